What follows belongs to an exercise in optimizing a design on an open flow for small area, a short achievable clock period and few clock cycles; a production flow would make more cautious choices. RTL that was checked went through simulation tests only; none was proved equivalent to the original. Runs are listed by start time; runs that overlapped did not see each other's results, and the first one shown may already differ from the original design. Some runs may be left out. An edit can pass the tests and still lose a function that they never use. The RTL of runs 2 to 4, 6 to 9, 12 and 17 was laid out without a check of its function. Power figures rest on the tool's default switching activity, not on a simulated workload.

### config.mk
export PLATFORM = sky130hd
export DESIGN_NAME = CHIP
export DESIGN_NICKNAME = CHIP
export VERILOG_FILES = /design/flow/design.v
export SDC_FILE = /design/flow/constraint.sdc
export NUM_CORES = 8
export LEC_CHECK = 0
export CAP_MARGIN = 20
export CORE_MARGIN = 2
export CORE_UTILIZATION = 40
export SETUP_SLACK_MARGIN = 0.3
export SLEW_MARGIN = 20
### constraint.sdc
create_clock -name core_clock -period 11.0 [get_ports {clk}]
set_input_delay 2.2000 -clock core_clock [delete_from_list [all_inputs] [get_ports {clk}]]
set_output_delay 2.2000 -clock core_clock [all_outputs]
set_load 0.01 [all_outputs]
### design.v
module CHIP(clk,
            rst_n,
            mem_wen_D,
            mem_addr_D,
            mem_wdata_D,
            mem_rdata_D,
            mem_addr_I,
            mem_rdata_I);
    input         clk, rst_n ;
    output        mem_wen_D  ;
    output [31:0] mem_addr_D ;
    output [31:0] mem_wdata_D;
    input  [31:0] mem_rdata_D;
    output [31:0] mem_addr_I ;
    input  [31:0] mem_rdata_I;
    reg    [31:0] PC          ;              
    reg    [31:0] PC_nxt      ;              
    wire          regWrite    ;              
    wire   [ 4:0] rs1, rs2, rd;              
    wire   [31:0] rs1_data    ;              
    wire   [31:0] rs2_data    ;              
    wire   [31:0] rd_data     ;              
    reg_file reg0(                           
        .clk(clk),                           
        .rst_n(rst_n),                       
        .wen(regWrite),                      
        .a1(rs1),                            
        .a2(rs2),                            
        .aw(rd),                             
        .d(rd_data),                         
        .q1(rs1_data),                       
        .q2(rs2_data));                      
    wire [6:0] opcode;
    wire [2:0] func3;
    wire [6:0] func7;
    wire [5:0] shamt;
    wire [11:0] imm12, imm_branch, imm_sw;
    wire [19:0] imm20, imm_jal;
    assign mem_addr_I = PC;
    assign opcode = mem_rdata_I[6:0];
    assign func3 = mem_rdata_I[14:12];
    assign func7 = mem_rdata_I[31:25];
    assign rd = mem_rdata_I[11:7];
    assign rs1 = mem_rdata_I[19:15];
    assign rs2 = mem_rdata_I[24:20];
    assign shamt = mem_rdata_I[25:20];
    assign imm12 = mem_rdata_I[31:20];
    assign imm_branch = {mem_rdata_I[31], mem_rdata_I[7], mem_rdata_I[30:25], mem_rdata_I[11:8]};
    assign imm_sw = {mem_rdata_I[31:25], mem_rdata_I[11:7]};
    assign imm20 = mem_rdata_I[31:12];
    assign imm_jal = {mem_rdata_I[31], mem_rdata_I[19:12], mem_rdata_I[20], mem_rdata_I[30:21]};
    reg alu_running, alu_running_nxt;
    wire mulDiv_valid;
    wire mulDiv_ready;
    wire [1:0] mulDiv_mode;
    assign mulDiv_mode = 2'd0;  
    wire [63:0] mulDiv_out;
    mulDiv alu(
        .clk(clk),
        .rst_n(rst_n),
        .valid(mulDiv_valid),
        .ready(mulDiv_ready),
        .mode(mulDiv_mode),   
        .in_A(rs1_data),
        .in_B(rs2_data),
        .out(mulDiv_out)
    );
    parameter auipc = 7'b0010111;
    parameter jal = 7'b1101111;
    parameter jalr = 7'b1100111;
    parameter branch = 7'b1100011;  
    parameter lw = 7'b0000011;
    parameter sw = 7'b0100011;
    parameter i_type = 7'b0010011;  
    parameter arith = 7'b0110011;   
    parameter beq = 3'b000;
    parameter bge = 3'b101;
    parameter addi = 3'b000;
    parameter slti = 3'b010;
    parameter slli = 3'b001;
    parameter srli = 3'b101;
    parameter xor3 = 3'b100;
    parameter add = 7'b0000000;  
    parameter sub = 7'b0100000;
    parameter mul = 7'b0000001;
    assign regWrite = !(opcode == branch)
                      && !(opcode == sw)
                      && !(opcode == mul && alu_running == 1'b0) 
                      && !(opcode == mul && alu_running == 1'b1 && mulDiv_ready == 1'b0);
    assign mem_wen_D = (opcode == sw);
    assign mem_addr_D = (opcode == lw) ? (rs1_data + {{20{imm12[11]}}, imm12}) :
                        (opcode == sw) ? (rs1_data + {{20{imm_sw[11]}}, imm_sw}) : 32'd0;
    assign mem_wdata_D = (opcode == sw) ? rs2_data : 32'd0;
    assign mulDiv_valid = (opcode == arith) && (func7 == mul) && (alu_running == 0);
    assign rd_data  = (opcode == auipc) ? (PC + {imm20, {12'd0}}) :
                      (opcode == jal || opcode == jalr) ? (PC + 4) :
                      (opcode == lw) ? mem_rdata_D :
                      (opcode == i_type) ? ( (func3 == addi) ? (rs1_data + {{20{imm12[11]}}, imm12}) : ((func3 == slti) ? {31'd0, ($signed(rs1_data) < $signed({{20{imm12[11]}}, imm12}))} :
                      ((func3 == slli) ? (rs1_data << shamt) : (rs1_data >> shamt))) ) :
                      (opcode == arith) ? ( (func3 == xor3) ? (rs1_data ^ rs2_data) : ((func7 == add) ? (rs1_data + rs2_data) :
                      ((func7 == sub) ? (rs1_data - rs2_data) : (mulDiv_ready == 1) ? mulDiv_out[31:0] : 32'd0)) ) : 32'd0;
    always @(*) begin
        case(opcode)
            jal : PC_nxt = PC + {{11{imm_jal[19]}}, imm_jal, 1'd0};
            jalr : PC_nxt = (rs1_data + {{20{imm12[11]}}, imm12}) & 32'hfffffffe;
            branch : begin
                case(func3)
                    beq : PC_nxt = (rs1_data == rs2_data) ? (PC + {{19{imm_branch[11]}}, imm_branch, 1'd0}) : (PC + 4);
                    bge : PC_nxt = ($signed(rs1_data) >= $signed(rs2_data)) ? (PC + {{19{imm_branch[11]}}, imm_branch, 1'd0}) : (PC + 4);
                    default : PC_nxt = PC + 4;
                endcase
            end
            arith : begin
                case(func7)
                    mul : PC_nxt = (mulDiv_ready == 1) ? (PC + 4) : PC;
                    default : PC_nxt = PC + 4;
                endcase
            end
            default : PC_nxt = PC + 4;
        endcase
    end
    always @(*) begin
        case(opcode)
            arith : begin
                case(func7)
                    mul : begin
                        case(alu_running)
                            1'b0 : alu_running_nxt = 1'b1;
                            1'b1 : begin
                                case(mulDiv_ready)
                                    1'b0 : alu_running_nxt = 1'b1;
                                    1'b1 : alu_running_nxt = 1'b0;
                                endcase
                            end 
                        endcase
                    end
                    default: alu_running_nxt = 1'b0;
                endcase
            end
            default : alu_running_nxt = 1'b0;
        endcase
    end
    always @(posedge clk or negedge rst_n) begin
        if (!rst_n) begin
            PC <= 32'h00010000;  
            alu_running <= 1'b0;
        end
        else begin
            PC <= PC_nxt;
            alu_running <= alu_running_nxt;
        end
    end
endmodule
module reg_file(clk, rst_n, wen, a1, a2, aw, d, q1, q2);
    parameter BITS = 32;
    parameter word_depth = 32;
    parameter addr_width = 5;  
    input clk, rst_n, wen;  
    input [BITS-1:0] d;
    input [addr_width-1:0] a1, a2, aw;
    output [BITS-1:0] q1, q2;
    reg [BITS-1:0] mem [0:word_depth-1];
    reg [BITS-1:0] mem_nxt [0:word_depth-1];
    integer i;
    assign q1 = mem[a1];
    assign q2 = mem[a2];
    always @(*) begin
        for (i=0; i<word_depth; i=i+1)
            mem_nxt[i] = (wen && (aw == i)) ? d : mem[i];
    end
    always @(posedge clk or negedge rst_n) begin
        if (!rst_n) begin
            mem[0] <= 0;
            for (i=1; i<word_depth; i=i+1) begin
                case(i)
                    32'd2: mem[i] <= 32'hbffffff0;
                    32'd3: mem[i] <= 32'h10008000;
                    default: mem[i] <= 32'h0;
                endcase
            end
        end
        else begin
            mem[0] <= 0;
            for (i=1; i<word_depth; i=i+1)
                mem[i] <= mem_nxt[i];
        end
    end
endmodule
module mulDiv(clk, rst_n, valid, ready, mode, in_A, in_B, out);
    input         clk, rst_n;
    input         valid;
    input  [1:0]  mode;  
    output        ready;
    input  [31:0] in_A, in_B;
    output [63:0] out;
    parameter IDLE = 3'd0;
    parameter MUL  = 3'd1;
    parameter DIV  = 3'd2;
    parameter AND = 3'd3;
    parameter AVG = 3'd4;
    parameter OUT  = 3'd5;
    reg  [ 2:0] state, state_nxt;
    reg  [ 4:0] counter, counter_nxt;
    reg  [63:0] shreg, shreg_nxt;
    reg  [31:0] alu_in, alu_in_nxt;
    reg  [32:0] alu_out;
    assign ready = (state == OUT) ? 1 : 0;
    assign out = (state == OUT) ? shreg : 0;
    always @(*) begin
        case(state)
            IDLE: begin
                if (valid == 0) begin
                    state_nxt = IDLE;
                end
                else begin
                    case(mode)
                        2'd0 : state_nxt = MUL;
                        2'd1 : state_nxt = DIV;
                        2'd2 : state_nxt = AND;
                        2'd3 : state_nxt = AVG;
                    endcase
                end
            end
            MUL : begin
                state_nxt = (counter != 31) ? MUL : OUT;
            end
            DIV : begin
                state_nxt = (counter != 31) ? DIV : OUT;
            end
            AND : state_nxt = OUT;
            AVG : state_nxt = OUT;
            OUT : state_nxt = IDLE;
            default : state_nxt = IDLE;
        endcase
    end
    always @(*) begin
        case(state)
            MUL : counter_nxt = counter + 1;
            DIV : counter_nxt = counter + 1;
            default : counter_nxt = 5'd0;
        endcase
    end
    always @(*) begin
        case(state)
            IDLE: begin
                if (valid) alu_in_nxt = in_B;
                else       alu_in_nxt = 0;
            end
            OUT : alu_in_nxt = 0;
            default: alu_in_nxt = alu_in;
        endcase
    end
    always @(*) begin
        case(state)
            MUL : alu_out = shreg[0] ? alu_in : 0;
            DIV : alu_out = (shreg[62:31] >= alu_in) ? {1'b0, shreg[62:31] - alu_in} : {1'b0, shreg[62:31]};
            AND : alu_out = {1'b0, shreg[31:0] & alu_in};
            AVG : alu_out = (shreg[32:0] + alu_in) >> 1;
            default : alu_out = 0;
        endcase
    end
    always @(*) begin
        case(state)
            IDLE: shreg_nxt = valid ? {32'd0, in_A} : 0;
            MUL : shreg_nxt = {1'b0, shreg[63:1]} + {alu_out[31:0], 31'd0};
            DIV : shreg_nxt = (shreg[62:31] >= alu_in) ? {alu_out[31:0], shreg[30:0], 1'b1} : {alu_out[31:0], shreg[30:0], 1'b0};
            AND : shreg_nxt = {32'd0, alu_out[31:0]};
            AVG : shreg_nxt = {32'd0, alu_out[31:0]};
            OUT : shreg_nxt = 0;
            default: shreg_nxt = shreg;
        endcase
    end
    always @(posedge clk or negedge rst_n) begin
        if (!rst_n) begin
            state <= IDLE;
            counter <= 5'd0;
            alu_in <= 32'd0;
            shreg <= 64'd0;
        end
        else begin
            state <= state_nxt;
            counter <= counter_nxt;
            alu_in <= alu_in_nxt;
            shreg <= shreg_nxt;
        end
    end
endmodule
### run.sh
#!/bin/bash
# synth_recipe.tcl (not shown) runs the flow's synth.tcl, then flattens the netlist and writes it again
# the make line also repeats each setting of config.mk as NAME=value (left out here)
make -C /OpenROAD-flow-scripts/flow DESIGN_CONFIG=/design/flow/config.mk WORK_HOME=/design/flow/orfs CLKGATE_MAP_FILE= SYNTH_SCRIPT=/design/flow/synth_recipe.tcl finish
==> impl_metrics.json, run 1 <==
{
  "status": "no timing/DRC/antenna violations",
  "drive_gt1_frac": 0.115,
  "arrival_ns": 8.57,
  "hp-class": "flop to flop",
  "setup_slack_ns": 0.230,
  "clk_latency_ns": 0.85,
  "ff2ff_path_depth": 27,
  "synthToLayoutAreaGrowth_pct": 15.2,
  "io_buffer_count": 161,
  "yosysTopAreaCell": "dfrtp_1",
  "clk_pin_slew_ns": 0.05,
  "wl_per_cell_um": 39.0,
  "placementRows": 164,
  "numCtsBuffers": 136,
  "cp-end-kind": "primary output",
  "dieWidth_um": 453,
  "maxCapViolations": 0,
  "clkPwrFrac": 0.363,
  "ys_ff_latch": 1128,
  "pre_cts_slack_ns": -0.108,
  "yosys.area.top_type_share": 0.340,
  "syn_area_um2": 80700,
  "critPathMaxFanout": 21,
  "regToRegSetupSlack_ns": 2.53,
  "wl_um": 493000,
  "rsz0062_at_grt": "yes",
  "core_area_um2": 200000,
  "cts.sinks": 1128,
  "hold_violations": 0,
  "reg2reg_to": "alu.shreg[61]",
  "setup.worst_path.start": "mem_rdata_I[18]",
  "grt_usage": 0.464,
  "final_max_slew_viol_count": 0,
  "cts-root-buf": "clkbuf_16",
  "nNetsFinal": 10200,
  "synth_async_sr_flop_share": 1.00,
  "antenna_left": 0,
  "fmax_mhz": 92.8,
  "cts_tree": "built",
  "synth-seq-area-share": 0.350,
  "dr.pass1.iters": 12,
  "drcViolationCount": 0,
  "setup_violations": 0,
  "syn_avg_cell_area_um2": 8.18,
  "p_sw_frac": 0.368,
  "slew_headroom": 0.0602,
  "syn_inst": 9871,
  "clock_skew_ns": 0.0521,
  "power.density_nw_per_um2": 143,
  "worst_ir_drop_vdd_uv": 205,
  "antenna_found_initial": 41,
  "routed-via-count": 91800,
  "worstSetupEndpoint": "mem_addr_D[31]",
  "ys_top_cells_by_area": "dfrtp_1 (34%), o21ai_0 (5.7%), nand2_1 (5.6%)",
  "cp_data_required_time_ns": 8.80,
  "holdWs_ns": 0.458,
  "htree_levels": 4,
  "internal_power_mw": 8.43,
  "critPathKind": "input pin to primary output",
  "gr-total-overflow": 0,
  "r2r_start": "alu.shreg[31]",
  "drt-vias-per-instance": 7.25,
  "cts_setup_buffers": 0,
  "grt_pass1_wl_um": 678000,
  "period_share": 0.979,
  "dieArea_um2": 205000,
  "worstMarginPinSlew_ns": 1.41,
  "dp_hpwl_um": 339000,
  "gp_congestion": 1.08,
  "cts_hold_buffers": 0,
  "synth_edf_count": 0,
  "yosysWarningCount": 5,
  "cts_buffer_depth": 3,
  "start_util": 0.403,
  "startpoint_type": "input pin",
  "final.fill_count": 19600,
  "p_comb_frac": 0.267,
  "ys.flop_type": "dfrtp_1",
  "grt_pass1_vias": 85000,
  "die_h_um": 453,
  "p_leak_nw": 40.9,
  "p_switching_mw": 4.90,
  "p_seq_frac": 0.370,
  "finalCriticalPeriod_ns": 10.77,
  "first_iter_violations": 17400,
  "grt_max_degree": 171,
  "io_pins": 163,
  "synth_cell_type_count": 110
}
[power by group through the flow]
stage          Sequential (mW)  Combinational (mW)  Clock (mW)
2_1_floorplan             4.75                1.94           0
3_3_place_gp              4.96                3.36           0
3_5_place_dp              4.96                3.37           0
4_1_cts                   4.89                3.39        4.84
5_1_grt                   4.92                3.71        5.02
6_report                  4.93                3.55        4.84
[critical path, cell delays in order]
cell             delay, ns
clkdlybuf4s50_1       0.46
buf_4                 0.34
or3b_4                0.48
nor2_2                0.64
buf_12                0.31
a2111oi_0             0.13
and4_1                0.28
and2_1                0.28
inv_1                 0.14
ha_1                  0.25
or4_1                 0.64
or3_1                 0.45
or3_1                 0.36
nor2_1                0.14
a2111oi_1             0.11
buf_4                 0.16
o22a_1                0.20
a21oi_2               0.24
buf_4                 0.16
clkdlybuf4s50_1       0.55
[state kept, by name, summed over array words and instances, names as in the netlist]
signal / flops
PC: 31
reg0.mem: 992
alu.state: 3
alu_running: 1
alu.shreg: 64
alu.alu_in: 32
alu.counter: 5
[how the worst min path moves through the flow]
stage / startpoint / endpoint / slack (ns) / cells past startpoint
floorplan: alu.counter[0] / alu.counter[0] / 0.43 / 1
global placement: alu.counter[0] / alu.counter[0] / 0.45 / 1
detailed placement: alu.counter[0] / alu.counter[0] / 0.45 / 1
CTS: alu.counter[0] / alu.counter[0] / 0.46 / 1
global route: alu.counter[0] / alu.counter[0] / 0.48 / 1
finish: alu.counter[0] / alu.counter[0] / 0.46 / 1
[cells in the final DEF (no fill, tap or decap), types with 43 or more instances in the layout]
master / synthesis / routed
o211ai_1: 72 / 72
nand3_1: 245 / 236
o31ai_1: 77 / 73
a21oi_1: 485 / 479
mux4_2: 43 / 43
and3_1: 536 / 536
a32o_1: 50 / 50
a21o_1: 114 / 113
o21a_1: 45 / 45
and2_1: 49 / 44
xnor2_1: 156 / 156
o21ai_1: 178 / 179
o22ai_1: 57 / 54
a2111oi_0: 145 / 142
a22oi_1: 352 / 352
mux2i_1: 111 / 111
a221oi_1: 198 / 197
buf_4: 16 / 518
xor2_1: 57 / 57
nor2_1: 753 / 694
buf_12: 0 / 57
nand4_1: 116 / 116
clkdlybuf4s50_1: 0 / 152
inv_1: 200 / 198
ha_1: 289 / 289
o21ai_0: 921 / 915
nand2_1: 1202 / 1178
a211oi_1: 59 / 59
a22o_1: 161 / 161
a31oi_1: 175 / 175
nor2b_1: 69 / 67
clkbuf_16: 0 / 138
nor3_1: 174 / 155
dfrtp_1: 1098 / 1098
o21bai_1: 48 / 48
or3_1: 57 / 55
[logic make-up after synthesis]
group,share of synthesized area
buffers and inverters,0.0532
other,0.0000464
xor gates and xnor gates,0.0231
and+or+nand+nor,0.206
muxes,0.0273
DFF,0.350
AOI/OAI and AO/OA,0.293
adders and majority gates,0.0473
[stage by stage]
stage                     power [mW]  std cells   util  setup TNS [ns]  area, um^2
after floorplan                 6.69       9871      -               0       80700
after global placement          8.32      12400  0.440          -0.154       88100
after detailed placement        8.33      12400  0.440          -0.108       88100
after CTS                       13.1      12600  0.463               0       92800
after global routing            13.6      12600  0.464               0       93000
final                           13.3      12700  0.464               0       93000
[final cells by class]
cell class,instances,area [um^2],area share
sequential,1128,28300,0.304
multi-input combinational,7653,49200,0.529
tap,2656,3320,0.0357
clock inverter,64,876,0.00942
antenna,12,30.0,0.000323
timing repair buffer,740,6670,0.0718
inverter,221,830,0.00892
clock buffer,186,3840,0.0413
[synthesized netlist by cell type (29+ instances only)]
cell type,instances
a2111oi_0,145
a211o_1,30
a211oi_1,59
a21o_1,114
a21oi_1,485
a221o_1,29
a221oi_1,198
a222oi_1,42
a22o_1,161
a22oi_1,352
a31oi_1,175
a32o_1,50
and2_1,49
and3_1,536
and4_1,41
buf_1,43
buf_2,63
clkbuf_1,732
dfrtp_1,1098
dfstp_2,30
ha_1,289
inv_1,200
mux2i_1,111
mux4_2,43
nand2_1,1202
nand2b_1,37
nand3_1,245
nand4_1,116
nor2_1,753
nor2b_1,69
nor3_1,174
nor4_1,43
o211ai_1,72
o21a_1,45
o21ai_0,921
o21ai_1,178
o21bai_1,48
o221ai_1,33
o22ai_1,57
o31ai_1,77
or3_1,57
xnor2_1,156
xor2_1,57
[repair_timing]
item	4_1_cts	5_1_grt
hold endpoints to repair	0	0
endpoints found under the setup margin	13	16
gates resized for setup	5	15
pin swaps	0	1
[layer usage]
layer | vias to the layer above | GRT usage | part of all wire
met4 | 45 | 0.329 | 0.092
met1 | 44300 | 0.567 | 0.36
met3 | 2506 | 0.210 | 0.15
met5 | - | 0.00886 | 0.0011
li1 | 37000 | - | -
met2 | 8020 | 0.644 | 0.39
Testbench counts, summed over its fixed seeds: cycles 344,195.
==> inputs of run 2 (changes only) <==
==> design.v (replaced) <==
module CHIP(clk,
            rst_n,
            mem_wen_D,
            mem_addr_D,
            mem_wdata_D,
            mem_rdata_D,
            mem_addr_I,
            mem_rdata_I);
    input         clk, rst_n ;
    output        mem_wen_D  ;
    output [31:0] mem_addr_D ;
    output [31:0] mem_wdata_D;
    input  [31:0] mem_rdata_D;
    output [31:0] mem_addr_I ;
    input  [31:0] mem_rdata_I;
    reg  [31:2] pc_f;                
    reg         init;                
    reg         d_valid;
    reg  [31:0] ir;
    reg  [31:2] pc_d;
    reg         e_valid;
    reg  [31:0] e_op1, e_op2, e_aux;
    reg  [4:0]  e_rd;
    reg         e_wr;                
    reg         e_load, e_store, e_branch, e_bge, e_jalr, e_link, e_mul;
    reg         e_sub, e_xor, e_slt, e_sll, e_srl;
    reg         e_pred;              
    reg         e_fwd1, e_fwd2, e_fwd3;
    reg         m_wr, m_load, m_store;
    reg  [4:0]  m_rd;
    reg  [31:0] m_res, m_wdata;
    reg         mu_busy;
    reg  [4:0]  mu_rd;
    reg  [31:0] mu_a, mu_b, mu_p;
    wire        mu_done = mu_busy && (mu_b == 32'd0 || mu_a == 32'd0);
    wire        mu_wb   = mu_done && !m_wr;
    wire        wp_we   = m_wr || mu_wb;
    wire [4:0]  wp_addr = m_wr ? m_rd : mu_rd;
    wire [31:0] wp_data = m_wr ? (m_load ? mem_rdata_D : m_res) : mu_p;
    wire [31:0] rf [0:31];
    assign rf[0] = 32'd0;
    genvar g;
    generate
        for (g = 1; g < 32; g = g + 1) begin : R
            reg [31:0] q;
            assign rf[g] = q;
            if (g == 2 || g == 3) begin : S
                always @(posedge clk or negedge rst_n) begin
                    if (!rst_n)
                        q <= (g == 2) ? 32'hbffffff0 : 32'h10008000;
                    else if (wp_we && wp_addr == g)
                        q <= wp_data;
                end
            end else begin : N
                always @(posedge clk) begin
                    if (init || (wp_we && wp_addr == g))
                        q <= init ? 32'd0 : wp_data;
                end
            end
        end
    endgenerate
    wire [6:0] op  = ir[6:0];
    wire [4:0] rd  = ir[11:7];
    wire [2:0] f3  = ir[14:12];
    wire [4:0] rs1 = ir[19:15];
    wire [4:0] rs2 = ir[24:20];
    wire d_auipc  = (op[6:4] == 3'b001) &&  op[2];
    wire d_opimm  = (op[6:4] == 3'b001) && !op[2];
    wire d_load   = (op[6:4] == 3'b000);
    wire d_store  = (op[6:4] == 3'b010);
    wire d_opreg  = (op[6:4] == 3'b011);
    wire d_branch = (op[6:4] == 3'b110) && (op[3:2] == 2'b00);
    wire d_jalr   = (op[6:4] == 3'b110) && (op[3:2] == 2'b01);
    wire d_jal    = (op[6:4] == 3'b110) && op[3];
    wire d_mul    = d_opreg && ir[25] && (f3 != 3'b100);
    wire d_use1 = !d_auipc && !d_jal;
    wire d_use2 = d_opreg || d_branch || d_store;
    wire d_wr   = !d_branch && !d_store && (rd != 5'd0);
    wire [31:0] imm_i = {{20{ir[31]}}, ir[31:20]};
    wire [31:0] imm_s = {{20{ir[31]}}, ir[31:25], ir[11:7]};
    wire [31:0] imm_b = {{19{ir[31]}}, ir[31], ir[7], ir[30:25], ir[11:8], 1'b0};
    wire [31:0] imm_u = {ir[31:12], 12'd0};
    wire [31:0] imm_j = {{11{ir[31]}}, ir[31], ir[19:12], ir[20], ir[30:21], 1'b0};
    wire [31:0] rd1 = rf[rs1];
    wire [31:0] rd2 = rf[rs2];
    wire [31:0] v1  = (wp_we && wp_addr == rs1 && rs1 != 5'd0) ? wp_data : rd1;
    wire [31:0] v2  = (wp_we && wp_addr == rs2 && rs2 != 5'd0) ? wp_data : rd2;
    wire e_hit1 = e_valid && e_wr && (e_rd == rs1);
    wire e_hit2 = e_valid && e_wr && (e_rd == rs2);
    wire e_hitd = e_valid && e_wr && (e_rd == rd);
    wire m_hit1 = mu_busy && !mu_wb && (mu_rd == rs1);
    wire m_hit2 = mu_busy && !mu_wb && (mu_rd == rs2);
    wire m_hitd = mu_busy && !mu_wb && (mu_rd == rd);
    wire e_slow = e_load || e_mul;        
    wire d_stall = d_valid && (
        (e_slow && ((d_use1 && e_hit1) || (d_use2 && e_hit2))) ||
        (e_mul && e_valid && e_wr && d_wr && e_hitd) ||
        (d_use1 && m_hit1) || (d_use2 && m_hit2) || (d_wr && m_hitd) ||
        (d_mul && d_wr && ((e_valid && e_mul && e_wr) || (mu_busy && !mu_wb))));
    wire [31:0] d_tgt_imm = d_jal ? imm_j : imm_b;
    wire [31:2] d_tgt = pc_d + d_tgt_imm[31:2];
    wire [31:2] d_pc4 = pc_d + 30'd1;
    wire d_jalr_pred = d_jalr && (ir[31:21] == 11'd0) && !e_hit1;
    wire d_pred = d_jal || (d_branch && ir[31]) || d_jalr_pred;
    wire d_go = d_valid && !d_stall;
    wire d_redirect = d_go && d_pred;
    wire [31:2] d_target = d_jalr_pred ? v1[31:2] : d_tgt;
    wire [31:0] a  = e_fwd1 ? m_res : e_op1;
    wire [31:0] b  = e_fwd2 ? m_res : e_op2;
    wire [31:0] sd = e_fwd3 ? m_res : e_aux;
    wire [31:0] b_inv = e_sub ? ~b : b;
    wire [32:0] sum_x = {1'b0, a} + {1'b0, b_inv} + {32'd0, e_sub};
    wire [31:0] sum   = sum_x[31:0];
    wire        lt    = (a[31] != b[31]) ? a[31] : sum[31];    
    wire        eq    = (a == b);
    wire [31:0] sll   = a << b[4:0];
    wire [31:0] srl   = a >> b[4:0];
    wire [31:0] e_res = e_link ? sd :
                        e_xor  ? (a ^ b) :
                        e_slt  ? {31'd0, lt} :
                        e_sll  ? sll :
                        e_srl  ? srl : sum;
    wire br_taken = e_bge ? !lt : eq;
    wire e_mis_br   = e_branch && (br_taken != e_pred);
    wire e_mis_jalr = e_jalr && !(e_pred && !a[0]);
    wire e_redirect = e_valid && (e_mis_br || e_mis_jalr);
    wire [31:2] e_target = e_jalr ? sum[31:2] : sd[31:2];
    assign mem_addr_I = {pc_f, 2'b00};
    always @(posedge clk or negedge rst_n) begin
        if (!rst_n) begin
            pc_f    <= 30'h00004000;
            d_valid <= 1'b0;
            init    <= 1'b1;
        end else begin
            init <= 1'b0;
            if (e_redirect) begin
                pc_f    <= e_target;
                d_valid <= 1'b0;
            end else if (d_redirect) begin
                pc_f    <= d_target;
                d_valid <= 1'b0;
            end else if (!d_stall) begin
                pc_f    <= pc_f + 30'd1;
                d_valid <= 1'b1;
            end
        end
    end
    always @(posedge clk) begin
        if (!d_stall) begin
            ir   <= mem_rdata_I;
            pc_d <= pc_f;
        end
    end
    always @(posedge clk or negedge rst_n) begin
        if (!rst_n) e_valid <= 1'b0;
        else        e_valid <= d_go && !e_redirect;
    end
    always @(posedge clk) begin
        e_op1 <= d_auipc ? {pc_d, 2'b00} : v1;
        e_op2 <= (d_opreg || d_branch) ? v2 :
                 d_store ? imm_s :
                 d_auipc ? imm_u : imm_i;
        e_aux <= d_store ? v2 :
                 (d_branch && !ir[31]) ? {d_tgt, 2'b00} : {d_pc4, 2'b00};
        e_rd     <= rd;
        e_wr     <= d_wr;
        e_load   <= d_load;
        e_store  <= d_store;
        e_branch <= d_branch;
        e_bge    <= f3[0];
        e_jalr   <= d_jalr;
        e_link   <= d_jal || d_jalr;
        e_mul    <= d_mul;
        e_sub    <= (d_opreg && ir[30]) || d_branch || (d_opimm && f3 == 3'b010);
        e_xor    <= d_opreg && f3 == 3'b100;
        e_slt    <= d_opimm && f3 == 3'b010;
        e_sll    <= d_opimm && f3 == 3'b001;
        e_srl    <= d_opimm && f3 == 3'b101;
        e_pred   <= (d_branch && ir[31]) || d_jalr_pred;
        e_fwd1   <= e_hit1 && d_use1 && !d_auipc;
        e_fwd2   <= e_hit2 && (d_opreg || d_branch);
        e_fwd3   <= e_hit2 && d_store;
    end
    wire e_go = e_valid && !e_mul;
    always @(posedge clk or negedge rst_n) begin
        if (!rst_n) begin
            m_wr    <= 1'b0;
            m_load  <= 1'b0;
            m_store <= 1'b0;
        end else begin
            m_wr    <= e_go && e_wr;
            m_load  <= e_go && e_load;
            m_store <= e_go && e_store;
        end
    end
    always @(posedge clk) begin
        m_rd    <= e_rd;
        m_res   <= e_res;
        m_wdata <= sd;
    end
    assign mem_wen_D   = m_store;
    assign mem_addr_D  = m_res;
    assign mem_wdata_D = m_wdata;
    wire mu_issue = e_valid && e_mul && e_wr;
    wire [31:0] pp0 = mu_b[0] ? mu_a : 32'd0;
    wire [31:0] pp1 = mu_b[1] ? {mu_a[30:0], 1'b0} : 32'd0;
    wire [31:0] pp2 = mu_b[2] ? {mu_a[29:0], 2'b0} : 32'd0;
    wire [31:0] pp3 = mu_b[3] ? {mu_a[28:0], 3'b0} : 32'd0;
    always @(posedge clk or negedge rst_n) begin
        if (!rst_n) mu_busy <= 1'b0;
        else if (mu_issue) mu_busy <= 1'b1;
        else if (mu_wb) mu_busy <= 1'b0;
    end
    always @(posedge clk) begin
        if (mu_issue) begin
            mu_a  <= a;
            mu_b  <= b;
            mu_p  <= 32'd0;
            mu_rd <= e_rd;
        end else if (!mu_done) begin
            mu_a <= {mu_a[27:0], 4'd0};
            mu_b <= {4'd0, mu_b[31:4]};
            mu_p <= mu_p + pp0 + pp1 + pp2 + pp3;
        end
    end
endmodule
==> run 2 against run 1 <==
Effect of this change:
- core utilization down 0.32 points
- design area fell by 12%
- first-iteration DRC count shrank 28%
- fmax is 71% higher
- global-route usage decreased by 9.2 points
- sequential power is about 90% higher
- wire length is 29% lower
- via count is 30% lower
==> impl_metrics.json, run 2 <==
{
  "core_area_um2": 178000,
  "antenna_found_initial": 20,
  "final_cell_mix": "edfxtp_1 (1057), nand2_1 (722), a22oi_1 (643), o21ai_0 (369), nor2_1 (324)",
  "arrival_ns": 7.01,
  "cts_hold_buffers": 0,
  "synth-seq-area-share": 0.540,
  "critPathKind": "flop to flop",
  "synthToLayoutAreaGrowth_pct": 14.7,
  "routed-via-count": 64300,
  "clk_latency_ns": 0.85,
  "dp_hpwl_um": 213000,
  "final_max_slew_viol_count": 0,
  "clock_skew_ns": 0.0559,
  "fin_area_um2": 82200,
  "synth_common_cells": "edfxtp_1 (1057), nand2_1 (726), a22oi_1 (643)",
  "ys_ff_latch": 1377,
  "grt_pass1_wl_um": 474000,
  "first_iter_violations": 12600,
  "start_util": 0.402,
  "drt-vias-per-instance": 7.02,
  "syn_area_um2": 71700,
  "grt_usage": 0.373,
  "yosysMostFrequentCell": "edfxtp_1",
  "syn_inst": 6561,
  "status": "no timing/DRC/antenna violations",
  "drive_gt1_frac": 0.109,
  "die_h_um": 427,
  "fin_util": 0.461,
  "finalCriticalPeriod_ns": 6.31,
  "post_cts_resized": 0,
  "wl_um": 350000,
  "holdWs_ns": 0.455,
  "gr-total-overflow": 0,
  "critPathMaxFanout": 36,
  "yosysWarningCount": 1,
  "cp-end-kind": "flop",
  "setup_violations": 0,
  "dieArea_um2": 183000,
  "placementRows": 155,
  "gp_congestion": 1.02,
  "cts.sinks": 1377,
  "layout_commonest_cell": "edfxtp_1",
  "io_buffer_count": 158,
  "cts_tree": "built",
  "synth_cell_type_count": 91,
  "synth_edf_count": 1057,
  "hold_violations": 0,
  "drcViolationCount": 0,
  "dpl_cell_area_um2": 76900,
  "clk_pin_slew_ns": 0.07,
  "cts_buffer_depth": 3,
  "htree_levels": 4,
  "dr.pass1.iters": 14,
  "power.total_mw": 24.6,
  "numCtsBuffers": 152,
  "synth_async_sr_flop_share": 0.0733,
  "worst_ir_drop_vdd_uv": 187,
  "antenna_left": 0,
  "worstMarginPinSlew_ns": 1.36,
  "largest_register_ffs": 992,
  "io_pins": 163,
  "hp-class": "flop to flop",
  "maxCapViolations": 0,
  "rsz0062_at_grt": "no",
  "p_leak_nw": 30.5,
  "yosysTopAreaCell": "edfxtp_1",
  "yosys.area.top_type_share": 0.443,
  "grt_max_degree": 94,
  "largest-register": "R.q",
  "wl_per_cell_um": 38.2,
  "cts-root-buf": "clkbuf_16",
  "fmax_mhz": 158,
  "ys_top_cells_by_area": "edfxtp_1 (44%), a22oi_1 (6.7%), dfxtp_1 (6.1%)",
  "nNetsFinal": 6907,
  "grt_pass1_vias": 60100,
  "power.density_nw_per_um2": 300,
  "tns_ns": 0,
  "cts_setup_buffers": 0,
  "period_share": 0.574,
  "startpoint_type": "flop",
  "slew_headroom": 0.0820,
  "dieWidth_um": 427,
  "syn_avg_cell_area_um2": 10.9,
  "cp_data_required_time_ns": 11.70,
  "ys.flop_type": "edfxtp_1"
}
## run 2: cell count changes in the layout (fill, tap and decap cells not counted), moves of 175 or more
cell | previous run | this run
edfxtp_1 | 0 | 1057
o21ai_0 | 915 | 369
buf_4 | 518 | 236
dfrtp_1 | 1098 | 69
nand2_1 | 1178 | 722
dfxtp_1 | 0 | 214
a22oi_1 | 352 | 643
a21oi_1 | 479 | 259
ha_1 | 289 | 93
o21ai_1 | 179 | 4
and3_1 | 536 | 41
nor2_1 | 694 | 324
## run 2: power by group
part / total, mW / switching, mW / internal [mW]
sequential: 9.38 / 1.61 / 7.76
combinational: 9.94 / 6.70 / 3.24
clock: 5.31 / 2.30 / 3.02
total: 24.6 / 10.6 / 14.0
## run 2: area by class of cell
class | instances | area [um^2]
Timing Repair Buffer | 394 | 3350
Fill cell | 16200 | 96000
Sequential cell | 1377 | 38700
Tap cell | 2355 | 2950
Multi-Input combinational cell | 4479 | 31000
Clock buffer | 202 | 4210
Antenna cell | 21 | 52.6
Clock inverter | 80 | 962
Inverter | 254 | 953
## run 2: critical path, cell delays in order (launching register included)
cell and delay (ns):
dfxtp_2 0.31, buf_4 0.53, mux2i_1 1.00, inv_1 0.39
ha_1 0.55, nand2_1 0.16, nor3_1 0.16, o21ai_1 0.16
a21oi_1 0.41, a211oi_1 0.09, nand3b_1 0.39, a21oi_1 0.34
mux2i_1 0.27, o21a_2 0.95, mux2_2 0.42
## run 2: routing by layer
layer,global-route usage,vias up,wire [um]
met4,0.272,28,33900
met1,0.444,30900,117000
li1,-,25300,-
met5,0.0286,-,787
met3,0.166,1863,56600
met2,0.528,6131,142000
## run 2: cell families (layout without fill, tap and decap cells)
group | after synthesis | in the layout | synth area share
AO/OA/AOI/OAI | 2047 | 2047 | 0.200
XOR/XNOR | 230 | 230 | 0.0285
adder cells (fa/ha/maj) | 183 | 183 | 0.0414
buffers and inverters | 707 | 930 | 0.0386
flip-flops | 1377 | 1377 | 0.540
multiplexers | 285 | 285 | 0.0414
other | 1 | 24 | 0.0000523
AND/OR/NAND/NOR | 1731 | 1731 | 0.110
## run 2: worst paths after layout
path                       startpoint        end  slack [ns]  cells after the start
hold / removal                e_rd[3]    m_rd[3]        0.45                      0
min in group asynchronous       rst_n   pc_f[25]        1.34                      1
hold reg to reg               e_rd[3]    m_rd[3]        0.45                      0
setup / recovery               e_fwd1    pc_f[2]        4.69                     14
max in group asynchronous       rst_n  R[3].q[5]        8.08                      2
setup reg to reg               e_fwd1    pc_f[2]        4.69                     14
## run 2: through the flow
stage / setup WS (ns) / std cells
after global routing: 4.62 / 9145
after CTS: 4.92 / 9141
after global placement: 4.98 / 8859
after floorplan: 6.11 / 6563
final: 4.69 / 9162
after detailed placement: 4.95 / 8859
==> inputs of run 3 (changes only) <==
==> design.v (replaced) <==
module CHIP(clk,
            rst_n,
            mem_wen_D,
            mem_addr_D,
            mem_wdata_D,
            mem_rdata_D,
            mem_addr_I,
            mem_rdata_I);
    input         clk, rst_n ;
    output        mem_wen_D  ;
    output [31:0] mem_addr_D ;
    output [31:0] mem_wdata_D;
    input  [31:0] mem_rdata_D;
    output [31:0] mem_addr_I ;
    input  [31:0] mem_rdata_I;
    reg  [31:2] pc_f;                
    reg         init;                
    reg         d_valid;
    reg  [31:0] ir;
    reg  [31:2] pc_d;
    reg         e_valid;
    reg  [31:0] e_op1;               
    reg  [31:0] e_op2;               
    reg  [31:0] e_aux;               
    reg  [4:0]  e_rd;
    reg  [4:0]  e_sh;
    reg         e_wr;                
    reg         e_load, e_store, e_branch, e_bge, e_jalr, e_link, e_mul;
    reg         e_sub, e_xor, e_slt, e_sll, e_srl;
    reg         e_pred;              
    reg         m_wr, m_load, m_store;
    reg  [4:0]  m_rd;
    reg  [31:0] m_res, m_wdata;
    reg         mu_busy, mu_fin;
    reg  [4:0]  mu_rd;
    reg  [31:0] mu_a, mu_b, mu_s, mu_c;
    wire        mu_last = (mu_b == 32'd0) || (mu_a == 32'd0);
    wire        mu_wb   = mu_busy && mu_fin && !m_wr;
    wire        wp_we   = m_wr || mu_wb;
    wire [4:0]  wp_addr = m_wr ? m_rd : mu_rd;
    wire [31:0] wp_data = m_wr ? (m_load ? mem_rdata_D : m_res) : mu_s;
    wire [31:0] wd_clr = wp_data & {32{~init}};
    wire [31:0] wd_set = wp_data | {32{init}};
    wire [31:0] rf [0:31];
    assign rf[0] = 32'd0;
    genvar g;
    generate
        for (g = 1; g < 32; g = g + 1) begin : R
            localparam [31:0] RV = (g == 2) ? 32'hbffffff0 :
                                   (g == 3) ? 32'h10008000 : 32'd0;
            reg [31:0] q;
            assign rf[g] = q;
            always @(posedge clk) begin
                if (init || (wp_we && wp_addr == g))
                    q <= (wd_set & RV) | (wd_clr & ~RV);
            end
        end
    endgenerate
    wire [6:0] op  = ir[6:0];
    wire [4:0] rd  = ir[11:7];
    wire [2:0] f3  = ir[14:12];
    wire [4:0] rs1 = ir[19:15];
    wire [4:0] rs2 = ir[24:20];
    wire d_auipc  = (op[6:4] == 3'b001) &&  op[2];
    wire d_opimm  = (op[6:4] == 3'b001) && !op[2];
    wire d_load   = (op[6:4] == 3'b000);
    wire d_store  = (op[6:4] == 3'b010);
    wire d_opreg  = (op[6:4] == 3'b011);
    wire d_branch = (op[6:4] == 3'b110) && (op[3:2] == 2'b00);
    wire d_jalr   = (op[6:4] == 3'b110) && (op[3:2] == 2'b01);
    wire d_jal    = (op[6:4] == 3'b110) && op[3];
    wire d_mul    = d_opreg && ir[25] && (f3 != 3'b100);
    wire d_sub    = (d_opreg && ir[30]) || d_branch || (d_opimm && f3 == 3'b010);
    wire d_use1 = !d_auipc && !d_jal;
    wire d_use2 = d_opreg || d_branch || d_store;
    wire d_wr   = !d_branch && !d_store && (rd != 5'd0);
    wire [31:0] imm_i = {{20{ir[31]}}, ir[31:20]};
    wire [31:0] imm_s = {{20{ir[31]}}, ir[31:25], ir[11:7]};
    wire [31:0] imm_b = {{19{ir[31]}}, ir[31], ir[7], ir[30:25], ir[11:8], 1'b0};
    wire [31:0] imm_u = {ir[31:12], 12'd0};
    wire [31:0] imm_j = {{11{ir[31]}}, ir[31], ir[19:12], ir[20], ir[30:21], 1'b0};
    wire [31:0] v1 = (wp_we && wp_addr == rs1) ? wp_data : rf[rs1];
    wire [31:0] v2 = (wp_we && wp_addr == rs2) ? wp_data : rf[rs2];
    wire e_hit1 = e_valid && e_wr && (e_rd == rs1);
    wire e_hit2 = e_valid && e_wr && (e_rd == rs2);
    wire e_hitd = e_valid && e_wr && (e_rd == rd);
    wire m_wait = mu_busy && !mu_wb;
    wire m_hit1 = m_wait && (mu_rd == rs1);
    wire m_hit2 = m_wait && (mu_rd == rs2);
    wire m_hitd = m_wait && (mu_rd == rd);
    wire e_slow = e_load || e_mul;        
    wire d_stall = d_valid && (
        (e_slow && ((d_use1 && e_hit1) || (d_use2 && e_hit2))) ||
        (e_mul && d_wr && e_hitd) ||
        (d_use1 && m_hit1) || (d_use2 && m_hit2) || (d_wr && m_hitd) ||
        (d_mul && d_wr && ((e_valid && e_mul && e_wr) || m_wait)));
    wire [31:0] d_tgt_imm = d_jal ? imm_j : imm_b;
    wire [31:2] d_tgt = pc_d + d_tgt_imm[31:2];
    wire [31:2] d_pc4 = pc_d + 30'd1;
    wire d_jalr_pred = d_jalr && (ir[31:21] == 11'd0) && !e_hit1;
    wire d_pred = d_jal || (d_branch && ir[31]) || d_jalr_pred;
    wire d_go = d_valid && !d_stall;
    wire d_redirect = d_go && d_pred;
    wire [31:2] d_target = d_jalr_pred ? v1[31:2] : d_tgt;
    wire [31:0] a = e_op1;
    wire [31:0] b = e_op2;
    wire [32:0] sum_c = {a, 1'b1} + {b, e_sub};
    wire [31:0] sum = sum_c[32:1];
    wire        b31 = b[31] ^ e_sub;
    wire        lt  = (a[31] != b31) ? a[31] : sum[31];    
    wire        eq  = &(a ^ b);                            
    wire [31:0] sll = a << e_sh;
    wire [31:0] srl = a >> e_sh;
    wire [31:0] e_res = e_link ? e_aux :
                        e_xor  ? (a ^ b) :
                        e_slt  ? {31'd0, lt} :
                        e_sll  ? sll :
                        e_srl  ? srl : sum;
    wire br_taken   = e_bge ? !lt : eq;
    wire e_mis_br   = e_branch && (br_taken != e_pred);
    wire e_mis_jalr = e_jalr && !(e_pred && !a[0]);
    wire e_redirect = e_valid && (e_mis_br || e_mis_jalr);
    wire [31:2] e_target = e_jalr ? sum[31:2] : e_aux[31:2];
    assign mem_addr_I = {pc_f, 2'b00};
    always @(posedge clk or negedge rst_n) begin
        if (!rst_n) begin
            pc_f    <= 30'h00004000;
            d_valid <= 1'b0;
            init    <= 1'b1;
        end else begin
            init <= 1'b0;
            if (e_redirect) begin
                pc_f    <= e_target;
                d_valid <= 1'b0;
            end else if (d_redirect) begin
                pc_f    <= d_target;
                d_valid <= 1'b0;
            end else if (!d_stall) begin
                pc_f    <= pc_f + 30'd1;
                d_valid <= 1'b1;
            end
        end
    end
    always @(posedge clk) begin
        if (!d_stall) begin
            ir   <= mem_rdata_I;
            pc_d <= pc_f;
        end
    end
    wire [31:0] f1 = e_hit1 ? e_res : v1;
    wire [31:0] f2 = e_hit2 ? e_res : v2;
    always @(posedge clk or negedge rst_n) begin
        if (!rst_n) e_valid <= 1'b0;
        else        e_valid <= d_go && !e_redirect;
    end
    always @(posedge clk) begin
        e_op1 <= d_auipc ? {pc_d, 2'b00} : f1;
        e_op2 <= ((d_opreg || d_branch) ? f2 :
                  d_store ? imm_s :
                  d_auipc ? imm_u : imm_i) ^ {32{d_sub}};
        e_aux <= d_store ? f2 :
                 (d_branch && !ir[31]) ? {d_tgt, 2'b00} : {d_pc4, 2'b00};
        e_sh     <= ir[24:20];
        e_rd     <= rd;
        e_wr     <= d_wr;
        e_load   <= d_load;
        e_store  <= d_store;
        e_branch <= d_branch;
        e_bge    <= f3[0];
        e_jalr   <= d_jalr;
        e_link   <= d_jal || d_jalr;
        e_mul    <= d_mul;
        e_sub    <= d_sub;
        e_xor    <= d_opreg && f3 == 3'b100;
        e_slt    <= d_opimm && f3 == 3'b010;
        e_sll    <= d_opimm && f3 == 3'b001;
        e_srl    <= d_opimm && f3 == 3'b101;
        e_pred   <= (d_branch && ir[31]) || d_jalr_pred;
    end
    wire e_go = e_valid && !e_mul;
    always @(posedge clk or negedge rst_n) begin
        if (!rst_n) begin
            m_wr    <= 1'b0;
            m_load  <= 1'b0;
            m_store <= 1'b0;
        end else begin
            m_wr    <= e_go && e_wr;
            m_load  <= e_go && e_load;
            m_store <= e_go && e_store;
        end
    end
    always @(posedge clk) begin
        m_rd    <= e_rd;
        m_res   <= e_res;
        m_wdata <= e_aux;
    end
    assign mem_wen_D   = m_store;
    assign mem_addr_D  = m_res;
    assign mem_wdata_D = m_wdata;
    wire mu_issue = e_valid && e_mul && e_wr;
    wire [31:0] pp0 = mu_b[0] ? mu_a : 32'd0;
    wire [31:0] pp1 = mu_b[1] ? {mu_a[30:0], 1'b0} : 32'd0;
    wire [31:0] pp2 = mu_b[2] ? {mu_a[29:0], 2'b0} : 32'd0;
    wire [31:0] pp3 = mu_b[3] ? {mu_a[28:0], 3'b0} : 32'd0;
    wire [31:0] s1 = mu_s ^ mu_c ^ pp0;
    wire [31:0] c1 = {((mu_s & mu_c) | (mu_s & pp0) | (mu_c & pp0)), 1'b0};
    wire [31:0] s2 = pp1 ^ pp2 ^ pp3;
    wire [31:0] c2 = {((pp1 & pp2) | (pp1 & pp3) | (pp2 & pp3)), 1'b0};
    wire [31:0] s3 = s1 ^ c1 ^ s2;
    wire [31:0] c3 = {((s1 & c1) | (s1 & s2) | (c1 & s2)), 1'b0};
    wire [31:0] s4 = s3 ^ c3 ^ c2;
    wire [31:0] c4 = {((s3 & c3) | (s3 & c2) | (c3 & c2)), 1'b0};
    always @(posedge clk or negedge rst_n) begin
        if (!rst_n)        mu_busy <= 1'b0;
        else if (mu_issue) mu_busy <= 1'b1;
        else if (mu_wb)    mu_busy <= 1'b0;
    end
    always @(posedge clk) begin
        if (mu_issue) begin
            mu_a   <= a;
            mu_b   <= b;
            mu_s   <= 32'd0;
            mu_c   <= 32'd0;
            mu_fin <= 1'b0;
            mu_rd  <= e_rd;
        end else if (!mu_last) begin
            mu_a <= {mu_a[27:0], 4'd0};
            mu_b <= {4'd0, mu_b[31:4]};
            mu_s <= s4;
            mu_c <= c4;
        end else if (!mu_fin) begin
            mu_s   <= mu_s + mu_c;
            mu_fin <= 1'b1;
        end
    end
endmodule
--- a/config.mk
+++ b/config.mk
@@ -7,6 +7,6 @@
 export LEC_CHECK = 0
 export CAP_MARGIN = 20
 export CORE_MARGIN = 2
-export CORE_UTILIZATION = 40
-export SETUP_SLACK_MARGIN = 0.3
+export CORE_UTILIZATION = 55
+export SETUP_SLACK_MARGIN = 5
 export SLEW_MARGIN = 20
==> run 3 against run 2 <==
Effect of this change:
- register-to-register slack improved by 0.77 ns
- die area decreased by 25%
- via count increased by 2.6%
- clock power increased by 4.7%
- combinational power decreased by 18%
- count of clock-buffer cells in the layout decreased by 20
- sequential share of layout area increased by 0.50 points
- critical endpoint is now e_op2[2]
- highest routed layer unchanged
==> impl_metrics.json, run 3 <==
{
  "die_h_um": 369,
  "rsz0062_at_grt": "no",
  "final.fill_count": 10500,
  "layout_commonest_cell": "edfxtp_1",
  "synth-seq-area-share": 0.539,
  "cts_setup_buffers": 0,
  "pre_cts_slack_ns": 5.58,
  "gr-total-overflow": 0,
  "first_iter_violations": 13000,
  "final_cell_mix": "edfxtp_1 (1121), a22oi_1 (900), nand2_1 (766), nor2_1 (365), a21oi_1 (328)",
  "ys_top_cells_by_area": "edfxtp_1 (46%), a22oi_1 (9.2%), dfxtp_1 (6.8%)",
  "syn_area_um2": 73400,
  "cp_data_required_time_ns": 11.68,
  "ys.flop_type": "edfxtp_1",
  "syn_avg_cell_area_um2": 11.0,
  "tns_ns": 0,
  "grt_pass1_vias": 61600,
  "hp-class": "flop to flop",
  "cts.sinks": 1409,
  "setup_slack_ns": 5.45,
  "p_switching_mw": 9.49,
  "grt_max_degree": 88,
  "cts_hold_buffers": 0,
  "holdWs_ns": 0.374,
  "period_share": 0.504,
  "multiInputGateArea_um2": 32000,
  "maxCapViolations": 0,
  "drt-vias-per-instance": 7.63,
  "dp_hpwl_um": 220000,
  "status": "no timing/DRC/antenna violations",
  "placementRows": 134,
  "drcViolationCount": 0,
  "startpoint_type": "flop",
  "clkPwrFrac": 0.241,
  "power.density_nw_per_um2": 277,
  "cp_common_cell": "a21oi_1",
  "io_buffer_count": 158,
  "dieWidth_um": 369,
  "clk_pin_slew_ns": 0.06,
  "numCtsBuffers": 150,
  "syn_inst": 6662,
  "p_seq_frac": 0.405,
  "synth_cell_type_count": 93,
  "finalCriticalPeriod_ns": 5.55,
  "p_leak_nw": 31.4,
  "setup_violations": 0,
  "seq_area_um2": 39600,
  "cts_tree": "built",
  "wl_per_cell_um": 41.1,
  "crit_path_max_incr_delay_ns": 1.13,
  "core_area_um2": 133000,
  "slew_headroom": 0.115,
  "largest-register": "R.q",
  "cts-root-buf": "clkbuf_16",
  "p_comb_frac": 0.355,
  "yosysTopAreaCell": "edfxtp_1",
  "nNetsFinal": 7015,
  "clock_skew_ns": 0.0589,
  "cp-end-kind": "flop",
  "wl_um": 355000,
  "grt_usage": 0.510,
  "drive_gt1_frac": 0.101,
  "start_util": 0.552,
  "cts_buffer_depth": 3,
  "post_cts_resized": 0,
  "ys_ff_latch": 1409,
  "cp_top_family": "simple AND/OR/NAND/NOR gates",
  "largest_register_ffs": 992,
  "synthToLayoutAreaGrowth_pct": 13.4,
  "routed-via-count": 66000,
  "fmax_mhz": 180,
  "clk_latency_ns": 0.84,
  "gp_congestion": 1.06,
  "antenna_found_initial": 33,
  "slowest_stage": "nor2_4",
  "synth_edf_count": 1121,
  "p_sw_frac": 0.411,
  "yosysWarningCount": 1,
  "io_pins": 163,
  "synth_common_cells": "edfxtp_1 (1121), a22oi_1 (900), nand2_1 (768)",
  "dieArea_um2": 136000,
  "worst_ir_drop_vdd_uv": 188,
  "critPathMaxFanout": 18,
  "crit_buf_inv": 1,
  "yosysMostFrequentCell": "edfxtp_1",
  "hold_violations": 0,
  "internal_power_mw": 13.6,
  "synth_async_sr_flop_share": 0.0263,
  "antenna_left": 0,
  "grt_pass1_wl_um": 481000,
  "final_max_slew_viol_count": 0,
  "yosys.area.top_type_share": 0.458,
  "fin_util": 0.626,
  "power.total_mw": 23.1,
  "path_cells": "nand2b_1 -> nor2_4 -> buf_4 -> a22oi_1 -> nand2_1 -> nor3_1 -> a21oi_1 -> a21oi_1 -> nand2_1 -> o21ai_0 -> a21oi_1 -> xnor2_1",
  "critPathKind": "flop to flop",
  "htree_levels": 4,
  "worstMarginPinSlew_ns": 1.31,
  "dr.pass1.iters": 13,
  "arrival_ns": 6.22
}
[run 3: area by class of cell]
cell class / instances / share of cell area
multi-input combinational: 4579 / 0.384
tap: 1768 / 0.0266
inverter: 221 / 0.00999
clock inverter: 96 / 0.0163
antenna: 16 / 0.000481
sequential: 1409 / 0.476
timing repair buffer: 376 / 0.0388
clock buffer: 182 / 0.0479
[run 3: metal layers]
layer / wire [um] / global-route usage / part of all wire / up-vias
met5: 719 / 0.0246 / 0.0020 / -
met1: 115000 / 0.606 / 0.32 / 31500
li1: - / - / - / 25600
met3: 58700 / 0.225 / 0.17 / 2114
met2: 144000 / 0.721 / 0.41 / 6690
met4: 36700 / 0.395 / 0.10 / 40
[run 3: kinds of logic after synthesis]
family                   share of synthesized area
other                                    0.0000511
AND/OR/NAND/NOR                              0.123
AO/OA/AOI/OAI                                0.193
flip-flops                                   0.539
buffers and inverters                       0.0358
adder cells (fa/ha/maj)                     0.0481
XOR/XNOR                                    0.0196
multiplexers                                0.0406
[run 3: worst paths after layout]
check                           startpoint         end  slack [ns]  cells after the start
worst max-delay path                ir[23]    e_op2[2]        5.45                     12
worst min-delay path              e_aux[7]  m_wdata[7]        0.37                      0
worst max register to register      ir[23]    e_op2[2]        5.45                     12
worst min register to register    e_aux[7]  m_wdata[7]        0.37                      0
max in group asynchronous            rst_n        m_wr        9.01                      2
min in group asynchronous            rst_n    pc_f[20]        1.48                      2
[run 3: worst reg2reg max path: cells and delay by family, from the launching register on]
family | cells | cell delay [ns]
AND/OR/NAND/NOR | 5 | 2.11
flip-flops | 1 | 0.81
XOR/XNOR | 1 | 0.25
buffers and inverters | 1 | 0.63
AO/OA/AOI/OAI | 5 | 1.63
[run 3: power groups by stage]
stage / sequential (mW) / clock (mW) / combinational, mW
final: 9.34 / 5.56 / 8.19
after global routing: 9.39 / 5.72 / 8.52
after CTS: 9.23 / 5.52 / 7.80
after detailed placement: 9.31 / 0 / 7.75
after global placement: 9.30 / 0 / 7.68
after floorplan: 8.49 / 0 / 4.47
[run 3: through the flow]
stage	cells	cell area [um^2]
floorplan	6664	73500
finish	8647	83300
global route	8634	83200
global placement	8351	77800
CTS	8630	83200
detailed placement	8352	77900
==> inputs of run 4 (changes only) <==
==> flow/run.sh (new file) <==
#!/bin/bash
set -o pipefail
bash standard.sh CORE_UTILIZATION=55 SETUP_SLACK_MARGIN=7.5 finish > orfs_flow.log 2>&1
==> standard.sh (new file) <==
#!/bin/bash
# synth_recipe.tcl (not shown) runs the flow's synth.tcl, then flattens the netlist and writes it again
# the make line also repeats each setting of config.mk as NAME=value (left out here)
make -C /OpenROAD-flow-scripts/flow DESIGN_CONFIG=/design/flow/config.mk WORK_HOME=/design/flow/orfs CLKGATE_MAP_FILE= SYNTH_SCRIPT=/design/flow/synth_recipe.tcl "${@:-finish}"
--- a/config.mk
+++ b/config.mk
@@ -7,6 +7,6 @@
 export LEC_CHECK = 0
 export CAP_MARGIN = 20
 export CORE_MARGIN = 2
-export CORE_UTILIZATION = 55
-export SETUP_SLACK_MARGIN = 5
+export CORE_UTILIZATION = 40
+export SETUP_SLACK_MARGIN = 0.3
 export SLEW_MARGIN = 20
removed: run.sh
==> run 4 against run 3 <==
Effect of this change:
- sequential power about the same
- combinational power increased by 21%
- worst hold slack improved by 0.0025 ns
- register-to-register slack improved by 1.5 ns
- count of clock-buffer cells in the layout increased by 2
- setup slack improved by 1.5 ns
- first-iteration DRC count increased by 6.4%
- core utilization increased by 4.1 points
- critical path depth increased by 1
- final cell count increased by 2.9%
- die area unchanged
- design area increased by 6.5%
- critical path type unchanged
==> impl_metrics.json, run 4 <==
{
  "largest_register_ffs": 992,
  "first_iter_violations": 13800,
  "power.total_mw": 24.5,
  "worstSetupEndpoint": "pc_f[27]",
  "critPathMaxFanout": 16,
  "startpoint_type": "flop",
  "rsz0062_at_grt": "yes",
  "cp-end-kind": "flop",
  "synth-seq-area-share": 0.539,
  "numCtsBuffers": 150,
  "gp_congestion": 1.07,
  "status": "no timing/DRC/antenna violations",
  "yosys.area.top_type_share": 0.458,
  "io_buffer_count": 158,
  "nNetsFinal": 7271,
  "placementRows": 134,
  "tns_ns": 0,
  "r2r_start": "ir[16]",
  "start_util": 0.552,
  "critPathKind": "flop to flop",
  "wl_per_cell_um": 41.1,
  "cts-root-buf": "clkbuf_16",
  "core_area_um2": 133000,
  "antenna_left": 0,
  "grt_pass1_vias": 63200,
  "gr-total-overflow": 0,
  "dr.pass1.iters": 12,
  "drcViolationCount": 0,
  "synth_common_cells": "edfxtp_1 (1121), a22oi_1 (900), nand2_1 (768)",
  "antenna_found_initial": 28,
  "cp_data_required_time_ns": 11.71,
  "largest-register": "R.q",
  "ys_top_cells_by_area": "edfxtp_1 (46%), a22oi_1 (9.2%), dfxtp_1 (6.8%)",
  "cts_hold_buffers": 0,
  "cts_buffer_depth": 3,
  "htree_levels": 4,
  "clock_skew_ns": 0.0384,
  "cts.sinks": 1409,
  "synthToLayoutAreaGrowth_pct": 20.8,
  "p_sw_frac": 0.419,
  "synth_async_sr_flop_share": 0.0263,
  "internal_power_mw": 14.2,
  "syn_inst": 6662,
  "ys_ff_latch": 1409,
  "p_leak_nw": 33.6,
  "ys.flop_type": "edfxtp_1",
  "synth_edf_count": 1121,
  "setup_violations": 0,
  "io_pins": 163,
  "drive_gt1_frac": 0.213,
  "setup.worst_path.start": "ir[16]",
  "die_h_um": 369,
  "worstMarginPinSlew_ns": 1.21,
  "p_switching_mw": 10.2,
  "grt_usage": 0.523,
  "clk_latency_ns": 0.84,
  "final_max_slew_viol_count": 0,
  "clkPwrFrac": 0.214,
  "wl_um": 366000,
  "period_share": 0.366,
  "arrival_ns": 4.74,
  "layout_commonest_cell": "edfxtp_1",
  "dieWidth_um": 369,
  "yosysTopAreaCell": "edfxtp_1",
  "dp_hpwl_um": 220000,
  "pre_cts_slack_ns": 5.50,
  "yosysMostFrequentCell": "edfxtp_1",
  "clk_pin_slew_ns": 0.06,
  "drt-vias-per-instance": 7.66,
  "final_cell_mix": "edfxtp_1 (1121), a22oi_1 (894), nand2_1 (732), buf_4 (349), nor2_1 (329)",
  "fin_area_um2": 88700,
  "p_comb_frac": 0.405,
  "p_seq_frac": 0.381,
  "slew_headroom": 0.189,
  "holdWs_ns": 0.377,
  "syn_area_um2": 73400,
  "regToRegSetupSlack_ns": 6.97,
  "grt_max_degree": 91,
  "hp-class": "flop to flop",
  "hold_violations": 0,
  "reg2reg_to": "pc_f[27]",
  "fmax_mhz": 248,
  "finalCriticalPeriod_ns": 4.03,
  "ff2ff_path_depth": 13,
  "grt_pass1_wl_um": 494000,
  "dpl_cell_area_um2": 77800,
  "setup_slack_ns": 6.97,
  "routed-via-count": 68100,
  "cts_tree": "built",
  "synth_cell_type_count": 93,
  "power.density_nw_per_um2": 276,
  "maxCapViolations": 0,
  "worst_ir_drop_vdd_uv": 175,
  "dieArea_um2": 136000,
  "syn_avg_cell_area_um2": 11.0,
  "yosysWarningCount": 1
}
run 4: how the worst min path moves through the flow:
stage,from,end,depth (start not counted)
final,e_aux[15],m_wdata[15],0
after floorplan,e_aux[1],m_wdata[1],0
after global routing,e_aux[15],m_wdata[15],0
after detailed placement,e_aux[7],m_wdata[7],0
after global placement,e_aux[15],m_wdata[15],0
after CTS,e_aux[15],m_wdata[15],0
run 4: cell type report:
cell class                 instances  area [um^2]
fill                           10000        44300
sequential                      1409        39800
multi-input combinational       4580        34800
timing repair buffer             631         5980
clock buffer                     184         4060
tap                             1768         2210
clock inverter                    93          980
inverter                         221          860
antenna                           15         37.5
run 4: worst max-delay path, stage by stage (launching register included):
cell      delay, ns
edfxtp_1       0.34
buf_4          0.32
nand3b_1       0.44
nor2_4         0.04
buf_4          0.31
a222oi_1       0.38
nand3_1        0.14
nor3_1         0.17
nand2_1        0.30
a22oi_1        0.63
nor2_1         0.11
a21oi_1        0.26
o221ai_1       0.17
mux2_4         0.28
run 4: power by group through the flow:
stage	registers, mW	clock network, mW	logic (mW)
floorplan	8.48	0	4.49
global placement	9.25	0	7.79
detailed placement	9.26	0	7.86
CTS	9.17	5.20	8.83
global route	9.36	5.41	10.2
finish	9.32	5.24	9.92
run 4: stage by stage:
stage,cells,utilization
final,8901,0.667
after global routing,8889,0.667
after CTS,8815,0.651
after detailed placement,8337,0.585
after global placement,8337,0.585
after floorplan,6664,-
run 4: logic make-up after synthesis:
group,after synthesis,share of synthesized area
compound gates,2030,0.193
xor+xnor,164,0.0196
fa+ha+maj,212,0.0481
buf+inv,676,0.0358
flops,1409,0.539
mux,217,0.0406
other cells,1,0.0000511
simple gates,1953,0.123
run 4: per-layer routing:
layer,vias up,part of all wire,GRT usage
met2,6981,0.40,0.733
met4,24,0.11,0.412
met5,-,0.0011,0.0214
met1,32600,0.32,0.623
li1,26200,-,-
met3,2325,0.17,0.234
run 4: repair_timing:
| item | in CTS | in global routing |
|---|---|---|
| gates cloned | 6 | 3 |
| resized for setup | 971 | 319 |
| pin swaps | 129 | 112 |
| buffers inserted | 195 | 64 |
| setup endpoints to repair | 994 | 741 |
==> inputs of run 5 (changes only) <==
--- a/design.v
+++ b/design.v
@@ -23,18 +23,18 @@
     reg  [31:0] e_op2;               
     reg  [31:0] e_aux;               
     reg  [4:0]  e_rd;
-    reg  [4:0]  e_sh;
     reg         e_wr;                
     reg         e_load, e_store, e_branch, e_bge, e_jalr, e_link, e_mul;
-    reg         e_sub, e_xor, e_slt, e_sll, e_srl;
+    reg         e_sub, e_add, e_xor, e_slt;
+    reg  [3:0]  e_sl1, e_sl2, e_sr1, e_sr2;    
+    reg  [1:0]  e_sl3, e_sr3;
     reg         e_pred;              
     reg         m_wr, m_load, m_store;
     reg  [4:0]  m_rd;
     reg  [31:0] m_res, m_wdata;
-    reg         mu_busy, mu_fin;
+    reg         mu_busy, mu_fin, mu_last;
     reg  [4:0]  mu_rd;
     reg  [31:0] mu_a, mu_b, mu_s, mu_c;
-    wire        mu_last = (mu_b == 32'd0) || (mu_a == 32'd0);
     wire        mu_wb   = mu_busy && mu_fin && !m_wr;
     wire        wp_we   = m_wr || mu_wb;
     wire [4:0]  wp_addr = m_wr ? m_rd : mu_rd;
@@ -61,6 +61,7 @@
     wire [2:0] f3  = ir[14:12];
     wire [4:0] rs1 = ir[19:15];
     wire [4:0] rs2 = ir[24:20];
+    wire [4:0] sh  = ir[24:20];
     wire d_auipc  = (op[6:4] == 3'b001) &&  op[2];
     wire d_opimm  = (op[6:4] == 3'b001) && !op[2];
     wire d_load   = (op[6:4] == 3'b000);
@@ -70,7 +71,12 @@
     wire d_jalr   = (op[6:4] == 3'b110) && (op[3:2] == 2'b01);
     wire d_jal    = (op[6:4] == 3'b110) && op[3];
     wire d_mul    = d_opreg && ir[25] && (f3 != 3'b100);
-    wire d_sub    = (d_opreg && ir[30]) || d_branch || (d_opimm && f3 == 3'b010);
+    wire d_xor    = d_opreg && (f3 == 3'b100);
+    wire d_slt    = d_opimm && (f3 == 3'b010);
+    wire d_sll    = d_opimm && (f3 == 3'b001);
+    wire d_srl    = d_opimm && (f3 == 3'b101);
+    wire d_sub    = (d_opreg && ir[30]) || d_branch || d_slt;
+    wire d_add    = !d_xor && !d_slt && !d_sll && !d_srl && !d_jal && !d_jalr;
     wire d_use1 = !d_auipc && !d_jal;
     wire d_use2 = d_opreg || d_branch || d_store;
     wire d_wr   = !d_branch && !d_store && (rd != 5'd0);
@@ -97,25 +103,44 @@
     wire [31:0] d_tgt_imm = d_jal ? imm_j : imm_b;
     wire [31:2] d_tgt = pc_d + d_tgt_imm[31:2];
     wire [31:2] d_pc4 = pc_d + 30'd1;
-    wire d_jalr_pred = d_jalr && (ir[31:21] == 11'd0) && !e_hit1;
+    wire x1_busy = (e_valid && e_wr && e_rd == 5'd1) ||
+                   (wp_we && wp_addr == 5'd1) || (mu_busy && mu_rd == 5'd1);
+    wire d_jalr_pred = d_jalr && (rs1 == 5'd1) && (ir[31:21] == 11'd0) && !x1_busy;
     wire d_pred = d_jal || (d_branch && ir[31]) || d_jalr_pred;
     wire d_go = d_valid && !d_stall;
     wire d_redirect = d_go && d_pred;
-    wire [31:2] d_target = d_jalr_pred ? v1[31:2] : d_tgt;
+    wire [31:2] d_target = d_jalr_pred ? rf[1][31:2] : d_tgt;
     wire [31:0] a = e_op1;
     wire [31:0] b = e_op2;
     wire [32:0] sum_c = {a, 1'b1} + {b, e_sub};
     wire [31:0] sum = sum_c[32:1];
-    wire        b31 = b[31] ^ e_sub;
-    wire        lt  = (a[31] != b31) ? a[31] : sum[31];    
-    wire        eq  = &(a ^ b);                            
-    wire [31:0] sll = a << e_sh;
-    wire [31:0] srl = a >> e_sh;
-    wire [31:0] e_res = e_link ? e_aux :
-                        e_xor  ? (a ^ b) :
-                        e_slt  ? {31'd0, lt} :
-                        e_sll  ? sll :
-                        e_srl  ? srl : sum;
+    wire [31:0] bt = ~b;
+    reg  [31:0] t_lt, t_eq;
+    integer k, w;
+    always @(*) begin
+        t_lt = ~a & bt;
+        t_lt[31] = a[31] & ~bt[31];
+        t_eq = ~(a ^ bt);
+        for (w = 1; w < 32; w = w * 2)
+            for (k = 2 * w - 1; k < 32; k = k + 2 * w) begin
+                t_lt[k] = t_lt[k] | (t_eq[k] & t_lt[k - w]);
+                t_eq[k] = t_eq[k] & t_eq[k - w];
+            end
+    end
+    wire lt = t_lt[31];
+    wire eq = t_eq[31];
+    wire [31:0] l1 = ({32{e_sl1[0]}} & a) | ({32{e_sl1[1]}} & {a[30:0], 1'b0}) |
+                     ({32{e_sl1[2]}} & {a[29:0], 2'b0}) | ({32{e_sl1[3]}} & {a[28:0], 3'b0});
+    wire [31:0] l2 = ({32{e_sl2[0]}} & l1) | ({32{e_sl2[1]}} & {l1[27:0], 4'b0}) |
+                     ({32{e_sl2[2]}} & {l1[23:0], 8'b0}) | ({32{e_sl2[3]}} & {l1[19:0], 12'b0});
+    wire [31:0] l3 = ({32{e_sl3[0]}} & l2) | ({32{e_sl3[1]}} & {l2[15:0], 16'b0});
+    wire [31:0] r1 = ({32{e_sr1[0]}} & a) | ({32{e_sr1[1]}} & {1'b0, a[31:1]}) |
+                     ({32{e_sr1[2]}} & {2'b0, a[31:2]}) | ({32{e_sr1[3]}} & {3'b0, a[31:3]});
+    wire [31:0] r2 = ({32{e_sr2[0]}} & r1) | ({32{e_sr2[1]}} & {4'b0, r1[31:4]}) |
+                     ({32{e_sr2[2]}} & {8'b0, r1[31:8]}) | ({32{e_sr2[3]}} & {12'b0, r1[31:12]});
+    wire [31:0] r3 = ({32{e_sr3[0]}} & r2) | ({32{e_sr3[1]}} & {16'b0, r2[31:16]});
+    wire [31:0] e_res = ({32{e_add}} & sum) | ({32{e_xor}} & (a ^ b)) |
+                        {31'd0, e_slt & lt} | ({32{e_link}} & e_aux) | l3 | r3;
     wire br_taken   = e_bge ? !lt : eq;
     wire e_mis_br   = e_branch && (br_taken != e_pred);
     wire e_mis_jalr = e_jalr && !(e_pred && !a[0]);
@@ -124,22 +149,25 @@
     assign mem_addr_I = {pc_f, 2'b00};
     always @(posedge clk or negedge rst_n) begin
         if (!rst_n) begin
-            pc_f    <= 30'h00004000;
             d_valid <= 1'b0;
             init    <= 1'b1;
         end else begin
             init <= 1'b0;
-            if (e_redirect) begin
-                pc_f    <= e_target;
+            if (init || e_redirect || d_redirect)
                 d_valid <= 1'b0;
-            end else if (d_redirect) begin
-                pc_f    <= d_target;
-                d_valid <= 1'b0;
-            end else if (!d_stall) begin
-                pc_f    <= pc_f + 30'd1;
+            else if (!d_stall)
                 d_valid <= 1'b1;
-            end
-        end
+        end
+    end
+    always @(posedge clk) begin
+        if (init)
+            pc_f <= 30'h00004000;
+        else if (e_redirect)
+            pc_f <= e_target;
+        else if (d_redirect)
+            pc_f <= d_target;
+        else if (!d_stall)
+            pc_f <= pc_f + 30'd1;
     end
     always @(posedge clk) begin
         if (!d_stall) begin
@@ -160,7 +188,6 @@
                   d_auipc ? imm_u : imm_i) ^ {32{d_sub}};
         e_aux <= d_store ? f2 :
                  (d_branch && !ir[31]) ? {d_tgt, 2'b00} : {d_pc4, 2'b00};
-        e_sh     <= ir[24:20];
         e_rd     <= rd;
         e_wr     <= d_wr;
         e_load   <= d_load;
@@ -171,10 +198,15 @@
         e_link   <= d_jal || d_jalr;
         e_mul    <= d_mul;
         e_sub    <= d_sub;
-        e_xor    <= d_opreg && f3 == 3'b100;
-        e_slt    <= d_opimm && f3 == 3'b010;
-        e_sll    <= d_opimm && f3 == 3'b001;
-        e_srl    <= d_opimm && f3 == 3'b101;
+        e_add    <= d_add;
+        e_xor    <= d_xor;
+        e_slt    <= d_slt;
+        e_sl1    <= {4{d_sll}} & (4'b0001 << sh[1:0]);
+        e_sl2    <= 4'b0001 << sh[3:2];
+        e_sl3    <= sh[4] ? 2'b10 : 2'b01;
+        e_sr1    <= {4{d_srl}} & (4'b0001 << sh[1:0]);
+        e_sr2    <= 4'b0001 << sh[3:2];
+        e_sr3    <= sh[4] ? 2'b10 : 2'b01;
         e_pred   <= (d_branch && ir[31]) || d_jalr_pred;
     end
     wire e_go = e_valid && !e_mul;
@@ -217,20 +249,22 @@
     end
     always @(posedge clk) begin
         if (mu_issue) begin
-            mu_a   <= a;
-            mu_b   <= b;
-            mu_s   <= 32'd0;
-            mu_c   <= 32'd0;
-            mu_fin <= 1'b0;
-            mu_rd  <= e_rd;
+            mu_a    <= a;
+            mu_b    <= b;
+            mu_s    <= 32'd0;
+            mu_c    <= 32'd0;
+            mu_fin  <= 1'b0;
+            mu_last <= (a == 32'd0) || (b == 32'd0);
+            mu_rd   <= e_rd;
         end else if (!mu_last) begin
-            mu_a <= {mu_a[27:0], 4'd0};
-            mu_b <= {4'd0, mu_b[31:4]};
-            mu_s <= s4;
-            mu_c <= c4;
+            mu_a    <= {mu_a[27:0], 4'd0};
+            mu_b    <= {4'd0, mu_b[31:4]};
+            mu_s    <= s4;
+            mu_c    <= c4;
+            mu_last <= (mu_a[27:0] == 28'd0) || (mu_b[31:4] == 28'd0);
         end else if (!mu_fin) begin
-            mu_s   <= mu_s + mu_c;
-            mu_fin <= 1'b1;
+            mu_s    <= mu_s + mu_c;
+            mu_fin  <= 1'b1;
         end
     end
 endmodule
==> run 5 against run 4 <==
Effect of this change:
- wire length up 3.3%
- sequential share of layout area about the same
- synthesized area is 0.28% higher
- global-route usage up 1.0 points
- first-iteration DRC count increased by 13%
- synthesized cell count is 2.1% higher
- clock power is 1% higher
- critical path type unchanged
- highest routed layer unchanged
==> impl_metrics.json, run 5 <==
{
  "ys_top_cells_by_area": "edfxtp_1 (46%), a22oi_1 (11%), dfxtp_1 (7.9%)",
  "synth_cell_type_count": 110,
  "yosys.area.top_type_share": 0.457,
  "drive_gt1_frac": 0.205,
  "dp_hpwl_um": 226000,
  "synth-seq-area-share": 0.538,
  "routed-via-count": 70100,
  "setup_slack_ns": 7.25,
  "cp_common_cell": "buf_6",
  "slew_headroom": 0.199,
  "drcViolationCount": 0,
  "clk_latency_ns": 0.84,
  "holdWs_ns": 0.389,
  "dieWidth_um": 370,
  "startpoint_type": "flop",
  "grt_pass1_wl_um": 507000,
  "syn_area_um2": 73600,
  "critPathMaxFanout": 4,
  "synth_edf_count": 1121,
  "power.total_mw": 19.9,
  "largest-register": "R.q",
  "gr-total-overflow": 0,
  "reg2reg_to": "pc_f[30]",
  "yosysTopAreaCell": "edfxtp_1",
  "ff2ff_path_depth": 19,
  "cp_top_family": "compound AO/OA/AOI/OAI gates",
  "cp-end-kind": "flop",
  "whs_path_depth": 0,
  "dr.pass1.iters": 13,
  "worstMarginPinSlew_ns": 1.20,
  "numCtsBuffers": 150,
  "nNetsFinal": 7436,
  "first_iter_violations": 15700,
  "yosysMostFrequentCell": "edfxtp_1",
  "min_to": "m_wdata[30]",
  "layout_commonest_cell": "edfxtp_1",
  "final.fill_count": 10100,
  "final_max_slew_viol_count": 0,
  "path_cells": "buf_6 -> nand2_4 -> nor2_4 -> and2_4 -> buf_6 -> nand2_2 -> nand2_2 -> inv_2 -> fa_2 -> nor2b_2 -> o31a_1 -> o221ai_4 -> buf_6 -> a21oi_4 -> a21oi_4 -> o41ai_2 -> xor2_1 -> o32ai_1 -> o32ai_1",
  "slowest_stage": "edfxtp_1",
  "cts-root-buf": "clkbuf_16",
  "grt_max_degree": 118,
  "r2r_start": "ir[6]",
  "htree_levels": 4,
  "cts.sinks": 1418,
  "rsz0062_at_grt": "yes",
  "crit_path_max_incr_delay_ns": 0.38,
  "hp-class": "flop to flop",
  "synthToLayoutAreaGrowth_pct": 20.9,
  "critPathKind": "flop to flop",
  "maxCapViolations": 0,
  "fmax_mhz": 267,
  "power.density_nw_per_um2": 223,
  "pre_cts_slack_ns": 5.70,
  "antenna_left": 0,
  "wl_um": 378000,
  "min-delay-start": "e_aux[30]",
  "cts_hold_buffers": 0,
  "wl_per_cell_um": 41.9,
  "die_h_um": 370,
  "grt_pass1_vias": 64500,
  "antenna_found_initial": 25,
  "cts_tree": "built",
  "syn_avg_cell_area_um2": 10.8,
  "tns_ns": 0,
  "grt_usage": 0.534,
  "period_share": 0.341,
  "gp_congestion": 1.09,
  "ys_ff_latch": 1418,
  "cp_data_required_time_ns": 11.72,
  "dieArea_um2": 137000,
  "arrival_ns": 4.47,
  "syn_inst": 6803,
  "core_area_um2": 133000,
  "drt-vias-per-instance": 7.75,
  "io_pins": 163,
  "final_cell_mix": "edfxtp_1 (1121), a22oi_1 (1065), nand2_1 (769), buf_4 (383), nor2_1 (248)",
  "cts_buffer_depth": 3,
  "synth_common_cells": "edfxtp_1 (1121), a22oi_1 (1066), nand2_1 (804)",
  "clock_skew_ns": 0.0381,
  "crit_buf_inv": 4,
  "worst_ir_drop_vdd_uv": 179,
  "yosysWarningCount": 1,
  "setup_violations": 0,
  "largest_register_ffs": 992,
  "p_leak_nw": 34.0,
  "status": "no timing/DRC/antenna violations",
  "clk_pin_slew_ns": 0.07,
  "ys.flop_type": "edfxtp_1",
  "finalCriticalPeriod_ns": 3.75,
  "regToRegSetupSlack_ns": 7.25,
  "start_util": 0.553,
  "hold_violations": 0,
  "synth_async_sr_flop_share": 0.00494,
  "placementRows": 134,
  "io_buffer_count": 158
}
-- run 5: metal layers --
metal,track usage,wire [um]
met5,0.00734,447
met4,0.444,43400
met3,0.254,65900
met2,0.743,150000
met1,0.620,118000
-- run 5: metrics by stage --
stage                     cells  utilization  instance area (um^2)
after floorplan            6805            -                 73800
after global placement     8439        0.585                 77800
after detailed placement   8439        0.585                 77800
after CTS                  8926        0.652                 86800
after global routing       9018        0.669                 89000
final                      9034        0.669                 89100
-- run 5: logic make-up after synthesis --
kind of cell    Yosys count  share of synthesized area
simple gates           1928                      0.123
compound gates         2173                      0.209
fa+ha+maj               244                     0.0534
flops                  1418                      0.538
xor+xnor                172                     0.0206
mux                     111                     0.0153
buf+inv                 756                     0.0398
other cells               1                  0.0000509
-- run 5: how the worst max path moves through the flow --
stage	startpoint	end	slack [ns]	cells past startpoint
global placement	mem_rdata_D[25]	e_op2[25]	5.75	9
detailed placement	mem_rdata_D[25]	e_op2[25]	5.70	9
floorplan	mem_rdata_D[24]	R[10].q[24]	7.50	4
global route	ir[6]	pc_f[26]	7.18	20
finish	ir[6]	pc_f[30]	7.25	19
CTS	ir[6]	pc_f[27]	7.36	19
-- run 5: power by group --
part | switching [mW] | internal [mW]
sequential | 0.922 | 7.13
clock | 2.34 | 2.95
combinational | 4.24 | 2.31
-- run 5: worst reg2reg max path, cell delays in order, from the launching register on --
cell,delay (ns)
edfxtp_1,0.38
buf_6,0.13
nand2_4,0.05
nor2_4,0.12
and2_4,0.18
buf_6,0.12
nand2_2,0.05
nand2_2,0.10
inv_2,0.04
fa_2,0.37
nor2b_2,0.13
o31a_1,0.22
o221ai_4,0.18
buf_6,0.16
a21oi_4,0.20
a21oi_4,0.11
o41ai_2,0.30
xor2_1,0.29
o32ai_1,0.17
o32ai_1,0.32
-- run 5: layout make-up --
type | count | area (um^2) | area share
Sequential cell | 1418 | 39900 | 0.448
Multi-Input combinational cell | 4631 | 34400 | 0.387
Timing Repair Buffer | 675 | 6380 | 0.0716
Clock buffer | 178 | 4010 | 0.0450
Tap cell | 1768 | 2210 | 0.0248
Clock inverter | 98 | 1060 | 0.0119
Inverter | 250 | 1030 | 0.0115
Antenna cell | 16 | 40.0 | 0.000450
-- run 5: what timing repair did --
item / 4_1_cts / 5_1_grt
endpoints found under the setup margin: 1402 / 660
pin swaps: 81 / 114
setup buffers: 208 / 88
gates cloned: 3 / 4
resized for setup: 1010 / 328
Testbench counts for the RTL of run 5, summed over its fixed seeds: cycles 217,804.
==> inputs of run 6 (changes only) <==
--- a/design.v
+++ b/design.v
@@ -18,13 +18,14 @@
     reg         d_valid;
     reg  [31:0] ir;
     reg  [31:2] pc_d;
+    reg         d_fp;                
     reg         e_valid;
     reg  [31:0] e_op1;               
     reg  [31:0] e_op2;               
     reg  [31:0] e_aux;               
     reg  [4:0]  e_rd;
     reg         e_wr;                
-    reg         e_load, e_store, e_branch, e_bge, e_jalr, e_link, e_mul;
+    reg         e_load, e_store, e_branch, e_bge, e_jal, e_jalr, e_link, e_mul;
     reg         e_sub, e_add, e_xor, e_slt;
     reg  [3:0]  e_sl1, e_sl2, e_sr1, e_sr2;    
     reg  [1:0]  e_sl3, e_sr3;
@@ -38,9 +39,9 @@
     wire        mu_wb   = mu_busy && mu_fin && !m_wr;
     wire        wp_we   = m_wr || mu_wb;
     wire [4:0]  wp_addr = m_wr ? m_rd : mu_rd;
-    wire [31:0] wp_data = m_wr ? (m_load ? mem_rdata_D : m_res) : mu_s;
-    wire [31:0] wd_clr = wp_data & {32{~init}};
-    wire [31:0] wd_set = wp_data | {32{init}};
+    wire [31:0] wp_data = ({32{m_wr &  m_load}} & mem_rdata_D) |
+                          ({32{m_wr & ~m_load}} & m_res) |
+                          ({32{mu_wb}} & mu_s);
     wire [31:0] rf [0:31];
     assign rf[0] = 32'd0;
     genvar g;
@@ -52,7 +53,7 @@
             assign rf[g] = q;
             always @(posedge clk) begin
                 if (init || (wp_we && wp_addr == g))
-                    q <= (wd_set & RV) | (wd_clr & ~RV);
+                    q <= (RV == 32'd0) ? wp_data : (wp_data | (RV & {32{init}}));
             end
         end
     endgenerate
@@ -76,7 +77,7 @@
     wire d_sll    = d_opimm && (f3 == 3'b001);
     wire d_srl    = d_opimm && (f3 == 3'b101);
     wire d_sub    = (d_opreg && ir[30]) || d_branch || d_slt;
-    wire d_add    = !d_xor && !d_slt && !d_sll && !d_srl && !d_jal && !d_jalr;
+    wire d_add    = !d_xor && !d_slt && !d_sll && !d_srl && !d_jalr;
     wire d_use1 = !d_auipc && !d_jal;
     wire d_use2 = d_opreg || d_branch || d_store;
     wire d_wr   = !d_branch && !d_store && (rd != 5'd0);
@@ -100,16 +101,10 @@
         (e_mul && d_wr && e_hitd) ||
         (d_use1 && m_hit1) || (d_use2 && m_hit2) || (d_wr && m_hitd) ||
         (d_mul && d_wr && ((e_valid && e_mul && e_wr) || m_wait)));
-    wire [31:0] d_tgt_imm = d_jal ? imm_j : imm_b;
+    wire [31:0] d_tgt_imm = ir[3] ? imm_j : imm_b;
     wire [31:2] d_tgt = pc_d + d_tgt_imm[31:2];
     wire [31:2] d_pc4 = pc_d + 30'd1;
-    wire x1_busy = (e_valid && e_wr && e_rd == 5'd1) ||
-                   (wp_we && wp_addr == 5'd1) || (mu_busy && mu_rd == 5'd1);
-    wire d_jalr_pred = d_jalr && (rs1 == 5'd1) && (ir[31:21] == 11'd0) && !x1_busy;
-    wire d_pred = d_jal || (d_branch && ir[31]) || d_jalr_pred;
     wire d_go = d_valid && !d_stall;
-    wire d_redirect = d_go && d_pred;
-    wire [31:2] d_target = d_jalr_pred ? rf[1][31:2] : d_tgt;
     wire [31:0] a = e_op1;
     wire [31:0] b = e_op2;
     wire [32:0] sum_c = {a, 1'b1} + {b, e_sub};
@@ -144,9 +139,32 @@
     wire br_taken   = e_bge ? !lt : eq;
     wire e_mis_br   = e_branch && (br_taken != e_pred);
     wire e_mis_jalr = e_jalr && !(e_pred && !a[0]);
-    wire e_redirect = e_valid && (e_mis_br || e_mis_jalr);
+    wire e_mis_jal  = e_jal && !e_pred;
+    wire e_redirect = e_valid && (e_mis_br || e_mis_jalr || e_mis_jal);
     wire [31:2] e_target = e_jalr ? sum[31:2] : e_aux[31:2];
     assign mem_addr_I = {pc_f, 2'b00};
+    wire [31:0] fi = mem_rdata_I;
+    wire f_jal  = (fi[6:2] == 5'b11011);
+    wire f_bwd  = (fi[6:2] == 5'b11000) && fi[31];
+    wire x1_busy = (d_valid && d_wr && rd == 5'd1) ||
+                   (e_valid && e_wr && e_rd == 5'd1) ||
+                   (m_wr && m_rd == 5'd1) || (mu_busy && mu_rd == 5'd1);
+    wire f_ret  = (fi[6:2] == 5'b11001) && (fi[19:15] == 5'd1) &&
+                  (fi[31:21] == 11'd0) && !x1_busy;
+    wire [11:2] f_lo_j = pc_f[11:2] + {fi[20], fi[30:22]};
+    wire [11:2] f_lo_b = pc_f[11:2] + {fi[7], fi[30:25], fi[11:9]};
+    wire f_take = f_jal || f_bwd || f_ret;
+    wire [31:2] pc_f1  = pc_f + 30'd1;
+    wire [31:2] pc_seq = ({30{f_jal}} & {pc_f[31:12], f_lo_j}) |
+                         ({30{f_bwd}} & {pc_f[31:12], f_lo_b}) |
+                         ({30{f_ret}} & rf[1][31:2]) |
+                         ({30{~f_take}} & pc_f1);
+    wire        use_seq = !init && !e_redirect && !d_redirect && !d_stall;
+    wire [10:0] d_lo  = {1'b0, pc_d[11:2]} + {1'b0, d_tgt_imm[11:2]};
+    wire        d_sg  = ir[31];
+    wire        d_far = (d_jal && (ir[19:12] != {8{d_sg}})) || (d_lo[10] != d_sg);
+    wire        d_mis = d_fp && (d_jal || d_branch) && d_far;
+    wire        d_redirect = d_go && d_mis;
     always @(posedge clk or negedge rst_n) begin
         if (!rst_n) begin
             d_valid <= 1'b0;
@@ -159,43 +177,45 @@
                 d_valid <= 1'b1;
         end
     end
-    always @(posedge clk) begin
-        if (init)
-            pc_f <= 30'h00004000;
-        else if (e_redirect)
-            pc_f <= e_target;
-        else if (d_redirect)
-            pc_f <= d_target;
-        else if (!d_stall)
-            pc_f <= pc_f + 30'd1;
-    end
+    wire [31:2] pc_other = init ? 30'h00004000 :
+                           e_redirect ? e_target :
+                           d_redirect ? d_pc4 : pc_f;
+    always @(posedge clk)
+        pc_f <= ({30{use_seq}} & pc_seq) | ({30{~use_seq}} & pc_other);
     always @(posedge clk) begin
         if (!d_stall) begin
             ir   <= mem_rdata_I;
             pc_d <= pc_f;
-        end
-    end
-    wire [31:0] f1 = e_hit1 ? e_res : v1;
-    wire [31:0] f2 = e_hit2 ? e_res : v2;
+            d_fp <= f_take;
+        end
+    end
+    wire        byp1 = e_hit1 && d_use1;
+    wire        byp2 = e_hit2 && (d_opreg || d_branch);
+    wire        byp3 = e_hit2 && d_store;
+    wire [31:0] op1_n = d_auipc ? {pc_d, 2'b00} : d_jal ? {d_pc4, 2'b00} : v1;
+    wire [31:0] op2_n = ((d_opreg || d_branch) ? v2 :
+                         d_store ? imm_s :
+                         d_auipc ? imm_u :
+                         d_jal ? 32'd0 : imm_i) ^ {32{d_sub}};
+    wire [31:0] aux_n = d_store ? v2 :
+                        (d_jal || (d_branch && !ir[31])) ? {d_tgt, 2'b00} : {d_pc4, 2'b00};
     always @(posedge clk or negedge rst_n) begin
         if (!rst_n) e_valid <= 1'b0;
         else        e_valid <= d_go && !e_redirect;
     end
     always @(posedge clk) begin
-        e_op1 <= d_auipc ? {pc_d, 2'b00} : f1;
-        e_op2 <= ((d_opreg || d_branch) ? f2 :
-                  d_store ? imm_s :
-                  d_auipc ? imm_u : imm_i) ^ {32{d_sub}};
-        e_aux <= d_store ? f2 :
-                 (d_branch && !ir[31]) ? {d_tgt, 2'b00} : {d_pc4, 2'b00};
+        e_op1 <= byp1 ? e_res : op1_n;
+        e_op2 <= byp2 ? (e_res ^ {32{d_sub}}) : op2_n;
+        e_aux <= byp3 ? e_res : aux_n;
         e_rd     <= rd;
         e_wr     <= d_wr;
         e_load   <= d_load;
         e_store  <= d_store;
         e_branch <= d_branch;
         e_bge    <= f3[0];
+        e_jal    <= d_jal;
         e_jalr   <= d_jalr;
-        e_link   <= d_jal || d_jalr;
+        e_link   <= d_jalr;
         e_mul    <= d_mul;
         e_sub    <= d_sub;
         e_add    <= d_add;
@@ -207,7 +227,7 @@
         e_sr1    <= {4{d_srl}} & (4'b0001 << sh[1:0]);
         e_sr2    <= 4'b0001 << sh[3:2];
         e_sr3    <= sh[4] ? 2'b10 : 2'b01;
-        e_pred   <= (d_branch && ir[31]) || d_jalr_pred;
+        e_pred   <= d_fp && !d_mis;
     end
     wire e_go = e_valid && !e_mul;
     always @(posedge clk or negedge rst_n) begin
==> flow/run.sh (replaced) <==
#!/bin/bash
# The standard ORFS layout (standard.sh), with its timing repair aimed
# well below the clock period (a repair target only: the design is still
# constrained and signed off at the design's period) and plain buffers on the
# ports. ORFS writes each step's log under orfs/logs; make's output goes to
# orfs_flow.log.
set -o pipefail
bash standard.sh CORE_UTILIZATION=55 SETUP_SLACK_MARGIN=7.5 \
    "BUFFER_PORTS_ARGS=-buffer_cell sky130_fd_sc_hd__buf_4" \
    finish > orfs_flow.log 2>&1
==> run 6 against run 5 <==
Effect of this change:
- critical path type unchanged
- synthesized area fell by 0.26%
- largest power group unchanged
- final cell count fell by 2.0%
- setup slack worse by 0.32 ns
- fmax shrank 7.8%
- design area increased by 1.0%
- core utilization increased by 0.78 points
- global-route usage is 0.46 points higher
- register-to-register slack got worse by 0.32 ns
- wire length rose by 2.6%
==> impl_metrics.json, run 6 <==
{
  "worst_ir_drop_vdd_uv": 154,
  "synthToLayoutAreaGrowth_pct": 22.5,
  "fmax_mhz": 246,
  "final_cell_mix": "edfxtp_1 (1122), a22oi_1 (635), buf_4 (473), nand2_1 (441), nor2_1 (256)",
  "io_buffer_count": 158,
  "slowest_stage": "edfxtp_1",
  "ys.flop_type": "edfxtp_1",
  "die_h_um": 369,
  "cp_data_required_time_ns": 11.69,
  "yosysMostFrequentCell": "edfxtp_1",
  "grt_max_degree": 72,
  "hp-class": "flop to flop",
  "largest-register": "R.q",
  "antenna_left": 0,
  "synth_edf_count": 1122,
  "synth_cell_type_count": 84,
  "syn_avg_cell_area_um2": 11.2,
  "ys_top_cells_by_area": "edfxtp_1 (46%), dfxtp_1 (7.9%), a22oi_1 (6.5%)",
  "placementRows": 134,
  "critPathKind": "flop to flop",
  "grt_pass1_wl_um": 508000,
  "gr-total-overflow": 0,
  "pre_cts_slack_ns": 5.53,
  "rsz0062_at_grt": "yes",
  "period_share": 0.370,
  "slew_headroom": 0.173,
  "routed-via-count": 70700,
  "io_pins": 163,
  "drcViolationCount": 0,
  "yosysWarningCount": 1,
  "htree_levels": 4,
  "start_util": 0.552,
  "cts-root-buf": "clkbuf_16",
  "ys_ff_latch": 1419,
  "clk_pin_slew_ns": 0.06,
  "dieWidth_um": 369,
  "grt_pass1_vias": 63800,
  "cp_common_cell": "buf_12",
  "first_iter_violations": 15400,
  "synth_common_cells": "edfxtp_1 (1122), a22oi_1 (639), nand2_1 (459)",
  "dieArea_um2": 136000,
  "status": "no timing/DRC/antenna violations",
  "clk_latency_ns": 0.86,
  "startpoint_type": "flop",
  "setup_violations": 0,
  "cp-end-kind": "flop",
  "cts_tree": "built",
  "antenna_found_initial": 27,
  "cts.sinks": 1419,
  "tns_ns": 0,
  "power.density_nw_per_um2": 225,
  "numCtsBuffers": 151,
  "maxCapViolations": 0,
  "yosys.area.top_type_share": 0.459,
  "layout_commonest_cell": "edfxtp_1",
  "largest_register_ffs": 992,
  "synth_async_sr_flop_share": 0.00493,
  "syn_area_um2": 73500,
  "wl_per_cell_um": 43.8,
  "clock_skew_ns": 0.0496,
  "critPathMaxFanout": 13,
  "wl_um": 388000,
  "core_area_um2": 133000,
  "grt_usage": 0.538,
  "final.fill_count": 9949,
  "syn_inst": 6557,
  "dp_hpwl_um": 223000,
  "final_max_slew_viol_count": 0,
  "dr.pass1.iters": 14,
  "crit_path_max_incr_delay_ns": 0.42,
  "p_leak_nw": 33.6,
  "drt-vias-per-instance": 7.99,
  "setup_slack_ns": 6.93,
  "gp_congestion": 1.07,
  "cts_buffer_depth": 3,
  "synth-seq-area-share": 0.540,
  "finalCriticalPeriod_ns": 4.07,
  "arrival_ns": 4.76,
  "drive_gt1_frac": 0.228,
  "cp_top_family": "compound AO/OA/AOI/OAI gates",
  "worstMarginPinSlew_ns": 1.23,
  "nNetsFinal": 7258,
  "yosysTopAreaCell": "edfxtp_1",
  "hold_violations": 0,
  "crit_buf_inv": 5,
  "path_cells": "buf_12 -> mux2_2 -> ha_1 -> nor2b_2 -> o31a_1 -> o21ba_4 -> o31a_1 -> or2_4 -> o21ai_4 -> nor4_4 -> buf_12 -> nor3_4 -> nand2_4 -> buf_12 -> buf_4 -> nand2b_4 -> buf_8 -> o22ai_2"
}
==> run 6: layer usage <==
metal,track usage,up-vias,share of wire
li1,-,26500,-
met1,0.629,33800,0.31
met2,0.746,7740,0.39
met3,0.259,2657,0.18
met4,0.434,54,0.12
met5,0.0442,-,0.0049
==> run 6: final cells by class <==
type	instances	area (um^2)	area share
tap	1768	2210	0.0246
antenna	24	60.1	0.000668
clock inverter	87	923	0.0103
timing repair inverter	1	6.26	0.0000695
multi-input combinational	4389	34500	0.384
sequential	1419	39900	0.444
inverter	268	1060	0.0118
timing repair buffer	704	7170	0.0797
clock buffer	190	4070	0.0452
==> run 6: final timing paths <==
path | start | end | slack [ns] | depth (start not counted)
max | ir[24] | pc_f[9] | 6.93 | 18
min | e_aux[5] | m_wdata[5] | 0.38 | 0
max reg2reg | ir[24] | pc_f[9] | 6.93 | 18
min reg2reg | e_aux[5] | m_wdata[5] | 0.38 | 0
max in group asynchronous | rst_n | init | 9.56 | 1
min in group asynchronous | rst_n | mu_busy | 1.20 | 1
==> run 6: kinds of logic (layout without fill, tap and decap cells) <==
group | after synthesis | count (layout) | share of synthesized area
AO/OA/AOI/OAI | 2245 | 2256 | 0.221
AND/OR/NAND/NOR | 1559 | 1561 | 0.103
flip-flops | 1419 | 1419 | 0.540
buffers and inverters | 764 | 1250 | 0.0396
adder cells (fa/ha/maj) | 258 | 258 | 0.0561
XOR/XNOR | 190 | 190 | 0.0227
multiplexers | 121 | 121 | 0.0167
other | 1 | 27 | 0.0000511
==> run 6: repair_timing <==
action | CTS | global route
endpoints found under the setup margin | 1643 | 252
resized for setup | 601 | 365
hold buffers | 0 | 0
pin swaps | 110 | 137
setup buffers | 215 | 97
cloned | 20 | 18
==> run 6: stage by stage <==
| step | hold slack [ns] | area, um^2 | std cells | util | power [mW] |
|---|---|---|---|---|---|
| after floorplan | 0.331 | 74100 | 6559 | - | 11.1 |
| after global placement | 0.360 | 77600 | 8193 | 0.584 | 13.6 |
| after detailed placement | 0.365 | 77600 | 8193 | 0.584 | 13.7 |
| after CTS | 0.372 | 87100 | 8705 | 0.655 | 19.4 |
| after global routing | 0.384 | 89900 | 8832 | 0.676 | 20.8 |
| final | 0.376 | 90000 | 8850 | 0.677 | 20.3 |
==> run 6: power by group <==
group / internal [mW] / switching, mW
clock network: 2.89 / 2.33
registers: 7.12 / 0.912
logic: 2.50 / 4.51
total: 12.5 / 7.75
==> inputs of run 7 (changes only) <==
--- a/design.v
+++ b/design.v
@@ -19,6 +19,9 @@
     reg  [31:0] ir;
     reg  [31:2] pc_d;
     reg         d_fp;                
+    reg  [11:2] d_lo;                
+    reg         d_lc;                
+    reg         d_far;               
     reg         e_valid;
     reg  [31:0] e_op1;               
     reg  [31:0] e_op2;               
@@ -101,8 +104,9 @@
         (e_mul && d_wr && e_hitd) ||
         (d_use1 && m_hit1) || (d_use2 && m_hit2) || (d_wr && m_hitd) ||
         (d_mul && d_wr && ((e_valid && e_mul && e_wr) || m_wait)));
-    wire [31:0] d_tgt_imm = ir[3] ? imm_j : imm_b;
-    wire [31:2] d_tgt = pc_d + d_tgt_imm[31:2];
+    wire [31:12] d_tgt_hi = pc_d[31:12] + {{12{ir[31]}}, (ir[3] ? ir[19:12] : {8{ir[31]}})} +
+                            {19'd0, d_lc};
+    wire [31:2] d_tgt = {d_tgt_hi, d_lo};
     wire [31:2] d_pc4 = pc_d + 30'd1;
     wire d_go = d_valid && !d_stall;
     wire [31:0] a = e_op1;
@@ -151,18 +155,17 @@
                    (m_wr && m_rd == 5'd1) || (mu_busy && mu_rd == 5'd1);
     wire f_ret  = (fi[6:2] == 5'b11001) && (fi[19:15] == 5'd1) &&
                   (fi[31:21] == 11'd0) && !x1_busy;
-    wire [11:2] f_lo_j = pc_f[11:2] + {fi[20], fi[30:22]};
-    wire [11:2] f_lo_b = pc_f[11:2] + {fi[7], fi[30:25], fi[11:9]};
+    wire [12:2] f_lo_j = {1'b0, pc_f[11:2]} + {1'b0, fi[20], fi[30:22]};
+    wire [12:2] f_lo_b = {1'b0, pc_f[11:2]} + {1'b0, fi[7], fi[30:25], fi[11:9]};
+    wire        f_far  = fi[2] ? ((fi[19:12] != {8{fi[31]}}) || (f_lo_j[12] != fi[31]))
+                               : (f_lo_b[12] != fi[31]);
     wire f_take = f_jal || f_bwd || f_ret;
     wire [31:2] pc_f1  = pc_f + 30'd1;
-    wire [31:2] pc_seq = ({30{f_jal}} & {pc_f[31:12], f_lo_j}) |
-                         ({30{f_bwd}} & {pc_f[31:12], f_lo_b}) |
+    wire [31:2] pc_seq = ({30{f_jal}} & {pc_f[31:12], f_lo_j[11:2]}) |
+                         ({30{f_bwd}} & {pc_f[31:12], f_lo_b[11:2]}) |
                          ({30{f_ret}} & rf[1][31:2]) |
                          ({30{~f_take}} & pc_f1);
     wire        use_seq = !init && !e_redirect && !d_redirect && !d_stall;
-    wire [10:0] d_lo  = {1'b0, pc_d[11:2]} + {1'b0, d_tgt_imm[11:2]};
-    wire        d_sg  = ir[31];
-    wire        d_far = (d_jal && (ir[19:12] != {8{d_sg}})) || (d_lo[10] != d_sg);
     wire        d_mis = d_fp && (d_jal || d_branch) && d_far;
     wire        d_redirect = d_go && d_mis;
     always @(posedge clk or negedge rst_n) begin
@@ -186,7 +189,10 @@
         if (!d_stall) begin
             ir   <= mem_rdata_I;
             pc_d <= pc_f;
-            d_fp <= f_take;
+            d_fp  <= f_take;
+            d_lo  <= fi[2] ? f_lo_j[11:2] : f_lo_b[11:2];
+            d_lc  <= fi[2] ? f_lo_j[12] : f_lo_b[12];
+            d_far <= f_far;
         end
     end
     wire        byp1 = e_hit1 && d_use1;
@@ -197,8 +203,9 @@
                          d_store ? imm_s :
                          d_auipc ? imm_u :
                          d_jal ? 32'd0 : imm_i) ^ {32{d_sub}};
+    wire        d_ptaken = d_fp && !d_mis;
     wire [31:0] aux_n = d_store ? v2 :
-                        (d_jal || (d_branch && !ir[31])) ? {d_tgt, 2'b00} : {d_pc4, 2'b00};
+                        (d_jal || (d_branch && !d_ptaken)) ? {d_tgt, 2'b00} : {d_pc4, 2'b00};
     always @(posedge clk or negedge rst_n) begin
         if (!rst_n) e_valid <= 1'b0;
         else        e_valid <= d_go && !e_redirect;
@@ -227,7 +234,7 @@
         e_sr1    <= {4{d_srl}} & (4'b0001 << sh[1:0]);
         e_sr2    <= 4'b0001 << sh[3:2];
         e_sr3    <= sh[4] ? 2'b10 : 2'b01;
-        e_pred   <= d_fp && !d_mis;
+        e_pred   <= d_ptaken;
     end
     wire e_go = e_valid && !e_mul;
     always @(posedge clk or negedge rst_n) begin
==> run 7 against run 6 <==
Effect of this change:
- the layout now fails its checks (capacitance limit, slew limit)
- synthesized area grew 0.34%
- fmax fell by 0.48%
- worst hold slack improved by 0.015 ns
- register-to-register slack lost 0.02 ns
- largest power group unchanged
==> impl_metrics.json, run 7 <==
{
  "status": "failed layout checks",
  "failed_checks": "capacitance limit, slew limit",
  "synth-seq-area-share": 0.543,
  "gr-total-overflow": 0,
  "synth_async_sr_flop_share": 0.00489,
  "cp_top_family": "simple AND/OR/NAND/NOR gates",
  "hp-class": "flop to flop",
  "worstMarginPinSlew_ns": 1.60,
  "gp_congestion": 1.11,
  "htree_levels": 4,
  "path_cells": "buf_12 -> or3_4 -> nor2_4 -> buf_6 -> buf_6 -> a222oi_1 -> nand3_1 -> nor4_4 -> nor2_2 -> a21oi_2 -> o21ai_0 -> o21ai_1 -> xnor2_4",
  "drt-vias-per-instance": 8.01,
  "wl_um": 398000,
  "syn_avg_cell_area_um2": 11.2,
  "critPathKind": "flop to flop",
  "grt_usage": 0.561,
  "grt_pass1_vias": 65500,
  "slew_headroom": -0.0704,
  "critPathMaxFanout": 26,
  "slowest_stage": "xnor2_4",
  "largest_register_ffs": 992,
  "grt_max_degree": 83,
  "yosys.area_share.simple": 0.104,
  "io_pins": 163,
  "crit_path_max_incr_delay_ns": 0.63,
  "power.density_nw_per_um2": 237,
  "grt_use_met2": 0.761,
  "clock_skew_ns": 0.0451,
  "muxShareOfSynthArea": 0.0167,
  "cts-root-buf": "clkbuf_16",
  "placementRows": 134,
  "synth_common_cells": "edfxtp_1 (1134), a22oi_1 (725), nand2_1 (545)",
  "startpoint_type": "flop",
  "syn_area_um2": 73700,
  "die_h_um": 370,
  "layout_commonest_cell": "edfxtp_1",
  "drcViolationCount": 0,
  "clk_pin_slew_ns": 0.06,
  "worst_ir_drop_vdd_uv": 215,
  "ys_ff_latch": 1431,
  "drive_gt1_frac": 0.241,
  "rsz0062_at_grt": "yes",
  "grt-busiest-layer": "met2",
  "maxCapViolations": 1,
  "fin_util": 0.681,
  "dieWidth_um": 370,
  "routed-via-count": 71500,
  "cp_common_cell": "buf_6",
  "cp_data_required_time_ns": 11.66,
  "grt.met3_usage": 0.312,
  "final_max_slew_viol_count": 2,
  "ys.flop_type": "edfxtp_1",
  "fmax_mhz": 245,
  "pre_cts_slack_ns": 5.34,
  "grt_pass1_wl_um": 527000,
  "met1_usage": 0.638,
  "cts_hold_buffers": 0,
  "yosys.area.top_type_share": 0.462,
  "crit_buf_inv": 3,
  "synthAdderAreaFrac": 0.0547,
  "hold_violations": 0,
  "clk_latency_ns": 0.87,
  "core_area_um2": 133000,
  "cts_buffer_depth": 3,
  "cts_tree": "built",
  "dr.pass1.iters": 11,
  "cp-end-kind": "flop",
  "first_iter_violations": 16000,
  "nNetsFinal": 7344,
  "yosysTopAreaCell": "edfxtp_1",
  "arrival_ns": 4.75,
  "setup_violations": 0,
  "dieArea_um2": 137000,
  "cts.sinks": 1431,
  "dp_hpwl_um": 225000,
  "setup_slack_ns": 6.91,
  "antenna_found_initial": 31,
  "numCtsBuffers": 153,
  "p_leak_nw": 34.2,
  "synthToLayoutAreaGrowth_pct": 23.1,
  "synth_compound_area_frac": 0.219,
  "largest-register": "R.q",
  "io_buffer_count": 158,
  "antenna_left": 0,
  "yosys.area_share.xor_xnor": 0.0228,
  "synth_cell_type_count": 88,
  "yosysWarningCount": 1,
  "synth_edf_count": 1134,
  "final_cell_mix": "edfxtp_1 (1134), a22oi_1 (710), nand2_1 (528), buf_4 (516), a21oi_1 (250)",
  "wl_per_cell_um": 44.5,
  "syn_inst": 6602,
  "start_util": 0.553,
  "final.fill_count": 9848,
  "finalCriticalPeriod_ns": 4.09,
  "ys_top_cells_by_area": "edfxtp_1 (46%), dfxtp_1 (7.9%), a22oi_1 (7.4%)",
  "yosysMostFrequentCell": "edfxtp_1",
  "tns_ns": 0,
  "period_share": 0.372,
  "synth_top_family_by_area": "compound AO/OA/AOI/OAI gates"
}
[run 7: changes by cell type in the layout (fill, tap and decap cells not counted), moves of 17 or more]
cell / before / now
a221oi_1: 227 / 194
a22o_1: 239 / 201
a22oi_1: 635 / 710
a31o_2: 21 / 2
and3_1: 49 / 31
buf_4: 473 / 516
dfxtp_1: 193 / 170
inv_2: 6 / 26
nand2_1: 441 / 528
nor2_1: 256 / 239
nor2_4: 69 / 49
[run 7: worst reg2reg max path: stages (launching register included)]
cell      delay (ns)
edfxtp_1        0.42
buf_12          0.21
or3_4           0.45
nor2_4          0.12
buf_6           0.34
buf_6           0.38
a222oi_1        0.15
nand3_1         0.15
nor4_4          0.10
nor2_2          0.28
a21oi_2         0.09
o21ai_0         0.34
o21ai_1         0.23
xnor2_4         0.63
[run 7: timing repair]
item | 4_1_cts | 5_1_grt
gates resized for setup | 683 | 343
gates cloned | 22 | 11
setup buffers | 245 | 113
pin swaps | 116 | 117
setup endpoints to repair | 1081 | 569
[run 7: cell type report]
class	count	area, um^2	share of cell area
Antenna cell	18	45.0	0.000496
Clock buffer	187	4080	0.0450
Clock inverter	86	836	0.00921
Inverter	272	1080	0.0119
Multi-Input combinational cell	4414	34600	0.381
Sequential cell	1431	40300	0.445
Tap cell	1768	2210	0.0244
Timing Repair Buffer	756	7540	0.0832
[run 7: stage by stage]
stage	hold WS, ns	total power, mW	cells	instance area [um^2]
2_1_floorplan	0.327	11.8	6604	74500
3_3_place_gp	0.385	14.5	8242	78100
3_5_place_dp	0.387	14.6	8244	78100
4_1_cts	0.396	20.4	8784	87900
5_1_grt	0.389	22.0	8919	90700
6_report	0.391	21.5	8932	90700
[run 7: metal layers]
layer | vias to the layer above | part of all wire
met4 | 58 | 0.12
met1 | 33800 | 0.30
met3 | 2891 | 0.19
met5 | - | 0.0037
met2 | 8152 | 0.38
li1 | 26600 | -
[run 7: kinds of logic (layout without fill, tap and decap cells)]
logic type / Yosys count / after routing
xor gates and xnor gates: 192 / 192
muxes: 120 / 120
buffers and inverters: 774 / 1301
other: 1 / 21
AOI/OAI and AO/OA: 2243 / 2254
adders and majority gates: 250 / 250
and+or+nand+nor: 1591 / 1595
DFF: 1431 / 1431
[run 7: worst paths after layout]
path | from | slack [ns] | endpoint | cells past startpoint
min in group asynchronous | rst_n | 1.18 | d_valid | 1
max reg2reg | ir[23] | 6.91 | e_op2[9] | 13
max | ir[23] | 6.91 | e_op2[9] | 13
min reg2reg | e_aux[4] | 0.39 | m_wdata[4] | 0
min | e_aux[4] | 0.39 | m_wdata[4] | 0
max in group asynchronous | rst_n | 9.59 | init | 1
[run 7: report_power, final]
group | switching [mW] | internal (mW)
sequential | 1.05 | 7.54
clock | 2.34 | 2.85
combinational | 5.12 | 2.59
==> inputs of run 8 (changes only) <==
--- a/design.v
+++ b/design.v
@@ -148,24 +148,18 @@
     wire [31:2] e_target = e_jalr ? sum[31:2] : e_aux[31:2];
     assign mem_addr_I = {pc_f, 2'b00};
     wire [31:0] fi = mem_rdata_I;
-    wire f_jal  = (fi[6:2] == 5'b11011);
-    wire f_bwd  = (fi[6:2] == 5'b11000) && fi[31];
     wire x1_busy = (d_valid && d_wr && rd == 5'd1) ||
                    (e_valid && e_wr && e_rd == 5'd1) ||
                    (m_wr && m_rd == 5'd1) || (mu_busy && mu_rd == 5'd1);
-    wire f_ret  = (fi[6:2] == 5'b11001) && (fi[19:15] == 5'd1) &&
-                  (fi[31:21] == 11'd0) && !x1_busy;
-    wire [12:2] f_lo_j = {1'b0, pc_f[11:2]} + {1'b0, fi[20], fi[30:22]};
-    wire [12:2] f_lo_b = {1'b0, pc_f[11:2]} + {1'b0, fi[7], fi[30:25], fi[11:9]};
-    wire        f_far  = fi[2] ? ((fi[19:12] != {8{fi[31]}}) || (f_lo_j[12] != fi[31]))
-                               : (f_lo_b[12] != fi[31]);
-    wire f_take = f_jal || f_bwd || f_ret;
-    wire [31:2] pc_f1  = pc_f + 30'd1;
-    wire [31:2] pc_seq = ({30{f_jal}} & {pc_f[31:12], f_lo_j[11:2]}) |
-                         ({30{f_bwd}} & {pc_f[31:12], f_lo_b[11:2]}) |
-                         ({30{f_ret}} & rf[1][31:2]) |
-                         ({30{~f_take}} & pc_f1);
-    wire        use_seq = !init && !e_redirect && !d_redirect && !d_stall;
+    wire [31:2] pc_seq_n;
+    wire        f_take, f_lc, f_far;
+    wire [11:2] f_lo;
+    wire [31:2] pc_other;
+    wire        use_seq;
+    fetch_pred fp(.fi(fi), .pc_f(pc_f), .x1(rf[1][31:2]), .x1_busy(x1_busy),
+                  .use_seq(use_seq), .pc_other(pc_other), .pc_next(pc_seq_n),
+                  .take(f_take), .lo(f_lo), .lc(f_lc), .far(f_far));
+    assign      use_seq = !init && !e_redirect && !d_redirect && !d_stall;
     wire        d_mis = d_fp && (d_jal || d_branch) && d_far;
     wire        d_redirect = d_go && d_mis;
     always @(posedge clk or negedge rst_n) begin
@@ -180,18 +174,18 @@
                 d_valid <= 1'b1;
         end
     end
-    wire [31:2] pc_other = init ? 30'h00004000 :
+    assign      pc_other = init ? 30'h00004000 :
                            e_redirect ? e_target :
                            d_redirect ? d_pc4 : pc_f;
     always @(posedge clk)
-        pc_f <= ({30{use_seq}} & pc_seq) | ({30{~use_seq}} & pc_other);
+        pc_f <= pc_seq_n;
     always @(posedge clk) begin
         if (!d_stall) begin
             ir   <= mem_rdata_I;
             pc_d <= pc_f;
             d_fp  <= f_take;
-            d_lo  <= fi[2] ? f_lo_j[11:2] : f_lo_b[11:2];
-            d_lc  <= fi[2] ? f_lo_j[12] : f_lo_b[12];
+            d_lo  <= f_lo;
+            d_lc  <= f_lc;
             d_far <= f_far;
         end
     end
@@ -295,3 +289,28 @@
         end
     end
 endmodule
+module fetch_pred(fi, pc_f, x1, x1_busy, use_seq, pc_other, pc_next, take, lo, lc, far);
+    input  [31:0] fi;
+    input  [31:2] pc_f, x1, pc_other;
+    input         x1_busy, use_seq;
+    output [31:2] pc_next;
+    output        take, lc, far;
+    output [11:2] lo;
+    wire jal = (fi[6:2] == 5'b11011);
+    wire bwd = (fi[6:2] == 5'b11000) && fi[31];
+    wire ret = (fi[6:2] == 5'b11001) && (fi[19:15] == 5'd1) &&
+               (fi[31:21] == 11'd0) && !x1_busy;
+    wire [12:2] lo_j = {1'b0, pc_f[11:2]} + {1'b0, fi[20], fi[30:22]};
+    wire [12:2] lo_b = {1'b0, pc_f[11:2]} + {1'b0, fi[7], fi[30:25], fi[11:9]};
+    assign far  = fi[2] ? ((fi[19:12] != {8{fi[31]}}) || (lo_j[12] != fi[31]))
+                        : (lo_b[12] != fi[31]);
+    assign take = jal || bwd || ret;
+    assign lo   = fi[2] ? lo_j[11:2] : lo_b[11:2];
+    assign lc   = fi[2] ? lo_j[12] : lo_b[12];
+    wire [31:2] pc_f1 = pc_f + 30'd1;
+    wire [31:2] seq = ({30{jal}} & {pc_f[31:12], lo_j[11:2]}) |
+                      ({30{bwd}} & {pc_f[31:12], lo_b[11:2]}) |
+                      ({30{ret}} & x1) |
+                      ({30{~take}} & pc_f1);
+    assign pc_next = ({30{use_seq}} & seq) | ({30{~use_seq}} & pc_other);
+endmodule
==> flow/run.sh (replaced) <==
#!/bin/bash
# The standard ORFS layout (standard.sh) with: hierarchical synthesis
# (each module mapped on its own, then flattened, as the standard synthesis
# does), timing repair aimed well below the clock period (a repair target
# only: the design is still constrained and signed off at the design's
# period), larger slew/capacitance margins, and plain buffers on the ports.
# ORFS writes each step's log under orfs/logs; make's output goes to
# orfs_flow.log.
set -o pipefail
bash standard.sh CORE_UTILIZATION=55 SETUP_SLACK_MARGIN=7.5 \
    SYNTH_HIERARCHICAL=1 SLEW_MARGIN=35 CAP_MARGIN=35 \
    "BUFFER_PORTS_ARGS=-buffer_cell sky130_fd_sc_hd__buf_4" \
    finish > orfs_flow.log 2>&1
==> run 8 against run 7 <==
Effect of this change:
- the layout fails its checks (antenna rules)
- non-clock buffer count up 2
- combinational power up 6.0%
- global-route usage down 0.82 points
- fmax up 9.0%
- sequential power up 2.4%
- critical path type unchanged
- critical endpoint is now e_op2[24]
- highest routed layer unchanged
==> impl_metrics.json, run 8 <==
{
  "yosysMostFrequentCell": "edfxtp_1",
  "cts_hold_buffers": 0,
  "core_area_um2": 137000,
  "dieArea_um2": 142000,
  "worst_ir_drop_vdd_uv": 218,
  "cts_tree": "built",
  "ff2ff_path_depth": 14,
  "final_cell_mix": "edfxtp_1 (1134), a22oi_1 (930), nand2_1 (596), buf_4 (476), nor2_1 (273)",
  "cts_buffer_depth": 3,
  "p_switching_mw": 8.88,
  "final.fill_count": 10200,
  "hp-class": "flop to flop",
  "cp-end-kind": "flop",
  "cp_common_cell": "buf_4",
  "drive_gt1_frac": 0.229,
  "finalCriticalPeriod_ns": 3.75,
  "period_share": 0.341,
  "stdcell_count": 9272,
  "cp_data_required_time_ns": 11.70,
  "drcViolationCount": 0,
  "cts.sinks": 1431,
  "status": "failed layout checks",
  "nNetsFinal": 7624,
  "placementRows": 136,
  "start_util": 0.555,
  "htree_levels": 4,
  "holdWs_ns": 0.358,
  "wl_um": 408000,
  "multiInputGateArea_um2": 36000,
  "dp_hpwl_um": 249000,
  "maxCapViolations": 0,
  "slowest_stage": "edfxtp_1",
  "grt_usage": 0.552,
  "grt_max_degree": 121,
  "fmax_mhz": 267,
  "cts-root-buf": "clkbuf_16",
  "yosys.area.top_type_share": 0.447,
  "syn_avg_cell_area_um2": 11.0,
  "synth-seq-area-share": 0.525,
  "numCtsBuffers": 155,
  "largest-register": "R.q",
  "synth_common_cells": "edfxtp_1 (1134), a22oi_1 (948), nand2_1 (605)",
  "layout_commonest_cell": "edfxtp_1",
  "routed-wl-met3_um": 73400,
  "critPathKind": "flop to flop",
  "crit_path_max_incr_delay_ns": 0.44,
  "synth_async_sr_flop_share": 0.00489,
  "routed-via-count": 74600,
  "first_iter_violations": 17400,
  "ys.flop_type": "edfxtp_1",
  "p_comb_frac": 0.364,
  "p_sw_frac": 0.396,
  "seq_area_um2": 40400,
  "yosysTopAreaCell": "edfxtp_1",
  "wl_per_cell_um": 44.0,
  "startpoint_type": "flop",
  "dieWidth_um": 376,
  "clk_pin_slew_ns": 0.06,
  "synth_cell_type_count": 104,
  "gr-total-overflow": 0,
  "setup_violations": 0,
  "worstMarginPinSlew_ns": 1.10,
  "antenna_left": 2,
  "syn_area_um2": 76300,
  "ys_ff_latch": 1431,
  "largest_register_ffs": 992,
  "arrival_ns": 4.45,
  "top_layer": "met5",
  "syn_inst": 6936,
  "antenna_found_initial": 42,
  "dp.cells": 8569,
  "clk_latency_ns": 0.87,
  "critPathMaxFanout": 10,
  "io_buffer_count": 158,
  "whs_path_depth": 0,
  "wl_met1_um": 126000,
  "final_max_slew_viol_count": 0,
  "rsz0062_at_grt": "yes",
  "failed_checks": "antenna rules",
  "clkPwrFrac": 0.243,
  "clock_skew_ns": 0.0552,
  "hold_violations": 0,
  "power.density_nw_per_um2": 241,
  "ys_top_cells_by_area": "edfxtp_1 (45%), a22oi_1 (9.3%), dfxtp_1 (7.6%)",
  "grt_pass1_vias": 66900,
  "drt-vias-per-instance": 8.05,
  "yosysWarningCount": 7,
  "gp_congestion": 1.07,
  "tns_ns": 0,
  "grt_pass1_wl_um": 539000,
  "synth_edf_count": 1134,
  "p_seq_frac": 0.393,
  "die_h_um": 376,
  "p_leak_nw": 35.9,
  "wl_met2_um": 157000,
  "slew_headroom": 0.266,
  "io_pins": 163,
  "synthToLayoutAreaGrowth_pct": 21.6,
  "dr.pass1.iters": 12,
  "path_cells": "buf_12 -> buf_4 -> nor3b_4 -> buf_6 -> and2_4 -> buf_4 -> buf_4 -> a2111oi_0 -> and3_1 -> a31oi_4 -> a211oi_1 -> o31ai_1 -> a31oi_1 -> xnor2_1",
  "internal_power_mw": 13.5
}
run 8: changes by cell type after synthesis, moves of 35 or more:
cell / previous run / this run
a2111oi_0: 6 / 47
a21oi_1: 318 / 224
a221oi_1: 209 / 39
a22o_1: 201 / 40
a22oi_1: 725 / 948
and3_1: 32 / 225
buf_2: 28 / 100
clkbuf_1: 402 / 367
nand2_1: 545 / 605
nand3_1: 168 / 206
o21ai_0: 292 / 232
run 8: worst max-delay path, delay by kind of cell, from the launching register on:
| kind | cells | cell delay [ns] |
|---|---|---|
| buffers and inverters | 5 | 1.20 |
| XOR/XNOR | 1 | 0.16 |
| flip-flops | 1 | 0.44 |
| AND/OR/NAND/NOR | 3 | 0.75 |
| AO/OA/AOI/OAI | 5 | 1.02 |
run 8: stage by stage:
stage	setup slack [ns]	total power [mW]	utilization	cell area [um^2]
after floorplan	6.95	12.2	-	76800
after global placement	5.26	15.4	0.580	79700
after detailed placement	5.22	15.5	0.581	79900
after CTS	7.35	21.4	0.650	89300
after global routing	7.35	22.9	0.674	92700
final	7.25	22.4	0.675	92800
run 8: layer usage:
layer | up-vias | global-route usage
met5 | - | 0.0477
met4 | 53 | 0.464
met3 | 3068 | 0.283
met2 | 8511 | 0.746
met1 | 35300 | 0.643
li1 | 27700 | -
run 8: worst paths after layout:
kind | slack [ns] | endpoint | startpoint
max | 7.25 | e_op2[24] | ir[21]
min | 0.36 | m_wdata[2] | e_aux[2]
max reg2reg | 7.25 | e_op2[24] | ir[21]
min reg2reg | 0.36 | m_wdata[2] | e_aux[2]
max in group asynchronous | 9.63 | init | rst_n
min in group asynchronous | 1.15 | m_wr | rst_n
run 8: logic make-up after synthesis:
logic type,after synthesis,share of synthesized area
compound gates,2157,0.208
xor+xnor,195,0.0224
fa+ha+maj,250,0.0528
buf+inv,822,0.0464
flops,1431,0.525
mux,134,0.0178
other cells,1,0.0000492
simple gates,1946,0.128
run 8: modules after synthesis, one instance, submodules excluded:
module | times used | cell area [um^2]
fetch_pred | 1 | 2400
CHIP | 1 | 73900
run 8: repair_timing:
action,in CTS,in global routing
gates resized for setup,667,316
endpoints found under the setup margin,884,480
cloned,13,16
pin swaps,112,124
buffers inserted,170,167
run 8: area by class of cell:
type	count	share of cell area
repair buffers	758	0.0837
inverters	269	0.0112
multi-input cells	4693	0.388
flip-flops and latches	1431	0.435
diodes	47	0.00127
clock buffers	197	0.0453
clock inverters	83	0.0110
well taps	1794	0.0242
run 8: power by group through the flow:
stage / Combinational (mW) / Clock, mW / Sequential [mW]
2_1_floorplan: 4.00 / 0 / 8.23
4_1_cts: 7.34 / 5.38 / 8.72
3_3_place_gp: 6.58 / 0 / 8.81
5_1_grt: 8.44 / 5.59 / 8.86
3_5_place_dp: 6.71 / 0 / 8.83
6_report: 8.16 / 5.44 / 8.80
==> inputs of run 9 (changes only) <==
--- a/design.v
+++ b/design.v
@@ -19,6 +19,7 @@
     reg  [31:0] ir;
     reg  [31:2] pc_d;
     reg         d_fp;                
+    reg  [31:1] d_s1, d_s2;          
     reg  [11:2] d_lo;                
     reg         d_lc;                
     reg         d_far;               
@@ -89,8 +90,18 @@
     wire [31:0] imm_b = {{19{ir[31]}}, ir[31], ir[7], ir[30:25], ir[11:8], 1'b0};
     wire [31:0] imm_u = {ir[31:12], 12'd0};
     wire [31:0] imm_j = {{11{ir[31]}}, ir[31], ir[19:12], ir[20], ir[30:21], 1'b0};
-    wire [31:0] v1 = (wp_we && wp_addr == rs1) ? wp_data : rf[rs1];
-    wire [31:0] v2 = (wp_we && wp_addr == rs2) ? wp_data : rf[rs2];
+    reg  [31:0] rv1, rv2;
+    integer n;
+    always @(*) begin
+        rv1 = 32'd0;
+        rv2 = 32'd0;
+        for (n = 1; n < 32; n = n + 1) begin
+            rv1 = rv1 | ({32{d_s1[n]}} & rf[n]);
+            rv2 = rv2 | ({32{d_s2[n]}} & rf[n]);
+        end
+    end
+    wire [31:0] v1 = (wp_we && wp_addr == rs1) ? wp_data : rv1;
+    wire [31:0] v2 = (wp_we && wp_addr == rs2) ? wp_data : rv2;
     wire e_hit1 = e_valid && e_wr && (e_rd == rs1);
     wire e_hit2 = e_valid && e_wr && (e_rd == rs2);
     wire e_hitd = e_valid && e_wr && (e_rd == rd);
@@ -160,7 +171,8 @@
                   .use_seq(use_seq), .pc_other(pc_other), .pc_next(pc_seq_n),
                   .take(f_take), .lo(f_lo), .lc(f_lc), .far(f_far));
     assign      use_seq = !init && !e_redirect && !d_redirect && !d_stall;
-    wire        d_mis = d_fp && (d_jal || d_branch) && d_far;
+    wire        d_mis = d_fp && (((d_jal || d_branch) && d_far) ||
+                                 (d_jalr && (ir[31:21] != 11'd0)));
     wire        d_redirect = d_go && d_mis;
     always @(posedge clk or negedge rst_n) begin
         if (!rst_n) begin
@@ -184,6 +196,8 @@
             ir   <= mem_rdata_I;
             pc_d <= pc_f;
             d_fp  <= f_take;
+            d_s1  <= 31'd1 << (fi[19:15] - 5'd1);
+            d_s2  <= 31'd1 << (fi[24:20] - 5'd1);
             d_lo  <= f_lo;
             d_lc  <= f_lc;
             d_far <= f_far;
@@ -298,8 +312,7 @@
     output [11:2] lo;
     wire jal = (fi[6:2] == 5'b11011);
     wire bwd = (fi[6:2] == 5'b11000) && fi[31];
-    wire ret = (fi[6:2] == 5'b11001) && (fi[19:15] == 5'd1) &&
-               (fi[31:21] == 11'd0) && !x1_busy;
+    wire ret = (fi[6:2] == 5'b11001) && (fi[19:15] == 5'd1) && !x1_busy;
     wire [12:2] lo_j = {1'b0, pc_f[11:2]} + {1'b0, fi[20], fi[30:22]};
     wire [12:2] lo_b = {1'b0, pc_f[11:2]} + {1'b0, fi[7], fi[30:25], fi[11:9]};
     assign far  = fi[2] ? ((fi[19:12] != {8{fi[31]}}) || (lo_j[12] != fi[31]))
==> flow/run.sh (replaced) <==
#!/bin/bash
# The standard ORFS layout (standard.sh) with: hierarchical synthesis
# (each module mapped on its own, then flattened, as the standard synthesis
# does), timing repair aimed well below the clock period (a repair target
# only: the design is still constrained and signed off at the design's
# period), larger slew/capacitance margins, plain buffers on the ports, larger
# clock-tree sink clusters, and extra antenna-repair rounds after detailed
# routing (flow/post_drt.tcl). ORFS writes each step's log under orfs/logs;
# make's output goes to orfs_flow.log.
set -o pipefail
HERE=$(pwd)
bash standard.sh CORE_UTILIZATION=55 SETUP_SLACK_MARGIN=7.5 \
    SYNTH_HIERARCHICAL=1 SLEW_MARGIN=35 CAP_MARGIN=35 \
    CTS_CLUSTER_SIZE=22 CTS_CLUSTER_DIAMETER=80 \
    "BUFFER_PORTS_ARGS=-buffer_cell sky130_fd_sc_hd__buf_4" \
    POST_DETAIL_ROUTE_TCL=$HERE/flow/post_drt.tcl \
    finish > orfs_flow.log 2>&1
==> flow/post_drt.tcl (new file) <==
# Sourced by ORFS at the end of detailed routing (POST_DETAIL_ROUTE_TCL):
# keep repairing antennas and re-routing while violations remain, for a few
# more rounds than ORFS's own loop.
set my_antenna_rounds 0
while { [check_antennas] && $my_antenna_rounds < 6 } {
  repair_antennas
  detailed_route {*}$all_args
  incr my_antenna_rounds
}
puts "post_drt: extra antenna rounds $my_antenna_rounds"
==> run 9 against run 8 <==
Effect of this change:
- clock skew shrank 0.0036 ns
- now clean on timing, DRC and antenna
- critical path depth is 6 lower
- largest cell class unchanged
- synthesized cell count shrank 3.7%
- flip-flop and latch count is 62 higher
- critical path type is now input pin to flop
==> impl_metrics.json, run 9 <==
{
  "status": "no timing/DRC/antenna violations",
  "regToRegSetupSlack_ns": 7.29,
  "grt_pass1_wl_um": 533000,
  "arrival_ns": 4.40,
  "critPathMaxFanout": 33,
  "syn_inst": 6682,
  "cp_data_required_time_ns": 11.63,
  "cts_hold_buffers": 0,
  "power.density_nw_per_um2": 224,
  "multiInputGateArea_um2": 34200,
  "core_area_um2": 138000,
  "drt-vias-per-instance": 8.12,
  "synth_cell_type_count": 115,
  "gr-total-overflow": 0,
  "p_leak_nw": 33.5,
  "ff2ff_path_depth": 9,
  "hp-class": "flop to flop",
  "placementRows": 136,
  "yosys.area.top_type_share": 0.469,
  "final_cell_mix": "edfxtp_1 (1196), a22oi_1 (605), buf_4 (565), nand2_1 (470), nor2_1 (313)",
  "tns_ns": 0,
  "ys_top_cells_by_area": "edfxtp_1 (47%), dfxtp_1 (7.6%), a22oi_1 (6.1%)",
  "first_iter_violations": 15900,
  "holdWs_ns": 0.388,
  "dp_hpwl_um": 238000,
  "synth_async_sr_flop_share": 0.00469,
  "cp_top_family": "compound AO/OA/AOI/OAI gates",
  "yosysMostFrequentCell": "edfxtp_1",
  "maxCapViolations": 0,
  "dieArea_um2": 142000,
  "ys_ff_latch": 1493,
  "cp.depth": 8,
  "yosysWarningCount": 7,
  "slowest_stage": "o21ai_1",
  "setup.worst_path.start": "mem_rdata_D[30]",
  "finalCriticalPeriod_ns": 3.77,
  "worstSetupEndpoint": "e_op1[30]",
  "clock_skew_ns": 0.0516,
  "crit_buf_inv": 2,
  "setup_violations": 0,
  "cp_common_cell": "buf_4",
  "dieWidth_um": 377,
  "start_util": 0.556,
  "synth_common_cells": "edfxtp_1 (1196), a22oi_1 (619), nand2_1 (493)",
  "period_share": 0.343,
  "cts_tree": "built",
  "clk_pin_slew_ns": 0.09,
  "synthToLayoutAreaGrowth_pct": 16.4,
  "wl_um": 398000,
  "antenna_left": 0,
  "hold_violations": 0,
  "reg2reg_to": "e_op1[30]",
  "seq_area_um2": 42100,
  "nNetsFinal": 7293,
  "final.fill_count": 10800,
  "drive_gt1_frac": 0.195,
  "htree_levels": 3,
  "power.total_mw": 19.9,
  "rsz0062_at_grt": "yes",
  "yosysTopAreaCell": "edfxtp_1",
  "path_cells": "buf_4 -> mux2i_2 -> o21ai_4 -> buf_4 -> o21ai_1 -> a21oi_1 -> a221oi_1 -> nor2_1",
  "syn_area_um2": 76600,
  "grt_max_degree": 73,
  "worst_ir_drop_vdd_uv": 189,
  "grt_pass1_vias": 66000,
  "io_buffer_count": 158,
  "largest-register": "R.q",
  "largest_register_ffs": 992,
  "gp_congestion": 1.11,
  "cts.sinks": 1493,
  "dr.pass1.iters": 15,
  "routed-via-count": 71900,
  "grt_usage": 0.544,
  "clk_latency_ns": 0.79,
  "fin_util": 0.647,
  "critPathKind": "input pin to flop",
  "slew_headroom": 0.218,
  "cts-root-buf": "clkbuf_16",
  "r2r_start": "ir[15]",
  "worstMarginPinSlew_ns": 1.17,
  "io_pins": 163,
  "wl_per_cell_um": 44.9,
  "ys.flop_type": "edfxtp_1",
  "drcViolationCount": 0,
  "fmax_mhz": 265,
  "cts_buffer_depth": 3,
  "synth-seq-area-share": 0.547,
  "startpoint_type": "input pin",
  "antenna_found_initial": 42,
  "die_h_um": 377,
  "syn_avg_cell_area_um2": 11.5,
  "final_max_slew_viol_count": 0,
  "numCtsBuffers": 92,
  "synth_edf_count": 1196,
  "crit_path_max_incr_delay_ns": 0.60,
  "cp-end-kind": "flop",
  "layout_commonest_cell": "edfxtp_1"
}
==> run 9: final cells by class <==
cell class	instances	area share
Inverter	290	0.0131
Clock inverter	44	0.00630
Clock buffer	103	0.0266
Antenna cell	28	0.000786
Multi-Input combinational cell	4404	0.384
Sequential cell	1493	0.472
Timing Repair inverter	3	0.000196
Timing Repair Buffer	693	0.0719
Tap cell	1794	0.0252
==> run 9: per-module statistics from Yosys, one instance, submodules excluded <==
module	flip-flops and latches	times used	area [um^2]
CHIP	1493	1	74200
fetch_pred	0	1	2400
==> run 9: cell families after synthesis <==
logic type	share of synthesized area
compound gates	0.211
xor+xnor	0.0216
fa+ha+maj	0.0526
buf+inv	0.0413
flops	0.547
mux	0.0205
other cells	0.0000490
simple gates	0.106
==> run 9: stage by stage <==
stage	std cells	cell area (um^2)	setup slack [ns]
finish	8852	89200	7.23
global route	8825	89100	7.31
CTS	8692	86900	7.25
detailed placement	8370	80700	5.61
global placement	8350	80300	5.64
floorplan	6684	77100	6.66
==> run 9: what timing repair did <==
action	in CTS	in global routing
setup buffers	154	114
pin swaps	85	76
cloned	21	6
setup endpoints to repair	1145	553
gates resized for setup	410	218
==> run 9: how the worst min path moves through the flow <==
stage                          from          end  slack (ns)  cells past startpoint
after floorplan            e_aux[1]   m_wdata[1]        0.33                      0
after global placement    e_aux[27]  m_wdata[27]        0.37                      0
after detailed placement  e_aux[27]  m_wdata[27]        0.38                      0
after CTS                 e_aux[27]  m_wdata[27]        0.39                      0
after global routing      e_aux[27]  m_wdata[27]        0.40                      0
final                     e_aux[27]  m_wdata[27]        0.39                      0
==> run 9: power by group <==
group	internal, mW	switching (mW)	total [mW]
clock	1.67	2.15	3.82
combinational	2.73	4.90	7.63
sequential	7.47	1.01	8.47
==> run 9: metal layers <==
layer / up-vias / GRT usage / wire, um
li1: 26800 / - / -
met1: 34200 / 0.623 / 123000
met2: 8002 / 0.751 / 157000
met3: 2815 / 0.277 / 70900
met4: 44 / 0.458 / 46700
met5: - / 0.0172 / 598
==> inputs of run 10 (changes only) <==
--- a/design.v
+++ b/design.v
@@ -29,10 +29,10 @@
     reg  [31:0] e_aux;               
     reg  [4:0]  e_rd;
     reg         e_wr;                
-    reg         e_load, e_store, e_branch, e_bge, e_jal, e_jalr, e_link, e_mul;
+    reg         e_load, e_store, e_branch, e_bge, e_jal, e_jalr, e_mul;
     reg         e_sub, e_add, e_xor, e_slt;
-    reg  [3:0]  e_sl1, e_sl2, e_sr1, e_sr2;    
-    reg  [1:0]  e_sl3, e_sr3;
+    reg  [3:0]  e_sl1, e_sr1, e_sh2;    
+    reg  [1:0]  e_sh3;
     reg         e_pred;              
     reg         m_wr, m_load, m_store;
     reg  [4:0]  m_rd;
@@ -141,16 +141,16 @@
     wire eq = t_eq[31];
     wire [31:0] l1 = ({32{e_sl1[0]}} & a) | ({32{e_sl1[1]}} & {a[30:0], 1'b0}) |
                      ({32{e_sl1[2]}} & {a[29:0], 2'b0}) | ({32{e_sl1[3]}} & {a[28:0], 3'b0});
-    wire [31:0] l2 = ({32{e_sl2[0]}} & l1) | ({32{e_sl2[1]}} & {l1[27:0], 4'b0}) |
-                     ({32{e_sl2[2]}} & {l1[23:0], 8'b0}) | ({32{e_sl2[3]}} & {l1[19:0], 12'b0});
-    wire [31:0] l3 = ({32{e_sl3[0]}} & l2) | ({32{e_sl3[1]}} & {l2[15:0], 16'b0});
+    wire [31:0] l2 = ({32{e_sh2[0]}} & l1) | ({32{e_sh2[1]}} & {l1[27:0], 4'b0}) |
+                     ({32{e_sh2[2]}} & {l1[23:0], 8'b0}) | ({32{e_sh2[3]}} & {l1[19:0], 12'b0});
+    wire [31:0] l3 = ({32{e_sh3[0]}} & l2) | ({32{e_sh3[1]}} & {l2[15:0], 16'b0});
     wire [31:0] r1 = ({32{e_sr1[0]}} & a) | ({32{e_sr1[1]}} & {1'b0, a[31:1]}) |
                      ({32{e_sr1[2]}} & {2'b0, a[31:2]}) | ({32{e_sr1[3]}} & {3'b0, a[31:3]});
-    wire [31:0] r2 = ({32{e_sr2[0]}} & r1) | ({32{e_sr2[1]}} & {4'b0, r1[31:4]}) |
-                     ({32{e_sr2[2]}} & {8'b0, r1[31:8]}) | ({32{e_sr2[3]}} & {12'b0, r1[31:12]});
-    wire [31:0] r3 = ({32{e_sr3[0]}} & r2) | ({32{e_sr3[1]}} & {16'b0, r2[31:16]});
+    wire [31:0] r2 = ({32{e_sh2[0]}} & r1) | ({32{e_sh2[1]}} & {4'b0, r1[31:4]}) |
+                     ({32{e_sh2[2]}} & {8'b0, r1[31:8]}) | ({32{e_sh2[3]}} & {12'b0, r1[31:12]});
+    wire [31:0] r3 = ({32{e_sh3[0]}} & r2) | ({32{e_sh3[1]}} & {16'b0, r2[31:16]});
     wire [31:0] e_res = ({32{e_add}} & sum) | ({32{e_xor}} & (a ^ b)) |
-                        {31'd0, e_slt & lt} | ({32{e_link}} & e_aux) | l3 | r3;
+                        {31'd0, e_slt & lt} | ({32{e_jalr}} & e_aux) | l3 | r3;
     wire br_taken   = e_bge ? !lt : eq;
     wire e_mis_br   = e_branch && (br_taken != e_pred);
     wire e_mis_jalr = e_jalr && !(e_pred && !a[0]);
@@ -230,18 +230,15 @@
         e_bge    <= f3[0];
         e_jal    <= d_jal;
         e_jalr   <= d_jalr;
-        e_link   <= d_jalr;
         e_mul    <= d_mul;
         e_sub    <= d_sub;
         e_add    <= d_add;
         e_xor    <= d_xor;
         e_slt    <= d_slt;
         e_sl1    <= {4{d_sll}} & (4'b0001 << sh[1:0]);
-        e_sl2    <= 4'b0001 << sh[3:2];
-        e_sl3    <= sh[4] ? 2'b10 : 2'b01;
         e_sr1    <= {4{d_srl}} & (4'b0001 << sh[1:0]);
-        e_sr2    <= 4'b0001 << sh[3:2];
-        e_sr3    <= sh[4] ? 2'b10 : 2'b01;
+        e_sh2    <= 4'b0001 << sh[3:2];
+        e_sh3    <= sh[4] ? 2'b10 : 2'b01;
         e_pred   <= d_ptaken;
     end
     wire e_go = e_valid && !e_mul;
==> run 10 against run 9 <==
Effect of this change:
- flip-flop and latch count unchanged
- power up 9.9%
- sequential share of layout area up 1.0 points
- via count down 1.1%
- fmax down 0.12%
- final cell count down 1.4%
- wire length down 0.88%
- worst hold slack better by 0.026 ns
- design area down 2.0%
- non-clock buffer count down 112
==> impl_metrics.json, run 10 <==
{
  "status": "no timing/DRC/antenna violations",
  "dp.cells": 8366,
  "grt_max_degree": 77,
  "syn_inst": 6688,
  "ys_top_cells_by_area": "edfxtp_1 (47%), dfxtp_1 (7.6%), a22oi_1 (5.6%)",
  "syn_avg_cell_area_um2": 11.5,
  "critPathKind": "flop to flop",
  "dr.pass1.iters": 11,
  "worst_ir_drop_vdd_uv": 184,
  "cts_buffer_depth": 3,
  "top_layer": "met5",
  "die_h_um": 377,
  "fin_util": 0.634,
  "layout_commonest_cell": "edfxtp_1",
  "drt-vias-per-instance": 8.14,
  "setup_violations": 0,
  "path_cells": "buf_8 -> inv_1 -> ha_4 -> buf_4 -> o21ai_0 -> o21a_1 -> o211ai_1 -> a2bb2oi_2 -> nand4_1 -> mux2i_1 -> a211o_2 -> nor3b_4 -> and2_4 -> buf_12 -> buf_12 -> clkbuf_16 -> a31oi_1",
  "largest-register": "R.q",
  "io_pins": 163,
  "worstMarginPinSlew_ns": 1.16,
  "worstSetupEndpoint": "pc_f[16]",
  "start_util": 0.556,
  "arrival_ns": 4.42,
  "dieArea_um2": 142000,
  "htree_levels": 3,
  "wl_met2_um": 153000,
  "yosys.area.top_type_share": 0.469,
  "finalCriticalPeriod_ns": 3.78,
  "setup.worst_path.start": "e_op1[19]",
  "dieWidth_um": 377,
  "multiInputGateArea_um2": 33800,
  "pre_cts_slack_ns": 5.72,
  "reg2reg_to": "pc_f[16]",
  "syn_area_um2": 76600,
  "synth_cell_type_count": 108,
  "numCtsBuffers": 90,
  "nNetsFinal": 7171,
  "power.total_mw": 21.9,
  "final_cell_mix": "edfxtp_1 (1196), a22oi_1 (568), buf_4 (501), nand2_1 (435), nor2_1 (324)",
  "io_buffer_count": 158,
  "routed-via-count": 71100,
  "period_share": 0.343,
  "clkPwrFrac": 0.171,
  "p_comb_frac": 0.415,
  "grt_pass1_vias": 65300,
  "tns_ns": 0,
  "ys_ff_latch": 1493,
  "synth_async_sr_flop_share": 0.00469,
  "cts_hold_buffers": 0,
  "gr-total-overflow": 0,
  "yosysWarningCount": 7,
  "clk_latency_ns": 0.78,
  "dpl_cell_area_um2": 80500,
  "final_max_slew_viol_count": 0,
  "hold_violations": 0,
  "p_switching_mw": 9.37,
  "placementRows": 136,
  "first_iter_violations": 15200,
  "startpoint_type": "flop",
  "final.fill_count": 11000,
  "cp-end-kind": "flop",
  "yosysMostFrequentCell": "edfxtp_1",
  "largest_register_ffs": 992,
  "antenna_left": 0,
  "clock_skew_ns": 0.0519,
  "slowest_stage": "a211o_2",
  "ys.flop_type": "edfxtp_1",
  "regToRegSetupSlack_ns": 7.22,
  "internal_power_mw": 12.5,
  "antenna_found_initial": 36,
  "cts.sinks": 1493,
  "routed-wl-met3_um": 71200,
  "setup_slack_ns": 7.22,
  "grt_pass1_wl_um": 530000,
  "grt_usage": 0.541,
  "synth-seq-area-share": 0.547,
  "p_sw_frac": 0.428,
  "drive_gt1_frac": 0.174,
  "power.density_nw_per_um2": 251,
  "cts_tree": "built",
  "seq_area_um2": 42100,
  "wl_um": 394000,
  "critPathMaxFanout": 10,
  "drcViolationCount": 0,
  "ff2ff_path_depth": 17,
  "stdcell_count": 8726,
  "fmax_mhz": 265,
  "fin_area_um2": 87400,
  "p_leak_nw": 32.6,
  "wl_met1_um": 123000,
  "wl_per_cell_um": 45.2,
  "cp_data_required_time_ns": 11.64,
  "hp-class": "flop to flop",
  "holdWs_ns": 0.414,
  "core_area_um2": 138000,
  "cts-root-buf": "clkbuf_16",
  "yosysTopAreaCell": "edfxtp_1",
  "crit_path_max_incr_delay_ns": 0.39,
  "rsz0062_at_grt": "yes",
  "dp_hpwl_um": 238000,
  "synth_common_cells": "edfxtp_1 (1196), a22oi_1 (571), nand2_1 (440)",
  "r2r_start": "e_op1[19]",
  "synthToLayoutAreaGrowth_pct": 14.0,
  "p_seq_frac": 0.414,
  "slew_headroom": 0.222,
  "gp_congestion": 1.11,
  "cp_common_cell": "buf_12",
  "maxCapViolations": 0,
  "synth_edf_count": 1196,
  "clk_pin_slew_ns": 0.10
}
-- run 10: cell types whose count changed in the layout (fill, tap and decap cells not counted), moves of 19 or more --
cell     change
buf_4       -64
a22oi_1     -37
nand2_1     -35
o21ai_0     +32
a21oi_1     +25
o21ai_4     -25
a22o_1      +21
buf_12      -20
or2_2       +20
mux2_2      -19
-- run 10: logic make-up after synthesis --
group	synth area share
buffers and inverters	0.0402
adder cells (fa/ha/maj)	0.0526
AND/OR/NAND/NOR	0.104
AO/OA/AOI/OAI	0.216
flip-flops	0.547
XOR/XNOR	0.0219
other	0.0000489
multiplexers	0.0178
-- run 10: power by group through the flow --
| stage | clock (mW) | combinational, mW | sequential (mW) |
|---|---|---|---|
| global placement | 0 | 7.26 | 9.17 |
| floorplan | 0 | 4.43 | 8.56 |
| finish | 3.75 | 9.09 | 9.07 |
| global route | 3.88 | 9.37 | 9.13 |
| CTS | 3.70 | 8.18 | 8.96 |
| detailed placement | 0 | 7.42 | 9.18 |
-- run 10: critical path: cells and delay by family, from the launching register on --
kind	cells	cell delay, ns
AND/OR/NAND/NOR	3	0.79
multiplexers	1	0.22
flip-flops	1	0.35
buffers and inverters	6	0.93
adder cells (fa/ha/maj)	1	0.23
AO/OA/AOI/OAI	6	1.11
-- run 10: worst min-delay path by stage --
| stage | startpoint | end | slack, ns | cells after the start |
|---|---|---|---|---|
| 2_1_floorplan | e_aux[1] | m_wdata[1] | 0.33 | 0 |
| 3_3_place_gp | e_aux[27] | m_wdata[27] | 0.40 | 0 |
| 3_5_place_dp | e_aux[27] | m_wdata[27] | 0.39 | 0 |
| 4_1_cts | e_aux[27] | m_wdata[27] | 0.41 | 0 |
| 5_1_grt | e_aux[27] | m_wdata[27] | 0.42 | 0 |
| 6_report | e_aux[27] | m_wdata[27] | 0.41 | 0 |
-- run 10: area by class of cell --
class / count / share of cell area
flip-flops and latches: 1493 / 0.482
multi-input cells: 4408 / 0.387
repair buffers: 581 / 0.0589
clock buffers: 101 / 0.0265
well taps: 1794 / 0.0257
inverters: 278 / 0.0126
clock inverters: 39 / 0.00587
diodes: 29 / 0.000831
repair inverters: 3 / 0.000172
-- run 10: routing by layer --
layer | vias to the layer above | global-route usage
met1 | 34100 | 0.624
li1 | 26600 | -
met5 | - | 0.0168
met4 | 42 | 0.460
met2 | 7688 | 0.734
met3 | 2659 | 0.284
-- run 10: timing repair --
item	CTS	global route
resized for setup	370	154
pin swaps	59	45
setup buffers	118	47
gates cloned	16	4
endpoints found under the setup margin	764	288
-- run 10: per-module statistics from Yosys, one instance, submodules excluded --
module	area, um^2	cells inside
CHIP	74200	6325
fetch_pred	2370	363
Testbench counts for the RTL of run 10, summed over its fixed seeds: cycles 200,790.
==> inputs of run 11 (changes only) <==
--- a/flow/run.sh
+++ b/flow/run.sh
@@ -9,7 +9,7 @@
 # make's output goes to orfs_flow.log.
 set -o pipefail
 HERE=$(pwd)
-bash standard.sh CORE_UTILIZATION=55 SETUP_SLACK_MARGIN=7.5 \
+bash standard.sh CORE_UTILIZATION=55 SETUP_SLACK_MARGIN=8.0 \
     SYNTH_HIERARCHICAL=1 SLEW_MARGIN=35 CAP_MARGIN=35 \
     CTS_CLUSTER_SIZE=22 CTS_CLUSTER_DIAMETER=80 \
     "BUFFER_PORTS_ARGS=-buffer_cell sky130_fd_sc_hd__buf_4" \
==> run 11 against run 10 <==
Effect of this change:
- worst hold slack got worse by 0.014 ns
- register-to-register slack better by 0.24 ns
- final cell count is 3.8% higher
- via count up 4.1%
- count of clock-buffer cells in the layout grew 6
- flip-flop and latch count is the same
- sequential share of layout area down 3.5 points
- largest power group unchanged
- clock skew fell by 0.0063 ns
- first-iteration DRC count up 13%
==> impl_metrics.json, run 11 <==
{
  "final_cell_mix": "edfxtp_1 (1196), a22oi_1 (563), buf_4 (511), nand2_1 (426), a22o_1 (292)",
  "cts-root-buf": "clkbuf_16",
  "yosys.area.top_type_share": 0.469,
  "internal_power_mw": 13.5,
  "fmax_mhz": 283,
  "routed-via-count": 74000,
  "dieWidth_um": 377,
  "antenna_found_initial": 38,
  "numCtsBuffers": 91,
  "finalCriticalPeriod_ns": 3.53,
  "dieArea_um2": 142000,
  "yosysMostFrequentCell": "edfxtp_1",
  "synth_common_cells": "edfxtp_1 (1196), a22oi_1 (571), nand2_1 (440)",
  "io_pins": 163,
  "p_leak_nw": 35.2,
  "nNetsFinal": 7494,
  "stdcell_count": 9057,
  "largest-register": "R.q",
  "cts_tree": "built",
  "dp_hpwl_um": 239000,
  "dp.cells": 8358,
  "tns_ns": 0,
  "ys_top_cells_by_area": "edfxtp_1 (47%), dfxtp_1 (7.6%), a22oi_1 (5.6%)",
  "io_buffer_count": 158,
  "setup_violations": 0,
  "path_cells": "clkinvlp_4 -> ha_4 -> nand4_1 -> or2_4 -> nor3_4 -> o211ai_1 -> nand4_1 -> mux2i_1 -> a211o_2 -> buf_12 -> buf_4 -> mux2_2 -> nor2_1 -> nor2_4 -> a31oi_1",
  "synthToLayoutAreaGrowth_pct": 23.5,
  "gp_congestion": 1.07,
  "clock_skew_ns": 0.0456,
  "die_h_um": 377,
  "wl_per_cell_um": 45.3,
  "hold_violations": 0,
  "drcViolationCount": 0,
  "syn_avg_cell_area_um2": 11.5,
  "grt_max_degree": 92,
  "holdWs_ns": 0.401,
  "fin_util": 0.686,
  "status": "no timing/DRC/antenna violations",
  "syn_area_um2": 76600,
  "clk_pin_slew_ns": 0.10,
  "rsz0062_at_grt": "yes",
  "slowest_stage": "dfxtp_4",
  "yosysWarningCount": 7,
  "cp-end-kind": "flop",
  "ys_ff_latch": 1493,
  "layout_commonest_cell": "edfxtp_1",
  "cts_hold_buffers": 0,
  "largest_register_ffs": 992,
  "htree_levels": 3,
  "startpoint_type": "flop",
  "clk_latency_ns": 0.81,
  "p_seq_frac": 0.386,
  "final.fill_count": 10000,
  "period_share": 0.321,
  "arrival_ns": 4.23,
  "seq_area_um2": 42300,
  "antenna_left": 0,
  "worst_ir_drop_vdd_uv": 187,
  "cts_buffer_depth": 3,
  "syn_inst": 6688,
  "critPathMaxFanout": 5,
  "cp_common_cell": "nand4_1",
  "final_max_slew_viol_count": 0,
  "clkPwrFrac": 0.162,
  "grt_pass1_vias": 66800,
  "wl_um": 410000,
  "placementRows": 136,
  "p_sw_frac": 0.429,
  "crit_path_max_incr_delay_ns": 0.39,
  "critPathKind": "flop to flop",
  "multiInputGateArea_um2": 36700,
  "p_comb_frac": 0.453,
  "power.total_mw": 23.7,
  "synth_async_sr_flop_share": 0.00469,
  "slew_headroom": 0.219,
  "worstMarginPinSlew_ns": 1.17,
  "p_switching_mw": 10.2,
  "grt_pass1_wl_um": 546000,
  "hp-class": "flop to flop",
  "power.density_nw_per_um2": 250,
  "synth_edf_count": 1196,
  "grt_usage": 0.558,
  "dr.pass1.iters": 14,
  "synth_cell_type_count": 108,
  "cp_data_required_time_ns": 11.70,
  "start_util": 0.556,
  "drt-vias-per-instance": 8.17,
  "gr-total-overflow": 0,
  "maxCapViolations": 0,
  "core_area_um2": 138000,
  "first_iter_violations": 17200,
  "synth-seq-area-share": 0.547,
  "cts.sinks": 1493,
  "drive_gt1_frac": 0.275,
  "ys.flop_type": "edfxtp_1",
  "yosysTopAreaCell": "edfxtp_1"
}
==> run 11: power groups by stage <==
stage | combinational (mW) | sequential [mW] | clock [mW]
after floorplan | 4.54 | 8.58 | 0
after global placement | 7.33 | 9.31 | 0
after detailed placement | 7.54 | 9.30 | 0
after CTS | 9.40 | 9.01 | 3.75
after global routing | 11.0 | 9.19 | 3.94
final | 10.7 | 9.14 | 3.83
==> run 11: cell families after synthesis <==
family          synth area share
compound gates             0.216
xor+xnor                  0.0219
flops                      0.547
buf+inv                   0.0402
mux                       0.0178
other cells            0.0000489
simple gates               0.104
fa+ha+maj                 0.0526
==> run 11: Yosys stat by module (local to each module, per instance) <==
module	cells inside	flops+latches	times used
CHIP	6325	1493	1
fetch_pred	363	0	1
==> run 11: layout make-up <==
class,count,area share
flip-flops and latches,1493,0.447
repair buffers,880,0.0961
repair inverters,8,0.000741
well taps,1794,0.0237
clock buffers,107,0.0249
clock inverters,40,0.00601
multi-input cells,4426,0.388
inverters,278,0.0125
diodes,31,0.000820
==> run 11: final timing paths <==
path                            from          end  depth (start not counted)  slack [ns]
max in group asynchronous      rst_n         init                          1        9.51
setup / recovery           e_op1[27]     pc_f[18]                         15        7.47
hold reg to reg            e_aux[23]  m_wdata[23]                          0        0.40
hold / removal             e_aux[23]  m_wdata[23]                          0        0.40
min in group asynchronous      rst_n      m_store                          1        1.25
setup reg to reg           e_op1[27]     pc_f[18]                         15        7.47
==> run 11: layer usage <==
| metal | vias up | GRT usage | share of wire |
|---|---|---|---|
| li1 | 27300 | - | - |
| met1 | 35200 | 0.665 | 0.31 |
| met2 | 8630 | 0.750 | 0.38 |
| met3 | 2822 | 0.287 | 0.19 |
| met4 | 56 | 0.446 | 0.12 |
| met5 | - | 0.0199 | 0.0026 |
==> run 11: worst max-delay path: cells and delay by family, from the launching register on <==
family / cells / cell delay [ns]
buffers and inverters: 3 / 0.42
adders and majority gates: 1 / 0.28
AOI/OAI and AO/OA: 3 / 0.47
DFF: 1 / 0.39
muxes: 2 / 0.57
and+or+nand+nor: 6 / 1.30
==> run 11: metrics by stage <==
| step | worst slack (ns) | area (um^2) |
|---|---|---|
| detailed placement | 5.39 | 81100 |
| finish | 7.47 | 94600 |
| CTS | 7.51 | 91600 |
| global route | 7.46 | 94500 |
| floorplan | 6.92 | 77700 |
| global placement | 5.19 | 80600 |
==> run 11: repair_timing <==
action,CTS,global route
pin swaps,247,196
gates resized for setup,1043,427
hold endpoints to repair,0,0
buffers inserted,353,108
endpoints found under the setup margin,1317,876
cloned,39,19
==> inputs of run 12 (changes only) <==
--- a/design.v
+++ b/design.v
@@ -100,8 +100,9 @@
             rv2 = rv2 | ({32{d_s2[n]}} & rf[n]);
         end
     end
-    wire [31:0] v1 = (wp_we && wp_addr == rs1) ? wp_data : rv1;
-    wire [31:0] v2 = (wp_we && wp_addr == rs2) ? wp_data : rv2;
+    wire [31:0] byp_data = ({32{m_wr & ~m_load}} & m_res) | ({32{mu_wb}} & mu_s);
+    wire [31:0] v1 = (wp_we && wp_addr == rs1) ? byp_data : rv1;
+    wire [31:0] v2 = (wp_we && wp_addr == rs2) ? byp_data : rv2;
     wire e_hit1 = e_valid && e_wr && (e_rd == rs1);
     wire e_hit2 = e_valid && e_wr && (e_rd == rs2);
     wire e_hitd = e_valid && e_wr && (e_rd == rd);
@@ -110,8 +111,11 @@
     wire m_hit2 = m_wait && (mu_rd == rs2);
     wire m_hitd = m_wait && (mu_rd == rd);
     wire e_slow = e_load || e_mul;        
+    wire m_ld1 = m_wr && m_load && (m_rd == rs1);
+    wire m_ld2 = m_wr && m_load && (m_rd == rs2);
     wire d_stall = d_valid && (
         (e_slow && ((d_use1 && e_hit1) || (d_use2 && e_hit2))) ||
+        (d_use1 && m_ld1) || (d_use2 && m_ld2) ||
         (e_mul && d_wr && e_hitd) ||
         (d_use1 && m_hit1) || (d_use2 && m_hit2) || (d_wr && m_hitd) ||
         (d_mul && d_wr && ((e_valid && e_mul && e_wr) || m_wait)));
--- a/flow/run.sh
+++ b/flow/run.sh
@@ -9,7 +9,7 @@
 # make's output goes to orfs_flow.log.
 set -o pipefail
 HERE=$(pwd)
-bash standard.sh CORE_UTILIZATION=55 SETUP_SLACK_MARGIN=8.0 \
+bash standard.sh CORE_UTILIZATION=55 SETUP_SLACK_MARGIN=7.5 \
     SYNTH_HIERARCHICAL=1 SLEW_MARGIN=35 CAP_MARGIN=35 \
     CTS_CLUSTER_SIZE=22 CTS_CLUSTER_DIAMETER=80 \
     "BUFFER_PORTS_ARGS=-buffer_cell sky130_fd_sc_hd__buf_4" \
==> run 12 against run 11 <==
Effect of this change:
- setup slack got worse by 0.21 ns
- first-iteration DRC count fell by 7.7%
- register-to-register slack got worse by 0.21 ns
- clock skew rose by 0.019 ns
- combinational power fell by about 30%
- synthesized cell count up 0.96%
- design area decreased by 6.2%
- critical path depth shrank 4
- flip-flop and latch count unchanged
- largest power group is now sequential cells
- highest routed layer unchanged
==> impl_metrics.json, run 12 <==
{
  "ys_top_cells_by_area": "edfxtp_1 (47%), dfxtp_1 (7.6%), a22oi_1 (5.8%)",
  "die_h_um": 377,
  "final.fill_count": 10800,
  "drt-vias-per-instance": 8.12,
  "syn_inst": 6752,
  "synth_top_family_by_area": "compound AO/OA/AOI/OAI gates",
  "arrival_ns": 4.38,
  "power.density_nw_per_um2": 224,
  "synth_async_sr_flop_share": 0.00469,
  "synthAdderAreaFrac": 0.0527,
  "internal_power_mw": 11.9,
  "largest-register": "R.q",
  "yosysTopAreaCell": "edfxtp_1",
  "tns_ns": 0,
  "yosysMostFrequentCell": "edfxtp_1",
  "clk_pin_slew_ns": 0.09,
  "ys.flop_type": "edfxtp_1",
  "whs_path_depth": 0,
  "min-delay-start": "e_aux[6]",
  "syn_area_um2": 76400,
  "routed-via-count": 72400,
  "dieArea_um2": 142000,
  "core_area_um2": 138000,
  "first_iter_violations": 15900,
  "seq_area_um2": 42200,
  "cts.sinks": 1493,
  "clk_latency_ns": 0.82,
  "clkPwrFrac": 0.195,
  "synth_cell_type_count": 101,
  "ff2ff_path_depth": 11,
  "synth_edf_count": 1196,
  "critPathMaxFanout": 19,
  "status": "no timing/DRC/antenna violations",
  "antenna_found_initial": 41,
  "setup_violations": 0,
  "p_sw_frac": 0.402,
  "synth_compound_area_frac": 0.214,
  "gp_congestion": 1.07,
  "synthToLayoutAreaGrowth_pct": 16.2,
  "start_util": 0.555,
  "startpoint_type": "flop",
  "largest_register_ffs": 992,
  "final_max_slew_viol_count": 0,
  "synth-seq-area-share": 0.549,
  "hold_violations": 0,
  "dp_hpwl_um": 250000,
  "grt_pass1_wl_um": 534000,
  "cp_data_required_time_ns": 11.63,
  "min_to": "m_wdata[6]",
  "yosysWarningCount": 7,
  "layout_commonest_cell": "edfxtp_1",
  "p_seq_frac": 0.430,
  "critPathKind": "flop to flop",
  "fmax_mhz": 267,
  "wl_per_cell_um": 45.3,
  "io_pins": 163,
  "stdcell_count": 8912,
  "final_cell_mix": "edfxtp_1 (1196), a22oi_1 (589), nand2_1 (549), buf_4 (544), nor2_1 (329)",
  "numCtsBuffers": 91,
  "slew_headroom": 0.205,
  "drive_gt1_frac": 0.187,
  "p_switching_mw": 7.98,
  "io_buffer_count": 158,
  "grt_usage": 0.549,
  "regToRegSetupSlack_ns": 7.25,
  "yosys.area_share.xor_xnor": 0.0243,
  "muxShareOfSynthArea": 0.0149,
  "r2r_start": "d_s1[5]",
  "gr-total-overflow": 0,
  "maxCapViolations": 0,
  "drcViolationCount": 0,
  "htree_levels": 3,
  "grt_pass1_vias": 65600,
  "worst_ir_drop_vdd_uv": 193,
  "period_share": 0.341,
  "p_leak_nw": 33.4,
  "yosys.area.top_type_share": 0.470,
  "grt_max_degree": 88,
  "synth_common_cells": "edfxtp_1 (1196), a22oi_1 (589), nand2_1 (575)",
  "multiInputGateArea_um2": 34000,
  "yosys.area_share.simple": 0.107,
  "clock_skew_ns": 0.0651,
  "reg2reg_to": "e_op1[19]",
  "cts_tree": "built",
  "cts_buffer_depth": 3,
  "p_comb_frac": 0.376,
  "wl_um": 404000,
  "syn_avg_cell_area_um2": 11.3,
  "finalCriticalPeriod_ns": 3.75,
  "worstMarginPinSlew_ns": 1.19,
  "ys_ff_latch": 1493,
  "placementRows": 136,
  "cts_hold_buffers": 0,
  "dp.cells": 8467,
  "cts-root-buf": "clkbuf_16",
  "nNetsFinal": 7341,
  "hp-class": "flop to flop",
  "dr.pass1.iters": 14,
  "antenna_left": 0,
  "dieWidth_um": 377,
  "rsz0062_at_grt": "yes",
  "cp-end-kind": "flop"
}
## run 12: final cells by class
type                    count  share of cell area
diodes                     38             0.00107
clock buffers             102              0.0267
clock inverters            46             0.00714
inverters                 268              0.0117
multi-input cells        4489               0.384
flip-flops and latches   1493               0.475
well taps                1794              0.0253
repair buffers            682              0.0691
## run 12: timing repair
action	4_1_cts	5_1_grt
setup endpoints to repair	732	519
gates resized for setup	428	244
setup buffers	145	88
pin swaps	66	89
cloned	10	9
## run 12: worst max path at each step
stage / slack [ns] / start / cells past startpoint / end
finish: 7.25 / d_s1[5] / 11 / e_op1[19]
global route: 7.36 / ir[3] / 17 / e_aux[30]
CTS: 7.37 / init / 4 / R[31].q[12]
detailed placement: 5.44 / e_op1[14] / 16 / pc_f[10]
global placement: 5.44 / e_op1[14] / 16 / pc_f[10]
floorplan: 6.79 / m_wr / 6 / R[5].q[0]
## run 12: logic make-up after synthesis
family / after synthesis
flops: 1493
fa+ha+maj: 250
simple gates: 1682
other cells: 1
buf+inv: 778
mux: 110
compound gates: 2226
xor+xnor: 212
## run 12: power by group through the flow
stage	sequential (mW)	combinational (mW)	clock, mW
after floorplan	8.09	3.64	0
after global placement	8.57	5.95	0
after detailed placement	8.58	6.03	0
after CTS	8.45	6.70	3.80
after global routing	8.56	7.77	3.99
final	8.52	7.46	3.86
## run 12: metal layers
layer,global-route usage,part of all wire,up-vias
met1,0.640,0.31,34500
met5,0.0415,0.0027,-
met3,0.269,0.18,2705
li1,-,-,26800
met4,0.468,0.12,43
met2,0.748,0.39,8314
## run 12: Yosys stat by module, one instance, submodules excluded
module | area [um^2] | copies in the design
fetch_pred | 2350 | 1
CHIP | 74000 | 1
## run 12: per-stage QoR
step                      hold WS, ns  instance area (um^2)  power [mW]  worst slack [ns]   util
after floorplan                 0.330                 76700        11.7              6.79      -
after global placement          0.384                 80300        14.5              5.44  0.583
after detailed placement        0.382                 80600        14.6              5.44  0.585
after CTS                       0.395                 86600        18.9              7.37  0.629
after global routing            0.408                 88600        20.3              7.36  0.644
final                           0.393                 88700        19.8              7.25  0.645
## run 12: critical path, cell delays in order (launching register included)
cell      delay (ns)
edfxtp_1        0.37
buf_4           0.28
buf_4           0.39
a22o_1          0.30
a221oi_1        0.30
nand4_1         0.16
nor3_2          0.57
nand2_1         0.12
o21ai_0         0.22
a21oi_1         0.15
a221oi_1        0.56
a21oi_1         0.14
==> inputs of run 13 (changes only) <==
--- a/design.v
+++ b/design.v
@@ -100,9 +100,8 @@
             rv2 = rv2 | ({32{d_s2[n]}} & rf[n]);
         end
     end
-    wire [31:0] byp_data = ({32{m_wr & ~m_load}} & m_res) | ({32{mu_wb}} & mu_s);
-    wire [31:0] v1 = (wp_we && wp_addr == rs1) ? byp_data : rv1;
-    wire [31:0] v2 = (wp_we && wp_addr == rs2) ? byp_data : rv2;
+    wire [31:0] v1 = (wp_we && wp_addr == rs1) ? wp_data : rv1;
+    wire [31:0] v2 = (wp_we && wp_addr == rs2) ? wp_data : rv2;
     wire e_hit1 = e_valid && e_wr && (e_rd == rs1);
     wire e_hit2 = e_valid && e_wr && (e_rd == rs2);
     wire e_hitd = e_valid && e_wr && (e_rd == rd);
@@ -111,11 +110,8 @@
     wire m_hit2 = m_wait && (mu_rd == rs2);
     wire m_hitd = m_wait && (mu_rd == rd);
     wire e_slow = e_load || e_mul;        
-    wire m_ld1 = m_wr && m_load && (m_rd == rs1);
-    wire m_ld2 = m_wr && m_load && (m_rd == rs2);
     wire d_stall = d_valid && (
         (e_slow && ((d_use1 && e_hit1) || (d_use2 && e_hit2))) ||
-        (d_use1 && m_ld1) || (d_use2 && m_ld2) ||
         (e_mul && d_wr && e_hitd) ||
         (d_use1 && m_hit1) || (d_use2 && m_hit2) || (d_wr && m_hitd) ||
         (d_mul && d_wr && ((e_valid && e_mul && e_wr) || m_wait)));
--- a/flow/run.sh
+++ b/flow/run.sh
@@ -9,7 +9,7 @@
 # make's output goes to orfs_flow.log.
 set -o pipefail
 HERE=$(pwd)
-bash standard.sh CORE_UTILIZATION=55 SETUP_SLACK_MARGIN=7.5 \
+bash standard.sh CORE_UTILIZATION=55 SETUP_SLACK_MARGIN=7.5 TNS_END_PERCENT=5 \
     SYNTH_HIERARCHICAL=1 SLEW_MARGIN=35 CAP_MARGIN=35 \
     CTS_CLUSTER_SIZE=22 CTS_CLUSTER_DIAMETER=80 \
     "BUFFER_PORTS_ARGS=-buffer_cell sky130_fd_sc_hd__buf_4" \
==> run 13 against run 12 <==
Effect of this change:
- synthesized cell count fell by 0.95%
- final cell count fell by 2.1%
- clock skew fell by 0.0026 ns
- combinational power rose by 19%
==> impl_metrics.json, run 13 <==
{
  "status": "no timing/DRC/antenna violations",
  "largest-register": "R.q",
  "p_comb_frac": 0.405,
  "finalCriticalPeriod_ns": 3.93,
  "antenna_left": 0,
  "clk_pin_slew_ns": 0.09,
  "cp_data_required_time_ns": 11.67,
  "startpoint_type": "flop",
  "dr.pass1.iters": 11,
  "dieWidth_um": 377,
  "synth_common_cells": "edfxtp_1 (1196), a22oi_1 (571), nand2_1 (440)",
  "htree_levels": 3,
  "drive_gt1_frac": 0.161,
  "routed-via-count": 70100,
  "critPathKind": "flop to flop",
  "cp-end-kind": "flop",
  "stdcell_count": 8727,
  "rsz0062_at_grt": "yes",
  "gp_congestion": 1.08,
  "p_switching_mw": 9.29,
  "grt-busiest-layer": "met2",
  "power.density_nw_per_um2": 253,
  "yosysMostFrequentCell": "edfxtp_1",
  "ys.flop_type": "edfxtp_1",
  "drcViolationCount": 0,
  "first_iter_violations": 14300,
  "numCtsBuffers": 94,
  "arrival_ns": 4.60,
  "start_util": 0.556,
  "critPathMaxFanout": 23,
  "slew_headroom": 0.184,
  "grt_pass1_vias": 64900,
  "setup_violations": 0,
  "syn_avg_cell_area_um2": 11.5,
  "io_buffer_count": 158,
  "grt_pass1_wl_um": 522000,
  "antenna_found_initial": 41,
  "clock_skew_ns": 0.0625,
  "synth_async_sr_flop_share": 0.00469,
  "synth_edf_count": 1196,
  "period_share": 0.358,
  "yosysTopAreaCell": "edfxtp_1",
  "grt_use_met2": 0.745,
  "synth_cell_type_count": 108,
  "synth-seq-area-share": 0.547,
  "p_sw_frac": 0.425,
  "clkPwrFrac": 0.180,
  "holdWs_ns": 0.354,
  "placementRows": 136,
  "tns_ns": 0,
  "grt.met3_usage": 0.248,
  "ys_top_cells_by_area": "edfxtp_1 (47%), dfxtp_1 (7.6%), a22oi_1 (5.6%)",
  "syn_area_um2": 76600,
  "cts_buffer_depth": 3,
  "internal_power_mw": 12.6,
  "pre_cts_slack_ns": 5.45,
  "met1_usage": 0.610,
  "cts-root-buf": "clkbuf_16",
  "grt_max_degree": 79,
  "dieArea_um2": 142000,
  "wl_um": 388000,
  "synthToLayoutAreaGrowth_pct": 13.1,
  "grt_usage": 0.533,
  "syn_inst": 6688,
  "p_leak_nw": 32.4,
  "fmax_mhz": 254,
  "nNetsFinal": 7155,
  "power.total_mw": 21.9,
  "cts.sinks": 1493,
  "worstMarginPinSlew_ns": 1.22,
  "wl_per_cell_um": 44.4,
  "dp_hpwl_um": 242000,
  "gr-total-overflow": 0,
  "ys_ff_latch": 1493,
  "die_h_um": 377,
  "layout_commonest_cell": "edfxtp_1",
  "largest_register_ffs": 992,
  "worst_ir_drop_vdd_uv": 202,
  "dp.cells": 8379,
  "yosys.area.top_type_share": 0.469,
  "yosysWarningCount": 7,
  "core_area_um2": 138000,
  "io_pins": 163,
  "final_cell_mix": "edfxtp_1 (1196), a22oi_1 (570), buf_4 (490), nand2_1 (435), nor2_1 (318)",
  "clk_latency_ns": 0.80,
  "final.fill_count": 11000,
  "cts_hold_buffers": 0,
  "cts_tree": "built",
  "hp-class": "flop to flop",
  "p_seq_frac": 0.415,
  "hold_violations": 0,
  "maxCapViolations": 0,
  "setup_slack_ns": 7.07,
  "drt-vias-per-instance": 8.03,
  "final_max_slew_viol_count": 0
}
[run 13: logic make-up after synthesis]
group / Yosys count / share of synthesized area
other: 1 / 0.0000489
buffers and inverters: 795 / 0.0402
AOI/OAI and AO/OA: 2230 / 0.216
xor gates and xnor gates: 192 / 0.0219
adders and majority gates: 250 / 0.0526
and+or+nand+nor: 1593 / 0.104
muxes: 134 / 0.0178
DFF: 1493 / 0.547
[run 13: path summary, 6_finish.rpt]
| kind | slack [ns] | to | start | cells after the start |
|---|---|---|---|---|
| worst max-delay path | 7.07 | e_op2[2] | d_s2[5] | 9 |
| worst min-delay path | 0.35 | m_wdata[30] | e_aux[30] | 0 |
| worst max register to register | 7.07 | e_op2[2] | d_s2[5] | 9 |
| worst min register to register | 0.35 | m_wdata[30] | e_aux[30] | 0 |
| max in group asynchronous | 9.43 | init | rst_n | 1 |
| min in group asynchronous | 1.30 | m_store | rst_n | 1 |
[run 13: cell type report]
| type | instances | area (um^2) | share of cell area |
|---|---|---|---|
| sequential | 1493 | 42000 | 0.485 |
| multi-input combinational | 4407 | 33200 | 0.383 |
| timing repair buffer | 557 | 4830 | 0.0558 |
| clock buffer | 104 | 2450 | 0.0283 |
| tap | 1794 | 2240 | 0.0259 |
| inverter | 278 | 1090 | 0.0126 |
| clock inverter | 50 | 671 | 0.00774 |
| antenna | 36 | 90.1 | 0.00104 |
| timing repair inverter | 8 | 40.0 | 0.000462 |
[run 13: repair_timing]
item,CTS,global route
buffers inserted,101,31
hold endpoints to repair,0,0
pin swaps,59,19
gates cloned,20,1
endpoints found under the setup margin,764,299
resized for setup,317,71
[run 13: layer usage]
metal	wire, um	part of all wire
met4	46600	0.12
met5	637	0.0016
met3	63400	0.16
met2	155000	0.40
met1	122000	0.31
[run 13: worst max-delay path, cell delays in order, from the launching register on]
cell and delay (ns):
edfxtp_1 0.83, buf_4 0.55, a22o_1 0.30, a221oi_1 0.24, nand4_1 0.16, or4_1 0.78, o211ai_1 0.20, o21ai_1 0.25
a21oi_1 0.29, xnor2_1 0.16
[run 13: Yosys stat by module, one instance, submodules excluded]
module / flip-flops and latches / copies in the design / area [um^2]
fetch_pred: 0 / 1 / 2370
CHIP: 1493 / 1 / 74200
[run 13: through the flow]
| stage | cell area (um^2) | util |
|---|---|---|
| final | 86600 | 0.629 |
| after global routing | 86600 | 0.628 |
| after CTS | 85900 | 0.623 |
| after detailed placement | 80300 | 0.583 |
| after global placement | 80200 | 0.582 |
| after floorplan | 76800 | - |
[run 13: power by group through the flow]
stage	clock, mW	combinational (mW)	sequential, mW
after global placement	0	7.42	9.13
after global routing	4.07	9.13	9.14
after detailed placement	0	7.55	9.14
final	3.93	8.87	9.08
after floorplan	0	4.35	8.57
after CTS	3.89	8.20	8.99
Testbench counts for the RTL of run 13, summed over its fixed seeds: cycles 200,790.
==> inputs of run 14 (changes only) <==
--- a/flow/run.sh
+++ b/flow/run.sh
@@ -9,9 +9,9 @@
 # make's output goes to orfs_flow.log.
 set -o pipefail
 HERE=$(pwd)
-bash standard.sh CORE_UTILIZATION=55 SETUP_SLACK_MARGIN=7.5 TNS_END_PERCENT=5 \
+bash standard.sh CORE_UTILIZATION=55 SETUP_SLACK_MARGIN=7.5 \
     SYNTH_HIERARCHICAL=1 SLEW_MARGIN=35 CAP_MARGIN=35 \
-    CTS_CLUSTER_SIZE=22 CTS_CLUSTER_DIAMETER=80 \
+    CTS_CLUSTER_SIZE=26 CTS_CLUSTER_DIAMETER=90 \
     "BUFFER_PORTS_ARGS=-buffer_cell sky130_fd_sc_hd__buf_4" \
     POST_DETAIL_ROUTE_TCL=$HERE/flow/post_drt.tcl \
     finish > orfs_flow.log 2>&1
==> run 14 against run 13 <==
Effect of this change:
- design area grew 0.41%
- power shrank 1.9%
- still clean
- die area is the same
- largest power group is now combinational cells
==> impl_metrics.json, run 14 <==
{
  "first_iter_violations": 15200,
  "rsz0062_at_grt": "yes",
  "internal_power_mw": 12.2,
  "placementRows": 136,
  "p_leak_nw": 32.4,
  "crit_buf_inv": 6,
  "cp-end-kind": "flop",
  "dieWidth_um": 377,
  "numCtsBuffers": 73,
  "hold_violations": 0,
  "met1_usage": 0.628,
  "die_h_um": 377,
  "wl_per_cell_um": 45.3,
  "dp.cells": 8366,
  "power.total_mw": 21.5,
  "stdcell_count": 8713,
  "setup_violations": 0,
  "routed-via-count": 70900,
  "synth_cell_type_count": 108,
  "crit_path_max_incr_delay_ns": 0.44,
  "wl_um": 394000,
  "grt_pass1_wl_um": 530000,
  "clkPwrFrac": 0.155,
  "setup_slack_ns": 7.15,
  "dp_hpwl_um": 238000,
  "cts.sinks": 1493,
  "final_max_slew_viol_count": 0,
  "drt-vias-per-instance": 8.14,
  "layout_commonest_cell": "edfxtp_1",
  "finalCriticalPeriod_ns": 3.85,
  "start_util": 0.556,
  "io_pins": 163,
  "slew_headroom": 0.262,
  "drive_gt1_frac": 0.174,
  "yosys.area.top_type_share": 0.469,
  "syn_avg_cell_area_um2": 11.5,
  "p_seq_frac": 0.422,
  "hp-class": "flop to flop",
  "antenna_found_initial": 38,
  "path_cells": "inv_1 -> ha_4 -> buf_4 -> o21a_1 -> a211oi_2 -> a2bb2oi_2 -> nand4_1 -> mux2i_1 -> a211o_2 -> nor3b_4 -> and2_4 -> buf_6 -> buf_8 -> buf_6 -> buf_16 -> a31oi_4",
  "antenna_left": 0,
  "yosysMostFrequentCell": "edfxtp_1",
  "largest_register_ffs": 992,
  "cts_tree": "built",
  "yosysTopAreaCell": "edfxtp_1",
  "cts-root-buf": "clkbuf_16",
  "grt_use_met2": 0.732,
  "dpl_cell_area_um2": 80500,
  "synth_async_sr_flop_share": 0.00469,
  "core_area_um2": 138000,
  "final_cell_mix": "edfxtp_1 (1196), a22oi_1 (568), buf_4 (529), nand2_1 (435), nor2_1 (328)",
  "worstMarginPinSlew_ns": 1.10,
  "fmax_mhz": 259,
  "cp_data_required_time_ns": 11.63,
  "htree_levels": 3,
  "critPathMaxFanout": 7,
  "syn_area_um2": 76600,
  "cp_common_cell": "buf_6",
  "cp_top_family": "compound AO/OA/AOI/OAI gates",
  "p_switching_mw": 9.24,
  "ys.flop_type": "edfxtp_1",
  "dr.pass1.iters": 15,
  "grt_max_degree": 77,
  "startpoint_type": "flop",
  "yosysWarningCount": 7,
  "largest-register": "R.q",
  "synth_common_cells": "edfxtp_1 (1196), a22oi_1 (571), nand2_1 (440)",
  "period_share": 0.350,
  "fin_area_um2": 87000,
  "cts_buffer_depth": 3,
  "p_comb_frac": 0.423,
  "synthToLayoutAreaGrowth_pct": 13.5,
  "ys_ff_latch": 1493,
  "pre_cts_slack_ns": 5.72,
  "grt-busiest-layer": "met2",
  "fin_util": 0.631,
  "io_buffer_count": 158,
  "grt_usage": 0.542,
  "clk_pin_slew_ns": 0.12,
  "grt.met3_usage": 0.281,
  "drcViolationCount": 0,
  "slowest_stage": "dfxtp_4",
  "gp_congestion": 1.11,
  "synth_edf_count": 1196,
  "gr-total-overflow": 0,
  "tns_ns": 0,
  "clock_skew_ns": 0.0473,
  "syn_inst": 6688,
  "maxCapViolations": 0,
  "power.density_nw_per_um2": 247,
  "status": "no timing/DRC/antenna violations",
  "grt_pass1_vias": 65600,
  "worst_ir_drop_vdd_uv": 180,
  "nNetsFinal": 7186,
  "critPathKind": "flop to flop",
  "ys_top_cells_by_area": "edfxtp_1 (47%), dfxtp_1 (7.6%), a22oi_1 (5.6%)",
  "p_sw_frac": 0.431,
  "dieArea_um2": 142000,
  "cts_hold_buffers": 0,
  "clk_latency_ns": 0.76,
  "synth-seq-area-share": 0.547,
  "holdWs_ns": 0.412,
  "arrival_ns": 4.48
}
[run 14: cell counts after synthesis]
Identical to the previous run, type by type.
[run 14: power by group through the flow]
stage / sequential (mW) / combinational (mW) / clock (mW)
6_report: 9.06 / 9.07 / 3.32
4_1_cts: 8.96 / 8.21 / 3.28
3_3_place_gp: 9.17 / 7.26 / 0
2_1_floorplan: 8.56 / 4.43 / 0
3_5_place_dp: 9.18 / 7.42 / 0
5_1_grt: 9.12 / 9.36 / 3.45
[run 14: kinds of logic (layout without fill, tap and decap cells)]
family                   count (synthesis)  in the layout  share of synthesized area
buffers and inverters                  795            999                     0.0402
other                                    1             22                  0.0000489
multiplexers                           134            134                     0.0178
adder cells (fa/ha/maj)                250            250                     0.0526
AND/OR/NAND/NOR                       1593           1598                      0.104
flip-flops                            1493           1493                      0.547
XOR/XNOR                               192            192                     0.0219
AO/OA/AOI/OAI                         2230           2231                      0.216
[run 14: path summary, 6_finish.rpt]
| path | start | endpoint | slack [ns] | cells after the start |
|---|---|---|---|---|
| min in group asynchronous | rst_n | e_valid | 1.31 | 1 |
| max in group asynchronous | rst_n | init | 9.42 | 1 |
| min | e_aux[27] | m_wdata[27] | 0.41 | 0 |
| max | e_op2[29] | pc_f[18] | 7.15 | 16 |
| min reg2reg | e_aux[27] | m_wdata[27] | 0.41 | 0 |
| max reg2reg | e_op2[29] | pc_f[18] | 7.15 | 16 |
[run 14: Yosys stat by module, one instance, submodules excluded]
| module | copies in the design | cell area [um^2] | cells | flops+latches |
|---|---|---|---|---|
| CHIP | 1 | 74200 | 6325 | 1493 |
| fetch_pred | 1 | 2370 | 363 | 0 |
[run 14: worst register-to-register path: stages, from the launching register on]
cell,delay [ns]
dfxtp_4,0.44
inv_1,0.12
ha_4,0.30
buf_4,0.20
o21a_1,0.13
a211oi_2,0.31
a2bb2oi_2,0.24
nand4_1,0.30
mux2i_1,0.20
a211o_2,0.38
nor3b_4,0.23
and2_4,0.26
buf_6,0.14
buf_8,0.13
buf_6,0.11
buf_16,0.15
a31oi_4,0.09
[run 14: final cells by class]
cell class,count,area [um^2]
clock buffers,81,1890
diodes,19,47.5
inverters,278,1100
repair inverters,3,15.0
flip-flops and latches,1493,42100
repair buffers,613,5410
fillers,11000,50800
well taps,1794,2240
clock inverters,24,360
multi-input cells,4408,33800
[run 14: timing repair]
action | 4_1_cts | 5_1_grt
hold endpoints to repair | 0 | 0
buffers inserted | 140 | 55
pin swaps | 70 | 42
cloned | 19 | 1
endpoints found under the setup margin | 770 | 296
gates resized for setup | 404 | 115
[run 14: routing by layer]
metal  routed length, um  share of wire
met5                 751         0.0019
met4               45600           0.12
met3               71400           0.18
met2              153000           0.39
met1              123000           0.31
==> inputs of run 15 (changes only) <==
--- a/flow/run.sh
+++ b/flow/run.sh
@@ -9,9 +9,9 @@
 # make's output goes to orfs_flow.log.
 set -o pipefail
 HERE=$(pwd)
-bash standard.sh CORE_UTILIZATION=55 SETUP_SLACK_MARGIN=7.5 \
+bash standard.sh CORE_UTILIZATION=60 SETUP_SLACK_MARGIN=7.5 \
     SYNTH_HIERARCHICAL=1 SLEW_MARGIN=35 CAP_MARGIN=35 \
-    CTS_CLUSTER_SIZE=26 CTS_CLUSTER_DIAMETER=90 \
+    CTS_CLUSTER_SIZE=22 CTS_CLUSTER_DIAMETER=80 \
     "BUFFER_PORTS_ARGS=-buffer_cell sky130_fd_sc_hd__buf_4" \
     POST_DETAIL_ROUTE_TCL=$HERE/flow/post_drt.tcl \
     finish > orfs_flow.log 2>&1
==> run 15 against run 14 <==
Effect of this change:
- still clean
- sequential share of layout area is 0.26 points lower
- setup slack worse by 0.038 ns
- clock skew is 0.00080 ns higher
- clock power is about 10% higher
- via count is 0.30% higher
- wire length is 2.9% lower
- highest routed layer unchanged
==> impl_metrics.json, run 15 <==
{
  "power.total_mw": 21.9,
  "routed-via-count": 71100,
  "largest-register": "R.q",
  "finalCriticalPeriod_ns": 3.89,
  "drt-vias-per-instance": 8.27,
  "setup_violations": 0,
  "dr.pass1.iters": 15,
  "final.fill_count": 9460,
  "hold_violations": 0,
  "synthToLayoutAreaGrowth_pct": 14.0,
  "gp_congestion": 1.10,
  "p_leak_nw": 32.6,
  "syn_avg_cell_area_um2": 11.5,
  "placementRows": 131,
  "p_comb_frac": 0.423,
  "fin_util": 0.686,
  "yosysMostFrequentCell": "edfxtp_1",
  "critPathKind": "flop to flop",
  "rsz0062_at_grt": "yes",
  "antenna_found_initial": 43,
  "drcViolationCount": 0,
  "syn_area_um2": 76600,
  "clk_pin_slew_ns": 0.10,
  "critPathMaxFanout": 23,
  "die_h_um": 361,
  "wl_per_cell_um": 44.5,
  "p_switching_mw": 9.34,
  "syn_inst": 6688,
  "cts_buffer_depth": 3,
  "grt_pass1_vias": 65800,
  "htree_levels": 3,
  "internal_power_mw": 12.5,
  "dieWidth_um": 361,
  "cp_data_required_time_ns": 11.63,
  "p_sw_frac": 0.427,
  "synth-seq-area-share": 0.547,
  "path_cells": "buf_4 -> a22o_1 -> a221oi_1 -> nand4_1 -> nor3_1 -> a21oi_1 -> mux2i_1 -> nor2_1",
  "p_seq_frac": 0.410,
  "crit_path_max_incr_delay_ns": 1.05,
  "status": "no timing/DRC/antenna violations",
  "cts_tree": "built",
  "nNetsFinal": 7184,
  "wl_um": 383000,
  "dp_hpwl_um": 230000,
  "slowest_stage": "nor3_1",
  "ys.flop_type": "edfxtp_1",
  "grt_pass1_wl_um": 518000,
  "hp-class": "flop to flop",
  "yosysTopAreaCell": "edfxtp_1",
  "gr-total-overflow": 0,
  "worst_ir_drop_vdd_uv": 170,
  "synth_edf_count": 1196,
  "layout_commonest_cell": "edfxtp_1",
  "cts-root-buf": "clkbuf_16",
  "drive_gt1_frac": 0.176,
  "power.density_nw_per_um2": 251,
  "first_iter_violations": 16600,
  "ys_ff_latch": 1493,
  "arrival_ns": 4.53,
  "synth_async_sr_flop_share": 0.00469,
  "yosysWarningCount": 7,
  "worstMarginPinSlew_ns": 1.31,
  "slew_headroom": 0.120,
  "tns_ns": 0,
  "final_max_slew_viol_count": 0,
  "io_pins": 163,
  "synth_common_cells": "edfxtp_1 (1196), a22oi_1 (571), nand2_1 (440)",
  "final_cell_mix": "edfxtp_1 (1196), a22oi_1 (568), buf_4 (499), nand2_1 (432), nor2_1 (301)",
  "synth_cell_type_count": 108,
  "period_share": 0.354,
  "clk_latency_ns": 0.77,
  "dieArea_um2": 131000,
  "antenna_left": 0,
  "clkPwrFrac": 0.167,
  "fmax_mhz": 257,
  "clock_skew_ns": 0.0481,
  "grt_usage": 0.573,
  "cts.sinks": 1493,
  "cp-end-kind": "flop",
  "cts_hold_buffers": 0,
  "core_area_um2": 127000,
  "io_buffer_count": 158,
  "grt_max_degree": 84,
  "largest_register_ffs": 992,
  "ys_top_cells_by_area": "edfxtp_1 (47%), dfxtp_1 (7.6%), a22oi_1 (5.6%)",
  "start_util": 0.602,
  "numCtsBuffers": 90,
  "yosys.area.top_type_share": 0.469,
  "maxCapViolations": 0,
  "startpoint_type": "flop"
}
-- run 15: cell counts after synthesis --
No cell type changed its count.
-- run 15: critical path, delay by kind of cell, from the launching register on --
kind / cells / cell delay (ns)
DFF: 1 / 0.81
AOI/OAI and AO/OA: 3 / 0.87
buffers and inverters: 1 / 0.51
and+or+nand+nor: 3 / 1.25
muxes: 1 / 0.22
-- run 15: metrics by stage --
| stage | area, um^2 | setup slack [ns] | instances | hold slack [ns] |
|---|---|---|---|---|
| final | 87300 | 7.11 | 8604 | 0.368 |
| after global routing | 87300 | 7.21 | 8584 | 0.389 |
| after CTS | 85900 | 7.40 | 8521 | 0.370 |
| after detailed placement | 80300 | 5.38 | 8234 | 0.349 |
| after global placement | 80000 | 5.49 | 8222 | 0.355 |
| after floorplan | 77100 | 6.92 | 6690 | 0.330 |
-- run 15: layout make-up --
cell class                 count  area [um^2]  area share
sequential                  1493        42000       0.482
multi-input combinational   4407        33900       0.389
timing repair buffer         595         5350      0.0613
clock buffer                 100         2300      0.0263
tap                         1662         2080      0.0238
inverter                     278         1090      0.0125
clock inverter                36          429     0.00492
antenna                       30         75.1    0.000860
timing repair inverter         3         15.0    0.000172
-- run 15: cell families (layout without fill, tap and decap cells) --
| logic type | after synthesis | after routing | synth area share |
|---|---|---|---|
| AOI/OAI and AO/OA | 2230 | 2230 | 0.216 |
| and+or+nand+nor | 1593 | 1598 | 0.104 |
| DFF | 1493 | 1493 | 0.547 |
| buffers and inverters | 795 | 1012 | 0.0402 |
| adders and majority gates | 250 | 250 | 0.0526 |
| xor gates and xnor gates | 192 | 192 | 0.0219 |
| muxes | 134 | 134 | 0.0178 |
| other | 1 | 33 | 0.0000489 |
-- run 15: power by group through the flow --
| stage | clock network [mW] | registers (mW) | logic, mW |
|---|---|---|---|
| finish | 3.66 | 8.97 | 9.24 |
| global placement | 0 | 9.01 | 7.45 |
| CTS | 3.58 | 8.89 | 8.35 |
| floorplan | 0 | 8.56 | 4.43 |
| detailed placement | 0 | 9.04 | 7.64 |
| global route | 3.78 | 9.04 | 9.51 |
-- run 15: modules after synthesis, one instance, submodules excluded --
module      cells inside  flops+latches
fetch_pred           363              0
CHIP                6325           1493
-- run 15: metal layers --
metal	GRT usage	wire length (um)	vias to the layer above
met5	0.0414	1220	-
met4	0.491	47100	61
met3	0.319	71000	2908
met2	0.777	149000	7926
met1	0.645	115000	33600
li1	-	-	26600
-- run 15: repair_timing --
item,in CTS,in global routing
endpoints found under the setup margin,383,259
hold endpoints to repair,0,0
gates cloned,16,4
resized for setup,369,191
setup buffers,135,38
pin swaps,77,62
-- run 15: path summary, 6_finish.rpt --
| path | startpoint | to | slack [ns] | cells past startpoint |
|---|---|---|---|---|
| min in group asynchronous | rst_n | m_store | 1.30 | 1 |
| setup / recovery | d_s1[30] | e_op1[1] | 7.11 | 8 |
| setup reg to reg | d_s1[30] | e_op1[1] | 7.11 | 8 |
| max in group asynchronous | rst_n | init | 9.44 | 1 |
| hold / removal | e_aux[30] | m_wdata[30] | 0.37 | 0 |
| hold reg to reg | e_aux[30] | m_wdata[30] | 0.37 | 0 |
==> inputs of run 16 (changes only) <==
--- a/design.v
+++ b/design.v
@@ -19,7 +19,6 @@
     reg  [31:0] ir;
     reg  [31:2] pc_d;
     reg         d_fp;                
-    reg  [31:1] d_s1, d_s2;          
     reg  [11:2] d_lo;                
     reg         d_lc;                
     reg         d_far;               
@@ -90,16 +89,8 @@
     wire [31:0] imm_b = {{19{ir[31]}}, ir[31], ir[7], ir[30:25], ir[11:8], 1'b0};
     wire [31:0] imm_u = {ir[31:12], 12'd0};
     wire [31:0] imm_j = {{11{ir[31]}}, ir[31], ir[19:12], ir[20], ir[30:21], 1'b0};
-    reg  [31:0] rv1, rv2;
-    integer n;
-    always @(*) begin
-        rv1 = 32'd0;
-        rv2 = 32'd0;
-        for (n = 1; n < 32; n = n + 1) begin
-            rv1 = rv1 | ({32{d_s1[n]}} & rf[n]);
-            rv2 = rv2 | ({32{d_s2[n]}} & rf[n]);
-        end
-    end
+    wire [31:0] rv1 = rf[rs1];
+    wire [31:0] rv2 = rf[rs2];
     wire [31:0] v1 = (wp_we && wp_addr == rs1) ? wp_data : rv1;
     wire [31:0] v2 = (wp_we && wp_addr == rs2) ? wp_data : rv2;
     wire e_hit1 = e_valid && e_wr && (e_rd == rs1);
@@ -196,8 +187,6 @@
             ir   <= mem_rdata_I;
             pc_d <= pc_f;
             d_fp  <= f_take;
-            d_s1  <= 31'd1 << (fi[19:15] - 5'd1);
-            d_s2  <= 31'd1 << (fi[24:20] - 5'd1);
             d_lo  <= f_lo;
             d_lc  <= f_lc;
             d_far <= f_far;
--- a/flow/run.sh
+++ b/flow/run.sh
@@ -9,7 +9,7 @@
 # make's output goes to orfs_flow.log.
 set -o pipefail
 HERE=$(pwd)
-bash standard.sh CORE_UTILIZATION=60 SETUP_SLACK_MARGIN=7.5 \
+bash standard.sh CORE_UTILIZATION=55 SETUP_SLACK_MARGIN=7.5 \
     SYNTH_HIERARCHICAL=1 SLEW_MARGIN=35 CAP_MARGIN=35 \
     CTS_CLUSTER_SIZE=22 CTS_CLUSTER_DIAMETER=80 \
     "BUFFER_PORTS_ARGS=-buffer_cell sky130_fd_sc_hd__buf_4" \
==> run 16 against run 15 <==
Effect of this change:
- first-iteration DRC count shrank 9.2%
- combinational power shrank 22%
- global-route usage shrank 4.0 points
- design area grew 1.4%
- synthesized cell count grew 2.9%
- critical endpoint is now e_op1[22]
- synthesized area shrank 1.9%
- still clean
==> impl_metrics.json, run 16 <==
{
  "slew_headroom": 0.259,
  "routed-via-count": 70700,
  "drcViolationCount": 0,
  "numCtsBuffers": 87,
  "cts_tree": "built",
  "synth_common_cells": "edfxtp_1 (1134), a22oi_1 (1049), nand2_1 (713)",
  "clk_pin_slew_ns": 0.09,
  "wl_um": 387000,
  "drt-vias-per-instance": 7.84,
  "stdcell_count": 9019,
  "hp-class": "flop to flop",
  "cts_hold_buffers": 0,
  "nNetsFinal": 7475,
  "p_leak_nw": 33.7,
  "ys_ff_latch": 1431,
  "cp_data_required_time_ns": 11.64,
  "startpoint_type": "flop",
  "gr-total-overflow": 0,
  "worst_ir_drop_vdd_uv": 183,
  "gp_congestion": 1.08,
  "largest_register_ffs": 992,
  "ys_top_cells_by_area": "edfxtp_1 (45%), a22oi_1 (10%), dfxtp_1 (7.7%)",
  "dieArea_um2": 140000,
  "synth_async_sr_flop_share": 0.00489,
  "synth-seq-area-share": 0.533,
  "htree_levels": 3,
  "start_util": 0.554,
  "period_share": 0.337,
  "setup_violations": 0,
  "dp.cells": 8546,
  "fin_area_um2": 88500,
  "yosysTopAreaCell": "edfxtp_1",
  "yosysWarningCount": 7,
  "critPathMaxFanout": 19,
  "final_cell_mix": "edfxtp_1 (1134), a22oi_1 (1039), nand2_1 (696), buf_4 (517), nor2_1 (243)",
  "tns_ns": 0,
  "cts-root-buf": "clkbuf_16",
  "largest-register": "R.q",
  "final_max_slew_viol_count": 0,
  "fmax_mhz": 270,
  "syn_inst": 6880,
  "first_iter_violations": 15100,
  "maxCapViolations": 0,
  "dieWidth_um": 374,
  "synth_cell_type_count": 109,
  "layout_commonest_cell": "edfxtp_1",
  "grt_max_degree": 95,
  "dr.pass1.iters": 14,
  "dpl_cell_area_um2": 79600,
  "grt_pass1_wl_um": 517000,
  "io_buffer_count": 158,
  "ys.flop_type": "edfxtp_1",
  "antenna_found_initial": 38,
  "regToRegSetupSlack_ns": 7.30,
  "hold_violations": 0,
  "synth_edf_count": 1134,
  "antenna_left": 0,
  "fin_util": 0.652,
  "finalCriticalPeriod_ns": 3.70,
  "cts_buffer_depth": 3,
  "pre_cts_slack_ns": 5.43,
  "arrival_ns": 4.34,
  "power.total_mw": 19.1,
  "drive_gt1_frac": 0.208,
  "setup_slack_ns": 7.30,
  "grt_usage": 0.533,
  "syn_avg_cell_area_um2": 10.9,
  "final.fill_count": 10500,
  "cp-end-kind": "flop",
  "power.density_nw_per_um2": 215,
  "synthToLayoutAreaGrowth_pct": 17.7,
  "clk_latency_ns": 0.82,
  "clock_skew_ns": 0.0576,
  "dp_hpwl_um": 236000,
  "holdWs_ns": 0.410,
  "worstMarginPinSlew_ns": 1.11,
  "core_area_um2": 136000,
  "yosys.area.top_type_share": 0.453,
  "io_pins": 163,
  "yosysMostFrequentCell": "edfxtp_1",
  "cts.sinks": 1431,
  "placementRows": 135,
  "critPathKind": "flop to flop",
  "rsz0062_at_grt": "yes",
  "status": "no timing/DRC/antenna violations",
  "syn_area_um2": 75200,
  "grt_pass1_vias": 64800,
  "wl_per_cell_um": 43.0,
  "die_h_um": 374
}
[run 16: cell count changes after synthesis, sizes merged, moves of 44 or more]
cell    change
a22oi     +479
a22o      -255
a221oi    -234
clkbuf     -68
and3       +51
buf        +73
a21oi      +44
nand4      -49
nand2     +272
edfxtp     -62
[run 16: path summary, 6_finish.rpt]
check / start / to / cells after the start
min reg2reg: e_aux[27] / m_wdata[27] / 0
max in group asynchronous: rst_n / init / 1
min in group asynchronous: rst_n / m_store / 1
max reg2reg: ir[17] / e_op1[22] / 10
min: e_aux[27] / m_wdata[27] / 0
max: ir[17] / e_op1[22] / 10
[run 16: timing repair]
action	4_1_cts	5_1_grt
pin swaps	104	94
buffers inserted	212	70
setup endpoints to repair	913	191
gates cloned	7	11
resized for setup	514	271
[run 16: cell type report]
type,instances,area (um^2),share of cell area
clock buffer,108,2330,0.0263
inverter,271,1090,0.0124
tap,1781,2230,0.0252
antenna,21,52.6,0.000594
sequential,1431,40300,0.455
multi-input combinational,4662,35100,0.397
clock inverter,39,628,0.00710
timing repair buffer,706,6760,0.0764
[run 16: layer usage]
layer,global-route usage,vias up,part of all wire
met1,0.625,33600,0.31
met2,0.744,7641,0.40
met3,0.241,2467,0.17
met4,0.443,47,0.12
met5,0.0148,-,0.0020
li1,-,27000,-
[run 16: cell families after synthesis]
group / Yosys count / share of synthesized area
compound gates: 2231 / 0.211
xor+xnor: 205 / 0.0239
fa+ha+maj: 250 / 0.0536
buf+inv: 793 / 0.0422
flops: 1431 / 0.533
mux: 131 / 0.0178
other cells: 1 / 0.0000499
simple gates: 1838 / 0.118
[run 16: Yosys stat by module, one instance, submodules excluded]
module      cells inside  copies in the design  flip-flops and latches  area (um^2)
CHIP                6517                     1                    1431        72800
fetch_pred           363                     1                       0         2370
[run 16: where the power goes]
group,internal (mW),switching (mW),total [mW]
registers,7.18,0.894,8.07
logic,2.56,4.62,7.19
clock network,1.72,2.08,3.80
[run 16: worst max-delay path, stage by stage, from the launching register on]
cell and delay (ns):
edfxtp_1 0.52, or3b_2 0.64, nor2_4 0.12, buf_6 0.37, buf_8 0.34, a222oi_1 0.18
nand3_1 0.13, nor3_1 0.05, a21oi_1 0.52, a211oi_1 0.21, o31ai_1 0.45
Testbench counts for the RTL of run 16, summed over its fixed seeds: cycles 200,790.
==> inputs of run 17 (changes only) <==
--- a/design.v
+++ b/design.v
@@ -33,6 +33,7 @@
     reg  [3:0]  e_sl1, e_sr1, e_sh2;    
     reg  [1:0]  e_sh3;
     reg         e_pred;              
+    reg  [3:0]  e_bidx;              
     reg         m_wr, m_load, m_store;
     reg  [4:0]  m_rd;
     reg  [31:0] m_res, m_wdata;
@@ -150,6 +151,19 @@
     wire [31:2] e_target = e_jalr ? sum[31:2] : e_aux[31:2];
     assign mem_addr_I = {pc_f, 2'b00};
     wire [31:0] fi = mem_rdata_I;
+    reg  [15:0] bht;
+    genvar h;
+    generate
+        for (h = 0; h < 16; h = h + 1) begin : B
+            always @(posedge clk) begin
+                if (init)
+                    bht[h] <= 1'b0;
+                else if (e_valid && e_branch && e_bidx == h)
+                    bht[h] <= br_taken;
+            end
+        end
+    endgenerate
+    wire f_fwd_ok = bht[pc_f[5:2]];
     wire x1_busy = (d_valid && d_wr && rd == 5'd1) ||
                    (e_valid && e_wr && e_rd == 5'd1) ||
                    (m_wr && m_rd == 5'd1) || (mu_busy && mu_rd == 5'd1);
@@ -158,7 +172,7 @@
     wire [11:2] f_lo;
     wire [31:2] pc_other;
     wire        use_seq;
-    fetch_pred fp(.fi(fi), .pc_f(pc_f), .x1(rf[1][31:2]), .x1_busy(x1_busy),
+    fetch_pred fp(.fi(fi), .pc_f(pc_f), .x1(rf[1][31:2]), .x1_busy(x1_busy), .fwd_ok(f_fwd_ok),
                   .use_seq(use_seq), .pc_other(pc_other), .pc_next(pc_seq_n),
                   .take(f_take), .lo(f_lo), .lc(f_lc), .far(f_far));
     assign      use_seq = !init && !e_redirect && !d_redirect && !d_stall;
@@ -229,6 +243,7 @@
         e_sh2    <= 4'b0001 << sh[3:2];
         e_sh3    <= sh[4] ? 2'b10 : 2'b01;
         e_pred   <= d_ptaken;
+        e_bidx   <= pc_d[5:2];
     end
     wire e_go = e_valid && !e_mul;
     always @(posedge clk or negedge rst_n) begin
@@ -289,15 +304,15 @@
         end
     end
 endmodule
-module fetch_pred(fi, pc_f, x1, x1_busy, use_seq, pc_other, pc_next, take, lo, lc, far);
+module fetch_pred(fi, pc_f, x1, x1_busy, fwd_ok, use_seq, pc_other, pc_next, take, lo, lc, far);
     input  [31:0] fi;
     input  [31:2] pc_f, x1, pc_other;
-    input         x1_busy, use_seq;
+    input         x1_busy, fwd_ok, use_seq;
     output [31:2] pc_next;
     output        take, lc, far;
     output [11:2] lo;
     wire jal = (fi[6:2] == 5'b11011);
-    wire bwd = (fi[6:2] == 5'b11000) && fi[31];
+    wire bwd = (fi[6:2] == 5'b11000) && (fi[31] || fwd_ok);
     wire ret = (fi[6:2] == 5'b11001) && (fi[19:15] == 5'd1) && !x1_busy;
     wire [12:2] lo_j = {1'b0, pc_f[11:2]} + {1'b0, fi[20], fi[30:22]};
     wire [12:2] lo_b = {1'b0, pc_f[11:2]} + {1'b0, fi[7], fi[30:25], fi[11:9]};
==> run 17 against run 16 <==
Effect of this change:
- register-to-register slack got worse by 0.15 ns
- core utilization increased by 0.28 points
- clock power decreased by 1%
- largest power group unchanged
==> impl_metrics.json, run 17 <==
{
  "status": "no timing/DRC/antenna violations",
  "gp_congestion": 1.10,
  "syn_inst": 7122,
  "p_leak_nw": 35.1,
  "ys_ff_latch": 1451,
  "cts_hold_buffers": 0,
  "synth_edf_count": 1134,
  "synth_common_cells": "edfxtp_1 (1134), a22oi_1 (927), nand2_1 (598)",
  "synth-seq-area-share": 0.521,
  "final.fill_count": 10900,
  "synth_cell_type_count": 119,
  "clk_latency_ns": 0.80,
  "clkPwrFrac": 0.193,
  "r2r_start": "e_op2[11]",
  "start_util": 0.555,
  "regToRegSetupSlack_ns": 7.15,
  "rsz0062_at_grt": "yes",
  "p_sw_frac": 0.407,
  "power.total_mw": 19.5,
  "ff2ff_path_depth": 17,
  "numCtsBuffers": 89,
  "core_area_um2": 140000,
  "ys_top_cells_by_area": "edfxtp_1 (44%), a22oi_1 (9.0%), dfxtp_1 (8.0%)",
  "grt_max_degree": 91,
  "cts.sinks": 1451,
  "nNetsFinal": 7721,
  "grt_pass1_wl_um": 551000,
  "slowest_stage": "a211o_1",
  "antenna_left": 0,
  "p_comb_frac": 0.387,
  "arrival_ns": 4.49,
  "reg2reg_to": "pc_f[10]",
  "clk_pin_slew_ns": 0.09,
  "dpl_cell_area_um2": 81700,
  "dp_hpwl_um": 251000,
  "final_max_slew_viol_count": 0,
  "tns_ns": 0,
  "yosysTopAreaCell": "edfxtp_1",
  "dieArea_um2": 144000,
  "hp-class": "flop to flop",
  "dr.pass1.iters": 13,
  "cp-end-kind": "flop",
  "yosys.area.top_type_share": 0.439,
  "p_switching_mw": 7.93,
  "p_seq_frac": 0.420,
  "critPathMaxFanout": 8,
  "startpoint_type": "flop",
  "antenna_found_initial": 40,
  "die_h_um": 380,
  "slew_headroom": 0.203,
  "syn_avg_cell_area_um2": 10.9,
  "synth_async_sr_flop_share": 0.00482,
  "worst_ir_drop_vdd_uv": 179,
  "htree_levels": 3,
  "largest-register": "R.q",
  "io_pins": 163,
  "dieWidth_um": 380,
  "first_iter_violations": 16800,
  "setup_violations": 0,
  "placementRows": 137,
  "grt_usage": 0.549,
  "hold_violations": 0,
  "yosysWarningCount": 7,
  "fmax_mhz": 260,
  "yosysMostFrequentCell": "edfxtp_1",
  "final_cell_mix": "edfxtp_1 (1134), a22oi_1 (901), nand2_1 (592), buf_4 (510), dfxtp_1 (259)",
  "crit_path_max_incr_delay_ns": 0.44,
  "cp_top_family": "compound AO/OA/AOI/OAI gates",
  "path_cells": "inv_1 -> ha_4 -> nand4_1 -> nor2_1 -> a211oi_1 -> o211ai_1 -> a211o_1 -> o21ai_1 -> or3b_4 -> buf_12 -> nor3_4 -> and2_4 -> buf_12 -> inv_16 -> a21oi_4 -> o21ai_2 -> o32a_1",
  "period_share": 0.350,
  "finalCriticalPeriod_ns": 3.85,
  "wl_um": 416000,
  "power.density_nw_per_um2": 213,
  "maxCapViolations": 0,
  "crit_buf_inv": 4,
  "cts-root-buf": "clkbuf_16",
  "largest_register_ffs": 992,
  "setup.worst_path.start": "e_op2[11]",
  "io_buffer_count": 158,
  "gr-total-overflow": 0,
  "drcViolationCount": 0,
  "worstSetupEndpoint": "pc_f[10]",
  "worstMarginPinSlew_ns": 1.20,
  "syn_area_um2": 77600,
  "drive_gt1_frac": 0.213,
  "wl_per_cell_um": 44.3,
  "critPathKind": "flop to flop",
  "cts_buffer_depth": 3,
  "layout_commonest_cell": "edfxtp_1",
  "routed-via-count": 75200,
  "cp_common_cell": "buf_12",
  "cp_data_required_time_ns": 11.63,
  "cp.depth": 17,
  "ys.flop_type": "edfxtp_1",
  "fin_area_um2": 91600,
  "internal_power_mw": 11.6,
  "synthToLayoutAreaGrowth_pct": 18.1,
  "clock_skew_ns": 0.0554,
  "drt-vias-per-instance": 8.01,
  "grt_pass1_vias": 67400,
  "cts_tree": "built"
}
run 17: changes by cell type in the layout (fill, tap and decap cells not counted), moves of 36 or more:
cell and change:
nand3_1 +77, a22oi_1 -138, dfxtp_1 +42, buf_12 +36
and3_1 +175, nand2_1 -104
run 17: what timing repair did:
action / 4_1_cts / 5_1_grt
endpoints found under the setup margin: 905 / 255
pin swaps: 114 / 117
resized for setup: 621 / 329
buffers inserted: 215 / 90
gates cloned: 10 / 12
run 17: worst min-delay path by stage:
stage,startpoint,to,cells after the start
after floorplan,e_aux[1],m_wdata[1],0
after global placement,e_aux[7],m_wdata[7],0
after detailed placement,e_aux[7],m_wdata[7],0
after CTS,e_aux[7],m_wdata[7],0
after global routing,e_aux[6],m_wdata[6],0
final,e_aux[7],m_wdata[7],0
run 17: kinds of logic (layout without fill, tap and decap cells):
kind of cell | Yosys count | count (layout) | share of synthesized area
other | 1 | 56 | 0.0000483
buffers and inverters | 836 | 1155 | 0.0450
xor gates and xnor gates | 195 | 195 | 0.0220
and+or+nand+nor | 2057 | 2066 | 0.136
AOI/OAI and AO/OA | 2194 | 2194 | 0.205
DFF | 1451 | 1451 | 0.521
adders and majority gates | 250 | 250 | 0.0519
muxes | 138 | 138 | 0.0194
run 17: metrics by stage:
stage,std cells,utilization,setup slack (ns),hold slack [ns]
finish,9381,0.655,7.15,0.386
floorplan,7124,-,7.16,0.330
global route,9334,0.654,7.11,0.390
global placement,8848,0.582,5.43,0.378
detailed placement,8861,0.584,5.39,0.377
CTS,9224,0.637,7.27,0.390
run 17: layout make-up:
type / count / area [um^2] / share of cell area
Clock buffer: 98 / 2280 / 0.0249
Timing Repair Buffer: 731 / 7190 / 0.0785
Clock inverter: 40 / 603 / 0.00658
Multi-Input combinational cell: 4846 / 37300 / 0.407
Inverter: 285 / 1160 / 0.0126
Timing Repair inverter: 1 / 16.3 / 0.000177
Sequential cell: 1451 / 40600 / 0.443
Tap cell: 1876 / 2350 / 0.0256
Antenna cell: 53 / 133 / 0.00145
run 17: power groups by stage:
stage	Clock [mW]	Combinational, mW	Sequential (mW)
2_1_floorplan	0	3.62	7.84
3_3_place_gp	0	5.99	8.25
3_5_place_dp	0	6.09	8.26
4_1_cts	3.71	6.81	8.11
5_1_grt	3.89	7.81	8.25
6_report	3.76	7.53	8.18
run 17: modules after synthesis (local to each module, per instance):
| module | cells | cell area (um^2) | flip-flops and latches | copies in the design |
|---|---|---|---|---|
| CHIP | 6729 | 75100 | 1451 | 1 |
| fetch_pred | 393 | 2560 | 0 | 1 |
run 17: worst reg2reg max path: stages (launching register included):
cell,delay [ns]
dfxtp_1,0.43
inv_1,0.15
ha_4,0.34
nand4_1,0.14
nor2_1,0.08
a211oi_1,0.26
o211ai_1,0.15
a211o_1,0.44
o21ai_1,0.16
or3b_4,0.41
buf_12,0.15
nor3_4,0.11
and2_4,0.18
buf_12,0.15
inv_16,0.07
a21oi_4,0.13
o21ai_2,0.08
o32a_1,0.29
run 17: metal layers:
layer | GRT usage | up-vias | share of wire
met5 | 0 | - | 0.0024
met4 | 0.472 | 32 | 0.13
li1 | - | 28100 | -
met1 | 0.638 | 35600 | 0.31
met2 | 0.747 | 8399 | 0.38
met3 | 0.278 | 3060 | 0.18
==> inputs of run 18 (changes only) <==
==> design.v: back to that of run 16 <==
--- a/flow/run.sh
+++ b/flow/run.sh
@@ -10,7 +10,7 @@
 set -o pipefail
 HERE=$(pwd)
 bash standard.sh CORE_UTILIZATION=55 SETUP_SLACK_MARGIN=7.5 \
-    SYNTH_HIERARCHICAL=1 SLEW_MARGIN=35 CAP_MARGIN=35 \
+    SYNTH_HIERARCHICAL=1 SLEW_MARGIN=27 CAP_MARGIN=27 \
     CTS_CLUSTER_SIZE=22 CTS_CLUSTER_DIAMETER=80 \
     "BUFFER_PORTS_ARGS=-buffer_cell sky130_fd_sc_hd__buf_4" \
     POST_DETAIL_ROUTE_TCL=$HERE/flow/post_drt.tcl \
==> run 18 against run 17 <==
Effect of this change:
- still clean on timing, DRC and antenna
- critical path depth fell by 4
- core utilization barely moved
- clock skew rose by 0.034 ns
- global-route usage fell by 0.97 points
- clock power fell by 3%
- critical path type unchanged
- largest power group unchanged
==> impl_metrics.json, run 18 <==
{
  "power.total_mw": 19.1,
  "rsz0062_at_grt": "yes",
  "yosys.area.top_type_share": 0.453,
  "critPathMaxFanout": 24,
  "cts-root-buf": "clkbuf_16",
  "ys_top_cells_by_area": "edfxtp_1 (45%), a22oi_1 (10%), dfxtp_1 (7.7%)",
  "cp_data_required_time_ns": 11.68,
  "r2r_start": "ir[15]",
  "drcViolationCount": 0,
  "routed-wl-met3_um": 71400,
  "synthAdderAreaFrac": 0.0536,
  "startpoint_type": "flop",
  "dp_hpwl_um": 235000,
  "wl_per_cell_um": 43.6,
  "wl_met1_um": 122000,
  "antenna_found_initial": 26,
  "largest-register": "R.q",
  "io_buffer_count": 158,
  "slew_headroom": 0.189,
  "yosysMostFrequentCell": "edfxtp_1",
  "min_to": "m_wdata[27]",
  "clock_skew_ns": 0.0891,
  "yosysWarningCount": 7,
  "htree_levels": 3,
  "grt_pass1_vias": 64900,
  "grt_pass1_wl_um": 522000,
  "critPathKind": "flop to flop",
  "final.fill_count": 10500,
  "synth_cell_type_count": 109,
  "synthToLayoutAreaGrowth_pct": 18.3,
  "arrival_ns": 4.38,
  "clk_pin_slew_ns": 0.09,
  "whs_path_depth": 0,
  "synth_compound_area_frac": 0.211,
  "p_leak_nw": 33.9,
  "dr.pass1.iters": 13,
  "drt-vias-per-instance": 7.91,
  "cts_tree": "built",
  "fin_area_um2": 88900,
  "dieArea_um2": 140000,
  "worstMarginPinSlew_ns": 1.22,
  "hold_violations": 0,
  "drive_gt1_frac": 0.214,
  "maxCapViolations": 0,
  "numCtsBuffers": 86,
  "cp-end-kind": "flop",
  "ys.flop_type": "edfxtp_1",
  "final_cell_mix": "edfxtp_1 (1134), a22oi_1 (1030), nand2_1 (696), buf_4 (577), nor2_1 (250)",
  "dieWidth_um": 374,
  "clk_latency_ns": 0.79,
  "ys_ff_latch": 1431,
  "synth_edf_count": 1134,
  "gr-total-overflow": 0,
  "setup.worst_path.start": "ir[15]",
  "synth_common_cells": "edfxtp_1 (1134), a22oi_1 (1049), nand2_1 (713)",
  "regToRegSetupSlack_ns": 7.30,
  "final_max_slew_viol_count": 0,
  "grt_max_degree": 95,
  "reg2reg_to": "e_op1[25]",
  "gp_congestion": 1.08,
  "synth_top_family_by_area": "compound AO/OA/AOI/OAI gates",
  "period_share": 0.336,
  "top_layer": "met5",
  "start_util": 0.554,
  "synth_async_sr_flop_share": 0.00489,
  "syn_area_um2": 75200,
  "cts_hold_buffers": 0,
  "core_area_um2": 136000,
  "synth-seq-area-share": 0.533,
  "nNetsFinal": 7519,
  "cts.sinks": 1431,
  "placementRows": 135,
  "first_iter_violations": 15800,
  "wl_um": 395000,
  "status": "no timing/DRC/antenna violations",
  "fmax_mhz": 270,
  "wl_met2_um": 155000,
  "grt_usage": 0.540,
  "yosys.area_share.xor_xnor": 0.0239,
  "worst_ir_drop_vdd_uv": 191,
  "hp-class": "flop to flop",
  "antenna_left": 0,
  "yosys.area_share.simple": 0.118,
  "die_h_um": 374,
  "setup_violations": 0,
  "largest_register_ffs": 992,
  "muxShareOfSynthArea": 0.0178,
  "holdWs_ns": 0.408,
  "tns_ns": 0,
  "io_pins": 163,
  "min-delay-start": "e_aux[27]",
  "finalCriticalPeriod_ns": 3.70,
  "ff2ff_path_depth": 13,
  "routed-via-count": 71600,
  "layout_commonest_cell": "edfxtp_1",
  "syn_inst": 6880,
  "power.density_nw_per_um2": 215,
  "syn_avg_cell_area_um2": 10.9,
  "cts_buffer_depth": 3,
  "yosysTopAreaCell": "edfxtp_1",
  "dpl_cell_area_um2": 79300
}
run 18: modules after synthesis (local to each module, per instance):
module / cell area, um^2 / flip-flops and latches / cells
fetch_pred: 2370 / 0 / 363
CHIP: 72800 / 1431 / 6517
run 18: how the worst max path moves through the flow:
stage | endpoint | slack [ns]
2_1_floorplan | d_far | 6.92
3_3_place_gp | e_op2[31] | 5.42
3_5_place_dp | e_op2[31] | 5.39
4_1_cts | d_far | 7.38
5_1_grt | d_far | 7.31
6_report | e_op1[25] | 7.30
run 18: logic make-up after synthesis:
group,after synthesis
AO/OA/AOI/OAI,2231
AND/OR/NAND/NOR,1838
flip-flops,1431
buffers and inverters,793
adder cells (fa/ha/maj),250
XOR/XNOR,205
multiplexers,131
other,1
run 18: repair_timing:
action | CTS | global route
setup endpoints to repair | 997 | 165
endpoints found under the hold margin | 0 | 0
resized for setup | 540 | 296
setup buffers | 214 | 116
cloned | 16 | 16
pin swaps | 111 | 116
run 18: cell type report:
class                      count  area (um^2)  share of cell area
tap                         1781         2230              0.0251
multi-input combinational   4673        35500               0.399
sequential                  1431        40200               0.453
clock buffer                 101         2220              0.0249
inverter                     271         1090              0.0123
clock inverter                38          533             0.00599
timing repair buffer         740         7060              0.0794
antenna                       22         55.1            0.000619
run 18: critical path, stage by stage, from the launching register on:
cell	delay (ns)
edfxtp_1	0.53
buf_4	0.21
nand3b_1	0.22
buf_4	0.21
nor2_4	0.51
buf_8	0.45
a22oi_1	0.17
nand2_1	0.12
nor3_2	0.07
a21oi_4	0.31
a21oi_1	0.12
nor2_2	0.38
a221oi_1	0.15
mux2i_1	0.18
run 18: metal layers:
layer  vias up  global-route usage
met1     33900               0.627
met2      7906               0.746
met3      2638               0.266
met5         -              0.0165
li1      27100                   -
met4        38               0.445
run 18: metrics by stage:
| stage | util | instances | worst slack (ns) |
|---|---|---|---|
| 2_1_floorplan | - | 6882 | 6.92 |
| 3_3_place_gp | 0.584 | 8522 | 5.42 |
| 3_5_place_dp | 0.585 | 8530 | 5.39 |
| 4_1_cts | 0.636 | 8899 | 7.38 |
| 5_1_grt | 0.655 | 9038 | 7.31 |
| 6_report | 0.656 | 9057 | 7.30 |
run 18: power by group:
part,internal [mW],switching (mW)
combinational,2.59,4.77
clock,1.58,2.06
sequential,7.18,0.910
total,11.4,7.74
Testbench counts for the RTL of run 18, summed over its fixed seeds: cycles 200,790.

[port drivers added, routing unchanged]
The flow's constraints put no driver on any port. The routed layouts listed below were extracted and timed again, unchanged, in two steps. Step 1: set_driving_cell puts a clkbuf_16 on clk and a buf_2 on each other input, an assumption about the parent block. Step 2 moves the port delays by t, midway between the first and last clock arrival at a register: inputs arrive t later, outputs are due t later. That takes back most of the time a late clock gives input paths. Slacks: ideal ports / drivers / drivers and shift; pairs: ideal ports / drivers.
| run | shift t [ns] | slack for setup (ns) | worst setup path after step 2 |
|---|---|---|---|
| run 1 | 0.941 | 0.230 / 0.207 / 0.207 | input to output |
| run 2 | 0.901 | 4.688 / 4.688 / 4.688 | register to register |
| run 3 | 0.898 | 5.455 / 5.455 / 5.353 | input to register |
| run 4 | 0.906 | 6.972 / 6.972 / 6.268 | input to register |
| run 5 | 0.901 | 7.248 / 7.248 / 6.442 | input to register |
| run 6 | 0.917 | 6.931 / 6.931 / 6.089 | input to register |
| run 7 | 0.926 | 6.912 / 6.912 / 6.279 | input to register |
| run 8 | 0.931 | 7.251 / 7.251 / 6.519 | input to register |
| run 9 | 0.855 | 7.229 / 7.285 / 6.441 | input to register |
| run 10 | 0.838 | 7.225 / 7.225 / 6.566 | input to register |
| run 11 | 0.879 | 7.467 / 7.408 / 6.716 | input to register |
| run 12 | 0.877 | 7.254 / 7.254 / 6.616 | input to register |
| run 13 | 0.849 | 7.067 / 7.067 / 6.309 | input to register |
| run 14 | 0.825 | 7.146 / 7.146 / 6.456 | input to register |
| run 15 | 0.831 | 7.108 / 7.108 / 6.570 | input to register |
| run 16 | 0.877 | 7.297 / 7.297 / 6.551 | input to register |
| run 17 | 0.859 | 7.147 / 7.147 / 6.539 | input to register |
| run 18 | 0.825 | 7.300 / 7.300 / 6.555 | input to register |
The setup slack of run 6, which loses most, moves by 0.000 ns with the drivers and by -0.842 ns with both steps.
